Background: an optimization exercise with open tools, aiming at small area and a short achievable clock period. Do not read the settings as production practice. RTL that was checked went through simulation tests only; none was proved equivalent to the original. Order is by start time. A run may have started before the one above it ended, and the first run may already hold edits. The series may have gaps, and a smaller design here may also do less where the tests do not look. For runs 2 to 4, only the layout was checked, not whether the RTL still works. The flow treats the clock pin as an ideal source, which a real chip does not have. No activity file was given, so power comes from the tool's default toggle rates.

--- design/flow/config.mk ---
export PLATFORM = sky130hd
export DESIGN_NAME = SingleCycleMIPS
export DESIGN_NICKNAME = SingleCycleMIPS
export VERILOG_FILES = /design/flow/design.v
export SDC_FILE = /design/flow/constraint.sdc
export NUM_CORES = 8
export LEC_CHECK = 0
export CAP_MARGIN = 20
export CORE_MARGIN = 2
export CORE_UTILIZATION = 25
export SLEW_MARGIN = 20
--- design/flow/constraint.sdc ---
create_clock -name core_clock -period 18.0 [get_ports {clk}]
set_input_delay 3.6000 -clock core_clock [delete_from_list [all_inputs] [get_ports {clk}]]
set_output_delay 3.6000 -clock core_clock [all_outputs]
set_load 0.01 [all_outputs]
--- design/flow/run.sh ---
#!/bin/bash
# synth_recipe.tcl (not shown) runs the flow's synth.tcl, then flattens the netlist and writes it again
# the make line also repeats each setting of config.mk as NAME=value (left out here)
make -C /OpenROAD-flow-scripts/flow DESIGN_CONFIG=/design/flow/config.mk WORK_HOME=/design/flow/orfs CLKGATE_MAP_FILE= SYNTH_SCRIPT=/design/flow/synth_recipe.tcl finish
--- design/flow/design.v ---
module ALU(
    in1,
    in2,
    shamt,
    out,
    zero,
    mem_addr,
    alu_op,
    funct,
    jr
);
input signed  [31:0] in1, in2;
output  reg [31:0] out;
output  [6:0] mem_addr;
output   zero;
input   [4:0] shamt;
input   [1:0] alu_op;
wire  [3:0] alu_ctrl;
input   [5:0] funct;
output  jr;
wire    [4:0] temp[0:7];
wire    temp_ans;
assign temp[0] = in1[3:0]+in2[3:0];
assign temp[1] = in1[7:4]+in2[7:4]+{3'd0,temp[0][4]};
assign temp[2] = in1[11:8]+in2[11:8]+{3'd0,temp[1][4]};
assign temp[3] = in1[15:12]+in2[15:12]+{3'd0,temp[2][4]};
assign temp[4] = in1[19:16]+in2[19:16]+{3'd0,temp[3][4]};
assign temp[5] = in1[23:20]+in2[23:20]+{3'd0,temp[4][4]};
assign temp[6] = in1[27:24]+in2[27:24]+{3'd0,temp[5][4]};
assign temp[7] = in1[31:28]+in2[31:28]+{3'd0,temp[6][4]};
assign temp_ans = in1[8] ^ in2[8] ^ temp[1][4];
assign mem_addr = {temp_ans, temp[1][3:0], temp[0][3:2]};
assign alu_ctrl =   (alu_op==2'b00)? 4'b0010:
                    (alu_op==2'b01)? 4'b1111:
                    (alu_op==2'b10 & funct==6'b100000)? 4'b0010:
                    (alu_op==2'b10 & funct==6'b100100)? 4'b0000:
                    (alu_op==2'b10 & funct==6'b100101)? 4'b0001:
                    (alu_op==2'b10 & funct==6'b101010)? 4'b0111:
                    (alu_op==2'b10 & funct==6'b000000)? 4'b0011:
                    (alu_op==2'b10 & funct==6'b000010)? 4'b1000:
                    (alu_op==2'b10 & funct==6'b100010)? 4'b0110:
                    0;
always @(*) begin
    case(alu_ctrl)
        4'b0000: out = in1&in2;
        4'b0001: out = in1|in2;
        4'b0010: out = {temp[7][3:0],temp[6][3:0],temp[5][3:0],temp[4][3:0],temp[3][3:0],temp[2][3:0],temp[1][3:0],temp[0][3:0]};
        4'b0110: out = in1-in2;
        4'b0111: out = in1<in2;
        4'b1111: out = in1!=in2;
        4'b0011: out = in2 << shamt;
        4'b1000: out = in2 >>> shamt;
        default: out = 0;
    endcase
end
assign zero = (~out[0]);
assign jr = (alu_op==2'b10 & funct==6'b001000) ? 1 : 0;
endmodule
module CONTROL(
    opcode,
    regdst,
    jump,
    beq,
    bne,
    mem_read,
    mem_to_reg,
    alu_op,
    mem_write,
    alu_src,
    reg_write,
    mem_enable,
    jal
);
input wire  [5:0] opcode;
output wire regdst;
output wire jump;
output wire beq;
output wire bne;
output wire mem_read;
output wire mem_to_reg;
output wire [1:0] alu_op;
output wire mem_write;
output wire alu_src;
output wire reg_write;
output wire mem_enable;
output wire jal;
assign regdst = ~(opcode[3] | opcode[2] | opcode[1]);
assign jump = (~opcode[5] & opcode[1]);
assign beq = (opcode[2] & ~opcode[0]);
assign bne = (opcode[2] & opcode[0]);
assign mem_read = ~mem_to_reg;
assign mem_to_reg = (opcode[5] & ~opcode[3]);
assign alu_op[1] = regdst;
assign alu_op[0] = opcode[2];
assign mem_write = ~(opcode[5] & opcode[3]);
assign alu_src = (opcode[5] | opcode[3]);
assign reg_write = (~opcode[3] & opcode[1] & opcode[0] | ~(opcode[2] | opcode[1] | opcode[0]));
assign mem_enable = (~opcode[5]);
assign jal = (~opcode[5] & opcode[1] & opcode[0]);
endmodule
module REGISTER(
    clk,
    rst_n,
    reg_read,
    read_reg1,
    read_reg2,
    write_reg,
    ctrl_reg_w,
    write_data,
    read_data1,
    read_data2
);
input   clk, rst_n;
input   ctrl_reg_w;
input   reg_read;
input   [4:0] read_reg1, read_reg2, write_reg;
input   [31:0] write_data;
output  reg [31:0] read_data1, read_data2;
reg     [31:0] regs [0:31];
integer i;
always @(*) begin
    case (read_reg1)
        5'd0  : read_data1 = 31'b0;
        5'd1  : read_data1 = regs[1];
        5'd2  : read_data1 = regs[2];
        5'd3  : read_data1 = regs[3];
        5'd4  : read_data1 = regs[4];
        5'd5  : read_data1 = regs[5];
        5'd6  : read_data1 = regs[6];
        5'd7  : read_data1 = regs[7];
        5'd8  : read_data1 = regs[8];
        5'd9  : read_data1 = regs[9];
        5'd10 : read_data1 = regs[10];
        5'd11 : read_data1 = regs[11];
        5'd12 : read_data1 = regs[12];
        5'd13 : read_data1 = regs[13];
        5'd14 : read_data1 = regs[14];
        5'd15 : read_data1 = regs[15];
        5'd16 : read_data1 = regs[16];
        5'd17 : read_data1 = regs[17];
        5'd18 : read_data1 = regs[18];
        5'd19 : read_data1 = regs[19];
        5'd20 : read_data1 = regs[20];
        5'd21 : read_data1 = regs[21];
        5'd22 : read_data1 = regs[22];
        5'd23 : read_data1 = regs[23];
        5'd24 : read_data1 = regs[24];
        5'd25 : read_data1 = regs[25];
        5'd26 : read_data1 = regs[26];
        5'd27 : read_data1 = regs[27];
        5'd28 : read_data1 = regs[28];
        5'd29 : read_data1 = regs[29];
        5'd30 : read_data1 = regs[30];
        5'd31 : read_data1 = regs[31];
    endcase
    case (read_reg2)
        5'd0  : read_data2 = 31'b0;
        5'd1  : read_data2 = regs[1];
        5'd2  : read_data2 = regs[2];
        5'd3  : read_data2 = regs[3];
        5'd4  : read_data2 = regs[4];
        5'd5  : read_data2 = regs[5];
        5'd6  : read_data2 = regs[6];
        5'd7  : read_data2 = regs[7];
        5'd8  : read_data2 = regs[8];
        5'd9  : read_data2 = regs[9];
        5'd10 : read_data2 = regs[10];
        5'd11 : read_data2 = regs[11];
        5'd12 : read_data2 = regs[12];
        5'd13 : read_data2 = regs[13];
        5'd14 : read_data2 = regs[14];
        5'd15 : read_data2 = regs[15];
        5'd16 : read_data2 = regs[16];
        5'd17 : read_data2 = regs[17];
        5'd18 : read_data2 = regs[18];
        5'd19 : read_data2 = regs[19];
        5'd20 : read_data2 = regs[20];
        5'd21 : read_data2 = regs[21];
        5'd22 : read_data2 = regs[22];
        5'd23 : read_data2 = regs[23];
        5'd24 : read_data2 = regs[24];
        5'd25 : read_data2 = regs[25];
        5'd26 : read_data2 = regs[26];
        5'd27 : read_data2 = regs[27];
        5'd28 : read_data2 = regs[28];
        5'd29 : read_data2 = regs[29];
        5'd30 : read_data2 = regs[30];
        5'd31 : read_data2 = regs[31];
    endcase
end
always@(posedge clk) begin
	if (~rst_n) begin
        for (i=0; i<32; i=i+1) begin
            regs[i] <= 0;
        end
    end
    else if (ctrl_reg_w==1'b1) begin
        regs[write_reg] <= write_data;
    end
end
endmodule
module PC(
    clk,
    rst_n,
    in,
    out
);
input   clk, rst_n;
input   [29:0] in;
output  reg [29:0] out;
always@(posedge clk)begin
    if (rst_n==0) begin
        out <= 0;
    end
    else begin
        out <= in;
    end
end
endmodule
module SingleCycleMIPS( 
    clk,
    rst_n,
    IR_addr,
    IR,
    ReadDataMem,
    CEN,
    WEN,
    A,
    Data2Mem,
    OEN
);
    input         clk, rst_n;
    input  [31:0] IR;
    output [31:0] IR_addr;
    input  [31:0] ReadDataMem;  
    output        CEN;  
    output        WEN;  
    output [6:0] A;
    output [31:0] Data2Mem;  
    output        OEN;  
    wire w_regdst, w_jump, w_beq, w_bne, w_mem_r, w_mem2reg, w_jr;
    wire w_mem_w, w_alusrc, w_reg_w, w_mem_en, w_zero, w_jal;
    wire [1:0] w_aluop;
    wire [4:0] w_write_reg;
    wire [6:0] w_A;
    wire [29:0] w_pc_in, w_pc_out, w_pc_add4, w_pc_branch, w_pc_jump;
    wire [31:0] w_rd1, w_rd2, w_alu, w_se, w_alu_result, w_jal_wr;
REGISTER register(
    .clk(clk),
    .rst_n(rst_n),
    .reg_read(w_jump),
    .read_reg1(IR[25:21]),
    .read_reg2(IR[20:16]),
    .write_reg(w_write_reg),
    .ctrl_reg_w(w_reg_w),
    .write_data(w_jal_wr),
    .read_data1(w_rd1),
    .read_data2(w_rd2)
);
CONTROL control(
    .opcode(IR[31:26]),
    .regdst(w_regdst),
    .jump(w_jump),
    .beq(w_beq),
    .bne(w_bne),
    .mem_read(w_mem_r),
    .mem_to_reg(w_mem2reg),
    .alu_op(w_aluop),
    .mem_write(w_mem_w),
    .alu_src(w_alusrc),
    .reg_write(w_reg_w),
    .mem_enable(w_mem_en),
    .jal(w_jal)
);
ALU alu(
    .in1(w_rd1),
    .in2(w_alu),
    .shamt(IR[10:6]),
    .out(w_alu_result),
    .zero(w_zero),
    .mem_addr(A),
    .alu_op(w_aluop),
    .funct(IR[5:0]),
    .jr(w_jr)
);
PC pc(
    .clk(clk),
    .rst_n(rst_n),
    .in(w_pc_in),
    .out(w_pc_out)
);
assign w_pc_add4 = w_pc_out + 1;
assign w_se = { {16{IR[15]}},IR[15:0] };
assign w_pc_branch = w_pc_add4 + w_se[29:0];
assign w_pc_jump = {w_pc_add4[29:26], IR[25:0]};
assign w_write_reg = (w_jal) ? 5'd31 : ((w_regdst) ? IR[15:11] : IR[20:16]);
assign w_alu = (w_alusrc) ? w_se : w_rd2;
assign w_pc_in =    (w_jr) ? w_rd1 :
                    (w_jump) ? w_pc_jump :
                    (w_beq && w_zero) || (w_bne && ~w_zero) ? w_pc_branch :
                    w_pc_add4;
assign w_jal_wr = (w_jal) ? w_pc_add4 : ((w_mem2reg) ? ReadDataMem : w_alu_result);
assign IR_addr = {w_pc_out, 2'b00};
assign CEN = w_mem_en;
assign OEN = w_mem_r;
assign WEN = w_mem_w;
assign Data2Mem = w_rd2;
endmodule
==> results of run 1 <==
==> worst max-delay path, delay by kind of cell <==
family                   cells  cell delay, ns
adder cells (fa/ha/maj)     13            5.71
buffers and inverters        8            1.84
AND/OR/NAND/NOR              5            2.19
XOR/XNOR                     1            0.14
AO/OA/AOI/OAI               21            3.38
multiplexers                 1            0.13
==> flip-flops by register name, summed over array words and instances, names as in the netlist <==
register,flops
register.regs,992
pc.out,30
==> report_power, final <==
| group | internal [mW] | total (mW) | switching [mW] | leakage (nW) |
|---|---|---|---|---|
| logic | 0.437 | 1.61 | 1.17 | 14.4 |
| registers | 2.70 | 2.78 | 0.0795 | 10.5 |
| clock network | 1.26 | 2.35 | 1.09 | 1.69 |
| total | 4.39 | 6.74 | 2.34 | 26.6 |
==> cell usage in the layout, fill, tap and decap left out, types with 32 or more instances in the layout <==
| cell | netlist | layout |
|---|---|---|
| diode_2 | 0 | 79 |
| o221ai_1 | 41 | 32 |
| o21ai_0 | 105 | 103 |
| inv_1 | 124 | 122 |
| a22o_1 | 83 | 83 |
| a22oi_1 | 328 | 328 |
| nor2_1 | 1222 | 1167 |
| and3_1 | 485 | 484 |
| clkbuf_16 | 0 | 108 |
| a222oi_1 | 39 | 39 |
| nor3_1 | 82 | 78 |
| nand4_1 | 114 | 114 |
| xnor2_1 | 66 | 66 |
| nand3_1 | 225 | 224 |
| a2111oi_0 | 137 | 136 |
| nand2_1 | 220 | 160 |
| mux2i_1 | 68 | 68 |
| mux4_2 | 45 | 45 |
| ha_1 | 126 | 126 |
| a221oi_1 | 132 | 132 |
| edfxtp_1 | 992 | 992 |
| nand2_2 | 0 | 59 |
| a21o_1 | 32 | 32 |
| a21oi_1 | 147 | 143 |
| buf_4 | 16 | 369 |
| or4_1 | 35 | 35 |
| mux2_2 | 33 | 33 |
| nand3b_1 | 43 | 43 |
| clkdlybuf4s50_1 | 0 | 126 |
| nor2_4 | 0 | 33 |
==> area by class of cell <==
cell class              instances  area, µm²  share of cell area (%)
flip-flops and latches       1022      30400                    42.4
multi-input cells            4384      28800                    40.2
repair buffers                514       4280                    5.97
well taps                    3202       4010                    5.59
clock buffers                 129       2800                    3.91
clock inverters                68        736                    1.03
inverters                     129        484                   0.675
diodes                         79        198                   0.276
==> worst paths after layout <==
kind	slack, ns	start	end
setup / recovery	1.40	IR[18]	register.regs[15][31]
hold / removal	0.76	pc.out[27]	pc.out[29]
setup reg to reg	4.93	register.regs[10][2]	register.regs[15][31]
hold reg to reg	0.76	pc.out[27]	pc.out[29]
==> cell families (layout without fill, tap and decap cells) <==
group	Yosys count	after routing
adder cells (fa/ha/maj)	143	143
XOR/XNOR	95	95
AND/OR/NAND/NOR	2630	2630
flip-flops	1022	1022
multiplexers	148	148
AO/OA/AOI/OAI	1366	1366
buffers and inverters	716	840
other	1	81
==> per-layer routing <==
layer / wire, µm / track usage, % / part of all wire, %
met5: 1240 / 2.43 / 0.30
met3: 81300 / 19.0 / 20
met2: 153000 / 40.5 / 37
met1: 140000 / 37.8 / 34
met4: 40400 / 23.6 / 9.7
==> through the flow <==
step                hold slack (ns)  instance area [µm²]
floorplan                     0.662                61300
global placement              0.719                67900
detailed placement            0.735                67900
CTS                           0.748                71500
global route                  0.796                71500
finish                        0.763                71700
==> results_dict.tcl, run 1 <==
set metrics [dict create \
    worst_setup_hold_path_clk_slew_ns 0.07 \
    p_leak_nw 26.6 \
    dieWidth_um 499 \
    grt_usage_pct 31.6 \
    hpwl_um 268000 \
    synth-simple-area-share_pct 20.8 \
    tritoncts.num_buffers 108 \
    share_of_the_clock_period_used_by_the_worst_path_pct 92.2 \
    yosysUniqueCellTypes 101 \
    maximum_frequency_from_static_timing_analysis_mhz 60.2 \
    critPathArrivalTime_ns 17.14 \
    syn-instance-count 6121 \
    grt_pass1_wl_um 538000 \
    cts_hold_fix_bufs 0 \
    synth_compound_area_share_pct 17.1 \
    cpPeakStageDelay_ns 0.98 \
    yosysWarnings 3 \
    initial_utilization_pct 25.2 \
    vias_per_cell 7.01 \
    crit_slowest_cell "nor2_2" \
    ffs_w_async_s_r_synth_pct 0 \
    final_layout_size_suffix_gt1_share_pct 13.7 \
    fillCellCount 25200 \
    cts_resized 0 \
    syn_area_per_cell_um2 10.0 \
    period_needed_ns 16.60 \
    outcome "timing/DRC/antenna clean" \
    powerDensity_nw_per_um2 94.0 \
    htree_num_levels 3 \
    finalWeightedCongestion 1.09 \
    finalPower_mw 6.74 \
    clockRootBuffer "clkbuf_16" \
    yosys.cell_count.top_type "nor2_1" \
    critical_path.most_common_cell "fa_1" \
    cts.sinks 1022 \
    worstMarginPinSlew_ns 1.25 \
    grt_pass1_vias 59100 \
    slew_violations 0 \
    io_buffer_count 136 \
    worstRegToRegCells 48 \
    worstHoldPathCells 4 \
    dominantRegCellSynth "edfxtp_1" \
    ioPinCount 140 \
    crit_path_end_kind "register" \
    antenna_violations_before_repair 59 \
    die_y_um 499 \
    wl_um 416000 \
    synth_top_cell_area_share_pct 48.6 \
    flow.area_growth_from_synthesis_pct 17.1 \
    critPathRequiredTime_ns 18.54 \
    post-place-ws_ns 0.830 \
    timing.hold.worst.class "reg2reg" \
    total_congestion_overflow 0 \
    drv.max_cap_violation_count 0 \
    number_of_flops_mapped_to_enable_cells_by_yosys 992 \
    setup_slack_ns 1.40 \
    wire_per_inst_um 43.6 \
    std_cell_rows 181 \
    ys_seq_area_share_pct 49.6 \
    drt_pass1_iterations 14 \
    report.final.hold_viol_count 0 \
    setup-tns-final_ns 0 \
    synthesis.area_um2 61200 \
    start_kind "input port" \
    timing_worst_setup_path_type "in2reg" \
    clk_latency_ns 0.84 \
    final_setup_fails 0 \
    utilization_pct 29.5 \
    drt.antenna.violating_nets 0 \
    num_vias 66800 \
    ir_drop_mv 0.0993 \
    timing.slew.headroom_pct 16.9 \
    ctsLongestPathBuffers 3 \
    yosys-mux-area-fraction_pct 3.42 \
    final_nets 6368 \
    synth_fa_ha_area_share_pct 3.13 \
    yosys.area_share.xor_xnor_pct 1.36 \
    design.die.area_um2 249000 \
    ys_top_cells_by_count "nor2_1 (1,222), edfxtp_1 (992), and3_1 (485)" \
    final_cell_count_no_fill 9527 \
    unrepaired_setup_endpoints_after_global_routing "no" \
    drt_drc_violations_left 0 \
    cts_tree "done" \
    synthDominantAreaCellType "edfxtp_1" \
    core-area_um2 243000 \
    synth_top_area_cells "edfxtp_1 (49%), nor2_1 (7.5%), and3_1 (5.0%), a22oi_1 (4.0%), clkbuf_1 (3.0%)" \
    drt_iter0_drc 17300 \
    postSynthRegisterBits 1022 \
    timing.clock.skew_ns 0.114 \
    synth_top_family_by_area "simple AND/OR/NAND/NOR gates" \
    grt_start_max_net_pins 82 \
    numPlacedInstances 9250 \
    crit_path_max_fanout 31 \
    number_of_buffers_added_for_setup_after_cts 0 \
]
==> run 2, diff against run 1 <==
==> design/flow/design.v (replaced) <==
module c_ao22(input a1, a2, b1, b2, output y);
    assign y = (a1 & a2) | (b1 & b2);
endmodule
module c_aoi222(input a1, a2, b1, b2, c1, c2, output y);
    assign y = ~((a1 & a2) | (b1 & b2) | (c1 & c2));
endmodule
module c_nand2(input a, b, output y);
    assign y = ~(a & b);
endmodule
module c_nand4(input a, b, c, d, output y);
    assign y = ~(a & b & c & d);
endmodule
module c_nand3(input a, b, c, output y);
    assign y = ~(a & b & c);
endmodule
module c_or3(input a, b, c, output y);
    assign y = a | b | c;
endmodule
module rf_rdbit(input [31:1] s, input [31:1] d, output y);
    wire [10:0] t;
    wire [2:0]  o;
    genvar k;
    generate for (k = 0; k < 10; k = k + 1) begin : g
        c_aoi222 u(.a1(s[3*k+1]), .a2(d[3*k+1]), .b1(s[3*k+2]), .b2(d[3*k+2]),
                   .c1(s[3*k+3]), .c2(d[3*k+3]), .y(t[k]));
    end endgenerate
    c_nand2 u10(.a(s[31]), .b(d[31]), .y(t[10]));
    c_nand4 n0(.a(t[0]), .b(t[1]), .c(t[2]), .d(t[3]), .y(o[0]));
    c_nand4 n1(.a(t[4]), .b(t[5]), .c(t[6]), .d(t[7]), .y(o[1]));
    c_nand3 n2(.a(t[8]), .b(t[9]), .c(t[10]), .y(o[2]));
    c_or3   r (.a(o[0]), .b(o[1]), .c(o[2]), .y(y));
endmodule
module SingleCycleMIPS(
    clk,
    rst_n,
    IR_addr,
    IR,
    ReadDataMem,
    CEN,
    WEN,
    A,
    Data2Mem,
    OEN
);
    input         clk, rst_n;
    input  [31:0] IR;
    output [31:0] IR_addr;
    input  [31:0] ReadDataMem;
    output        CEN;
    output        WEN;
    output [6:0]  A;
    output [31:0] Data2Mem;
    output        OEN;
    wire [5:0]  op     = IR[31:26];
    wire [4:0]  rs     = IR[25:21];
    wire [4:0]  rt     = IR[20:16];
    wire [4:0]  rd     = IR[15:11];
    wire [4:0]  shamt  = IR[10:6];
    wire [5:0]  funct  = IR[5:0];
    wire [31:0] se     = {{16{IR[15]}}, IR[15:0]};
    wire rtype  = ~(op[5] | op[3] | op[2] | op[1]);
    wire is_mem = op[5];                  
    wire is_sw  = op[5] & op[3];
    wire is_lw  = op[5] & ~op[3];
    wire is_br  = ~op[5] & op[2];         
    wire is_jmp = ~op[5] & op[1];         
    wire is_jal = is_jmp & op[0];
    wire use_imm = op[5] | op[3];         
    wire f_shift = ~funct[5] & ~funct[3];           
    wire f_jr    = rtype & ~funct[5] & funct[3];
    wire f_sll   = ~funct[1];
    wire f_slt   = funct[5] & funct[3];
    wire f_logic = funct[5] & ~funct[3] & funct[2];  
    wire f_sub   = funct[5] & funct[1];             
    wire reg_we  = rtype | is_lw | (op[3] & ~op[5]) | is_jal;
    wire [4:0] wa = is_jal ? 5'd31 : (rtype ? rd : rt);
    reg  [31:0] r [1:31];
    reg  [31:1] v;
    wire [31:0] wd;
    wire [31:0] rd1, rd2;
    wire [31:1] s1, s2, we;
    genvar i, j;
    generate for (i = 1; i < 32; i = i + 1) begin : g_sel
        assign s1[i] = (rs == i) & v[i];
        assign s2[i] = (rt == i) & v[i];
        assign we[i] = reg_we & (wa == i);
        always @(posedge clk)
            if (~rst_n)     v[i] <= 1'b0;
            else if (we[i]) v[i] <= 1'b1;
    end endgenerate
    generate for (j = 0; j < 32; j = j + 1) begin : g_bit
        wire [31:1] col;
        for (i = 1; i < 32; i = i + 1) begin : g_w
            wire dn;
            assign col[i] = r[i][j];
            c_ao22 h(.a1(we[i]), .a2(wd[j]), .b1(~we[i]), .b2(r[i][j]), .y(dn));
            always @(posedge clk) r[i][j] <= dn;
        end
        rf_rdbit p1(.s(s1), .d(col), .y(rd1[j]));
        rf_rdbit p2(.s(s2), .d(col), .y(rd2[j]));
    end endgenerate
    wire        sub   = rtype & f_sub;
    wire [31:0] b     = use_imm ? se : rd2;
    wire [31:0] bx    = b ^ {32{sub}};
    wire [32:0] sum   = {1'b0, rd1} + {1'b0, bx} + {32'd0, sub};
    wire        lt    = (rd1[31] ^ rd2[31]) ? rd1[31] : sum[31];
    wire        eq    = (rd1 == rd2);
    wire [31:0] rt_rev;
    genvar gi;
    generate for (gi = 0; gi < 32; gi = gi + 1) begin : g_rev
        assign rt_rev[gi] = rd2[31-gi];
    end endgenerate
    wire [31:0] sh_in  = f_sll ? rt_rev : rd2;
    wire        fill   = ~f_sll & rd2[31];
    wire [63:0] sh_ext = {{32{fill}}, sh_in};
    wire [31:0] sh_out = sh_ext >> shamt;
    wire [31:0] sh_rev;
    generate for (gi = 0; gi < 32; gi = gi + 1) begin : g_rev2
        assign sh_rev[gi] = sh_out[31-gi];
    end endgenerate
    wire [31:0] and_r = rd1 & rd2;
    wire [31:0] or_r  = rd1 | rd2;
    wire s_add  = ~rtype | (funct[5] & ~funct[3] & ~funct[2]);   
    wire s_log_and = rtype & f_logic & ~funct[0];
    wire s_log_or  = rtype & f_logic &  funct[0];
    wire s_slt  = rtype & f_slt;
    wire s_sll  = rtype & f_shift & f_sll;
    wire s_srl  = rtype & f_shift & ~f_sll;
    wire [29:0] pc_add4;
    assign wd = is_jal ? {2'b00, pc_add4} :
                is_lw  ? ReadDataMem :
                ({32{s_add}} & sum[31:0]) |
                ({32{s_log_and}} & and_r) |
                ({32{s_log_or}} & or_r) |
                ({32{s_slt}} & {31'd0, lt}) |
                ({32{s_sll}} & sh_rev) |
                ({32{s_srl}} & sh_out);
    reg  [29:0] pc;
    assign pc_add4 = pc + 30'd1;
    wire [29:0] pc_br  = pc_add4 + se[29:0];
    wire        taken  = is_br & (eq ^ op[0]);
    wire [29:0] pc_nxt = f_jr   ? rd1[29:0] :
                         is_jmp ? {pc_add4[29:26], IR[25:0]} :
                         taken  ? pc_br : pc_add4;
    always @(posedge clk) begin
        if (~rst_n) pc <= 30'd0;
        else        pc <= pc_nxt;
    end
    assign IR_addr  = {pc, 2'b00};
    assign CEN      = ~is_mem;
    assign WEN      = ~is_sw;
    assign OEN      = ~is_lw;
    assign A        = sum[8:2];
    assign Data2Mem = rd2;
endmodule
--- a/design/flow/config.mk
+++ b/design/flow/config.mk
@@ -8,4 +8,5 @@
 export CAP_MARGIN = 20
 export CORE_MARGIN = 2
-export CORE_UTILIZATION = 25
+export CORE_UTILIZATION = 50
 export SLEW_MARGIN = 20
+export SYNTH_HIERARCHICAL = 1
==> results_dict.tcl, run 2 <==
set metrics [dict create \
    outcome "timing/DRC/antenna clean" \
    cts_resized 0 \
    ffs_w_async_s_r_synth_pct 0 \
    vias_per_cell 7.98 \
    ys_seq_area_share_pct 42.6 \
    report.final.hold_viol_count 0 \
    cts_tree "done" \
    crit_path_max_fanout 32 \
    grt_pass1_vias 47400 \
    powerDensity_nw_per_um2 121 \
    syn-instance-count 4748 \
    total_congestion_overflow 0 \
    io_buffer_count 136 \
    fillCellCount 8625 \
    flow.area_growth_from_synthesis_pct 16.8 \
    syn_area_per_cell_um2 10.4 \
    timing.hold.worst.class "reg2reg" \
    setup-tns-final_ns 0 \
    core-area_um2 98300 \
    std_cell_rows 115 \
    worstMarginPinSlew_ns 1.31 \
    antenna_violations_before_repair 32 \
    ctsLongestPathBuffers 3 \
    holdWs_ns 0.488 \
    top_register "r" \
    maximum_frequency_from_static_timing_analysis_mhz 71.4 \
    synthDominantAreaCellType "dfxtp_1" \
    grt_start_max_net_pins 59 \
    yosysUniqueCellTypes 85 \
    period_needed_ns 14.00 \
    htree_num_levels 3 \
    cts_hold_fix_bufs 0 \
    grt_pass1_wl_um 356000 \
    ys_top_cells_by_count "dfxtp_1 (1,053), a22o_1 (992), a222oi_1 (640)" \
    post_layout_inst_area_um2 57800 \
    drt_pass1_iterations 15 \
    num_vias 51500 \
    design.die.area_um2 101000 \
    drv.max_cap_violation_count 0 \
    ioPinCount 140 \
    number_of_flops_mapped_to_enable_cells_by_yosys 0 \
    yosys.cell_count.top_type "dfxtp_1" \
    drt_iter0_drc 11100 \
    cts.sinks 1053 \
    initial_utilization_pct 50.3 \
    share_of_the_clock_period_used_by_the_worst_path_pct 77.8 \
    drt_drc_violations_left 0 \
    crit_path_end_kind "output port" \
    finalWeightedCongestion 1.03 \
    p_leak_nw 23.3 \
    placed_cell_area_um2 54000 \
    worst_setup_hold_path_clk_slew_ns 0.07 \
    critPathRequiredTime_ns 14.40 \
    timing_worst_setup_path_type "in2out" \
    ir_drop_mv 0.100 \
    synthesis.area_um2 49500 \
    tritoncts.num_buffers 109 \
    timing.slew.headroom_pct 12.7 \
    final_setup_fails 0 \
    slew_violations 0 \
    timing.clock.skew_ns 0.0816 \
    mostFrequentLayoutCells "dfxtp_1 (1,053), a22o_1 (992), a222oi_1 (640)" \
    critPathArrivalTime_ns 10.40 \
    dieWidth_um 319 \
    wl_um 254000 \
    grt_usage_pct 47.9 \
    clk_latency_ns 0.76 \
    dominantRegCellSynth "dfxtp_1" \
    reg_top3 "r (992), v (31), pc (30)" \
    synth_top_area_cells "dfxtp_1 (43%), a22o_1 (18%), a222oi_1 (13%), ha_1 (3.2%), nand4_1 (1.9%)" \
    number_of_buffers_added_for_setup_after_cts 0 \
    hpwl_um 160000 \
    start_kind "input port" \
    finalPower_mw 6.97 \
    final_common_cell "dfxtp_1" \
    largest_register_ffs 992 \
    die_y_um 319 \
    clockRootBuffer "clkbuf_16" \
    postSynthRegisterBits 1053 \
    wire_per_inst_um 39.3 \
    final_layout_size_suffix_gt1_share_pct 10.9 \
    synth_top_cell_area_share_pct 42.6 \
    yosysWarnings 9 \
    final_nets 5263 \
    unrepaired_setup_endpoints_after_global_routing "no" \
    drt.antenna.violating_nets 0 \
]
==> run 2: cell count changes after synthesis, moves of 115 or more <==
cell,change
a222oi_1,+601
a221oi_1,-115
a22oi_1,-325
nor2_1,-1009
a2111oi_0,-132
a22o_1,+909
and3_1,-410
clkbuf_1,-397
dfxtp_1,+1023
edfxtp_1,-992
==> run 2: cell type report <==
class | instances | area (µm²) | share of cell area (%)
diodes | 15 | 37.5 | 0.0650
clock buffers | 160 | 3140 | 5.43
clock inverters | 39 | 513 | 0.888
inverters | 130 | 489 | 0.847
multi-input cells | 3452 | 28100 | 48.6
flip-flops and latches | 1053 | 21100 | 36.5
well taps | 1287 | 1610 | 2.79
repair buffers | 321 | 2840 | 4.91
==> run 2: worst paths after layout <==
check	start	end	slack (ns)	depth (start not counted)
worst min-delay path	v[20]	v[20]	0.49	2
worst max register to register	v[1]	r[5][17]	10.51	16
worst max-delay path	IR[19]	A[6]	4.00	19
worst min register to register	v[20]	v[20]	0.49	2
==> run 2: cells by family (layout without fill, tap and decap cells) <==
kind of cell	after synthesis	count (layout)	share of synthesized area [%]
adders and majority gates	130	130	3.32
xor gates and xnor gates	102	102	1.81
muxes	114	114	3.41
and+or+nand+nor	963	963	9.71
DFF	1053	1053	42.6
other	1	17	0.00758
buffers and inverters	244	650	1.97
AOI/OAI and AO/OA	2141	2141	37.2
==> run 2: critical path: stages <==
cell and delay [ns]:
clkdlybuf4s50_1 0.79, nor2b_1 0.67, and3_2 1.13, a222oi_1 0.16, nand4_1 0.38, or3_1 0.41
mux2i_1 0.15, xnor2_1 0.16, ha_1 0.37, nor2b_1 0.18, o31a_1 0.30, or2_2 0.33
a21oi_1 0.23, nor2b_1 0.07, o21ai_0 0.17, nand2b_1 0.09, xnor2_1 0.55, inv_1 0.11
clkdlybuf4s50_1 0.50
==> run 2: where the power goes <==
group	internal [mW]	switching, mW	total (mW)
clock	1.31	1.01	2.33
combinational	0.573	0.539	1.11
sequential	3.00	0.526	3.53
total	4.89	2.08	6.97
==> run 2: through the flow <==
step,worst slack [ns],std cells,utilization (%)
floorplan,6.84,4749,-
global placement,4.44,6236,54.9
detailed placement,4.37,6241,55.0
CTS,4.36,6440,58.7
global route,3.96,6443,58.7
finish,4.00,6457,58.8
==> run 2: Yosys stat by module (local to each module, per instance), a selection <==
module / cells inside / copies in the design
c_nand4: 1 / 128
c_nand3: 1 / 64
c_ao22: 1 / 992
SingleCycleMIPS: 2796 / 1
c_or3: 1 / 64
c_nand2: 1 / 64
c_aoi222: 1 / 640
==> run 2: layer usage <==
layer / wire length [µm] / GRT usage, % / up-vias
li1: - / - / 21200
met1: 91200 / 60.2 / 24900
met2: 101000 / 67.1 / 4454
met3: 40100 / 17.9 / 965
met4: 21100 / 34.2 / 26
met5: 167 / 0.331 / -
==> run 3, diff against run 2 <==
==> design/flow/design.v (replaced) <==
module alu_add(input [31:0] a, input [31:0] bn, input cin, output [31:0] sum, output eq);
    wire [31:0] b = ~bn;
    assign sum = a + b + {31'd0, cin};
    assign eq  = &(a ^ b);
endmodule
module addr_add(input [8:0] a, input [8:0] b, output [6:0] y);
    wire [8:0] s = a + b;
    assign y = s[8:2];
endmodule
module sh_level #(parameter K = 1) (input [31:0] x, input l, n, r, f, output [31:0] y);
    genvar i;
    generate for (i = 0; i < 32; i = i + 1) begin : g
        wire xl = (i - K >= 0) ? x[(i - K) < 0 ? 0 : i - K] : f;
        wire xr = (i + K <= 31) ? x[(i + K) > 31 ? 31 : i + K] : f;
        c_aoi222 u(.a1(l), .a2(xl), .b1(n), .b2(x[i]), .c1(r), .c2(xr), .y(y[i]));
    end endgenerate
endmodule
module c_ao22(input a1, a2, b1, b2, output y);
    assign y = (a1 & a2) | (b1 & b2);
endmodule
module c_aoi222(input a1, a2, b1, b2, c1, c2, output y);
    assign y = ~((a1 & a2) | (b1 & b2) | (c1 & c2));
endmodule
module c_aoi22(input a1, a2, b1, b2, output y);
    assign y = ~((a1 & a2) | (b1 & b2));
endmodule
module c_nand2(input a, b, output y);
    assign y = ~(a & b);
endmodule
module c_nand3(input a, b, c, output y);
    assign y = ~(a & b & c);
endmodule
module c_nand4(input a, b, c, d, output y);
    assign y = ~(a & b & c & d);
endmodule
module c_or3(input a, b, c, output y);
    assign y = a | b | c;
endmodule
module c_nor3(input a, b, c, output y);
    assign y = ~(a | b | c);
endmodule
module c_maj3(input a, b, c, output y);
    assign y = (a & b) | (a & c) | (b & c);
endmodule
module rf_rdbit(input [31:1] s, input [31:1] d, output y, output yn);
    wire [10:0] t;
    wire [2:0]  o;
    genvar k;
    generate for (k = 0; k < 10; k = k + 1) begin : g
        c_aoi222 u(.a1(s[3*k+1]), .a2(d[3*k+1]), .b1(s[3*k+2]), .b2(d[3*k+2]),
                   .c1(s[3*k+3]), .c2(d[3*k+3]), .y(t[k]));
    end endgenerate
    c_nand2 u10(.a(s[31]), .b(d[31]), .y(t[10]));
    c_nand4 n0(.a(t[0]), .b(t[1]), .c(t[2]), .d(t[3]), .y(o[0]));
    c_nand4 n1(.a(t[4]), .b(t[5]), .c(t[6]), .d(t[7]), .y(o[1]));
    c_nand3 n2(.a(t[8]), .b(t[9]), .c(t[10]), .y(o[2]));
    c_or3   r (.a(o[0]), .b(o[1]), .c(o[2]), .y(y));
    c_nor3  rn(.a(o[0]), .b(o[1]), .c(o[2]), .y(yn));
endmodule
module rf_rdbit1(input [31:1] s, input [31:1] d, output y);
    wire [10:0] t;
    wire [2:0]  o;
    genvar k;
    generate for (k = 0; k < 10; k = k + 1) begin : g
        c_aoi222 u(.a1(s[3*k+1]), .a2(d[3*k+1]), .b1(s[3*k+2]), .b2(d[3*k+2]),
                   .c1(s[3*k+3]), .c2(d[3*k+3]), .y(t[k]));
    end endgenerate
    c_nand2 u10(.a(s[31]), .b(d[31]), .y(t[10]));
    c_nand4 n0(.a(t[0]), .b(t[1]), .c(t[2]), .d(t[3]), .y(o[0]));
    c_nand4 n1(.a(t[4]), .b(t[5]), .c(t[6]), .d(t[7]), .y(o[1]));
    c_nand3 n2(.a(t[8]), .b(t[9]), .c(t[10]), .y(o[2]));
    c_or3   r (.a(o[0]), .b(o[1]), .c(o[2]), .y(y));
endmodule
module pc_inc(input [29:0] pc, output [29:0] y);
    assign y = pc + 30'd1;
endmodule
module pc_br(input [29:0] pc, input [15:0] imm, output [29:0] y);
    assign y = pc + {{14{imm[15]}}, imm} + 30'd1;
endmodule
module SingleCycleMIPS(
    clk,
    rst_n,
    IR_addr,
    IR,
    ReadDataMem,
    CEN,
    WEN,
    A,
    Data2Mem,
    OEN
);
    input         clk, rst_n;
    input  [31:0] IR;
    output [31:0] IR_addr;
    input  [31:0] ReadDataMem;
    output        CEN;
    output        WEN;
    output [6:0]  A;
    output [31:0] Data2Mem;
    output        OEN;
    wire [5:0]  op     = IR[31:26];
    wire [4:0]  rs     = IR[25:21];
    wire [4:0]  rt     = IR[20:16];
    wire [4:0]  rd     = IR[15:11];
    wire [4:0]  shamt  = IR[10:6];
    wire [5:0]  funct  = IR[5:0];
    wire [31:0] se     = {{16{IR[15]}}, IR[15:0]};
    wire rtype   = ~(op[5] | op[3] | op[2] | op[1]);
    wire is_sw   = op[5] & op[3];
    wire is_lw   = op[5] & ~op[3];
    wire is_addi = ~op[5] & op[3];
    wire is_br   = ~op[5] & op[2];        
    wire is_jmp  = ~op[5] & op[1];        
    wire is_jal  = is_jmp & op[0];
    wire use_imm = op[5] | op[3];         
    wire f_sll   = ~funct[1];             
    wire f_jr    = rtype & ~funct[5] & funct[3];
    wire s_add   = is_addi | (rtype & funct[5] & ~funct[3] & ~funct[2]);   
    wire s_log   = rtype & funct[5] & ~funct[3] & funct[2];                
    wire s_slt   = rtype & funct[5] & funct[3];
    wire s_sh    = rtype & ~funct[5] & ~funct[3];                          
    wire s_neg   = is_br | (rtype & funct[5] & funct[1]);                  
    wire s_pos   = ~use_imm & ~s_neg;
    wire reg_we  = rtype | is_lw | is_addi | is_jal;
    wire [4:0] wa = is_jal ? 5'd31 : (rtype ? rd : rt);
    reg  [31:0] r [1:31];
    reg  [31:1] v;
    wire [31:0] wd;
    wire [31:0] rd1, rd2, rd2n;
    wire [31:1] s1, s2, we, wen;
    genvar i, j;
    generate for (i = 1; i < 32; i = i + 1) begin : g_sel
        assign s1[i]  = (rs == i) & v[i];
        assign s2[i]  = (rt == i) & v[i];
        assign we[i]  = reg_we & (wa == i);
        assign wen[i] = ~we[i];
        always @(posedge clk) v[i] <= rst_n & (v[i] | we[i]);
    end endgenerate
    generate for (j = 0; j < 32; j = j + 1) begin : g_bit
        wire [31:1] col;
        for (i = 1; i < 32; i = i + 1) begin : g_w
            wire dn;
            assign col[i] = r[i][j];
            c_ao22 h(.a1(we[i]), .a2(wd[j]), .b1(wen[i]), .b2(r[i][j]), .y(dn));
            always @(posedge clk) r[i][j] <= dn;
        end
        rf_rdbit1 p1(.s(s1), .d(col), .y(rd1[j]));
        rf_rdbit  p2(.s(s2), .d(col), .y(rd2[j]), .yn(rd2n[j]));
    end endgenerate
    wire [31:0] bn, sum;
    wire        eq;
    generate for (j = 0; j < 32; j = j + 1) begin : g_b
        c_aoi222 u(.a1(use_imm), .a2(se[j]), .b1(s_pos), .b2(rd2[j]), .c1(s_neg), .c2(rd2n[j]), .y(bn[j]));
    end endgenerate
    alu_add u_add(.a(rd1), .bn(bn), .cin(s_neg), .sum(sum), .eq(eq));
    wire lt = (rd1[31] ^ rd2[31]) ? rd1[31] : sum[31];
    wire fill  = ~f_sll & rd2[31];
    wire filln = ~fill;
    wire [3:0] shl, shn, shr;
    generate for (j = 0; j < 4; j = j + 1) begin : g_shs
        assign shl[j] = f_sll & shamt[j];
        assign shr[j] = ~f_sll & shamt[j];
        assign shn[j] = ~shamt[j];
    end endgenerate
    wire [31:0] x1n, x2, x3n, x4;
    sh_level #(1) u_sh1(.x(rd2), .l(shl[0]), .n(shn[0]), .r(shr[0]), .f(fill),  .y(x1n));
    sh_level #(2) u_sh2(.x(x1n), .l(shl[1]), .n(shn[1]), .r(shr[1]), .f(filln), .y(x2));
    sh_level #(4) u_sh4(.x(x2),  .l(shl[2]), .n(shn[2]), .r(shr[2]), .f(fill),  .y(x3n));
    sh_level #(8) u_sh8(.x(x3n), .l(shl[3]), .n(shn[3]), .r(shr[3]), .f(filln), .y(x4));
    wire sl16 = s_sh & f_sll & shamt[4];
    wire sr16 = s_sh & ~f_sll & shamt[4];
    wire sn16 = s_sh & ~shamt[4];
    wire [29:0] pc1;
    generate for (j = 0; j < 32; j = j + 1) begin : g_wb
        wire lg, t1, t2, t3;
        wire xl = (j >= 16) ? x4[(j >= 16) ? j - 16 : 0] : fill;
        wire xr = (j <= 15) ? x4[(j <= 15) ? j + 16 : 0] : fill;
        c_maj3   m (.a(rd1[j]), .b(rd2[j]), .c(funct[0]), .y(lg));
        c_aoi222 a1(.a1(s_add), .a2(sum[j]), .b1(s_log), .b2(lg), .c1(sn16), .c2(x4[j]), .y(t1));
        if (j < 30) begin : g_pc
            c_aoi222 a2(.a1(sl16), .a2(xl), .b1(sr16), .b2(xr), .c1(is_jal), .c2(pc1[j]), .y(t2));
        end else begin : g_nopc
            c_aoi22  a2(.a1(sl16), .a2(xl), .b1(sr16), .b2(xr), .y(t2));
        end
        c_nand2  a3(.a(is_lw), .b(ReadDataMem[j]), .y(t3));
        if (j == 0) begin : g_slt
            wire t4;
            c_nand2 a4(.a(s_slt), .b(lt), .y(t4));
            c_nand4 o(.a(t1), .b(t2), .c(t3), .d(t4), .y(wd[j]));
        end else begin : g_o
            c_nand3 o(.a(t1), .b(t2), .c(t3), .y(wd[j]));
        end
    end endgenerate
    reg  [29:0] pc;
    wire [29:0] pcb, pcd;
    pc_inc u_inc(.pc(pc), .y(pc1));
    pc_br  u_br (.pc(pc), .imm(IR[15:0]), .y(pcb));
    wire [29:0] pcj = {pc1[29:26], IR[25:0]};
    wire taken  = is_br & (eq ^ op[0]);
    wire p_jr   = rst_n & f_jr;
    wire p_j    = rst_n & is_jmp;
    wire p_br   = rst_n & taken;
    wire p_seq  = rst_n & ~f_jr & ~is_jmp & ~taken;
    generate for (j = 0; j < 30; j = j + 1) begin : g_pc
        wire u, w;
        c_aoi222 a(.a1(p_jr), .a2(rd1[j]), .b1(p_j), .b2(pcj[j]), .c1(p_br), .c2(pcb[j]), .y(u));
        c_nand2  b(.a(p_seq), .b(pc1[j]), .y(w));
        c_nand2  o(.a(u), .b(w), .y(pcd[j]));
    end endgenerate
    always @(posedge clk) pc <= pcd;
    assign IR_addr  = {pc, 2'b00};
    assign CEN      = ~op[5];
    assign WEN      = ~is_sw;
    assign OEN      = ~is_lw;
    addr_add u_a(.a(rd1[8:0]), .b(IR[8:0]), .y(A));
    assign Data2Mem = rd2;
endmodule
--- a/design/flow/config.mk
+++ b/design/flow/config.mk
@@ -8,5 +8,6 @@
 export CAP_MARGIN = 20
 export CORE_MARGIN = 2
-export CORE_UTILIZATION = 50
+export CORE_UTILIZATION = 65
+export PLACE_DENSITY = 0.75
 export SLEW_MARGIN = 20
 export SYNTH_HIERARCHICAL = 1
==> results_dict.tcl, run 3 <==
set metrics [dict create \
    outcome "timing/DRC/antenna clean" \
    final_setup_fails 0 \
    multi_input_comb_area_um2 26800 \
    tritoncts.num_buffers 103 \
    powerDensity_nw_per_um2 113 \
    numPlacedInstances 5670 \
    unrepaired_setup_endpoints_after_global_routing "no" \
    critPathArrivalTime_ns 9.19 \
    drt.antenna.violating_nets 0 \
    synth_compound_area_share_pct 40.5 \
    ys_seq_area_share_pct 43.8 \
    clockRootBuffer "clkbuf_16" \
    final-seq-area_um2 21100 \
    setup_slack_ns 5.21 \
    ctsLongestPathBuffers 3 \
    total_congestion_overflow 0 \
    yosysWarnings 9 \
    ioPinCount 140 \
    yosysUniqueCellTypes 99 \
    final_cell_count_no_fill 5883 \
    holdCritStartpoint "v[29]" \
    mostFrequentLayoutCells "dfxtp_1 (1,053), a22o_1 (994), a222oi_1 (892)" \
    slew_violations 0 \
    postSynthRegisterBits 1053 \
    htree_num_levels 3 \
    core-area_um2 73100 \
    io_buffer_count 136 \
    wire_per_inst_um 39.2 \
    largest_register_ffs 992 \
    finalWeightedCongestion 1.11 \
    grt_pass1_wl_um 330000 \
    synth-simple-area-share_pct 10.2 \
    timing.hold.worst.class "reg2reg" \
    hpwl_um 139000 \
    final_nets 4963 \
    start_kind "input port" \
    top_register "r" \
    grt_start_max_net_pins 43 \
    hold_path_end "v[29]" \
    yosys.area_share.xor_xnor_pct 1.68 \
    vias_per_cell 9.09 \
    worstMarginPinSlew_ns 1.39 \
    timing.clock.skew_ns 0.0639 \
    report.final.hold_viol_count 0 \
    grt_usage_pct 57.1 \
    syn-instance-count 4440 \
    setup-tns-final_ns 0 \
    synth_fa_ha_area_share_pct 2.64 \
    crit_path_max_fanout 32 \
    fillCellCount 5102 \
    drv.max_cap_violation_count 0 \
    rr_endpoint "r[25][10]" \
    yosys-mux-area-fraction_pct 0.0624 \
    p_leak_nw 21.8 \
    final_common_cell "dfxtp_1" \
    std_cell_rows 99 \
    worst_setup_hold_path_clk_slew_ns 0.06 \
    number_of_flops_mapped_to_enable_cells_by_yosys 0 \
    post-place-ws_ns 5.72 \
    period_needed_ns 12.79 \
    reg_top3 "r (992), v (31), pc (30)" \
    final_layout_size_suffix_gt1_share_pct 10.3 \
    setup.reg_to_reg.worst_slack_ns 10.73 \
    worstHoldPathCells 2 \
    drt_drc_violations_left 0 \
    maximum_frequency_from_static_timing_analysis_mhz 78.2 \
    antenna_violations_before_repair 17 \
    synth_top_cell_area_share_pct 43.8 \
    cts_resized 0 \
    flow.area_growth_from_synthesis_pct 15.9 \
    synth_top_area_cells "dfxtp_1 (44%), a222oi_1 (19%), a22o_1 (18%), nand2_1 (2.1%), nand4_1 (2.0%)" \
    timing.slew.headroom_pct 7.56 \
    crit_path_end_kind "output port" \
    number_of_buffers_added_for_setup_after_cts 0 \
    cts.sinks 1053 \
    synth_top_family_by_area "compound AO/OA/AOI/OAI gates" \
    cts_tree "done" \
    critPathRequiredTime_ns 14.40 \
    clk_latency_ns 0.72 \
    grt_pass1_vias 49400 \
    ys_top_cells_by_count "dfxtp_1 (1,053), a22o_1 (994), a222oi_1 (892)" \
    ffs_w_async_s_r_synth_pct 0 \
    design.die.area_um2 76200 \
    reg2reg_from "v[11]" \
    dieWidth_um 276 \
    initial_utilization_pct 65.8 \
    timing_worst_setup_path_type "in2out" \
    num_vias 53500 \
    cts_hold_fix_bufs 0 \
    yosys.cell_count.top_type "dfxtp_1" \
    ir_drop_mv 0.109 \
    share_of_the_clock_period_used_by_the_worst_path_pct 71.1 \
    syn_area_per_cell_um2 10.8 \
    drt_iter0_drc 16200 \
    synthesis.area_um2 48100 \
    synthDominantAreaCellType "dfxtp_1" \
    wl_um 231000 \
    drt_pass1_iterations 31 \
    dominantRegCellSynth "dfxtp_1" \
    worstRegToRegCells 17 \
    die_y_um 276 \
]
run 3: cell types whose count changed in the layout (fill, tap and decap cells not counted), sizes merged, moves of 29 or more:
cell    change
a21oi      -51
a222oi    +252
ha         -60
inv        -43
maj3       +32
mux2       -29
mux2i      -43
mux4       -39
nand2      +54
nor2      -134
o211ai     -32
o21ai      -53
o22ai      -31
run 3: where the power goes:
group	leakage [nW]	internal, mW	switching, mW
Clock	1.75	1.30	0.985
Sequential	8.65	2.78	0.373
Combinational	11.4	0.409	0.442
Total	21.8	4.48	1.80
run 3: per-layer routing:
layer | vias up | part of all wire [%] | GRT usage (%)
met5 | - | 0.11 | 2.31
met4 | 18 | 10 | 43.6
met3 | 1638 | 20 | 31.0
met2 | 5933 | 37 | 76.2
met1 | 25000 | 32 | 67.8
li1 | 20900 | - | -
run 3: layout make-up:
type	instances	area share (%)
diodes	13	0.0584
multi-input cells	3266	48.0
flip-flops and latches	1053	37.8
repair buffers	321	4.99
inverters	81	0.546
clock buffers	146	5.29
well taps	959	2.15
clock inverters	44	1.12
run 3: critical path, stage by stage:
cell and delay [ns]:
clkdlybuf4s50_1 0.93, nor2_1 0.24, and3_1 0.23, buf_4 0.30, a222oi_1 0.68, nand4_1 0.55
or3_1 0.78, ha_1 0.41, a31o_2 0.27, a21oi_2 0.20, o21ai_2 0.11, a21oi_2 0.15
xnor2_1 0.13, clkdlybuf4s50_1 0.57
run 3: worst max-delay path by stage:
stage	startpoint	cells after the start	slack [ns]	end
4_1_cts	IR[21]	14	5.70	A[6]
3_3_place_gp	IR[25]	14	5.82	A[6]
6_report	IR[25]	14	5.21	A[6]
5_1_grt	IR[21]	14	5.32	A[4]
3_5_place_dp	IR[21]	14	5.72	A[6]
2_1_floorplan	IR[23]	11	8.03	A[6]
run 3: cell families after synthesis:
logic type	Yosys count
compound gates	2151
flops	1053
simple gates	915
buf+inv	122
fa+ha+maj	103
xor+xnor	92
mux	3
other cells	1
run 3: through the flow:
step / util, % / power (mW) / area [µm²] / hold WS [ns]
detailed placement: 71.2 / 3.96 / 52000 / 0.453
global route: 76.2 / 6.43 / 55700 / 0.489
global placement: 71.2 / 3.90 / 52000 / 0.446
floorplan: - / 3.64 / 48100 / 0.431
CTS: 76.1 / 6.19 / 55600 / 0.465
finish: 76.3 / 6.28 / 55700 / 0.469
run 3: Yosys stat by module, one instance, submodules excluded, a selection:
| module | copies in the design | flip-flops and latches | cell area [µm²] |
|---|---|---|---|
| c_or3 | 64 | 0 | 6.26 |
| c_aoi222 | 892 | 0 | 10.0 |
| c_maj3 | 32 | 0 | 11.3 |
| pc_br | 1 | 0 | 1690 |
| c_aoi22 | 2 | 0 | 12.5 |
| c_nand4 | 129 | 0 | 6.26 |
| pc_inc | 1 | 0 | 606 |
| addr_add | 1 | 0 | 279 |
| c_nand2 | 157 | 0 | 3.75 |
| alu_add | 1 | 0 | 2040 |
| c_nor3 | 32 | 0 | 10.0 |
==> run 4, diff against run 3 <==
--- a/design/flow/config.mk
+++ b/design/flow/config.mk
@@ -8,6 +8,5 @@
 export CAP_MARGIN = 20
 export CORE_MARGIN = 2
-export CORE_UTILIZATION = 65
-export PLACE_DENSITY = 0.75
+export CORE_UTILIZATION = 50
 export SLEW_MARGIN = 20
 export SYNTH_HIERARCHICAL = 1
==> results_dict.tcl, run 4 <==
set metrics [dict create \
    outcome "timing/DRC/antenna clean" \
    synth_top_family_by_area "compound AO/OA/AOI/OAI gates" \
    drt_pass1_iterations 20 \
    syn-instance-count 4440 \
    ir_drop_mv 0.0976 \
    cts_hold_fix_bufs 0 \
    timing.clock.skew_ns 0.0611 \
    dominantRegCellSynth "dfxtp_1" \
    reg_top3 "r (992), v (31), pc (30)" \
    die_y_um 314 \
    start_kind "input port" \
    dieWidth_um 314 \
    grt_pass1_vias 46800 \
    critPathRequiredTime_ns 14.40 \
    crit_path_end_kind "output port" \
    drt_iter0_drc 13500 \
    synth_top_cell_area_share_pct 43.8 \
    drt.antenna.violating_nets 0 \
    ioPinCount 140 \
    yosysWarnings 9 \
    unrepaired_setup_endpoints_after_global_routing "no" \
    largest_register_ffs 992 \
    cts_tree "done" \
    std_cell_rows 113 \
    synthDominantAreaCellType "dfxtp_1" \
    cts_resized 0 \
    number_of_flops_mapped_to_enable_cells_by_yosys 0 \
    holdWs_ns 0.462 \
    htree_num_levels 3 \
    cts.sinks 1053 \
    final_common_cell "dfxtp_1" \
    worstRegToRegCells 17 \
    timing.hold.worst.class "reg2reg" \
    period_needed_ns 12.70 \
    yosys-mux-area-fraction_pct 0.0624 \
    synth_fa_ha_area_share_pct 2.64 \
    fillCellCount 8085 \
    ctsLongestPathBuffers 3 \
    yosys.cell_count.top_type "dfxtp_1" \
    vias_per_cell 8.35 \
    synth_top_area_cells "dfxtp_1 (44%), a222oi_1 (19%), a22o_1 (18%), nand2_1 (2.1%), nand4_1 (2.0%)" \
    final_layout_size_suffix_gt1_share_pct 10.7 \
    p_int_mw 4.51 \
    report.final.hold_viol_count 0 \
    maximum_frequency_from_static_timing_analysis_mhz 78.8 \
    hold_path_end "v[17]" \
    ys_top_cells_by_count "dfxtp_1 (1,053), a22o_1 (994), a222oi_1 (892)" \
    seq_power_share_pct 49.8 \
    rr_endpoint "r[9][31]" \
    power.combinational.fraction_pct 13.4 \
    setup-tns-final_ns 0 \
    finalWeightedCongestion 0.999 \
    worstHoldPathCells 2 \
    worstMarginPinSlew_ns 1.34 \
    power.switching_fraction_pct 28.4 \
    share_of_the_clock_period_used_by_the_worst_path_pct 70.5 \
    tritoncts.num_buffers 106 \
    initial_utilization_pct 50.6 \
    setup.reg_to_reg.worst_slack_ns 10.68 \
    switching_power_mw 1.79 \
    num_vias 51600 \
    yosys.area_share.xor_xnor_pct 1.68 \
    utilization_pct 59.1 \
    wl_um 243000 \
    io_buffer_count 136 \
    core-area_um2 95200 \
    ffs_w_async_s_r_synth_pct 0 \
    timing_worst_setup_path_type "in2out" \
    grt_start_max_net_pins 43 \
    timing.slew.headroom_pct 10.6 \
    holdCritStartpoint "v[17]" \
    worst_setup_hold_path_clk_slew_ns 0.06 \
    mostFrequentLayoutCells "dfxtp_1 (1,053), a22o_1 (994), a222oi_1 (892)" \
    design.die.area_um2 98700 \
    slew_violations 0 \
    synth-simple-area-share_pct 10.2 \
    multi_input_comb_area_um2 26800 \
    clockRootBuffer "clkbuf_16" \
    grt_pass1_wl_um 340000 \
    synthesis.area_um2 48100 \
    drv.max_cap_violation_count 0 \
    postSynthRegisterBits 1053 \
    grt_usage_pct 46.8 \
    reg2reg_from "v[13]" \
    clk_latency_ns 0.75 \
    final-seq-area_um2 21100 \
    finalPower_mw 6.30 \
    wire_per_inst_um 39.3 \
    p_leak_nw 21.9 \
    clk_network_pwr_share_pct 36.9 \
    synth_compound_area_share_pct 40.5 \
    ys_seq_area_share_pct 43.8 \
    number_of_buffers_added_for_setup_after_cts 0 \
    final_setup_fails 0 \
    crit_path_max_fanout 23 \
    critPathArrivalTime_ns 9.10 \
    total_congestion_overflow 0 \
    top_register "r" \
    powerDensity_nw_per_um2 112 \
    drt_drc_violations_left 0 \
    yosysUniqueCellTypes 99 \
    syn_area_per_cell_um2 10.8 \
    antenna_violations_before_repair 20 \
    flow.area_growth_from_synthesis_pct 16.9 \
    hpwl_um 150000 \
    final_nets 4955 \
]
==> run 4: cell counts after synthesis <==
Identical to the previous run, type by type.
==> run 4: cell families after synthesis <==
group                    Yosys count
AO/OA/AOI/OAI                   2151
XOR/XNOR                          92
adder cells (fa/ha/maj)          103
buffers and inverters            122
flip-flops                      1053
multiplexers                       3
other                              1
AND/OR/NAND/NOR                  915
==> run 4: worst max-delay path by stage <==
stage          slack (ns)    from   end
2_1_floorplan        8.03  IR[23]  A[6]
3_3_place_gp         5.68  IR[21]  A[4]
3_5_place_dp         5.67  IR[21]  A[4]
4_1_cts              5.65  IR[21]  A[4]
5_1_grt              5.29  IR[23]  A[6]
6_report             5.30  IR[23]  A[4]
==> run 4: stage by stage <==
stage	cells	area, µm²	setup WS [ns]
global placement	5964	52400	5.68
finish	6179	56200	5.30
detailed placement	5966	52400	5.67
floorplan	4441	48100	8.03
CTS	6161	56100	5.65
global route	6171	56200	5.29
==> run 4: layer usage <==
metal,wire (µm),vias up,track usage (%)
met5,71,-,0.242
met2,95700,4852,65.0
met3,40700,960,17.1
met1,87900,24800,61.0
li1,-,20900,-
met4,18300,10,29.6
==> run 4: per-module statistics from Yosys, one instance, submodules excluded, excerpt <==
module	cell area (µm²)	flip-flops and latches	times used
c_or3	6.26	0	64
SingleCycleMIPS	22900	1053	1
c_nand2	3.75	0	157
c_aoi22	12.5	0	2
c_nand4	6.26	0	129
c_maj3	11.3	0	32
pc_inc	606	0	1
alu_add	2040	0	1
c_nand3	5.00	0	95
c_ao22	8.76	0	992
c_nor3	10.0	0	32
pc_br	1690	0	1
==> run 4: area by class of cell <==
cell class | count | share of cell area (%)
flip-flops and latches | 1053 | 37.5
well taps | 1265 | 2.81
clock buffers | 158 | 5.63
inverters | 81 | 0.541
multi-input cells | 3266 | 47.7
clock inverters | 37 | 0.874
diodes | 9 | 0.0400
repair buffers | 310 | 4.89
==> run 4: power groups by stage <==
stage | clock network [mW] | registers [mW] | logic [mW]
2_1_floorplan | 0 | 3.07 | 0.566
5_1_grt | 2.42 | 3.18 | 0.890
6_report | 2.32 | 3.14 | 0.842
3_5_place_dp | 0 | 3.15 | 0.807
3_3_place_gp | 0 | 3.14 | 0.787
4_1_cts | 2.33 | 3.12 | 0.810
==> run 4: critical path, cell delays in order <==
cell and delay [ns]:
clkdlybuf4s50_1 0.81, nor2b_1 0.31, and3_1 0.44, buf_4 0.37
a222oi_1 0.42, nand4_1 0.57, or3_1 0.77, ha_1 0.44
nor3_1 0.08, a211oi_2 0.29, a21oi_2 0.13, o21bai_2 0.13
xor2_1 0.15, clkdlybuf4s50_1 0.55
==> run 5, diff against run 4 <==
--- a/design/flow/design.v
+++ b/design/flow/design.v
@@ -1,10 +1,59 @@
-module alu_add(input [31:0] a, input [31:0] bn, input cin, output [31:0] sum, output eq);
-    wire [31:0] b = ~bn;
-    assign sum = a + b + {31'd0, cin};
-    assign eq  = &(a ^ b);
-endmodule
-module addr_add(input [8:0] a, input [8:0] b, output [6:0] y);
-    wire [8:0] s = a + b;
-    assign y = s[8:2];
+module addr_add(input [8:0] a, input [8:0] imm, output [6:0] y);
+    wire pn1, gn2, tn4, pn6, gn7, tn9, pn11, gn12;
+    wire tn15, pn17, gn18, tn21, pn23, gn24, tn27, pn29;
+    wire gn30, tn33, pn35, gn36, tn39, pn41, gn42, tn45;
+    wire pn47, gn48, g50, g52, p54, g56, p58, g60;
+    wire p62, i64, g66, g68, i70, g72, p74, g76;
+    wire p78, g80, i82, g84, g86, g88;
+    c_nand2 u3(.a(a[0]), .b(imm[0]), .y(gn2));
+    c_nor2 u5(.a(a[0]), .b(imm[0]), .y(tn4));
+    c_nand2 u8(.a(a[1]), .b(imm[1]), .y(gn7));
+    c_nor2 u10(.a(a[1]), .b(imm[1]), .y(tn9));
+    c_xnor2 u13(.a(a[2]), .b(imm[2]), .y(pn11));
+    c_nand2 u14(.a(a[2]), .b(imm[2]), .y(gn12));
+    c_nor2 u16(.a(a[2]), .b(imm[2]), .y(tn15));
+    c_xnor2 u19(.a(a[3]), .b(imm[3]), .y(pn17));
+    c_nand2 u20(.a(a[3]), .b(imm[3]), .y(gn18));
+    c_nor2 u22(.a(a[3]), .b(imm[3]), .y(tn21));
+    c_xnor2 u25(.a(a[4]), .b(imm[4]), .y(pn23));
+    c_nand2 u26(.a(a[4]), .b(imm[4]), .y(gn24));
+    c_nor2 u28(.a(a[4]), .b(imm[4]), .y(tn27));
+    c_xnor2 u31(.a(a[5]), .b(imm[5]), .y(pn29));
+    c_nand2 u32(.a(a[5]), .b(imm[5]), .y(gn30));
+    c_nor2 u34(.a(a[5]), .b(imm[5]), .y(tn33));
+    c_xnor2 u37(.a(a[6]), .b(imm[6]), .y(pn35));
+    c_nand2 u38(.a(a[6]), .b(imm[6]), .y(gn36));
+    c_nor2 u40(.a(a[6]), .b(imm[6]), .y(tn39));
+    c_xnor2 u43(.a(a[7]), .b(imm[7]), .y(pn41));
+    c_nand2 u44(.a(a[7]), .b(imm[7]), .y(gn42));
+    c_nor2 u46(.a(a[7]), .b(imm[7]), .y(tn45));
+    c_xnor2 u49(.a(a[8]), .b(imm[8]), .y(pn47));
+    c_o21ai u51(.a1(tn9), .a2(gn2), .b(gn7), .y(g50));
+    c_o21ai u53(.a1(tn21), .a2(gn12), .b(gn18), .y(g52));
+    c_nor2 u55(.a(tn21), .b(tn15), .y(p54));
+    c_o21ai u57(.a1(tn33), .a2(gn24), .b(gn30), .y(g56));
+    c_nor2 u59(.a(tn33), .b(tn27), .y(p58));
+    c_o21ai u61(.a1(tn45), .a2(gn36), .b(gn42), .y(g60));
+    c_nor2 u63(.a(tn45), .b(tn39), .y(p62));
+    c_inv u65(.a(tn15), .y(i64));
+    c_a21boi u67(.a1(i64), .a2(g50), .bn(gn12), .y(g66));
+    c_a21oi u69(.a1(p54), .a2(g50), .b(g52), .y(g68));
+    c_inv u71(.a(tn39), .y(i70));
+    c_a21boi u73(.a1(i70), .a2(g56), .bn(gn36), .y(g72));
+    c_nand2 u75(.a(i70), .b(p58), .y(p74));
+    c_a21oi u77(.a1(p62), .a2(g56), .b(g60), .y(g76));
+    c_nand2 u79(.a(p62), .b(p58), .y(p78));
+    c_o21ai u81(.a1(tn27), .a2(g68), .b(gn24), .y(g80));
+    c_inv u83(.a(p58), .y(i82));
+    c_o21bai u85(.a1(i82), .a2(g68), .bn(g56), .y(g84));
+    c_o21ai u87(.a1(p74), .a2(g68), .b(g72), .y(g86));
+    c_o21ai u89(.a1(p78), .a2(g68), .b(g76), .y(g88));
+    c_xnor2 u90(.a(pn11), .b(g50), .y(y[0]));
+    c_xor2 u91(.a(pn17), .b(g66), .y(y[1]));
+    c_xor2 u92(.a(pn23), .b(g68), .y(y[2]));
+    c_xnor2 u93(.a(pn29), .b(g80), .y(y[3]));
+    c_xnor2 u94(.a(pn35), .b(g84), .y(y[4]));
+    c_xnor2 u95(.a(pn41), .b(g86), .y(y[5]));
+    c_xnor2 u96(.a(pn47), .b(g88), .y(y[6]));
 endmodule
 module sh_level #(parameter K = 1) (input [31:0] x, input l, n, r, f, output [31:0] y);
@@ -16,32 +65,251 @@
     end endgenerate
 endmodule
-module c_ao22(input a1, a2, b1, b2, output y);
-    assign y = (a1 & a2) | (b1 & b2);
-endmodule
+module alu_add(input [31:0] an, input [31:0] bn, input cin, output [31:0] sum, output eq,
+               output [31:0] orr, output [31:0] xn);
+    wire g65, g67, p69, g71, p73, g75, p77, g79;
+    wire p81, g83, p85, g87, p89, g91, p93, g95;
+    wire p97, g99, p101, g103, p105, g107, p109, g111;
+    wire p113, g115, p117, g119, p121, g123, p125, g127;
+    wire g129, p131, g133, p135, g137, p139, g141, p143;
+    wire g145, p147, g149, p151, g153, p155, g157, g159;
+    wire p161, g163, p165, g167, p169, g171, g173, p175;
+    wire g177, i179, g181, i183, g185, g187, g189, i191;
+    wire g193, g195, g197, g199, g201, i203, g205, g207;
+    wire i209, g211, g213, g215, g217, g219, i221, g223;
+    wire g225, g227, g229, i231, g233, g235, g237, g239;
+    wire i241, g243, g245, e279, e281, e283, e285, e287;
+    wire e289, e291, e293, e295, e297, e299, e301, e303;
+    wire e305, e307, e309, e311, e313, e315, e317;
+    c_xnor2 u1(.a(an[0]), .b(bn[0]), .y(xn[0]));
+    c_nand2 u2(.a(an[0]), .b(bn[0]), .y(orr[0]));
+    c_xnor2 u3(.a(an[1]), .b(bn[1]), .y(xn[1]));
+    c_nand2 u4(.a(an[1]), .b(bn[1]), .y(orr[1]));
+    c_xnor2 u5(.a(an[2]), .b(bn[2]), .y(xn[2]));
+    c_nand2 u6(.a(an[2]), .b(bn[2]), .y(orr[2]));
+    c_xnor2 u7(.a(an[3]), .b(bn[3]), .y(xn[3]));
+    c_nand2 u8(.a(an[3]), .b(bn[3]), .y(orr[3]));
+    c_xnor2 u9(.a(an[4]), .b(bn[4]), .y(xn[4]));
+    c_nand2 u10(.a(an[4]), .b(bn[4]), .y(orr[4]));
+    c_xnor2 u11(.a(an[5]), .b(bn[5]), .y(xn[5]));
+    c_nand2 u12(.a(an[5]), .b(bn[5]), .y(orr[5]));
+    c_xnor2 u13(.a(an[6]), .b(bn[6]), .y(xn[6]));
+    c_nand2 u14(.a(an[6]), .b(bn[6]), .y(orr[6]));
+    c_xnor2 u15(.a(an[7]), .b(bn[7]), .y(xn[7]));
+    c_nand2 u16(.a(an[7]), .b(bn[7]), .y(orr[7]));
+    c_xnor2 u17(.a(an[8]), .b(bn[8]), .y(xn[8]));
+    c_nand2 u18(.a(an[8]), .b(bn[8]), .y(orr[8]));
+    c_xnor2 u19(.a(an[9]), .b(bn[9]), .y(xn[9]));
+    c_nand2 u20(.a(an[9]), .b(bn[9]), .y(orr[9]));
+    c_xnor2 u21(.a(an[10]), .b(bn[10]), .y(xn[10]));
+    c_nand2 u22(.a(an[10]), .b(bn[10]), .y(orr[10]));
+    c_xnor2 u23(.a(an[11]), .b(bn[11]), .y(xn[11]));
+    c_nand2 u24(.a(an[11]), .b(bn[11]), .y(orr[11]));
+    c_xnor2 u25(.a(an[12]), .b(bn[12]), .y(xn[12]));
+    c_nand2 u26(.a(an[12]), .b(bn[12]), .y(orr[12]));
+    c_xnor2 u27(.a(an[13]), .b(bn[13]), .y(xn[13]));
+    c_nand2 u28(.a(an[13]), .b(bn[13]), .y(orr[13]));
+    c_xnor2 u29(.a(an[14]), .b(bn[14]), .y(xn[14]));
+    c_nand2 u30(.a(an[14]), .b(bn[14]), .y(orr[14]));
+    c_xnor2 u31(.a(an[15]), .b(bn[15]), .y(xn[15]));
+    c_nand2 u32(.a(an[15]), .b(bn[15]), .y(orr[15]));
+    c_xnor2 u33(.a(an[16]), .b(bn[16]), .y(xn[16]));
+    c_nand2 u34(.a(an[16]), .b(bn[16]), .y(orr[16]));
+    c_xnor2 u35(.a(an[17]), .b(bn[17]), .y(xn[17]));
+    c_nand2 u36(.a(an[17]), .b(bn[17]), .y(orr[17]));
+    c_xnor2 u37(.a(an[18]), .b(bn[18]), .y(xn[18]));
+    c_nand2 u38(.a(an[18]), .b(bn[18]), .y(orr[18]));
+    c_xnor2 u39(.a(an[19]), .b(bn[19]), .y(xn[19]));
+    c_nand2 u40(.a(an[19]), .b(bn[19]), .y(orr[19]));
+    c_xnor2 u41(.a(an[20]), .b(bn[20]), .y(xn[20]));
+    c_nand2 u42(.a(an[20]), .b(bn[20]), .y(orr[20]));
+    c_xnor2 u43(.a(an[21]), .b(bn[21]), .y(xn[21]));
+    c_nand2 u44(.a(an[21]), .b(bn[21]), .y(orr[21]));
+    c_xnor2 u45(.a(an[22]), .b(bn[22]), .y(xn[22]));
+    c_nand2 u46(.a(an[22]), .b(bn[22]), .y(orr[22]));
+    c_xnor2 u47(.a(an[23]), .b(bn[23]), .y(xn[23]));
+    c_nand2 u48(.a(an[23]), .b(bn[23]), .y(orr[23]));
+    c_xnor2 u49(.a(an[24]), .b(bn[24]), .y(xn[24]));
+    c_nand2 u50(.a(an[24]), .b(bn[24]), .y(orr[24]));
+    c_xnor2 u51(.a(an[25]), .b(bn[25]), .y(xn[25]));
+    c_nand2 u52(.a(an[25]), .b(bn[25]), .y(orr[25]));
+    c_xnor2 u53(.a(an[26]), .b(bn[26]), .y(xn[26]));
+    c_nand2 u54(.a(an[26]), .b(bn[26]), .y(orr[26]));
+    c_xnor2 u55(.a(an[27]), .b(bn[27]), .y(xn[27]));
+    c_nand2 u56(.a(an[27]), .b(bn[27]), .y(orr[27]));
+    c_xnor2 u57(.a(an[28]), .b(bn[28]), .y(xn[28]));
+    c_nand2 u58(.a(an[28]), .b(bn[28]), .y(orr[28]));
+    c_xnor2 u59(.a(an[29]), .b(bn[29]), .y(xn[29]));
+    c_nand2 u60(.a(an[29]), .b(bn[29]), .y(orr[29]));
+    c_xnor2 u61(.a(an[30]), .b(bn[30]), .y(xn[30]));
+    c_nand2 u62(.a(an[30]), .b(bn[30]), .y(orr[30]));
+    c_xnor2 u63(.a(an[31]), .b(bn[31]), .y(xn[31]));
+    c_nand2 u64(.a(an[31]), .b(bn[31]), .y(orr[31]));
+    c_o21ai u66(.a1(xn[0]), .a2(cin), .b(orr[0]), .y(g65));
+    c_o21ai u68(.a1(xn[2]), .a2(orr[1]), .b(orr[2]), .y(g67));
+    c_nor2 u70(.a(xn[2]), .b(xn[1]), .y(p69));
+    c_o21ai u72(.a1(xn[4]), .a2(orr[3]), .b(orr[4]), .y(g71));
+    c_nor2 u74(.a(xn[4]), .b(xn[3]), .y(p73));
+    c_o21ai u76(.a1(xn[6]), .a2(orr[5]), .b(orr[6]), .y(g75));
+    c_nor2 u78(.a(xn[6]), .b(xn[5]), .y(p77));
+    c_o21ai u80(.a1(xn[8]), .a2(orr[7]), .b(orr[8]), .y(g79));
+    c_nor2 u82(.a(xn[8]), .b(xn[7]), .y(p81));
+    c_o21ai u84(.a1(xn[10]), .a2(orr[9]), .b(orr[10]), .y(g83));
+    c_nor2 u86(.a(xn[10]), .b(xn[9]), .y(p85));
+    c_o21ai u88(.a1(xn[12]), .a2(orr[11]), .b(orr[12]), .y(g87));
+    c_nor2 u90(.a(xn[12]), .b(xn[11]), .y(p89));
+    c_o21ai u92(.a1(xn[14]), .a2(orr[13]), .b(orr[14]), .y(g91));
+    c_nor2 u94(.a(xn[14]), .b(xn[13]), .y(p93));
+    c_o21ai u96(.a1(xn[16]), .a2(orr[15]), .b(orr[16]), .y(g95));
+    c_nor2 u98(.a(xn[16]), .b(xn[15]), .y(p97));
+    c_o21ai u100(.a1(xn[18]), .a2(orr[17]), .b(orr[18]), .y(g99));
+    c_nor2 u102(.a(xn[18]), .b(xn[17]), .y(p101));
+    c_o21ai u104(.a1(xn[20]), .a2(orr[19]), .b(orr[20]), .y(g103));
+    c_nor2 u106(.a(xn[20]), .b(xn[19]), .y(p105));
+    c_o21ai u108(.a1(xn[22]), .a2(orr[21]), .b(orr[22]), .y(g107));
+    c_nor2 u110(.a(xn[22]), .b(xn[21]), .y(p109));
+    c_o21ai u112(.a1(xn[24]), .a2(orr[23]), .b(orr[24]), .y(g111));
+    c_nor2 u114(.a(xn[24]), .b(xn[23]), .y(p113));
+    c_o21ai u116(.a1(xn[26]), .a2(orr[25]), .b(orr[26]), .y(g115));
+    c_nor2 u118(.a(xn[26]), .b(xn[25]), .y(p117));
+    c_o21ai u120(.a1(xn[28]), .a2(orr[27]), .b(orr[28]), .y(g119));
+    c_nor2 u122(.a(xn[28]), .b(xn[27]), .y(p121));
+    c_o21ai u124(.a1(xn[30]), .a2(orr[29]), .b(orr[30]), .y(g123));
+    c_nor2 u126(.a(xn[30]), .b(xn[29]), .y(p125));
+    c_a21oi u128(.a1(p69), .a2(g65), .b(g67), .y(g127));
+    c_a21oi u130(.a1(p77), .a2(g71), .b(g75), .y(g129));
+    c_nand2 u132(.a(p77), .b(p73), .y(p131));
+    c_a21oi u134(.a1(p85), .a2(g79), .b(g83), .y(g133));
+    c_nand2 u136(.a(p85), .b(p81), .y(p135));
+    c_a21oi u138(.a1(p93), .a2(g87), .b(g91), .y(g137));
+    c_nand2 u140(.a(p93), .b(p89), .y(p139));
+    c_a21oi u142(.a1(p101), .a2(g95), .b(g99), .y(g141));
+    c_nand2 u144(.a(p101), .b(p97), .y(p143));
+    c_a21oi u146(.a1(p109), .a2(g103), .b(g107), .y(g145));
+    c_nand2 u148(.a(p109), .b(p105), .y(p147));
+    c_a21oi u150(.a1(p117), .a2(g111), .b(g115), .y(g149));
+    c_nand2 u152(.a(p117), .b(p113), .y(p151));
+    c_a21oi u154(.a1(p125), .a2(g119), .b(g123), .y(g153));
+    c_nand2 u156(.a(p125), .b(p121), .y(p155));
+    c_o21ai u158(.a1(p131), .a2(g127), .b(g129), .y(g157));
+    c_o21ai u160(.a1(p139), .a2(g133), .b(g137), .y(g159));
+    c_nor2 u162(.a(p139), .b(p135), .y(p161));
+    c_o21ai u164(.a1(p147), .a2(g141), .b(g145), .y(g163));
+    c_nor2 u166(.a(p147), .b(p143), .y(p165));
+    c_o21ai u168(.a1(p155), .a2(g149), .b(g153), .y(g167));
+    c_nor2 u170(.a(p155), .b(p151), .y(p169));
+    c_a21oi u172(.a1(p161), .a2(g157), .b(g159), .y(g171));
+    c_a21oi u174(.a1(p169), .a2(g163), .b(g167), .y(g173));
+    c_nand2 u176(.a(p169), .b(p165), .y(p175));
+    c_o21ai u178(.a1(p175), .a2(g171), .b(g173), .y(g177));
+    c_inv u180(.a(g171), .y(i179));
+    c_a21oi u182(.a1(p165), .a2(i179), .b(g163), .y(g181));
+    c_inv u184(.a(g157), .y(i183));
+    c_o21ai u186(.a1(p135), .a2(i183), .b(g133), .y(g185));
+    c_o21ai u188(.a1(p143), .a2(g171), .b(g141), .y(g187));
+    c_o21ai u190(.a1(p151), .a2(g181), .b(g149), .y(g189));
+    c_inv u192(.a(g127), .y(i191));
+    c_a21oi u194(.a1(p73), .a2(i191), .b(g71), .y(g193));
+    c_a21oi u196(.a1(p81), .a2(g157), .b(g79), .y(g195));
+    c_a21oi u198(.a1(p89), .a2(g185), .b(g87), .y(g197));
+    c_a21oi u200(.a1(p97), .a2(i179), .b(g95), .y(g199));
+    c_a21oi u202(.a1(p105), .a2(g187), .b(g103), .y(g201));
+    c_inv u204(.a(g181), .y(i203));
+    c_a21oi u206(.a1(p113), .a2(i203), .b(g111), .y(g205));
+    c_a21oi u208(.a1(p121), .a2(g189), .b(g119), .y(g207));
+    c_inv u210(.a(g65), .y(i209));
+    c_o21ai u212(.a1(xn[1]), .a2(i209), .b(orr[1]), .y(g211));
+    c_o21ai u214(.a1(xn[3]), .a2(g127), .b(orr[3]), .y(g213));
+    c_o21ai u216(.a1(xn[5]), .a2(g193), .b(orr[5]), .y(g215));
+    c_o21ai u218(.a1(xn[7]), .a2(i183), .b(orr[7]), .y(g217));
+    c_o21ai u220(.a1(xn[9]), .a2(g195), .b(orr[9]), .y(g219));
+    c_inv u222(.a(g185), .y(i221));
+    c_o21ai u224(.a1(xn[11]), .a2(i221), .b(orr[11]), .y(g223));
+    c_o21ai u226(.a1(xn[13]), .a2(g197), .b(orr[13]), .y(g225));
+    c_o21ai u228(.a1(xn[15]), .a2(g171), .b(orr[15]), .y(g227));
+    c_o21ai u230(.a1(xn[17]), .a2(g199), .b(orr[17]), .y(g229));
+    c_inv u232(.a(g187), .y(i231));
+    c_o21ai u234(.a1(xn[19]), .a2(i231), .b(orr[19]), .y(g233));
+    c_o21ai u236(.a1(xn[21]), .a2(g201), .b(orr[21]), .y(g235));
+    c_o21ai u238(.a1(xn[23]), .a2(g181), .b(orr[23]), .y(g237));
+    c_o21ai u240(.a1(xn[25]), .a2(g205), .b(orr[25]), .y(g239));
+    c_inv u242(.a(g189), .y(i241));
+    c_o21ai u244(.a1(xn[27]), .a2(i241), .b(orr[27]), .y(g243));
+    c_o21ai u246(.a1(xn[29]), .a2(g207), .b(orr[29]), .y(g245));
+    c_xnor2 u247(.a(xn[0]), .b(cin), .y(sum[0]));
+    c_xor2 u248(.a(xn[1]), .b(g65), .y(sum[1]));
+    c_xor2 u249(.a(xn[2]), .b(g211), .y(sum[2]));
+    c_xnor2 u250(.a(xn[3]), .b(g127), .y(sum[3]));
+    c_xor2 u251(.a(xn[4]), .b(g213), .y(sum[4]));
+    c_xnor2 u252(.a(xn[5]), .b(g193), .y(sum[5]));
+    c_xor2 u253(.a(xn[6]), .b(g215), .y(sum[6]));
+    c_xor2 u254(.a(xn[7]), .b(g157), .y(sum[7]));
+    c_xor2 u255(.a(xn[8]), .b(g217), .y(sum[8]));
+    c_xnor2 u256(.a(xn[9]), .b(g195), .y(sum[9]));
+    c_xor2 u257(.a(xn[10]), .b(g219), .y(sum[10]));
+    c_xor2 u258(.a(xn[11]), .b(g185), .y(sum[11]));
+    c_xor2 u259(.a(xn[12]), .b(g223), .y(sum[12]));
+    c_xnor2 u260(.a(xn[13]), .b(g197), .y(sum[13]));
+    c_xor2 u261(.a(xn[14]), .b(g225), .y(sum[14]));
+    c_xnor2 u262(.a(xn[15]), .b(g171), .y(sum[15]));
+    c_xor2 u263(.a(xn[16]), .b(g227), .y(sum[16]));
+    c_xnor2 u264(.a(xn[17]), .b(g199), .y(sum[17]));
+    c_xor2 u265(.a(xn[18]), .b(g229), .y(sum[18]));
+    c_xor2 u266(.a(xn[19]), .b(g187), .y(sum[19]));
+    c_xor2 u267(.a(xn[20]), .b(g233), .y(sum[20]));
+    c_xnor2 u268(.a(xn[21]), .b(g201), .y(sum[21]));
+    c_xor2 u269(.a(xn[22]), .b(g235), .y(sum[22]));
+    c_xnor2 u270(.a(xn[23]), .b(g181), .y(sum[23]));
+    c_xor2 u271(.a(xn[24]), .b(g237), .y(sum[24]));
+    c_xnor2 u272(.a(xn[25]), .b(g205), .y(sum[25]));
+    c_xor2 u273(.a(xn[26]), .b(g239), .y(sum[26]));
+    c_xor2 u274(.a(xn[27]), .b(g189), .y(sum[27]));
+    c_xor2 u275(.a(xn[28]), .b(g243), .y(sum[28]));
+    c_xnor2 u276(.a(xn[29]), .b(g207), .y(sum[29]));
+    c_xor2 u277(.a(xn[30]), .b(g245), .y(sum[30]));
+    c_xor2 u278(.a(xn[31]), .b(g177), .y(sum[31]));
+    c_nor2 u280(.a(xn[0]), .b(xn[1]), .y(e279));
+    c_nor2 u282(.a(xn[2]), .b(xn[3]), .y(e281));
+    c_nor2 u284(.a(xn[4]), .b(xn[5]), .y(e283));
+    c_nor2 u286(.a(xn[6]), .b(xn[7]), .y(e285));
+    c_nor2 u288(.a(xn[8]), .b(xn[9]), .y(e287));
+    c_nor2 u290(.a(xn[10]), .b(xn[11]), .y(e289));
+    c_nor2 u292(.a(xn[12]), .b(xn[13]), .y(e291));
+    c_nor2 u294(.a(xn[14]), .b(xn[15]), .y(e293));
+    c_nor2 u296(.a(xn[16]), .b(xn[17]), .y(e295));
+    c_nor2 u298(.a(xn[18]), .b(xn[19]), .y(e297));
+    c_nor2 u300(.a(xn[20]), .b(xn[21]), .y(e299));
+    c_nor2 u302(.a(xn[22]), .b(xn[23]), .y(e301));
+    c_nor2 u304(.a(xn[24]), .b(xn[25]), .y(e303));
+    c_nor2 u306(.a(xn[26]), .b(xn[27]), .y(e305));
+    c_nor2 u308(.a(xn[28]), .b(xn[29]), .y(e307));
+    c_nor2 u310(.a(xn[30]), .b(xn[31]), .y(e309));
+    c_nand4 u312(.a(e279), .b(e281), .c(e283), .d(e285), .y(e311));
+    c_nand4 u314(.a(e287), .b(e289), .c(e291), .d(e293), .y(e313));
+    c_nand4 u316(.a(e295), .b(e297), .c(e299), .d(e301), .y(e315));
+    c_nand4 u318(.a(e303), .b(e305), .c(e307), .d(e309), .y(e317));
+    c_nor4 u319(.a(e311), .b(e313), .c(e315), .d(e317), .y(eq));
+endmodule
+module c_inv(input a, output y);            assign y = ~a;                              endmodule
+module c_buf(input a, output y);            assign y = a;                               endmodule
+module c_nand2(input a, b, output y);       assign y = ~(a & b);                        endmodule
+module c_nor2(input a, b, output y);        assign y = ~(a | b);                        endmodule
+module c_nand3(input a, b, c, output y);    assign y = ~(a & b & c);                    endmodule
+module c_nor3(input a, b, c, output y);     assign y = ~(a | b | c);                    endmodule
+module c_nand4(input a, b, c, d, output y); assign y = ~(a & b & c & d);                endmodule
+module c_nor4(input a, b, c, d, output y);  assign y = ~(a | b | c | d);                endmodule
+module c_xor2(input a, b, output y);        assign y = a ^ b;                           endmodule
+module c_xnor2(input a, b, output y);       assign y = ~(a ^ b);                        endmodule
+module c_a21oi(input a1, a2, b, output y);  assign y = ~((a1 & a2) | b);                endmodule
+module c_o21ai(input a1, a2, b, output y);  assign y = ~((a1 | a2) & b);                endmodule
+module c_a21boi(input a1, a2, bn, output y); assign y = ~((a1 & a2) | ~bn);             endmodule
+module c_o21bai(input a1, a2, bn, output y); assign y = ~((a1 | a2) & ~bn);             endmodule
+module c_ao22(input a1, a2, b1, b2, output y);  assign y = (a1 & a2) | (b1 & b2);       endmodule
+module c_aoi22(input a1, a2, b1, b2, output y); assign y = ~((a1 & a2) | (b1 & b2));    endmodule
 module c_aoi222(input a1, a2, b1, b2, c1, c2, output y);
     assign y = ~((a1 & a2) | (b1 & b2) | (c1 & c2));
 endmodule
-module c_aoi22(input a1, a2, b1, b2, output y);
-    assign y = ~((a1 & a2) | (b1 & b2));
-endmodule
-module c_nand2(input a, b, output y);
-    assign y = ~(a & b);
-endmodule
-module c_nand3(input a, b, c, output y);
-    assign y = ~(a & b & c);
-endmodule
-module c_nand4(input a, b, c, d, output y);
-    assign y = ~(a & b & c & d);
-endmodule
-module c_or3(input a, b, c, output y);
-    assign y = a | b | c;
-endmodule
-module c_nor3(input a, b, c, output y);
-    assign y = ~(a | b | c);
-endmodule
-module c_maj3(input a, b, c, output y);
-    assign y = (a & b) | (a & c) | (b & c);
-endmodule
-module rf_rdbit(input [31:1] s, input [31:1] d, output y, output yn);
+module c_o21a(input a1, a2, b, output y);   assign y = (a1 | a2) & b;                   endmodule
+module c_ha(input a, b, output s, co);      assign s = a ^ b; assign co = a & b;        endmodule
+module rf_rdbit(input [31:1] s, input [31:1] d, output yn);
     wire [10:0] t;
     wire [2:0]  o;
@@ -55,26 +323,225 @@
     c_nand4 n1(.a(t[4]), .b(t[5]), .c(t[6]), .d(t[7]), .y(o[1]));
     c_nand3 n2(.a(t[8]), .b(t[9]), .c(t[10]), .y(o[2]));
-    c_or3   r (.a(o[0]), .b(o[1]), .c(o[2]), .y(y));
-    c_nor3  rn(.a(o[0]), .b(o[1]), .c(o[2]), .y(yn));
+    c_nor3  r (.a(o[0]), .b(o[1]), .c(o[2]), .y(yn));
 endmodule
-module rf_rdbit1(input [31:1] s, input [31:1] d, output y);
-    wire [10:0] t;
-    wire [2:0]  o;
+module rf_rdbit_fast(input [31:1] s, input [31:1] d, output ya, output yb);
+    wire [31:1] t;
+    wire [7:0]  o;
+    wire [3:0]  q;
     genvar k;
-    generate for (k = 0; k < 10; k = k + 1) begin : g
-        c_aoi222 u(.a1(s[3*k+1]), .a2(d[3*k+1]), .b1(s[3*k+2]), .b2(d[3*k+2]),
-                   .c1(s[3*k+3]), .c2(d[3*k+3]), .y(t[k]));
+    generate for (k = 1; k < 32; k = k + 1) begin : g
+        c_nand2 u(.a(s[k]), .b(d[k]), .y(t[k]));
+    end endgenerate
+    generate for (k = 0; k < 7; k = k + 1) begin : h
+        c_nand4 u(.a(t[4*k+1]), .b(t[4*k+2]), .c(t[4*k+3]), .d(t[4*k+4]), .y(o[k]));
+    end endgenerate
+    c_nand3 n7(.a(t[29]), .b(t[30]), .c(t[31]), .y(o[7]));
+    generate for (k = 0; k < 4; k = k + 1) begin : m
+        c_nor2 u(.a(o[2*k]), .b(o[2*k+1]), .y(q[k]));
+    end endgenerate
+    c_nand4 ra(.a(q[0]), .b(q[1]), .c(q[2]), .d(q[3]), .y(ya));
+    c_nand4 rb(.a(q[0]), .b(q[1]), .c(q[2]), .d(q[3]), .y(yb));
+endmodule
+module rf_dec(input [4:0] a, input [31:1] v, output [31:1] s);
+    genvar i;
+    generate for (i = 1; i < 32; i = i + 1) begin : g
+        assign s[i] = (a == i) & v[i];
     end endgenerate
-    c_nand2 u10(.a(s[31]), .b(d[31]), .y(t[10]));
-    c_nand4 n0(.a(t[0]), .b(t[1]), .c(t[2]), .d(t[3]), .y(o[0]));
-    c_nand4 n1(.a(t[4]), .b(t[5]), .c(t[6]), .d(t[7]), .y(o[1]));
-    c_nand3 n2(.a(t[8]), .b(t[9]), .c(t[10]), .y(o[2]));
-    c_or3   r (.a(o[0]), .b(o[1]), .c(o[2]), .y(y));
 endmodule
 module pc_inc(input [29:0] pc, output [29:0] y);
-    assign y = pc + 30'd1;
+    wire [29:0] c;
+    c_inv i0(.a(pc[0]), .y(y[0]));
+    assign c[1] = pc[0];
+    genvar i;
+    generate for (i = 1; i < 29; i = i + 1) begin : g
+        c_ha h(.a(pc[i]), .b(c[i]), .s(y[i]), .co(c[i+1]));
+    end endgenerate
+    c_xor2 x29(.a(pc[29]), .b(c[29]), .y(y[29]));
 endmodule
-module pc_br(input [29:0] pc, input [15:0] imm, output [29:0] y);
-    assign y = pc + {{14{imm[15]}}, imm} + 30'd1;
+module pc_br_add(input [29:0] pc, input [15:0] imm, output [29:0] y);
+    wire pn1, gn2, pn5, gn6, pn9, gn10, pn13, gn14;
+    wire pn17, gn18, pn21, gn22, pn25, gn26, pn29, gn30;
+    wire pn33, gn34, pn37, gn38, pn41, gn42, pn45, gn46;
+    wire pn49, gn50, pn53, gn54, pn57, gn58, pn61, gn62;
+    wire pn65, gn66, pn69, gn70, pn73, gn74, pn77, gn78;
+    wire pn81, gn82, pn85, gn86, pn89, gn90, pn93, gn94;
+    wire pn97, gn98, pn101, gn102, pn105, gn106, pn109, gn110;
+    wire pn113, gn114, pn117, gn118, g120, g122, p124, g126;
+    wire p128, g130, p132, g134, p136, g138, p140, g142;
+    wire p144, g146, p148, g150, p152, g154, p156, g158;
+    wire p160, g162, p164, g166, p168, g170, p172, g174;
+    wire g176, p178, g180, p182, g184, p186, g188, p190;
+    wire g192, p194, g196, p198, g200, g202, p204, g206;
+    wire p208, g210, i212, g214, i216, g218, g220, g222;
+    wire i224, g226, g228, g230, g232, g234, i236, g238;
+    wire i240, g242, g244, g246, g248, g250, i252, g254;
+    wire g256, g258, g260, i262, g264, g266, g268, g270;
+    wire i272, g274;
+    c_xnor2 u3(.a(pc[0]), .b(imm[0]), .y(y[0]));
+    c_nor2 u4(.a(pc[0]), .b(imm[0]), .y(gn2));
+    c_xnor2 u7(.a(pc[1]), .b(imm[1]), .y(pn5));
+    c_nand2 u8(.a(pc[1]), .b(imm[1]), .y(gn6));
+    c_xnor2 u11(.a(pc[2]), .b(imm[2]), .y(pn9));
+    c_nand2 u12(.a(pc[2]), .b(imm[2]), .y(gn10));
+    c_xnor2 u15(.a(pc[3]), .b(imm[3]), .y(pn13));
+    c_nand2 u16(.a(pc[3]), .b(imm[3]), .y(gn14));
+    c_xnor2 u19(.a(pc[4]), .b(imm[4]), .y(pn17));
+    c_nand2 u20(.a(pc[4]), .b(imm[4]), .y(gn18));
+    c_xnor2 u23(.a(pc[5]), .b(imm[5]), .y(pn21));
+    c_nand2 u24(.a(pc[5]), .b(imm[5]), .y(gn22));
+    c_xnor2 u27(.a(pc[6]), .b(imm[6]), .y(pn25));
+    c_nand2 u28(.a(pc[6]), .b(imm[6]), .y(gn26));
+    c_xnor2 u31(.a(pc[7]), .b(imm[7]), .y(pn29));
+    c_nand2 u32(.a(pc[7]), .b(imm[7]), .y(gn30));
+    c_xnor2 u35(.a(pc[8]), .b(imm[8]), .y(pn33));
+    c_nand2 u36(.a(pc[8]), .b(imm[8]), .y(gn34));
+    c_xnor2 u39(.a(pc[9]), .b(imm[9]), .y(pn37));
+    c_nand2 u40(.a(pc[9]), .b(imm[9]), .y(gn38));
+    c_xnor2 u43(.a(pc[10]), .b(imm[10]), .y(pn41));
+    c_nand2 u44(.a(pc[10]), .b(imm[10]), .y(gn42));
+    c_xnor2 u47(.a(pc[11]), .b(imm[11]), .y(pn45));
+    c_nand2 u48(.a(pc[11]), .b(imm[11]), .y(gn46));
+    c_xnor2 u51(.a(pc[12]), .b(imm[12]), .y(pn49));
+    c_nand2 u52(.a(pc[12]), .b(imm[12]), .y(gn50));
+    c_xnor2 u55(.a(pc[13]), .b(imm[13]), .y(pn53));
+    c_nand2 u56(.a(pc[13]), .b(imm[13]), .y(gn54));
+    c_xnor2 u59(.a(pc[14]), .b(imm[14]), .y(pn57));
+    c_nand2 u60(.a(pc[14]), .b(imm[14]), .y(gn58));
+    c_xnor2 u63(.a(pc[15]), .b(imm[15]), .y(pn61));
+    c_nand2 u64(.a(pc[15]), .b(imm[15]), .y(gn62));
+    c_xnor2 u67(.a(pc[16]), .b(imm[15]), .y(pn65));
+    c_nand2 u68(.a(pc[16]), .b(imm[15]), .y(gn66));
+    c_xnor2 u71(.a(pc[17]), .b(imm[15]), .y(pn69));
+    c_nand2 u72(.a(pc[17]), .b(imm[15]), .y(gn70));
+    c_xnor2 u75(.a(pc[18]), .b(imm[15]), .y(pn73));
+    c_nand2 u76(.a(pc[18]), .b(imm[15]), .y(gn74));
+    c_xnor2 u79(.a(pc[19]), .b(imm[15]), .y(pn77));
+    c_nand2 u80(.a(pc[19]), .b(imm[15]), .y(gn78));
+    c_xnor2 u83(.a(pc[20]), .b(imm[15]), .y(pn81));
+    c_nand2 u84(.a(pc[20]), .b(imm[15]), .y(gn82));
+    c_xnor2 u87(.a(pc[21]), .b(imm[15]), .y(pn85));
+    c_nand2 u88(.a(pc[21]), .b(imm[15]), .y(gn86));
+    c_xnor2 u91(.a(pc[22]), .b(imm[15]), .y(pn89));
+    c_nand2 u92(.a(pc[22]), .b(imm[15]), .y(gn90));
+    c_xnor2 u95(.a(pc[23]), .b(imm[15]), .y(pn93));
+    c_nand2 u96(.a(pc[23]), .b(imm[15]), .y(gn94));
+    c_xnor2 u99(.a(pc[24]), .b(imm[15]), .y(pn97));
+    c_nand2 u100(.a(pc[24]), .b(imm[15]), .y(gn98));
+    c_xnor2 u103(.a(pc[25]), .b(imm[15]), .y(pn101));
+    c_nand2 u104(.a(pc[25]), .b(imm[15]), .y(gn102));
+    c_xnor2 u107(.a(pc[26]), .b(imm[15]), .y(pn105));
+    c_nand2 u108(.a(pc[26]), .b(imm[15]), .y(gn106));
+    c_xnor2 u111(.a(pc[27]), .b(imm[15]), .y(pn109));
+    c_nand2 u112(.a(pc[27]), .b(imm[15]), .y(gn110));
+    c_xnor2 u115(.a(pc[28]), .b(imm[15]), .y(pn113));
+    c_nand2 u116(.a(pc[28]), .b(imm[15]), .y(gn114));
+    c_xnor2 u119(.a(pc[29]), .b(imm[15]), .y(pn117));
+    c_o21ai u121(.a1(pn5), .a2(gn2), .b(gn6), .y(g120));
+    c_o21ai u123(.a1(pn13), .a2(gn10), .b(gn14), .y(g122));
+    c_nor2 u125(.a(pn13), .b(pn9), .y(p124));
+    c_o21ai u127(.a1(pn21), .a2(gn18), .b(gn22), .y(g126));
+    c_nor2 u129(.a(pn21), .b(pn17), .y(p128));
+    c_o21ai u131(.a1(pn29), .a2(gn26), .b(gn30), .y(g130));
+    c_nor2 u133(.a(pn29), .b(pn25), .y(p132));
+    c_o21ai u135(.a1(pn37), .a2(gn34), .b(gn38), .y(g134));
+    c_nor2 u137(.a(pn37), .b(pn33), .y(p136));
+    c_o21ai u139(.a1(pn45), .a2(gn42), .b(gn46), .y(g138));
+    c_nor2 u141(.a(pn45), .b(pn41), .y(p140));
+    c_o21ai u143(.a1(pn53), .a2(gn50), .b(gn54), .y(g142));
+    c_nor2 u145(.a(pn53), .b(pn49), .y(p144));
+    c_o21ai u147(.a1(pn61), .a2(gn58), .b(gn62), .y(g146));
+    c_nor2 u149(.a(pn61), .b(pn57), .y(p148));
+    c_o21ai u151(.a1(pn69), .a2(gn66), .b(gn70), .y(g150));
+    c_nor2 u153(.a(pn69), .b(pn65), .y(p152));
+    c_o21ai u155(.a1(pn77), .a2(gn74), .b(gn78), .y(g154));
+    c_nor2 u157(.a(pn77), .b(pn73), .y(p156));
+    c_o21ai u159(.a1(pn85), .a2(gn82), .b(gn86), .y(g158));
+    c_nor2 u161(.a(pn85), .b(pn81), .y(p160));
+    c_o21ai u163(.a1(pn93), .a2(gn90), .b(gn94), .y(g162));
+    c_nor2 u165(.a(pn93), .b(pn89), .y(p164));
+    c_o21ai u167(.a1(pn101), .a2(gn98), .b(gn102), .y(g166));
+    c_nor2 u169(.a(pn101), .b(pn97), .y(p168));
+    c_o21ai u171(.a1(pn109), .a2(gn106), .b(gn110), .y(g170));
+    c_nor2 u173(.a(pn109), .b(pn105), .y(p172));
+    c_a21oi u175(.a1(p124), .a2(g120), .b(g122), .y(g174));
+    c_a21oi u177(.a1(p132), .a2(g126), .b(g130), .y(g176));
+    c_nand2 u179(.a(p132), .b(p128), .y(p178));
+    c_a21oi u181(.a1(p140), .a2(g134), .b(g138), .y(g180));
+    c_nand2 u183(.a(p140), .b(p136), .y(p182));
+    c_a21oi u185(.a1(p148), .a2(g142), .b(g146), .y(g184));
+    c_nand2 u187(.a(p148), .b(p144), .y(p186));
+    c_a21oi u189(.a1(p156), .a2(g150), .b(g154), .y(g188));
+    c_nand2 u191(.a(p156), .b(p152), .y(p190));
+    c_a21oi u193(.a1(p164), .a2(g158), .b(g162), .y(g192));
+    c_nand2 u195(.a(p164), .b(p160), .y(p194));
+    c_a21oi u197(.a1(p172), .a2(g166), .b(g170), .y(g196));
+    c_nand2 u199(.a(p172), .b(p168), .y(p198));
+    c_o21ai u201(.a1(p178), .a2(g174), .b(g176), .y(g200));
+    c_o21ai u203(.a1(p186), .a2(g180), .b(g184), .y(g202));
+    c_nor2 u205(.a(p186), .b(p182), .y(p204));
+    c_o21ai u207(.a1(p194), .a2(g188), .b(g192), .y(g206));
+    c_nor2 u209(.a(p194), .b(p190), .y(p208));
+    c_a21oi u211(.a1(p204), .a2(g200), .b(g202), .y(g210));
+    c_inv u213(.a(g210), .y(i212));
+    c_a21oi u215(.a1(p208), .a2(i212), .b(g206), .y(g214));
+    c_inv u217(.a(g200), .y(i216));
+    c_o21ai u219(.a1(p182), .a2(i216), .b(g180), .y(g218));
+    c_o21ai u221(.a1(p190), .a2(g210), .b(g188), .y(g220));
+    c_o21ai u223(.a1(p198), .a2(g214), .b(g196), .y(g222));
+    c_inv u225(.a(g174), .y(i224));
+    c_a21oi u227(.a1(p128), .a2(i224), .b(g126), .y(g226));
+    c_a21oi u229(.a1(p136), .a2(g200), .b(g134), .y(g228));
+    c_a21oi u231(.a1(p144), .a2(g218), .b(g142), .y(g230));
+    c_a21oi u233(.a1(p152), .a2(i212), .b(g150), .y(g232));
+    c_a21oi u235(.a1(p160), .a2(g220), .b(g158), .y(g234));
+    c_inv u237(.a(g214), .y(i236));
+    c_a21oi u239(.a1(p168), .a2(i236), .b(g166), .y(g238));
+    c_inv u241(.a(g120), .y(i240));
+    c_o21ai u243(.a1(pn9), .a2(i240), .b(gn10), .y(g242));
+    c_o21ai u245(.a1(pn17), .a2(g174), .b(gn18), .y(g244));
+    c_o21ai u247(.a1(pn25), .a2(g226), .b(gn26), .y(g246));
+    c_o21ai u249(.a1(pn33), .a2(i216), .b(gn34), .y(g248));
+    c_o21ai u251(.a1(pn41), .a2(g228), .b(gn42), .y(g250));
+    c_inv u253(.a(g218), .y(i252));
+    c_o21ai u255(.a1(pn49), .a2(i252), .b(gn50), .y(g254));
+    c_o21ai u257(.a1(pn57), .a2(g230), .b(gn58), .y(g256));
+    c_o21ai u259(.a1(pn65), .a2(g210), .b(gn66), .y(g258));
+    c_o21ai u261(.a1(pn73), .a2(g232), .b(gn74), .y(g260));
+    c_inv u263(.a(g220), .y(i262));
+    c_o21ai u265(.a1(pn81), .a2(i262), .b(gn82), .y(g264));
+    c_o21ai u267(.a1(pn89), .a2(g234), .b(gn90), .y(g266));
+    c_o21ai u269(.a1(pn97), .a2(g214), .b(gn98), .y(g268));
+    c_o21ai u271(.a1(pn105), .a2(g238), .b(gn106), .y(g270));
+    c_inv u273(.a(g222), .y(i272));
+    c_o21ai u275(.a1(pn113), .a2(i272), .b(gn114), .y(g274));
+    c_xor2 u276(.a(pn5), .b(gn2), .y(y[1]));
+    c_xnor2 u277(.a(pn9), .b(g120), .y(y[2]));
+    c_xnor2 u278(.a(pn13), .b(g242), .y(y[3]));
+    c_xor2 u279(.a(pn17), .b(g174), .y(y[4]));
+    c_xnor2 u280(.a(pn21), .b(g244), .y(y[5]));
+    c_xor2 u281(.a(pn25), .b(g226), .y(y[6]));
+    c_xnor2 u282(.a(pn29), .b(g246), .y(y[7]));
+    c_xnor2 u283(.a(pn33), .b(g200), .y(y[8]));
+    c_xnor2 u284(.a(pn37), .b(g248), .y(y[9]));
+    c_xor2 u285(.a(pn41), .b(g228), .y(y[10]));
+    c_xnor2 u286(.a(pn45), .b(g250), .y(y[11]));
+    c_xnor2 u287(.a(pn49), .b(g218), .y(y[12]));
+    c_xnor2 u288(.a(pn53), .b(g254), .y(y[13]));
+    c_xor2 u289(.a(pn57), .b(g230), .y(y[14]));
+    c_xnor2 u290(.a(pn61), .b(g256), .y(y[15]));
+    c_xor2 u291(.a(pn65), .b(g210), .y(y[16]));
+    c_xnor2 u292(.a(pn69), .b(g258), .y(y[17]));
+    c_xor2 u293(.a(pn73), .b(g232), .y(y[18]));
+    c_xnor2 u294(.a(pn77), .b(g260), .y(y[19]));
+    c_xnor2 u295(.a(pn81), .b(g220), .y(y[20]));
+    c_xnor2 u296(.a(pn85), .b(g264), .y(y[21]));
+    c_xor2 u297(.a(pn89), .b(g234), .y(y[22]));
+    c_xnor2 u298(.a(pn93), .b(g266), .y(y[23]));
+    c_xor2 u299(.a(pn97), .b(g214), .y(y[24]));
+    c_xnor2 u300(.a(pn101), .b(g268), .y(y[25]));
+    c_xor2 u301(.a(pn105), .b(g238), .y(y[26]));
+    c_xnor2 u302(.a(pn109), .b(g270), .y(y[27]));
+    c_xnor2 u303(.a(pn113), .b(g222), .y(y[28]));
+    c_xnor2 u304(.a(pn117), .b(g274), .y(y[29]));
 endmodule
 module SingleCycleMIPS(
@@ -127,10 +594,12 @@
     reg  [31:1] v;
     wire [31:0] wd;
-    wire [31:0] rd1, rd2, rd2n;
-    wire [31:1] s1, s2, we, wen;
+    wire [31:0] rd1, rd1n, rd2, rd2n;
+    wire [8:0]  rd1a;            
+    wire [31:1] s1, s1f, s2, we, wen;
+    rf_dec d1 (.a(rs), .v(v), .s(s1));
+    rf_dec d1f(.a(rs), .v(v), .s(s1f));
+    rf_dec d2 (.a(rt), .v(v), .s(s2));
     genvar i, j;
     generate for (i = 1; i < 32; i = i + 1) begin : g_sel
-        assign s1[i]  = (rs == i) & v[i];
-        assign s2[i]  = (rt == i) & v[i];
         assign we[i]  = reg_we & (wa == i);
         assign wen[i] = ~we[i];
@@ -145,13 +614,20 @@
             always @(posedge clk) r[i][j] <= dn;
         end
-        rf_rdbit1 p1(.s(s1), .d(col), .y(rd1[j]));
-        rf_rdbit  p2(.s(s2), .d(col), .y(rd2[j]), .yn(rd2n[j]));
+        if (j < 9) begin : g_fast
+            rf_rdbit_fast p1(.s(s1f), .d(col), .ya(rd1a[j]), .yb(rd1[j]));
+            c_inv         i1(.a(rd1[j]), .y(rd1n[j]));
+        end else begin : g_slow
+            rf_rdbit      p1(.s(s1), .d(col), .yn(rd1n[j]));
+            c_inv         i1(.a(rd1n[j]), .y(rd1[j]));
+        end
+        rf_rdbit p2(.s(s2), .d(col), .yn(rd2n[j]));
+        c_inv    i2(.a(rd2n[j]), .y(rd2[j]));
     end endgenerate
-    wire [31:0] bn, sum;
+    wire [31:0] bn, sum, orr, xn;
     wire        eq;
     generate for (j = 0; j < 32; j = j + 1) begin : g_b
         c_aoi222 u(.a1(use_imm), .a2(se[j]), .b1(s_pos), .b2(rd2[j]), .c1(s_neg), .c2(rd2n[j]), .y(bn[j]));
     end endgenerate
-    alu_add u_add(.a(rd1), .bn(bn), .cin(s_neg), .sum(sum), .eq(eq));
+    alu_add u_add(.an(rd1n), .bn(bn), .cin(s_neg), .sum(sum), .eq(eq), .orr(orr), .xn(xn));
     wire lt = (rd1[31] ^ rd2[31]) ? rd1[31] : sum[31];
     wire fill  = ~f_sll & rd2[31];
@@ -176,5 +652,5 @@
         wire xl = (j >= 16) ? x4[(j >= 16) ? j - 16 : 0] : fill;
         wire xr = (j <= 15) ? x4[(j <= 15) ? j + 16 : 0] : fill;
-        c_maj3   m (.a(rd1[j]), .b(rd2[j]), .c(funct[0]), .y(lg));
+        c_o21a   m (.a1(funct[0]), .a2(xn[j]), .b(orr[j]), .y(lg));
         c_aoi222 a1(.a1(s_add), .a2(sum[j]), .b1(s_log), .b2(lg), .c1(sn16), .c2(x4[j]), .y(t1));
         if (j < 30) begin : g_pc
@@ -194,6 +670,6 @@
     reg  [29:0] pc;
     wire [29:0] pcb, pcd;
-    pc_inc u_inc(.pc(pc), .y(pc1));
-    pc_br  u_br (.pc(pc), .imm(IR[15:0]), .y(pcb));
+    pc_inc    u_inc(.pc(pc), .y(pc1));
+    pc_br_add u_br (.pc(pc), .imm(IR[15:0]), .y(pcb));
     wire [29:0] pcj = {pc1[29:26], IR[25:0]};
     wire taken  = is_br & (eq ^ op[0]);
@@ -213,5 +689,5 @@
     assign WEN      = ~is_sw;
     assign OEN      = ~is_lw;
-    addr_add u_a(.a(rd1[8:0]), .b(IR[8:0]), .y(A));
+    addr_add u_a(.a(rd1a), .imm(IR[8:0]), .y(A));
     assign Data2Mem = rd2;
 endmodule
==> design/flow/flow/run.sh (new file) <==
#!/bin/bash
# Own layout flow: the standard flow (standard.sh, unchanged synthesis)
# with stronger timing repair, plain buffers on the ports and a clock tree
# without dummy loads. Each tool's output goes to the ORFS logs under
# orfs/logs/; make's own output goes to standard.log.
set -euo pipefail
cd "$(dirname "$0")/.."
bash standard.sh \
  MATCH_CELL_FOOTPRINT=0 \
  SETUP_SLACK_MARGIN=8 \
  "BUFFER_PORTS_ARGS=-buffer_cell sky130_fd_sc_hd__buf_2" \
  "CTS_ARGS=-sink_clustering_enable -repair_clock_nets -dont_use_dummy_load -sink_clustering_size 30 -sink_clustering_max_diameter 100" \
  finish > standard.log 2>&1
==> design/flow/standard.sh (new file) <==
#!/bin/bash
# synth_recipe.tcl (not shown) runs the flow's synth.tcl, then flattens the netlist and writes it again
# the make line also repeats each setting of config.mk as NAME=value (left out here)
make -C /OpenROAD-flow-scripts/flow DESIGN_CONFIG=/design/flow/config.mk WORK_HOME=/design/flow/orfs CLKGATE_MAP_FILE= SYNTH_SCRIPT=/design/flow/synth_recipe.tcl "${@:-finish}"
--- a/design/flow/config.mk
+++ b/design/flow/config.mk
@@ -8,5 +8,6 @@
 export CAP_MARGIN = 20
 export CORE_MARGIN = 2
-export CORE_UTILIZATION = 50
+export CORE_UTILIZATION = 55
+export PLACE_DENSITY = 0.65
 export SLEW_MARGIN = 20
 export SYNTH_HIERARCHICAL = 1
removed: design/flow/run.sh
==> results_dict.tcl, run 5 <==
set metrics [dict create \
    ys_top_cells_by_count "dfxtp_1 (1,053), a22o_1 (1,007), a222oi_1 (802)" \
    insertedDiodeCount 0 \
    final_setup_fails 0 \
    final_nets 5046 \
    largest_register_ffs 992 \
    syn_area_per_cell_um2 10.4 \
    p_leak_nw 21.0 \
    final_layout_size_suffix_gt1_share_pct 12.0 \
    unrepaired_setup_endpoints_after_global_routing "yes" \
    antenna_violations_before_repair 4 \
    hpwl_um 142000 \
    design.die.area_um2 88800 \
    cts_hold_fix_bufs 0 \
    cts.sinks 1053 \
    mostFrequentLayoutCells "dfxtp_1 (1,053), a22o_1 (1,007), a222oi_1 (802)" \
    drt_iter0_drc 12400 \
    clk_latency_ns 0.66 \
    final_common_cell "dfxtp_1" \
    setup-tns-final_ns 0 \
    maximum_frequency_from_static_timing_analysis_mhz 98.3 \
    top_register "r" \
    start_kind "input port" \
    yosysWarnings 9 \
    htree_num_levels 2 \
    period_needed_ns 10.17 \
    utilization_pct 61.9 \
    synth_top_cell_area_share_pct 44.3 \
    syn-instance-count 4576 \
    reg2reg_from "pc[0]" \
    crit_path_end_kind "output port" \
    drt_pass1_iterations 22 \
    critPathArrivalTime_ns 6.57 \
    worst_setup_hold_path_clk_slew_ns 0.08 \
    yosysUniqueCellTypes 60 \
    drv.max_cap_violation_count 0 \
    std_cell_rows 107 \
    die_y_um 298 \
    powerDensity_nw_per_um2 98.3 \
    reg_top3 "r (992), v (31), pc (30)" \
    yosys.cell_count.top_type "dfxtp_1" \
    initial_utilization_pct 55.7 \
    drt_drc_violations_left 0 \
    report.final.hold_viol_count 0 \
    io_buffer_count 136 \
    synthesis.area_um2 47600 \
    crit_family "simple AND/OR/NAND/NOR gates" \
    ys_seq_area_share_pct 44.3 \
    number_of_flops_mapped_to_enable_cells_by_yosys 0 \
    ioPinCount 140 \
    critical_path.most_common_cell "buf_6" \
    share_of_the_clock_period_used_by_the_worst_path_pct 56.5 \
    grt_start_max_net_pins 55 \
    cts_tree "done" \
    crit_slowest_cell "nand4_1" \
    crit_path_max_fanout 16 \
    critPathRequiredTime_ns 14.40 \
    wl_um 232000 \
    timing.clock.skew_ns 0.0771 \
    ffs_w_async_s_r_synth_pct 0 \
    core-area_um2 85400 \
    total_congestion_overflow 0 \
    cpPeakStageDelay_ns 0.68 \
    grt_usage_pct 48.9 \
    dominantRegCellSynth "dfxtp_1" \
    outcome "timing/DRC/antenna clean" \
    ir_drop_mv 0.101 \
    grt_pass1_wl_um 323000 \
    postSynthRegisterBits 1053 \
    finalWeightedCongestion 1.05 \
    holdCritStartpoint "r[29][5]" \
    drt.antenna.violating_nets 0 \
    timing.critical_path.cells "buf_8, and3b_2, and3_4, buf_12, a222oi_1, nand4_1, nor3_4, buf_6, clkinvlp_4, buf_6" \
    flow.area_growth_from_synthesis_pct 11.2 \
    setup_slack_ns 7.83 \
    slew_violations 0 \
    holdWs_ns 0.504 \
    synth_top_area_cells "dfxtp_1 (44%), a22o_1 (19%), a222oi_1 (17%), nand2_1 (4.4%), nand4_1 (2.6%)" \
    worstMarginPinSlew_ns 1.28 \
    crit_path_start "IR[16]" \
    grt_pass1_vias 45700 \
    tritoncts.num_buffers 43 \
    dieWidth_um 298 \
    ctsLongestPathBuffers 3 \
    timing.critical_path.buf_inv 5 \
    vias_per_cell 8.29 \
    num_vias 50500 \
    wire_per_inst_um 38.1 \
    synthDominantAreaCellType "dfxtp_1" \
    post-place-ws_ns 7.28 \
    timing_worst_setup_path_type "in2out" \
    clockRootBuffer "clkbuf_16" \
    timing.slew.headroom_pct 14.8 \
    timing.hold.worst.class "reg2reg" \
]
[run 5: Yosys stat by module (local to each module, per instance), excerpt]
module           area (µm²)  cells  times used
SingleCycleMIPS       22500   1286           1
c_aoi22                12.5      1           2
c_ha                   12.5      1          28
c_nor4                 12.5      1           1
c_aoi222               10.0      1         802
c_xnor2                8.76      1         104
c_xor2                 8.76      1          34
c_ao22                 8.76      1         992
c_o21bai               7.51      1           1
c_nand4                6.26      1         196
c_inv                  3.75      1          83
c_nor2                 3.75      1          96
c_nand2                3.75      1         511
[run 5: final timing paths]
path,end,slack [ns],depth (start not counted)
worst min-delay path,r[29][5],0.50,1
worst max-delay path,Data2Mem[24],7.83,10
worst min register to register,r[29][5],0.50,1
worst max register to register,r[16][29],10.56,33
[run 5: final cells by class]
cell class | count | area, µm²
Inverter | 102 | 387
Timing Repair Buffer | 345 | 2440
Clock buffer | 43 | 1080
Sequential cell | 1053 | 21100
Tap cell | 1144 | 1430
Multi-Input combinational cell | 3407 | 26400
Fill cell | 7400 | 32600
[run 5: kinds of logic after synthesis]
group / after synthesis / share of synthesized area (%)
compound gates: 2004 / 38.3
simple gates: 1227 / 13.0
flops: 1053 / 44.3
xor+xnor: 140 / 2.58
buf+inv: 117 / 0.968
fa+ha+maj: 28 / 0.737
mux: 6 / 0.129
other cells: 1 / 0.00789
[run 5: per-stage QoR]
stage	total power, mW	std cells	cell area (µm²)
after global placement	3.97	6017	51100
after global routing	5.36	6094	52900
after floorplan	3.69	4577	47600
final	5.20	6094	52900
after CTS	5.13	6072	52500
after detailed placement	4.00	6017	51100
[run 5: per-layer routing]
metal  vias to the layer above  wire length, µm  GRT usage (%)
met5                         -                0          0.108
met3                      1020            39700           19.0
met4                         0            20400           33.5
met1                     24300            79200           61.3
li1                      20700                -              -
met2                      4570            92600           69.1
[run 5: power by group]
group / switching (mW) / internal, mW
clock network: 0.745 / 0.433
logic: 0.451 / 0.412
registers: 0.364 / 2.79
total: 1.56 / 3.64
[run 5: what timing repair did]
item,4_1_cts,5_1_grt
gates cloned,0,3
endpoints found under the setup margin,37,87
buffers inserted,12,17
pin swaps,25,37
resized for setup,65,63
==> run 6, diff against run 5 <==
--- a/design/flow/design.v
+++ b/design/flow/design.v
@@ -57,9 +57,9 @@
     c_xnor2 u96(.a(pn47), .b(g88), .y(y[6]));
 endmodule
-module sh_level #(parameter K = 1) (input [31:0] x, input l, n, r, f, output [31:0] y);
+module sh_level #(parameter K = 1, parameter INV = 0) (input [31:0] x, input l, n, r, output [31:0] y);
     genvar i;
     generate for (i = 0; i < 32; i = i + 1) begin : g
-        wire xl = (i - K >= 0) ? x[(i - K) < 0 ? 0 : i - K] : f;
-        wire xr = (i + K <= 31) ? x[(i + K) > 31 ? 31 : i + K] : f;
+        wire xl = (i - K >= 0) ? x[(i - K) < 0 ? 0 : i - K] : (INV ? l : r);
+        wire xr = (i + K <= 31) ? x[(i + K) > 31 ? 31 : i + K] : x[31];
         c_aoi222 u(.a1(l), .a2(xl), .b1(n), .b2(x[i]), .c1(r), .c2(xr), .y(y[i]));
     end endgenerate
@@ -343,8 +343,8 @@
     c_nand4 rb(.a(q[0]), .b(q[1]), .c(q[2]), .d(q[3]), .y(yb));
 endmodule
-module rf_dec(input [4:0] a, input [31:1] v, output [31:1] s);
+module rf_dec(input [4:0] a, output [31:1] s);
     genvar i;
     generate for (i = 1; i < 32; i = i + 1) begin : g
-        assign s[i] = (a == i) & v[i];
+        assign s[i] = (a == i);
     end endgenerate
 endmodule
@@ -592,17 +592,15 @@
     wire [4:0] wa = is_jal ? 5'd31 : (rtype ? rd : rt);
     reg  [31:0] r [1:31];
-    reg  [31:1] v;
     wire [31:0] wd;
     wire [31:0] rd1, rd1n, rd2, rd2n;
     wire [8:0]  rd1a;            
     wire [31:1] s1, s1f, s2, we, wen;
-    rf_dec d1 (.a(rs), .v(v), .s(s1));
-    rf_dec d1f(.a(rs), .v(v), .s(s1f));
-    rf_dec d2 (.a(rt), .v(v), .s(s2));
+    rf_dec d1 (.a(rs), .s(s1));
+    rf_dec d1f(.a(rs), .s(s1f));
+    rf_dec d2 (.a(rt), .s(s2));
     genvar i, j;
     generate for (i = 1; i < 32; i = i + 1) begin : g_sel
-        assign we[i]  = reg_we & (wa == i);
+        assign we[i]  = (reg_we & (wa == i)) | ~rst_n;
         assign wen[i] = ~we[i];
-        always @(posedge clk) v[i] <= rst_n & (v[i] | we[i]);
     end endgenerate
     generate for (j = 0; j < 32; j = j + 1) begin : g_bit
@@ -611,5 +609,5 @@
             wire dn;
             assign col[i] = r[i][j];
-            c_ao22 h(.a1(we[i]), .a2(wd[j]), .b1(wen[i]), .b2(r[i][j]), .y(dn));
+            c_ao22 h(.a1(we[i]), .a2((i < 16) ? wd[j] : wdb[j]), .b1(wen[i]), .b2(r[i][j]), .y(dn));
             always @(posedge clk) r[i][j] <= dn;
         end
@@ -623,4 +621,5 @@
         rf_rdbit p2(.s(s2), .d(col), .yn(rd2n[j]));
         c_inv    i2(.a(rd2n[j]), .y(rd2[j]));
+        c_inv    i3(.a(rd2n[j]), .y(Data2Mem[j]));      
     end endgenerate
     wire [31:0] bn, sum, orr, xn;
@@ -631,39 +630,45 @@
     alu_add u_add(.an(rd1n), .bn(bn), .cin(s_neg), .sum(sum), .eq(eq), .orr(orr), .xn(xn));
     wire lt = (rd1[31] ^ rd2[31]) ? rd1[31] : sum[31];
-    wire fill  = ~f_sll & rd2[31];
-    wire filln = ~fill;
-    wire [3:0] shl, shn, shr;
-    generate for (j = 0; j < 4; j = j + 1) begin : g_shs
+    wire [4:0] shl, shn, shr;
+    generate for (j = 0; j < 5; j = j + 1) begin : g_shs
         assign shl[j] = f_sll & shamt[j];
         assign shr[j] = ~f_sll & shamt[j];
         assign shn[j] = ~shamt[j];
     end endgenerate
-    wire [31:0] x1n, x2, x3n, x4;
-    sh_level #(1) u_sh1(.x(rd2), .l(shl[0]), .n(shn[0]), .r(shr[0]), .f(fill),  .y(x1n));
-    sh_level #(2) u_sh2(.x(x1n), .l(shl[1]), .n(shn[1]), .r(shr[1]), .f(filln), .y(x2));
-    sh_level #(4) u_sh4(.x(x2),  .l(shl[2]), .n(shn[2]), .r(shr[2]), .f(fill),  .y(x3n));
-    sh_level #(8) u_sh8(.x(x3n), .l(shl[3]), .n(shn[3]), .r(shr[3]), .f(filln), .y(x4));
-    wire sl16 = s_sh & f_sll & shamt[4];
-    wire sr16 = s_sh & ~f_sll & shamt[4];
-    wire sn16 = s_sh & ~shamt[4];
+    wire [31:0] x16n, x8, x4n, x2;
+    sh_level #(16, 0) u_sh16(.x(rd2),  .l(shl[4]), .n(shn[4]), .r(shr[4]), .y(x16n));
+    sh_level #(8, 1)  u_sh8 (.x(x16n), .l(shl[3]), .n(shn[3]), .r(shr[3]), .y(x8));
+    sh_level #(4, 0)  u_sh4 (.x(x8),   .l(shl[2]), .n(shn[2]), .r(shr[2]), .y(x4n));
+    sh_level #(2, 1)  u_sh2 (.x(x4n),  .l(shl[1]), .n(shn[1]), .r(shr[1]), .y(x2));
+    wire sl1 = rst_n & s_sh & shl[0];
+    wire sr1 = rst_n & s_sh & shr[0];
+    wire sn1 = rst_n & s_sh & shn[0];
+    wire w_add = rst_n & s_add;
+    wire w_log = rst_n & s_log;
+    wire w_jal = rst_n & is_jal;
+    wire w_lw  = rst_n & is_lw;
+    wire w_slt = rst_n & s_slt;
     wire [29:0] pc1;
+    wire [31:0] wdb;
     generate for (j = 0; j < 32; j = j + 1) begin : g_wb
         wire lg, t1, t2, t3;
-        wire xl = (j >= 16) ? x4[(j >= 16) ? j - 16 : 0] : fill;
-        wire xr = (j <= 15) ? x4[(j <= 15) ? j + 16 : 0] : fill;
+        wire xl = (j >= 1)  ? x2[(j >= 1)  ? j - 1 : 0] : sr1;    
+        wire xr = (j <= 30) ? x2[(j <= 30) ? j + 1 : 0] : x2[31];
         c_o21a   m (.a1(funct[0]), .a2(xn[j]), .b(orr[j]), .y(lg));
-        c_aoi222 a1(.a1(s_add), .a2(sum[j]), .b1(s_log), .b2(lg), .c1(sn16), .c2(x4[j]), .y(t1));
+        c_aoi222 a1(.a1(w_add), .a2(sum[j]), .b1(w_log), .b2(lg), .c1(sn1), .c2(x2[j]), .y(t1));
         if (j < 30) begin : g_pc
-            c_aoi222 a2(.a1(sl16), .a2(xl), .b1(sr16), .b2(xr), .c1(is_jal), .c2(pc1[j]), .y(t2));
+            c_aoi222 a2(.a1(sl1), .a2(xl), .b1(sr1), .b2(xr), .c1(w_jal), .c2(pc1[j]), .y(t2));
         end else begin : g_nopc
-            c_aoi22  a2(.a1(sl16), .a2(xl), .b1(sr16), .b2(xr), .y(t2));
+            c_aoi22  a2(.a1(sl1), .a2(xl), .b1(sr1), .b2(xr), .y(t2));
         end
-        c_nand2  a3(.a(is_lw), .b(ReadDataMem[j]), .y(t3));
+        c_nand2  a3(.a(w_lw), .b(ReadDataMem[j]), .y(t3));
         if (j == 0) begin : g_slt
             wire t4;
-            c_nand2 a4(.a(s_slt), .b(lt), .y(t4));
-            c_nand4 o(.a(t1), .b(t2), .c(t3), .d(t4), .y(wd[j]));
+            c_nand2 a4(.a(w_slt), .b(lt), .y(t4));
+            c_nand4 o (.a(t1), .b(t2), .c(t3), .d(t4), .y(wd[j]));
+            c_nand4 ob(.a(t1), .b(t2), .c(t3), .d(t4), .y(wdb[j]));
         end else begin : g_o
-            c_nand3 o(.a(t1), .b(t2), .c(t3), .y(wd[j]));
+            c_nand3 o (.a(t1), .b(t2), .c(t3), .y(wd[j]));
+            c_nand3 ob(.a(t1), .b(t2), .c(t3), .y(wdb[j]));
         end
     end endgenerate
@@ -690,4 +695,3 @@
     assign OEN      = ~is_lw;
     addr_add u_a(.a(rd1a), .imm(IR[8:0]), .y(A));
-    assign Data2Mem = rd2;
 endmodule
--- a/design/flow/flow/run.sh
+++ b/design/flow/flow/run.sh
@@ -10,4 +10,4 @@
   SETUP_SLACK_MARGIN=8 \
   "BUFFER_PORTS_ARGS=-buffer_cell sky130_fd_sc_hd__buf_2" \
-  "CTS_ARGS=-sink_clustering_enable -repair_clock_nets -dont_use_dummy_load -sink_clustering_size 30 -sink_clustering_max_diameter 100" \
+  "CTS_ARGS=-sink_clustering_enable -repair_clock_nets -dont_use_dummy_load -sink_clustering_size 28 -sink_clustering_max_diameter 90" \
   finish > standard.log 2>&1
==> results_dict.tcl, run 6 <==
set metrics [dict create \
    wire_per_inst_um 37.3 \
    clockRootBuffer "clkbuf_16" \
    std_cell_rows 107 \
    timing.critical_path.buf_inv 4 \
    synth_fa_ha_area_share_pct 0.748 \
    synth-simple-area-share_pct 12.0 \
    final_nets 4941 \
    yosysUniqueCellTypes 49 \
    holdCritStartpoint "r[13][4]" \
    die_y_um 296 \
    worstMarginPinSlew_ns 1.32 \
    timing.clock.skew_ns 0.0968 \
    worstHoldPathCells 1 \
    largest_register_ffs 992 \
    crit_path_end_kind "output port" \
    hpwl_um 142000 \
    mostFrequentLayoutCells "dfxtp_1 (1,022), a22o_1 (992), a222oi_1 (802)" \
    finalPower_mw 5.43 \
    drt_drc_violations_left 0 \
    cpPeakStageDelay_ns 0.99 \
    worstRegToRegCells 32 \
    final-seq-area_um2 20500 \
    ioPinCount 140 \
    synth_top_cell_area_share_pct 43.7 \
    reg_top3 "r (992), pc (30)" \
    cts_hold_fix_bufs 0 \
    ctsLongestPathBuffers 3 \
    synth_top_area_cells "dfxtp_1 (44%), a22o_1 (19%), a222oi_1 (17%), nand2_1 (4.2%), nand4_1 (2.6%)" \
    grt_pass1_vias 43700 \
    dominantRegCellSynth "dfxtp_1" \
    rr_endpoint "r[1][29]" \
    final_setup_fails 0 \
    ir_drop_mv 0.0861 \
    period_needed_ns 10.21 \
    yosysWarnings 9 \
    share_of_the_clock_period_used_by_the_worst_path_pct 56.7 \
    crit_path_max_fanout 32 \
    crit_slowest_cell "a222oi_1" \
    worst_setup_hold_path_clk_slew_ns 0.05 \
    reg2reg_from "pc[0]" \
    finalWeightedCongestion 1.09 \
    synthDominantAreaCellType "dfxtp_1" \
    drt_iter0_drc 11700 \
    syn-instance-count 4551 \
    cts_tree "done" \
    critPathRequiredTime_ns 14.40 \
    top_register "r" \
    io_buffer_count 136 \
    grt_start_max_net_pins 66 \
    total_congestion_overflow 0 \
    critPathArrivalTime_ns 6.61 \
    postSynthRegisterBits 1022 \
    core-area_um2 84700 \
    antenna_violations_before_repair 1 \
    htree_num_levels 2 \
    drv.max_cap_violation_count 0 \
    synthesis.area_um2 46900 \
    syn_area_per_cell_um2 10.3 \
    p_leak_nw 20.0 \
    start_kind "input port" \
    flow.area_growth_from_synthesis_pct 11.7 \
    dieWidth_um 296 \
    ffs_w_async_s_r_synth_pct 0 \
    yosys-mux-area-fraction_pct 0.192 \
    report.final.hold_viol_count 0 \
    number_of_flops_mapped_to_enable_cells_by_yosys 0 \
    timing_worst_setup_path_type "in2out" \
    grt_pass1_wl_um 312000 \
    yosys.cell_count.top_type "dfxtp_1" \
    drt_pass1_iterations 23 \
    ys_seq_area_share_pct 43.7 \
    final_common_cell "dfxtp_1" \
    initial_utilization_pct 55.3 \
    timing.critical_path.cells "clkbuf_4, nand2b_4, nor2_2, buf_4, a222oi_1, nand4_1, nor3_2, inv_1, buf_2" \
    num_vias 49500 \
    hold_path_end "r[13][4]" \
    final_layout_size_suffix_gt1_share_pct 13.5 \
    drt.antenna.violating_nets 0 \
    synth_compound_area_share_pct 39.4 \
    outcome "timing/DRC/antenna clean" \
    powerDensity_nw_per_um2 104 \
    setup-tns-final_ns 0 \
    design.die.area_um2 87600 \
    timing.hold.worst.class "reg2reg" \
    wl_um 223000 \
    maximum_frequency_from_static_timing_analysis_mhz 97.9 \
    unrepaired_setup_endpoints_after_global_routing "yes" \
    crit_family "simple AND/OR/NAND/NOR gates" \
    vias_per_cell 8.26 \
    timing.slew.headroom_pct 12.3 \
    synth_top_family_by_area "compound AO/OA/AOI/OAI gates" \
    grt_usage_pct 48.6 \
    yosys.area_share.xor_xnor_pct 2.60 \
    fillCellCount 7211 \
    multi_input_comb_area_um2 27000 \
    tritoncts.num_buffers 45 \
    ys_top_cells_by_count "dfxtp_1 (1,022), a22o_1 (992), a222oi_1 (802)" \
    cts.sinks 1022 \
    setup.reg_to_reg.worst_slack_ns 10.18 \
    slew_violations 0 \
    clk_latency_ns 0.67 \
]
[run 6: cell types whose count changed in the layout (fill, tap and decap cells not counted), moves of 31 or more]
cell | previous run | this run
nor2_4 | 6 | 59
buf_4 | 200 | 151
and3_1 | 72 | 2
nor2_2 | 14 | 54
dfxtp_1 | 1053 | 1022
nand2_1 | 554 | 522
[run 6: how the worst max path moves through the flow]
stage                       from           end  slack, ns  cells past startpoint
final                     IR[20]  Data2Mem[25]       7.79                      9
after global routing      IR[20]     r[29][20]       7.87                     21
after CTS                 IR[19]  Data2Mem[14]       8.02                      9
after detailed placement  IR[20]      r[8][30]       6.66                     23
after floorplan           IR[20]   Data2Mem[0]       8.78                      7
after global placement    IR[20]      r[3][30]       6.68                     23
[run 6: logic make-up after synthesis]
family,after synthesis
AOI/OAI and AO/OA,2017
xor gates and xnor gates,139
adders and majority gates,28
buffers and inverters,165
DFF,1022
muxes,8
other,1
and+or+nand+nor,1171
[run 6: modules after synthesis (local to each module, per instance), a selection]
module,flip-flops and latches,cells inside,copies in the design
c_nor4,0,1,1
c_xor2,0,1,34
c_o21a,0,1,32
c_nand4,0,1,197
c_a21boi,0,1,2
c_o21ai,0,1,80
c_ao22,0,1,992
c_aoi222,0,1,802
c_aoi22,0,1,2
rf_dec,0,46,3
c_a21oi,0,1,35
c_nand2,0,1,511
c_nor3,0,1,55
c_nor2,0,1,96
SingleCycleMIPS,1022,1200,1
[run 6: area by class of cell]
type	count	area share [%]
diodes	1	0.00478
clock buffers	45	2.15
inverters	123	0.882
multi-input cells	3365	51.6
flip-flops and latches	1022	39.1
well taps	1144	2.73
repair buffers	290	3.58
[run 6: stage by stage]
step	std cells	hold WS (ns)	utilization, %	area, µm²	setup WS, ns
floorplan	4552	0.460	-	46900	8.78
global placement	5920	0.472	59.6	50500	6.68
detailed placement	5920	0.475	59.6	50500	6.66
CTS	5977	0.496	61.5	52100	8.02
global route	5989	0.519	61.8	52300	7.87
finish	5990	0.499	61.8	52400	7.79
[run 6: power breakdown]
group | leakage, nW | internal [mW] | switching [mW]
registers | 8.40 | 2.60 | 0.278
clock network | 0.555 | 0.450 | 0.729
logic | 11.1 | 0.508 | 0.857
total | 20.0 | 3.56 | 1.86
[run 6: repair_timing]
item	in CTS	in global routing
setup buffers	12	11
setup endpoints to repair	456	374
pin swaps	9	19
gates resized for setup	90	34
[run 6: metal layers]
layer	part of all wire [%]	global-route usage, %
met4	10	39.6
met2	39	67.2
met5	0	0
met1	35	63.1
met3	15	13.3
[run 6: worst register-to-register path: cells and delay by family, from the launching register on]
| kind | cells | cell delay (ns) |
|---|---|---|
| compound gates | 2 | 1.05 |
| xor+xnor | 1 | 0.20 |
| fa+ha+maj | 28 | 5.58 |
| flops | 1 | 0.41 |
| simple gates | 1 | 0.56 |
==> run 7, diff against run 6 <==
==> design/flow/flow/run.sh (replaced) <==
#!/bin/bash
# Own layout flow: the standard flow (standard.sh, unchanged synthesis)
# with stronger timing repair (a larger setup margin and more repair passes,
# see hooks.tcl), plain buffers on the ports and a clock tree without dummy
# loads. Each tool's output goes to the ORFS logs under orfs/logs/; make's
# own output goes to standard.log.
set -euo pipefail
cd "$(dirname "$0")/.."
HOOKS="$PWD/flow/hooks.tcl"
bash standard.sh \
  MATCH_CELL_FOOTPRINT=0 \
  SETUP_SLACK_MARGIN=8.5 \
  "BUFFER_PORTS_ARGS=-buffer_cell sky130_fd_sc_hd__buf_2" \
  "CTS_ARGS=-sink_clustering_enable -repair_clock_nets -dont_use_dummy_load -sink_clustering_size 28 -sink_clustering_max_diameter 90" \
  "PRE_FLOORPLAN_TCL=$HOOKS" "PRE_CTS_TCL=$HOOKS" "PRE_GLOBAL_ROUTE_TCL=$HOOKS" \
  finish > standard.log 2>&1
==> design/flow/flow/hooks.tcl (new file) <==
# Sourced before the floorplan, CTS and global-route steps: the same timing
# repair as ORFS's repair_timing_helper, with more repair passes.
proc repair_timing_helper { args } {
  set additional_args {}
  append_env_var additional_args SETUP_SLACK_MARGIN -setup_margin 1
  append_env_var additional_args HOLD_SLACK_MARGIN -hold_margin 1
  append_env_var additional_args SETUP_MOVE_SEQUENCE -sequence 1
  append_env_var additional_args TNS_END_PERCENT -repair_tns 1
  append_env_var additional_args SKIP_PIN_SWAP -skip_pin_swap 0
  append_env_var additional_args SKIP_GATE_CLONING -skip_gate_cloning 0
  append_env_var additional_args SKIP_BUFFER_REMOVAL -skip_buffer_removal 0
  append_env_var additional_args SKIP_LAST_GASP -skip_last_gasp 0
  append_env_var additional_args SKIP_VT_SWAP -skip_vt_swap 0
  append_env_var additional_args SKIP_CRIT_VT_SWAP -skip_crit_vt_swap 0
  append_env_var additional_args MATCH_CELL_FOOTPRINT -match_cell_footprint 0
  lappend additional_args -max_passes 200
  lappend additional_args {*}$args -verbose
  log_cmd repair_timing {*}$additional_args
}
==> results_dict.tcl, run 7 <==
set metrics [dict create \
    rr_endpoint "r[23][29]" \
    setup_slack_ns 8.28 \
    crit_path_start "IR[19]" \
    vias_per_cell 8.28 \
    crit_path_max_fanout 32 \
    ys_top_cells_by_count "dfxtp_1 (1,022), a22o_1 (992), a222oi_1 (802)" \
    syn_area_per_cell_um2 10.3 \
    report.final.hold_viol_count 0 \
    synthesis.area_um2 46900 \
    largest_register_ffs 992 \
    dieWidth_um 296 \
    drv.max_cap_violation_count 0 \
    timing.hold.worst.class "reg2reg" \
    unrepaired_setup_endpoints_after_global_routing "yes" \
    finalWeightedCongestion 1.09 \
    tritoncts.num_buffers 45 \
    final_setup_fails 0 \
    final_nets 5031 \
    synth_top_area_cells "dfxtp_1 (44%), a22o_1 (19%), a222oi_1 (17%), nand2_1 (4.2%), nand4_1 (2.6%)" \
    final_common_cell "dfxtp_1" \
    post-place-ws_ns 6.66 \
    maximum_frequency_from_static_timing_analysis_mhz 103 \
    grt_usage_pct 49.0 \
    drt_iter0_drc 12300 \
    synthDominantAreaCellType "dfxtp_1" \
    start_kind "input port" \
    final_layout_size_suffix_gt1_share_pct 16.0 \
    top_register "r" \
    crit_path_end_kind "output port" \
    design.die.area_um2 87600 \
    yosysWarnings 9 \
    powerDensity_nw_per_um2 102 \
    worst_setup_hold_path_clk_slew_ns 0.05 \
    ys_seq_area_share_pct 43.7 \
    setup-tns-final_ns 0 \
    mostFrequentLayoutCells "dfxtp_1 (1,022), a22o_1 (992), a222oi_1 (802)" \
    setup.reg_to_reg.worst_slack_ns 10.24 \
    core-area_um2 84700 \
    grt_pass1_vias 44300 \
    wire_per_inst_um 37.6 \
    clk_latency_ns 0.67 \
    holdWs_ns 0.499 \
    cts_tree "done" \
    slew_violations 0 \
    p_leak_nw 20.8 \
    grt_start_max_net_pins 66 \
    hpwl_um 142000 \
    reg_top3 "r (992), pc (30)" \
    critPathRequiredTime_ns 14.40 \
    yosys.cell_count.top_type "dfxtp_1" \
    dominantRegCellSynth "dfxtp_1" \
    number_of_flops_mapped_to_enable_cells_by_yosys 0 \
    insertedDiodeCount 0 \
    cts.sinks 1022 \
    postSynthRegisterBits 1022 \
    finalPower_mw 5.48 \
    timing.clock.skew_ns 0.0949 \
    io_buffer_count 136 \
    antenna_violations_before_repair 0 \
    worst_setup_path_endpoint "Data2Mem[22]" \
    share_of_the_clock_period_used_by_the_worst_path_pct 54.0 \
    syn-instance-count 4551 \
    grt_pass1_wl_um 314000 \
    period_needed_ns 9.72 \
    drt_pass1_iterations 28 \
    worstMarginPinSlew_ns 1.29 \
    ioPinCount 140 \
    std_cell_rows 107 \
    total_congestion_overflow 0 \
    worstRegToRegCells 32 \
    critPathArrivalTime_ns 6.12 \
    synth_top_cell_area_share_pct 43.7 \
    yosysUniqueCellTypes 49 \
    timing.slew.headroom_pct 14.3 \
    initial_utilization_pct 55.3 \
    drt.antenna.violating_nets 0 \
    flow.area_growth_from_synthesis_pct 15.3 \
    wl_um 228000 \
    drt_drc_violations_left 0 \
    ffs_w_async_s_r_synth_pct 0 \
    timing_worst_setup_path_type "in2out" \
    die_y_um 296 \
    num_vias 50300 \
    outcome "timing/DRC/antenna clean" \
    reg2reg_from "pc[0]" \
    ir_drop_mv 0.0870 \
]
run 7: cell count changes in the layout (fill, tap and decap cells not counted), moves of 17 or more:
cell    delta
nor3_4    +19
nor2_4    +17
buf_12    +19
nor2_1    -24
nor3_2    -19
buf_6     +18
buf_4     +38
run 7: routing by layer:
metal  track usage (%)  vias to the layer above  part of all wire [%]  wire length [µm]
met5                 0                        -                     0                 0
met4              40.5                        0                    11             24100
met3              13.7                     1061                    16             36200
met2              67.7                     4795                    39             88900
met1              63.2                    23900                    35             79200
li1                  -                    20600                     -                 -
run 7: stage by stage:
stage          cell area (µm²)  util (%)  instances
2_1_floorplan            46900         -       4552
3_3_place_gp             50500      59.6       5920
3_5_place_dp             50500      59.6       5920
4_1_cts                  53000      62.5       6031
5_1_grt                  54000      63.7       6079
6_report                 54000      63.7       6079
run 7: worst min path at each step:
stage / from / end / cells after the start
after floorplan: r[10][10] / r[10][10] / 1
after global placement: r[13][12] / r[13][12] / 1
after detailed placement: r[31][23] / r[31][23] / 1
after CTS: r[13][4] / r[13][4] / 1
after global routing: r[11][20] / r[11][20] / 1
final: r[13][4] / r[13][4] / 1
run 7: critical path, stage by stage:
cell and delay (ns):
buf_12 0.13, or2_4 0.17, buf_12 0.13, nor2_4 0.04, buf_8 0.21, a222oi_1 0.42
nand4_1 0.71, nor3_4 0.32, buf_4 0.18, inv_1 0.04, buf_2 0.13
run 7: repair_timing:
| action | CTS | global route |
|---|---|---|
| setup endpoints to repair | 768 | 446 |
| buffers inserted | 63 | 35 |
| pin swaps | 96 | 84 |
| gates resized for setup | 214 | 113 |
| cloned | 3 | 12 |
| hold buffers | 0 | 0 |
run 7: logic make-up after synthesis:
family | after synthesis | share of synthesized area [%]
buffers and inverters | 165 | 1.42
xor gates and xnor gates | 139 | 2.60
AOI/OAI and AO/OA | 2017 | 39.4
DFF | 1022 | 43.7
muxes | 8 | 0.192
other | 1 | 0.00800
and+or+nand+nor | 1171 | 12.0
adders and majority gates | 28 | 0.748
run 7: power breakdown:
part           total, mW  internal, mW  switching (mW)
registers           2.88          2.60           0.279
logic               1.42         0.544           0.877
clock network       1.18         0.450           0.728
run 7: layout make-up:
class	instances	area, µm²
flip-flops and latches	1022	20500
fillers	7012	30700
repair buffers	374	3100
clock buffers	45	1130
multi-input cells	3371	27400
well taps	1144	1430
inverters	123	462
run 7: modules after synthesis (local to each module, per instance), a selection:
| module | area [µm²] | cells | flip-flops and latches |
|---|---|---|---|
| c_ao22 | 8.76 | 1 | 0 |
| c_nand2 | 3.75 | 1 | 0 |
| c_nor4 | 12.5 | 1 | 0 |
| c_inv | 3.75 | 1 | 0 |
| c_a21boi | 11.3 | 1 | 0 |
| c_o21ai | 5.00 | 1 | 0 |
| c_xor2 | 8.76 | 1 | 0 |
| c_nor2 | 3.75 | 1 | 0 |
| c_aoi22 | 12.5 | 1 | 0 |
==> run 8, diff against run 7 <==
--- a/design/flow/design.v
+++ b/design/flow/design.v
@@ -311,7 +311,18 @@
 module c_o21a(input a1, a2, b, output y);   assign y = (a1 | a2) & b;                   endmodule
 module c_ha(input a, b, output s, co);      assign s = a ^ b; assign co = a & b;        endmodule
-module rf_rdbit(input [31:1] s, input [31:1] d, output yn);
+module rf_rdbit(input [31:1] s, input [31:1] d, output y);
+    wire [1:0] q;
+    rf_rdq u(.s(s), .d(d), .q(q));
+    c_nand2 r(.a(q[0]), .b(q[1]), .y(y));
+endmodule
+module rf_rdbit2(input [31:1] s, input [31:1] d, output ya, output yb);
+    wire [1:0] q;
+    rf_rdq u(.s(s), .d(d), .q(q));
+    c_nand2 ra(.a(q[0]), .b(q[1]), .y(ya));
+    c_nand2 rb(.a(q[0]), .b(q[1]), .y(yb));
+endmodule
+module rf_rdq(input [31:1] s, input [31:1] d, output [1:0] q);
     wire [10:0] t;
-    wire [2:0]  o;
+    wire [4:0]  o;
     genvar k;
     generate for (k = 0; k < 10; k = k + 1) begin : g
@@ -320,8 +331,10 @@
     end endgenerate
     c_nand2 u10(.a(s[31]), .b(d[31]), .y(t[10]));
-    c_nand4 n0(.a(t[0]), .b(t[1]), .c(t[2]), .d(t[3]), .y(o[0]));
-    c_nand4 n1(.a(t[4]), .b(t[5]), .c(t[6]), .d(t[7]), .y(o[1]));
-    c_nand3 n2(.a(t[8]), .b(t[9]), .c(t[10]), .y(o[2]));
-    c_nor3  r (.a(o[0]), .b(o[1]), .c(o[2]), .y(yn));
+    generate for (k = 0; k < 4; k = k + 1) begin : h
+        c_nand2 u(.a(t[2*k]), .b(t[2*k+1]), .y(o[k]));
+    end endgenerate
+    c_nand3 n4(.a(t[8]), .b(t[9]), .c(t[10]), .y(o[4]));
+    c_nor3  q0(.a(o[0]), .b(o[1]), .c(o[2]), .y(q[0]));
+    c_nor2  q1(.a(o[3]), .b(o[4]), .y(q[1]));
 endmodule
 module rf_rdbit_fast(input [31:1] s, input [31:1] d, output ya, output yb);
@@ -616,10 +629,9 @@
             c_inv         i1(.a(rd1[j]), .y(rd1n[j]));
         end else begin : g_slow
-            rf_rdbit      p1(.s(s1), .d(col), .yn(rd1n[j]));
-            c_inv         i1(.a(rd1n[j]), .y(rd1[j]));
+            rf_rdbit      p1(.s(s1), .d(col), .y(rd1[j]));
+            c_inv         i1(.a(rd1[j]), .y(rd1n[j]));
         end
-        rf_rdbit p2(.s(s2), .d(col), .yn(rd2n[j]));
-        c_inv    i2(.a(rd2n[j]), .y(rd2[j]));
-        c_inv    i3(.a(rd2n[j]), .y(Data2Mem[j]));      
+        rf_rdbit2 p2(.s(s2), .d(col), .ya(Data2Mem[j]), .yb(rd2[j]));
+        c_inv     i2(.a(rd2[j]), .y(rd2n[j]));
     end endgenerate
     wire [31:0] bn, sum, orr, xn;
==> design/flow/flow/run.sh (replaced) <==
#!/bin/bash
# Own layout flow: the standard flow (standard.sh, unchanged synthesis)
# with stronger timing repair (a larger setup margin, more repair passes and,
# after global routing, downsizing of gates with slack to spare followed by a
# second repair; see hooks.tcl), plain buffers on the ports and a clock tree
# without dummy loads. Each tool's output goes to the ORFS logs under
# orfs/logs/; make's own output goes to standard.log.
set -euo pipefail
cd "$(dirname "$0")/.."
HOOKS="$PWD/flow/hooks.tcl"
bash standard.sh \
  MATCH_CELL_FOOTPRINT=0 \
  SETUP_SLACK_MARGIN=8.5 \
  RECOVER_POWER=100 \
  "BUFFER_PORTS_ARGS=-buffer_cell sky130_fd_sc_hd__buf_2" \
  "CTS_ARGS=-sink_clustering_enable -repair_clock_nets -dont_use_dummy_load -sink_clustering_size 28 -sink_clustering_max_diameter 90" \
  "PRE_FLOORPLAN_TCL=$HOOKS" "PRE_CTS_TCL=$HOOKS" "PRE_GLOBAL_ROUTE_TCL=$HOOKS" \
  finish > standard.log 2>&1
--- a/design/flow/flow/hooks.tcl
+++ b/design/flow/flow/hooks.tcl
@@ -18,2 +18,16 @@
   log_cmd repair_timing {*}$additional_args
 }
+
+# In the global-route step, after its timing repair: downsize the gates that
+# have slack to spare (recover_power), then repair timing again and legalize.
+proc recover_power_helper { } {
+  if { $::env(RECOVER_POWER) == 0 } {
+    return
+  }
+  log_cmd repair_timing -recover_power $::env(RECOVER_POWER) \
+    -setup_margin $::env(SETUP_SLACK_MARGIN) -verbose
+  log_cmd estimate_parasitics -global_routing
+  repair_timing_helper
+  log_cmd detailed_placement
+  check_placement -verbose
+}
==> results_dict.tcl, run 8 <==
set metrics [dict create \
    drt_iter0_drc 11800 \
    holdCritStartpoint "r[5][21]" \
    reg2reg_from "pc[1]" \
    drt_drc_violations_left 0 \
    unrepaired_setup_endpoints_after_global_routing "yes" \
    worstMarginPinSlew_ns 1.16 \
    multi_input_comb_area_um2 28000 \
    ir_drop_mv 0.0838 \
    p_leak_nw 21.4 \
    crit_path_max_fanout 9 \
    seq_power_share_pct 52.9 \
    ys_seq_area_share_pct 43.1 \
    timing.slew.headroom_pct 22.8 \
    cts_tree "done" \
    finalPower_mw 5.44 \
    placed_cell_area_um2 51100 \
    final_setup_fails 0 \
    syn-instance-count 4772 \
    final_common_cell "dfxtp_1" \
    vias_per_cell 7.93 \
    postSynthRegisterBits 1022 \
    ys_top_cells_by_count "dfxtp_1 (1,022), a22o_1 (992), nand2_1 (830)" \
    gr-usage-met1_pct 61.2 \
    finalWeightedCongestion 1.05 \
    final_nets 5246 \
    wl_um 211000 \
    hold_path_end "r[5][21]" \
    crit_slowest_cell "or3b_4" \
    start_kind "input port" \
    number_of_flops_mapped_to_enable_cells_by_yosys 0 \
    dominantRegCellSynth "dfxtp_1" \
    synthDominantAreaCellType "dfxtp_1" \
    drt_pass1_iterations 23 \
    tritoncts.num_buffers 46 \
    drt.antenna.violating_nets 0 \
    timing.hold.worst.class "reg2reg" \
    post_layout_inst_area_um2 54000 \
    synth_top_cell_area_share_pct 43.1 \
    timing.clock.skew_ns 0.111 \
    yosysWarnings 9 \
    total_congestion_overflow 0 \
    cts_hold_fix_bufs 0 \
    io_buffer_count 136 \
    timing_worst_setup_path_type "in2out" \
    globalRoute.busiestLayer "met2" \
    grt_start_max_net_pins 66 \
    drv.max_cap_violation_count 0 \
    largest_register_ffs 992 \
    mostFrequentLayoutCells "dfxtp_1 (1,022), a22o_1 (992), nand2_1 (816)" \
    post-place-ws_ns 7.37 \
    die_y_um 298 \
    timing.critical_path.cells "buf_16, or3b_4, nor2_4, nand2_1, nand4_1, nor2_1, nand4_1, nand2_1, o21ai_2, a21oi_2, buf_6, o21bai_1, xnor2_1, buf_2" \
    powerDensity_nw_per_um2 101 \
    critPathArrivalTime_ns 5.99 \
    utilization_pct 63.4 \
    worstHoldPathCells 1 \
    synth_top_area_cells "dfxtp_1 (43%), a22o_1 (18%), a222oi_1 (17%), nand2_1 (6.6%), nor2_1 (2.1%)" \
    grt_usage_pct 44.8 \
    reg_top3 "r (992), pc (30)" \
    maximum_frequency_from_static_timing_analysis_mhz 104 \
    ioPinCount 140 \
    setup-tns-final_ns 0 \
    grt.met2_usage_pct 66.3 \
    outcome "timing/DRC/antenna clean" \
    syn_area_per_cell_um2 9.94 \
    power.combinational.fraction_pct 25.3 \
    cpPeakStageDelay_ns 0.52 \
    grt_use_met3_pct 12.9 \
    clk_network_pwr_share_pct 21.7 \
    num_vias 49900 \
    critPathRequiredTime_ns 14.40 \
    rr_endpoint "r[1][29]" \
    power.switching_fraction_pct 34.1 \
    antenna_violations_before_repair 9 \
    hpwl_um 138000 \
    clk_latency_ns 0.68 \
    setup.reg_to_reg.worst_slack_ns 10.23 \
    slew_violations 0 \
    yosys.cell_count.top_type "dfxtp_1" \
    fillCellCount 7165 \
    initial_utilization_pct 55.6 \
    worst_setup_hold_path_clk_slew_ns 0.04 \
    share_of_the_clock_period_used_by_the_worst_path_pct 53.3 \
    crit_path_end_kind "output port" \
    synthesis.area_um2 47400 \
    dieWidth_um 298 \
    flow.area_growth_from_synthesis_pct 13.9 \
    yosysUniqueCellTypes 49 \
    top_register "r" \
    design.die.area_um2 88600 \
    setup_slack_ns 8.41 \
    wire_per_inst_um 33.6 \
    final_layout_size_suffix_gt1_share_pct 13.9 \
    worstRegToRegCells 32 \
    switching_power_mw 1.86 \
    p_int_mw 3.59 \
    core-area_um2 85300 \
    ffs_w_async_s_r_synth_pct 0 \
    cts.sinks 1022 \
    period_needed_ns 9.59 \
    std_cell_rows 107 \
    grt_pass1_wl_um 304000 \
    final-seq-area_um2 20500 \
    grt_pass1_vias 44700 \
    report.final.hold_viol_count 0 \
]
run 8: changes by cell type after synthesis:
cell,delta
inv_1,-31
nand4_1,-110
nor2_1,+55
nand2_1,+307
run 8: modules after synthesis (local to each module, per instance), a selection:
module / cells inside / flops+latches
rf_dec: 46 / 0
c_a21boi: 1 / 0
c_aoi222: 1 / 0
c_nor3: 1 / 0
c_a21oi: 1 / 0
c_xor2: 1 / 0
c_xnor2: 1 / 0
c_o21a: 1 / 0
c_nand3: 1 / 0
c_nand2: 1 / 0
c_nor2: 1 / 0
c_inv: 1 / 0
run 8: cells by family (layout without fill, tap and decap cells):
| kind of cell | Yosys count | count (layout) | synth area share, % |
|---|---|---|---|
| other | 1 | 5 | 0.00791 |
| xor gates and xnor gates | 139 | 139 | 2.57 |
| AOI/OAI and AO/OA | 2017 | 2017 | 38.9 |
| buffers and inverters | 134 | 505 | 1.16 |
| and+or+nand+nor | 1423 | 1429 | 13.2 |
| muxes | 8 | 8 | 0.190 |
| adders and majority gates | 28 | 28 | 0.739 |
| DFF | 1022 | 1022 | 43.1 |
run 8: layout make-up:
cell class | instances | share of cell area, %
Antenna cell | 3 | 0.0139
Tap cell | 1144 | 2.65
Multi-Input combinational cell | 3623 | 51.9
Timing Repair Buffer | 367 | 4.82
Clock buffer | 46 | 2.13
Sequential cell | 1022 | 37.9
Inverter | 92 | 0.639
run 8: timing repair:
item	CTS	global route
pin swaps	39	103
cloned	5	2
resized for setup	170	225
setup endpoints to repair	352	714
buffers inserted	42	28
run 8: metrics by stage:
stage,hold WS (ns),instances
after global placement,0.473,6170
after CTS,0.494,6263
after detailed placement,0.476,6170
final,0.494,6297
after global routing,0.519,6297
after floorplan,0.460,4773
run 8: power by group through the flow:
stage	clock, mW	sequential (mW)	combinational [mW]
after global routing	1.25	2.92	1.44
after floorplan	0	2.85	0.853
final	1.18	2.88	1.38
after CTS	1.18	2.86	1.30
after detailed placement	0	2.91	1.27
after global placement	0	2.90	1.25
run 8: worst max-delay path by stage:
stage                     end  cells past startpoint  slack [ns]  startpoint
floorplan               pc[0]                     18        8.79      IR[20]
global route             A[4]                     17        8.36      IR[21]
global placement     r[2][26]                     24        7.38      IR[18]
detailed placement  r[16][26]                     24        7.37      IR[18]
CTS                      A[6]                     14        8.45      IR[21]
finish                   A[4]                     14        8.41      IR[21]
run 8: routing by layer:
layer  routed length (µm)  part of all wire (%)
met3                33400                    16
met1                79000                    37
met2                88200                    42
met4                10400                   4.9
met5                  290                  0.14
run 8: critical path: cells and delay by family:
family	cells	cell delay, ns
buffers and inverters	3	0.40
xor gates and xnor gates	1	0.13
AOI/OAI and AO/OA	3	0.48
and+or+nand+nor	7	1.37

==> afterwards: timing with drivers on the ports <==
No port has a modelled driver above. Below, the same layouts with a new extraction and two added sets of constraints.
Step 1 assumes that a clkbuf_16 drives the clock port and a buf_2 every other input.
Step 2, shift: input delay + t, output delay - t, t = (earliest + latest rising clock arrival at the registers) / 2. This alone moves slack from input paths to output paths.
a / b / c = ideal / step 1 / step 2; a / b = the first two.
| run | shift t [ns] | slack for setup (ns) | worst register clock-pin slew, ns | worst data-port slew with drivers (ns) | cell pins on the clock port's net |
|---|---|---|---|---|---|
| run 1 | 0.878 | 1.397 / 1.376 / 0.498 | 0.07 / 0.07 | 0.14 | 1 |
| run 2 | 0.791 | 4.004 / 3.926 / 3.926 | 0.07 / 0.07 | 0.13 | 1 |
| run 3 | 0.767 | 5.207 / 5.182 / 5.182 | 0.07 / 0.07 | 0.18 | 1 |
| run 4 | 0.795 | 5.303 / 5.270 / 5.270 | 0.07 / 0.07 | 0.20 | 1 |
| run 5 | 0.696 | 7.829 / 7.771 / 7.167 | 0.12 / 0.12 | 0.09 | 1 |
| run 6 | 0.696 | 7.787 / 7.761 / 7.171 | 0.11 / 0.11 | 0.06 | 1 |
| run 7 | 0.693 | 8.281 / 8.206 / 7.630 | 0.11 / 0.11 | 0.15 | 1 |
| run 8 | 0.697 | 8.407 / 8.316 / 7.961 | 0.11 / 0.11 | 0.14 | 1 |
After both steps setup and hold are still met in every run listed. For run 1, which loses most, drivers alone change the setup slack by -0.021 ns; drivers and shift together by -0.899 ns.
